Source: an optimization exercise on an open RTL-to-GDS flow (aim: small area). Production flows keep margins and buffers that such runs may drop. At most, simulation tests tie the RTL to the original design; equivalence was not proved. Runs are listed by start time; runs that overlapped did not see each other's results, and the first one shown may already differ from the original design. Some runs may be left out. An edit can pass the tests and still lose a function that they never use. For runs 5, 6, 19 and 21, only the layout was checked, not whether the RTL still works. Power and IR drop assume default switching activity.

File: design/flow/config.mk
export PLATFORM = sky130hd
export DESIGN_NAME = IPF
export DESIGN_NICKNAME = IPF
export VERILOG_FILES = /design/flow/design.v
export SDC_FILE = /design/flow/constraint.sdc
export NUM_CORES = 4
export LEC_CHECK = 0
export CAP_MARGIN = 60
export CELL_PAD_IN_SITES_DETAIL_PLACEMENT = 2
export CELL_PAD_IN_SITES_GLOBAL_PLACEMENT = 4
export CORE_MARGIN = 2
export CORE_UTILIZATION = 22
export PLACE_DENSITY = 0.32
export SLEW_MARGIN = 40
File: design/flow/constraint.sdc
create_clock -name core_clock -period 10.0 [get_ports {clk}]
set_input_delay 2.0000 -clock core_clock [delete_from_list [all_inputs] [get_ports {clk}]]
set_output_delay 2.0000 -clock core_clock [all_outputs]
set_load 0.01 [all_outputs]
File: design/flow/design.v
module IPF ( clk, reset, in_en, din, ipf_type, ipf_band_pos, ipf_wo_class, ipf_offset, lcu_x, lcu_y, lcu_size, busy, out_en, dout, dout_addr, finish);
    input   clk;
    input   reset;
    input   in_en;
    input   [7:0]  din;
    input   [1:0]  ipf_type;
    input   [4:0]  ipf_band_pos;
    input          ipf_wo_class;
    input   [15:0] ipf_offset;
    input   [2:0]  lcu_x;
    input   [2:0]  lcu_y;
    input   [1:0]  lcu_size;
    output busy;
    output finish;
    output out_en;
    output [7:0] dout;
    output [13:0] dout_addr;
    wire s16 = (lcu_size == 2'd0);
    wire s32 = (lcu_size == 2'd1);
    reg [5:0] col, orow;
    reg [2:0] px, py;      
    reg started, fin;
    wire col_end  = s16 ? (&col[3:0])  : s32 ? (&col[4:0])  : (&col);
    wire col_zero = s16 ? ~(|col[3:0]) : s32 ? ~(|col[4:0]) : ~(|col);
    wire col_one  = s16 ? (col[3:0] == 4'd1) : s32 ? (col[4:0] == 5'd1) : (col == 6'd1);
    wire row_end  = s16 ? (&orow[3:0])  : s32 ? (&orow[4:0])  : (&orow);
    wire row_zero = s16 ? ~(|orow[3:0]) : s32 ? ~(|orow[4:0]) : ~(|orow);
    wire [2:0] xsel = row_end ? px : lcu_x;
    wire [2:0] ysel = row_end ? py : lcu_y;
    always @(posedge clk or posedge reset) begin
        if (reset) begin
            col <= 6'd0;
            orow <= 6'h3f;
            px <= 3'd0;
            py <= 3'd0;
            started <= 1'b0;
            fin <= 1'b0;
        end
        else begin
            px <= xsel;
            py <= ysel;
            started <= started | in_en;
            if (in_en | started) begin
                col <= col + 6'd1;
                if (col_end) orow <= orow + 6'd1;
            end
            if (~in_en & started & row_end & col_end) fin <= 1'b1;
        end
    end
    assign finish = fin;
    assign busy = fin;
    assign out_en = 1'b1;
    wire [6:0] ax = s16 ? {xsel, col[3:0]} : s32 ? {xsel[1:0], col[4:0]} : {xsel[0], col};
    wire [6:0] ay = s16 ? {ysel, orow[3:0]} : s32 ? {ysel[1:0], orow[4:0]} : {ysel[0], orow};
    assign dout_addr = {ay, ax};
    wire [4:0] band = din[7:3];
    wire [4:0] bd = band - ipf_band_pos;
    wire prot = (bd == 5'd0) | (bd == 5'd31) | ((bd == 5'd1) & ~(&ipf_band_pos));
    reg [3:0] boff;
    always @(*) begin
        case (band[1:0])
            2'd0: boff = ipf_offset[15:12];
            2'd1: boff = ipf_offset[11:8];
            2'd2: boff = ipf_offset[7:4];
            default: boff = ipf_offset[3:0];
        endcase
    end
    wire [9:0] bsum = {2'b00, din} + {{6{boff[3]}}, boff};
    wire [7:0] bsat = bsum[9] ? 8'd0 : bsum[8] ? 8'd255 : bsum[7:0];
    wire [7:0] bout = ((ipf_type == 2'd1) & ~prot) ? bsat : din;
    reg [7:0] r0, r1;                  
    reg [7:0] la [1:63];               
    reg [7:0] lb [1:64];               
    wire [7:0] c = s16 ? la[15] : s32 ? la[31] : la[63];    
    wire [7:0] a = s16 ? lb[16] : s32 ? lb[32] : lb[64];    
    wire [7:0] ea = ipf_wo_class ? a : r1;
    wire [7:0] ec = ipf_wo_class ? c : r0;
    wire [7:0] eb = din;
    wire [8:0] esum = ea + eb;
    wire [7:0] em = esum[8:1];
    reg [3:0] eoff;
    always @(*) begin
        if (ec < ea & ec < eb)      eoff = ipf_offset[15:12];
        else if (ec > ea & ec > eb) eoff = ipf_offset[3:0];
        else if (ec < em)           eoff = ipf_offset[11:8];
        else if (ec > em)           eoff = ipf_offset[7:4];
        else                        eoff = 4'd0;
    end
    wire [7:0] eout = ec + {{4{eoff[3]}}, eoff};
    wire eo = (ipf_type == 2'd2);
    wire h_act = eo & ~ipf_wo_class & ~col_zero & ~col_one;
    wire v_act = eo & ipf_wo_class & ~row_end & ~row_zero;
    assign dout = v_act ? eout : c;
    integer i;
    always @(posedge clk) begin
        r0 <= bout;
        r1 <= r0;
        la[1] <= h_act ? eout : r0;
        for (i = 2; i <= 63; i = i + 1) la[i] <= la[i-1];
        lb[1] <= c;
        for (i = 2; i <= 64; i = i + 1) lb[i] <= lb[i-1];
    end
endmodule
File: design/flow/run.sh
#!/bin/bash
# synth_recipe.tcl (not shown) runs the flow's synth.tcl, then flattens the netlist and writes it again
# the make line also repeats each setting of config.mk as NAME=value (left out here)
make -C /OpenROAD-flow-scripts/flow DESIGN_CONFIG=/design/flow/config.mk WORK_HOME=/design/flow/orfs CLKGATE_MAP_FILE= SYNTH_SCRIPT=/design/flow/synth_recipe.tcl finish
==> flow_summary.yaml, run 1 <==
global_route:
  antenna_found_initial: 0
  grt_pass1_wl_um: 76670
  grt.overflow.total: 0
  grt_pass1_vias: 12721
  grt_usage: 0.08774
  grt_max_degree: 21
synth:
  synth_cell_type_count: 55
  synth_top_cells_by_count: "dfxtp_1 (1,032), nand2_1 (62), ha_1 (61)"
  async_flop_share: 0.01901
  synth_top_area_frac: 0.8359
  synth_flop_cell: "dfxtp_1"
  ys_seq_area_frac: 0.8564
  avgSynthCellArea_um2: 16.07
  synth-edff-count: 0
  syn_nets: 1646
  yosys.area.top_type: "dfxtp_1"
  synth_most_common_cell: "dfxtp_1"
  synth_cells: 1538
  synth_area_leaders: "dfxtp_1 (84%), ha_1 (3.1%), dfrtp_1 (1.4%), mux2i_1 (1.3%), mux2_2 (1.2%)"
  synth_seq_cells: 1052
  syn-cell-area_um2: 24720
  ys_warn_count: 3
min_path:
  holdPathStages: 0
  min_path_type: "flip-flop to flip-flop"
  hold_start: "lb[17][5]$_DFF_P_"
  hold_path_end: "lb[18][5]$_DFF_P_"
drt:
  antenna_left: 0
  drt_drc_violations_left: 0
  drtIter0Drc: 369
  drt_pass1_iterations: 4
  wire_per_inst_um: 14.61
  avgViaCountPerCell: 3.390
  num_vias: 11403
  routed_wl_um: 49160
layout:
  layout-drive-gt1-share: 0.1733
  area_growth_pct: 28.26
  fin_nets: 1892
clock_network:
  cts_max_path_buffers: 3
  cts-buffers-inserted: 114
  cts_tree: "built"
  cts-root-buf: "clkbuf_16"
  htree_levels: 3
  clk_pin_slew_ns: 0.05
  cts_sinks: 1052
  clock_latency_ns: 0.69
run_status:
  status: "no timing/DRC/antenna violations"
sta:
  layout_setup_ws_ns: 0.4483
  fin_crit_ns: 9.552
  maxSlewHeadroom: 0.5857
  min_period_over_period: 0.9552
  finalHoldViolCount: 0
  clock-skew-final_ns: 0.03741
  setup_viol: 0
  max_freq_ghz: 0.1047
  tightest_slew_ns: 0.6150
  finalMaxSlewViolations: 0
  rsz0062_at_grt: "no"
power_and_ir_drop:
  ir_worst_vdd_mv: 0.1497
  p_sw_mw: 2.252
  p_seq_frac: 0.503
  sw_frac_of_total: 0.2265
  p_leak_nw: 13.08
  powerDensity_nw_per_um2: 313.7
  pwr-share-clk: 0.417
  total_power_mw: 9.943
  power_frac_comb: 0.080
  intPower_mw: 7.691
critical_path:
  cp.arrival_ns: 7.55
  max_stage_delay_ns: 0.50
  regToRegEndpoint: "la[1][6]$_DFF_P_"
  cp-end-kind: "primary output"
  crit_required_ns: 8.00
  worst-r2r-cell-count: 28
  cp_max_fo: 11
  crit_type: "input port to primary output"
  slowest_stage: "clkdlybuf4s50_1"
  crit_top_cell: "ha_1"
  rrSetupSlack_ns: 4.51
  r2r_start: "lb[64][4]$_DFF_P_"
  critPathLaunchType: "input port"
placement:
  io_buffers: 66
  hpwl_um: 32580
  gp_congestion: 0.6920
  preCtsSetupSlack_ns: -0.1783
flow_run:
  cap_violations: 0
die:
  start_util: 0.2224
  dieArea_um2: 115000
  die_x_um: 339.2
  fp.coreArea_um2: 111100
  rows: 122
  die_height_um: 339.2
  num_io_pins: 68
stage by stage:
step	util	hold WS (ns)	std cells	instance area, um^2	setup TNS [ns]
6_report	0.2853	0.2939	3364	31700	0
5_1_grt	0.2853	0.2996	3363	31700	0
4_1_cts	0.2844	0.2931	3360	31610	-0.005289
3_5_place_dp	0.2498	0.3132	3152	27760	-0.3431
3_3_place_gp	0.2493	0.3097	3146	27710	-0.2889
2_1_floorplan	-	0.3096	1538	24720	0
timing repair:
item | 4_1_cts | 5_1_grt
buffers inserted | 1 | 3
pin swaps | 4 | 8
hold buffers | 0 | 0
hold endpoints to repair | 0 | 0
resized for setup | 9 | 23
setup endpoints to repair | 3 | 5
metal layers:
layer	GRT usage	routed length, um	up-vias
met5	0	0	-
met4	0.04019	1874	0
met3	0.02352	2147	127
met2	0.1333	21500	177
met1	0.1162	23640	5597
li1	-	-	5502
how the worst max path moves through the flow:
| stage | start | end | slack [ns] | cells after the start |
|---|---|---|---|---|
| finish | ipf_wo_class | dout[6] | 0.45 | 29 |
| floorplan | lcu_size[0] | dout[7] | 0.87 | 29 |
| CTS | ipf_wo_class | dout[7] | -0.005 | 29 |
| global route | ipf_wo_class | dout[6] | 0.03 | 31 |
| detailed placement | ipf_wo_class | dout[7] | -0.18 | 29 |
| global placement | ipf_wo_class | dout[7] | -0.18 | 29 |
registers in the layout (all words and copies together), names as in the netlist:
name,cells
orow,6
col,6
lb,512
r0,8
fin,1
px,3
r1,8
py,3
started,1
la,504
power groups by stage:
stage	Clock, mW	Sequential [mW]	Combinational, mW
4_1_cts	4.37	5.02	0.813
2_1_floorplan	0	5.01	0.402
6_report	4.15	5.00	0.797
3_3_place_gp	0	5.09	0.791
3_5_place_dp	0	5.10	0.801
5_1_grt	4.55	5.07	0.898
worst max-delay path, delay by kind of cell:
family          cells  cell delay [ns]
compound gates     12             1.79
xor+xnor            2             0.31
buf+inv             5             1.20
fa+ha+maj           4             1.21
mux                 2             0.43
simple gates        4             0.59
layout by cell type (no fill, tap or decap), types with 4 or more instances in the layout:
master           Yosys  final
dfrtp_1             14     14
clkbuf_16            0    116
a21oi_1             31     27
and3_1               5      5
xnor2_1             19     19
mux2_2              27     25
a21o_1              12     12
nand2_1             62     61
mux2i_1             31     30
clkbuf_8             0     25
buf_4               10     85
dfxtp_1           1032   1032
clkbuf_1            12     35
dfstp_2              6      6
ha_1                61     60
buf_2                2      6
clkdlybuf4s50_1      0     61
xor2_1              10     10
nand4_1              9      9
bufinv_16            0      6
nor2_1              18     17
nor2b_1              5      5
o211ai_1             8      8
nand3_1             14     14
inv_1               46     45
o21ai_1              0      7
a21oi_2              0      4
clkinv_2             0     12
o21ai_0             48     39
cell families after synthesis:
family / after synthesis / share of synthesized area
AO/OA/AOI/OAI: 118 / 0.02997
multiplexers: 62 / 0.02896
adder cells (fa/ha/maj): 65 / 0.03412
other: 1 / 0.0001517
AND/OR/NAND/NOR: 137 / 0.02663
XOR/XNOR: 29 / 0.01028
flip-flops: 1052 / 0.8564
buffers and inverters: 74 / 0.01347
final cells by class:
class,count,area (um^2)
multi-input cells,412,3317
diodes,1,2.502
clock buffers,176,3378
inverters,46,172.7
flip-flops and latches,1052,21170
well taps,1488,1862
fillers,11608,79420
repair buffers,158,1364
clock inverters,31,437.9
==> run 2, diff against run 1 <==
==> design/flow/config.mk (replaced) <==
export PLATFORM = sky130hd
export DESIGN_NAME = IPF
export DESIGN_NICKNAME = IPF
export VERILOG_FILES = /design/flow/design.v
export SDC_FILE = /design/flow/constraint.sdc
export NUM_CORES = 4
export LEC_CHECK = 0
export ABC_AREA = 1
export CAP_MARGIN = 20
export CORE_MARGIN = 2
export CORE_UTILIZATION = 60
export PLACE_DENSITY = 0.7
export SLEW_MARGIN = 20
==> run 2 against run 1 <==
Effect of this change: sequential power down 2%; setup slack better by 0.027 ns; non-clock buffer count down 84; global-route usage up 9.7 points; largest power group unchanged; highest routed layer unchanged.
==> flow_summary.yaml, run 2 <==
drt:
  drt_pass1_iterations: 5
  wire_per_inst_um: 16.05
  num_vias: 11025
  drt_drc_violations_left: 0
  routed_wl_um: 38610
  drtIter0Drc: 555
  avgViaCountPerCell: 4.584
  antenna_left: 0
global_route:
  grt_usage: 0.1851
  grt_pass1_vias: 11332
  grt_max_degree: 21
  grt_pass1_wl_um: 61470
  grt.overflow.total: 0
  antenna_found_initial: 2
die:
  die_x_um: 207.4
  rows: 74
  fp.coreArea_um2: 40830
  dieArea_um2: 42990
  start_util: 0.6076
  num_io_pins: 68
  die_height_um: 207.4
critical_path:
  r2r_start: "lb[16][0]$_DFF_P_"
  cp.arrival_ns: 7.52
  max_stage_delay_ns: 0.53
  critPathLaunch: "lcu_size[0]"
  critPathLaunchType: "input port"
  crit_type: "input port to primary output"
  crit_top_cell: "nand2_1"
  slowest_stage: "clkdlybuf4s50_1"
  cp-end-kind: "primary output"
  cp_max_fo: 9
  crit_required_ns: 8.00
clock_network:
  clk_pin_slew_ns: 0.06
  clock_latency_ns: 0.61
  cts_max_path_buffers: 3
  cts-root-buf: "clkbuf_16"
  cts_sinks: 1052
  htree_levels: 3
  cts_tree: "built"
  cts-buffers-inserted: 89
layout:
  nFillCells: 2555
  area_growth_pct: 17.94
  fin_area_um2: 29260
  n_antenna_cell: 0
  layout-drive-gt1-share: 0.1169
  area.sequential_um2: 21170
  fin_nets: 1913
  mostFrequentLayoutCells: "dfxtp_1 (1,032), nand2_1 (169), inv_1 (94)"
  multiInputGateArea_um2: 3144
  reg_top3: "lb (512), la (504)"
  layout_commonest_cell: "dfxtp_1"
  largest_reg_flops: 512
  top_register: "lb"
sta:
  max_freq_ghz: 0.1050
  hold_ws_ns: 0.3103
  rsz0062_at_grt: "no"
  finalMaxSlewViolations: 0
  clock-skew-final_ns: 0.02368
  finalHoldViolCount: 0
  fin_crit_ns: 9.524
  tns_ns: 0
  maxSlewHeadroom: 0.2245
  min_period_over_period: 0.9524
  setup_viol: 0
  tightest_slew_ns: 1.151
synth:
  synth_cells: 1663
  ys_seq_area_frac: 0.8532
  synth-edff-count: 0
  synth_top_cells_by_count: "dfxtp_1 (1,032), nand2_1 (170), inv_1 (94)"
  synth_most_common_cell: "dfxtp_1"
  synth_top_area_frac: 0.8327
  async_flop_share: 0.01901
  synth_cell_type_count: 50
  synth_flop_cell: "dfxtp_1"
  synth_area_leaders: "dfxtp_1 (83%), ha_1 (3.1%), nand2_1 (2.6%), inv_1 (1.4%), dfrtp_1 (1.4%)"
  ys_warn_count: 3
  synth_seq_cells: 1052
  yosys.area.top_type: "dfxtp_1"
  syn_nets: 1771
  avgSynthCellArea_um2: 14.92
  syn-cell-area_um2: 24810
placement:
  io_buffers: 66
  gp_congestion: 0.8726
  hpwl_um: 23140
  place_area_um2: 26040
min_path:
  min_path_type: "flip-flop to flip-flop"
  hold_start: "la[10][4]$_DFF_P_"
power_and_ir_drop:
  p_leak_nw: 12.66
  powerDensity_nw_per_um2: 309.7
  ir_worst_vdd_mv: 0.1900
run_status:
  status: "no timing/DRC/antenna violations"
flow_run:
  cap_violations: 0
## run 2: cell count changes after synthesis, moves of 11 or more
cell     delta
inv_1      +48
mux2_2     -25
mux2i_1    -31
nand2_1   +108
nand3_1    +21
nor2_1     +15
o21ai_0    -22
o21ai_2    +12
xnor2_1    -11
## run 2: worst max-delay path, delay by kind of cell
kind / cells / cell delay [ns]
simple gates: 13 / 1.56
compound gates: 9 / 1.38
buf+inv: 4 / 1.20
fa+ha+maj: 4 / 1.18
xor+xnor: 1 / 0.20
## run 2: routing by layer
layer | global-route usage | wire, um
met5 | 0 | 0
met4 | 0.06921 | 939
met2 | 0.2836 | 17140
met1 | 0.2603 | 18640
met3 | 0.04085 | 1890
## run 2: worst paths after layout
| path | end | slack (ns) | cells past startpoint |
|---|---|---|---|
| setup reg to reg | la[1][7]$_DFF_P_ | 5.35 | 32 |
| setup / recovery | dout[6] | 0.48 | 31 |
| hold / removal | la[11][4]$_DFF_P_ | 0.31 | 0 |
| hold reg to reg | la[11][4]$_DFF_P_ | 0.31 | 0 |
| min in group asynchronous | col[2]$_DFFE_PP0N_ | 1.90 | 2 |
| max in group asynchronous | py[2]$_DFF_PP0_ | 7.59 | 2 |
## run 2: per-stage QoR
| step | setup WS, ns | cells | utilization | total power [mW] |
|---|---|---|---|---|
| global placement | 0.5893 | 2246 | 0.6378 | 5.495 |
| global route | 0.001115 | 2405 | 0.7166 | 9.422 |
| detailed placement | 0.4138 | 2246 | 0.6378 | 5.521 |
| floorplan | 1.748 | 1663 | - | 5.279 |
| finish | 0.4758 | 2405 | 0.7166 | 9.064 |
| CTS | 0.3988 | 2405 | 0.7156 | 9.151 |
## run 2: power by group
part	internal [mW]	switching (mW)	total (mW)	leakage, nW
Clock	2.16	1.45	3.60	1.57
Sequential	4.72	0.169	4.89	8.75
Combinational	0.227	0.344	0.571	2.34
## run 2: logic make-up (layout without fill, tap and decap cells)
group | count (synthesis) | in the layout | share of synthesized area
AOI/OAI and AO/OA | 111 | 111 | 0.02859
xor gates and xnor gates | 30 | 30 | 0.01150
adders and majority gates | 65 | 65 | 0.03399
buffers and inverters | 126 | 336 | 0.02178
DFF | 1052 | 1052 | 0.8532
muxes | 4 | 4 | 0.001815
other | 1 | 1 | 0.0001511
and+or+nand+nor | 274 | 274 | 0.04902
## run 2: cell type report
cell class | instances | share of cell area
Tap cell | 532 | 0.02275
Sequential cell | 1052 | 0.7234
Inverter | 103 | 0.01321
Multi-Input combinational cell | 485 | 0.1075
Clock inverter | 33 | 0.01732
Timing Repair Buffer | 74 | 0.02463
Clock buffer | 126 | 0.09125
## run 2: timing repair
item,CTS,global route
setup buffers,0,0
hold buffers,0,0
gates resized for setup,0,7
endpoints found under the hold margin,0,0
endpoints found under the setup margin,0,2
==> run 3, diff against run 2 <==
--- a/design/flow/config.mk
+++ b/design/flow/config.mk
@@ -10,4 +10,7 @@
 export CORE_MARGIN = 2
-export CORE_UTILIZATION = 60
-export PLACE_DENSITY = 0.7
+export CORE_UTILIZATION = 70
+export CTS_BUF_LIST = sky130_fd_sc_hd__clkbuf_4 sky130_fd_sc_hd__clkbuf_8
+export CTS_CLUSTER_DIAMETER = 50
+export CTS_CLUSTER_SIZE = 20
+export PLACE_DENSITY = 0.8
 export SLEW_MARGIN = 20
==> run 3 against run 2 <==
Effect of this change: still clean; area after synthesis unchanged; utilization up 6.0 points; clock-buffer cell count is 59 lower; hold slack improved by 0.0078 ns; non-clock buffer count decreased by 1; combinational power is 1% higher; final cell count is 6.7% lower; final area decreased by 7.8%; setup slack got worse by 0.0075 ns; synthesized cell count is the same; highest routed layer unchanged.
==> flow_summary.yaml, run 3 <==
synth:
  yosys.area.top_type: "dfxtp_1"
  synth_most_common_cell: "dfxtp_1"
  ys_seq_area_frac: 0.8532
  synth_top_cells_by_count: "dfxtp_1 (1,032), nand2_1 (170), inv_1 (94)"
  synth_cell_type_count: 50
  synth_top_area_frac: 0.8327
  avgSynthCellArea_um2: 14.92
  synth_area_leaders: "dfxtp_1 (83%), ha_1 (3.1%), nand2_1 (2.6%), inv_1 (1.4%), dfrtp_1 (1.4%)"
  syn-cell-area_um2: 24810
  synth_cells: 1663
  syn_nets: 1771
  synth_flop_cell: "dfxtp_1"
  synth_seq_cells: 1052
  synth-edff-count: 0
  async_flop_share: 0.01901
  ys_warn_count: 3
clock_network:
  cts_hold_buf: 0
  cts-root-buf: "clkbuf_8"
  clock_latency_ns: 0.71
  htree_levels: 2
  cts-buffers-inserted: 60
  cts_max_path_buffers: 3
  cts_tree: "built"
  cts_sinks: 1052
  clk_pin_slew_ns: 0.11
sta:
  min_period_over_period: 0.9532
  layout_setup_ws_ns: 0.4682
  max_freq_ghz: 0.1049
  tightest_slew_ns: 0.9135
  maxSlewHeadroom: 0.3846
  clock-skew-final_ns: 0.03657
  fin_crit_ns: 9.532
  rsz0062_at_grt: "yes"
  setup_viol: 0
  finalHoldViolCount: 0
  finalMaxSlewViolations: 0
power_and_ir_drop:
  powerDensity_nw_per_um2: 268.7
  total_power_mw: 7.245
  ir_worst_vdd_mv: 0.2000
  p_leak_nw: 11.61
global_route:
  grt.overflow.total: 0
  grt_max_degree: 22
  grt_pass1_vias: 11111
  grt_pass1_wl_um: 59490
  antenna_found_initial: 2
  grt_usage: 0.2161
critical_path:
  endpoint: "dout[6]"
  rrSetupSlack_ns: 5.24
  critPathLaunch: "lcu_size[0]"
  r2r_start: "lb[16][3]$_DFF_P_"
  slowest_stage: "clkdlybuf4s50_1"
  cp.arrival_ns: 7.53
  max_stage_delay_ns: 0.53
  crit_top_cell: "nand2_1"
  crit_type: "input port to primary output"
  cp_max_fo: 9
  critPathLaunchType: "input port"
  crit_required_ns: 8.00
  cp-end-kind: "primary output"
  worst-r2r-cell-count: 28
  regToRegEndpoint: "la[1][6]$_DFF_P_"
layout:
  fin_nets: 1883
  largest_reg_flops: 512
  reg_top3: "lb (512), la (504)"
  layout_commonest_cell: "dfxtp_1"
  area.sequential_um2: 21170
  area_growth_pct: 8.684
  multiInputGateArea_um2: 3122
  nFillCells: 1962
  mostFrequentLayoutCells: "dfxtp_1 (1,032), nand2_1 (169), inv_1 (94)"
  top_register: "lb"
  layout-drive-gt1-share: 0.07998
  fin_area_um2: 26970
run_status:
  status: "no timing/DRC/antenna violations"
die:
  start_util: 0.7147
  rows: 68
  die_x_um: 192.3
  die_height_um: 192.3
  dieArea_um2: 36970
  num_io_pins: 68
  fp.coreArea_um2: 34710
drt:
  wire_per_inst_um: 17.23
  num_vias: 10922
  routed_wl_um: 38660
  drtIter0Drc: 668
  avgViaCountPerCell: 4.867
  antenna_left: 0
  drt_drc_violations_left: 0
  drt_pass1_iterations: 5
placement:
  preCtsSetupSlack_ns: 0.2633
  hpwl_um: 25270
  place_area_um2: 25930
  io_buffers: 66
  gp_congestion: 0.8711
flow_run:
  cap_violations: 0
min_path:
  min_path_type: "flip-flop to flip-flop"
==> run 3: cell counts after synthesis <==
Identical to the previous run, type by type.
==> run 3: worst min-delay path by stage <==
stage                                    to  slack [ns]  cells past startpoint         startpoint
final                     lb[14][6]$_DFF_P_        0.32                      0  lb[13][6]$_DFF_P_
after global routing      lb[14][6]$_DFF_P_        0.32                      0  lb[13][6]$_DFF_P_
after CTS                 lb[14][6]$_DFF_P_        0.32                      0  lb[13][6]$_DFF_P_
after detailed placement  la[31][7]$_DFF_P_        0.31                      0  la[30][7]$_DFF_P_
after global placement    lb[21][6]$_DFF_P_        0.31                      0  lb[20][6]$_DFF_P_
after floorplan           la[10][0]$_DFF_P_        0.31                      0   la[9][0]$_DFF_P_
==> run 3: power breakdown <==
part	switching [mW]	internal, mW	leakage (nW)
sequential	0.176	4.72	8.75
combinational	0.352	0.227	2.34
clock	1.16	0.617	0.515
==> run 3: critical path: cells and delay by family <==
kind                       cells  cell delay [ns]
and+or+nand+nor               15             1.84
adders and majority gates      3             0.95
AOI/OAI and AO/OA              8             1.31
xor gates and xnor gates       1             0.18
buffers and inverters          5             1.23
==> run 3: kinds of logic after synthesis <==
logic type | synth area share
other | 0.0001511
AO/OA/AOI/OAI | 0.02859
flip-flops | 0.8532
AND/OR/NAND/NOR | 0.04902
buffers and inverters | 0.02178
adder cells (fa/ha/maj) | 0.03399
multiplexers | 0.001815
XOR/XNOR | 0.01150
==> run 3: cell type report <==
cell class	instances	share of cell area
multi-input combinational	485	0.1158
sequential	1052	0.7850
timing repair buffer	73	0.02654
tap	455	0.02111
clock buffer	67	0.03280
antenna	1	0.00009280
inverter	103	0.01452
clock inverter	8	0.004176
==> run 3: per-layer routing <==
layer	wire, um	global-route usage
met1	17530	0.2913
met2	17590	0.3445
met3	2135	0.04055
met4	1405	0.09659
met5	0	0
==> run 3: metrics by stage <==
stage               cells  utilization  hold WS (ns)  setup TNS, ns
finish               2244       0.7768        0.3181              0
global route         2243       0.7767        0.3212      -0.005705
CTS                  2242       0.7758        0.3171              0
detailed placement   2167       0.7470        0.3121              0
global placement     2167       0.7470        0.3096              0
floorplan            1663            -        0.3096              0
==> run 3: timing repair <==
item,CTS,global route
buffers inserted,0,1
setup endpoints to repair,0,4
gates resized for setup,0,7
==> run 4, diff against run 3 <==
--- a/design/flow/design.v
+++ b/design/flow/design.v
@@ -19,18 +19,20 @@
     wire s32 = (lcu_size == 2'd1);
-    reg [5:0] col, orow;
-    reg [2:0] px, py;      
+    reg [6:0] ox, oy;
     reg started, fin;
-    wire col_end  = s16 ? (&col[3:0])  : s32 ? (&col[4:0])  : (&col);
-    wire col_zero = s16 ? ~(|col[3:0]) : s32 ? ~(|col[4:0]) : ~(|col);
-    wire col_one  = s16 ? (col[3:0] == 4'd1) : s32 ? (col[4:0] == 5'd1) : (col == 6'd1);
-    wire row_end  = s16 ? (&orow[3:0])  : s32 ? (&orow[4:0])  : (&orow);
-    wire row_zero = s16 ? ~(|orow[3:0]) : s32 ? ~(|orow[4:0]) : ~(|orow);
-    wire [2:0] xsel = row_end ? px : lcu_x;
-    wire [2:0] ysel = row_end ? py : lcu_y;
+    wire [6:0] mask = s16 ? 7'h0f : s32 ? 7'h1f : 7'h3f;
+    wire col_end  = &(ox | ~mask);
+    wire col_zero = ~(|(ox & mask));
+    wire col_one  = ((ox & mask) == 7'd1);
+    wire row_end  = &(oy | ~mask);
+    wire row_zero = ~(|(oy & mask));
+    wire adv = in_en | started;
+    wire new_lcu = adv & row_end & col_end;
+    wire [6:0] lx = s16 ? {lcu_x, 4'd0} : s32 ? {lcu_x[1:0], 5'd0} : {lcu_x[0], 6'd0};
+    wire [6:0] ly = s16 ? {lcu_y, 4'd0} : s32 ? {lcu_y[1:0], 5'd0} : {lcu_y[0], 6'd0};
+    wire [6:0] ox_inc = ox + 7'd1;
+    wire [6:0] oy_inc = oy + 7'd1;
     always @(posedge clk or posedge reset) begin
         if (reset) begin
-            col <= 6'd0;
-            orow <= 6'h3f;
-            px <= 3'd0;
-            py <= 3'd0;
+            ox <= 7'd0;
+            oy <= 7'h7f;
             started <= 1'b0;
@@ -39,9 +41,5 @@
         else begin
-            px <= xsel;
-            py <= ysel;
             started <= started | in_en;
-            if (in_en | started) begin
-                col <= col + 6'd1;
-                if (col_end) orow <= orow + 6'd1;
-            end
+            if (adv) ox <= (ox_inc & mask) | ((new_lcu ? lx : ox) & ~mask);
+            if (adv & col_end) oy <= (oy_inc & mask) | ((new_lcu ? ly : oy) & ~mask);
             if (~in_en & started & row_end & col_end) fin <= 1'b1;
@@ -52,5 +50,3 @@
     assign out_en = 1'b1;
-    wire [6:0] ax = s16 ? {xsel, col[3:0]} : s32 ? {xsel[1:0], col[4:0]} : {xsel[0], col};
-    wire [6:0] ay = s16 ? {ysel, orow[3:0]} : s32 ? {ysel[1:0], orow[4:0]} : {ysel[0], orow};
-    assign dout_addr = {ay, ax};
+    assign dout_addr = {oy, ox};
     wire [4:0] band = din[7:3];
@@ -67,4 +63,4 @@
     end
-    wire [9:0] bsum = {2'b00, din} + {{6{boff[3]}}, boff};
-    wire [7:0] bsat = bsum[9] ? 8'd0 : bsum[8] ? 8'd255 : bsum[7:0];
+    wire [8:0] bsum = {1'b0, din} + {1'b0, {4{boff[3]}}, boff};
+    wire [7:0] bsat = (bsum[8] ^ boff[3]) ? {8{~boff[3]}} : bsum[7:0];
     wire [7:0] bout = ((ipf_type == 2'd1) & ~prot) ? bsat : din;
==> design/flow/flow/run.sh (new file) <==
#!/bin/bash
# The standard layout, except that the port buffers use the smallest
# buffer cell (buf_1) instead of the resizer's default choice.
set -euo pipefail
export BUFFER_PORTS_ARGS="-buffer_cell sky130_fd_sc_hd__buf_1"
bash standard.sh > standard.log 2>&1
==> design/flow/standard.sh (new file) <==
#!/bin/bash
# synth_recipe.tcl (not shown) runs the flow's synth.tcl, then flattens the netlist and writes it again
# the make line also repeats each setting of config.mk as NAME=value (left out here)
make -C /OpenROAD-flow-scripts/flow DESIGN_CONFIG=/design/flow/config.mk WORK_HOME=/design/flow/orfs CLKGATE_MAP_FILE= SYNTH_SCRIPT=/design/flow/synth_recipe.tcl "${@:-finish}"
removed: design/flow/run.sh
==> run 4 against run 3 <==
Effect of this change: utilization fell by 1.7 points; hold slack gained 0.0021 ns; global-route usage is 1.1 points higher; clock skew increased by 0.0051 ns; sequential power barely moved; sequential share of layout area grew 1.8 points; non-clock buffer count is 4 lower; critical endpoint is now dout[7]; sequential cell count decreased by 4; wire length increased by 3.7%.
==> flow_summary.yaml, run 4 <==
clock_network:
  cts_max_path_buffers: 3
  cts_tree: "built"
  cts_hold_buf: 0
  clk_pin_slew_ns: 0.12
  htree_levels: 2
  cts-root-buf: "clkbuf_8"
  cts-buffers-inserted: 59
  cts.repair.resized: 0
  cts_setup_buffers: 0
  cts_sinks: 1048
  clock_latency_ns: 0.69
synth:
  synth_cell_type_count: 48
  synth_cells: 1647
  avgSynthCellArea_um2: 14.87
  synth_seq_cells: 1048
  synth_most_common_cell: "dfxtp_1"
  syn-cell-area_um2: 24500
  ys_warn_count: 3
  ys_seq_area_frac: 0.8601
  yosys.area.top_type: "dfxtp_1"
  syn_nets: 1752
  synth_top_area_frac: 0.8434
  synth_top_cells_by_count: "dfxtp_1 (1,032), nand2_1 (151), inv_1 (95)"
  async_flop_share: 0.01527
  synth_area_leaders: "dfxtp_1 (84%), ha_1 (3.0%), nand2_1 (2.3%), inv_1 (1.5%), dfrtp_1 (0.92%)"
  synth_flop_cell: "dfxtp_1"
  synth-edff-count: 0
layout:
  reg_top3: "lb (512), la (504)"
  top_register: "lb"
  fin_nets: 1870
  mostFrequentLayoutCells: "dfxtp_1 (1,032), nand2_1 (151), inv_1 (95)"
  layout_commonest_cell: "dfxtp_1"
  n_antenna_cell: 0
  layout-drive-gt1-share: 0.06303
  largest_reg_flops: 512
  area_growth_pct: 7.146
  fin_area_um2: 26250
sta:
  finalMaxSlewViolations: 0
  rsz0062_at_grt: "no"
  max_freq_ghz: 0.1065
  min_period_over_period: 0.9390
  finalHoldViolCount: 0
  fin_crit_ns: 9.390
  clock-skew-final_ns: 0.04172
  setup_viol: 0
  maxSlewHeadroom: 0.3096
  tns_ns: 0
  tightest_slew_ns: 1.025
flow_run:
  cap_violations: 0
die:
  fp.coreArea_um2: 34540
  die_height_um: 191.1
  num_io_pins: 68
  dieArea_um2: 36510
  rows: 68
  die_x_um: 191.1
  start_util: 0.7092
global_route:
  use_met2: 0.3704
  grt_pass1_wl_um: 61580
  gr-usage-met1: 0.3036
  grt.overflow.total: 0
  grt_max_degree: 22
  antenna_found_initial: 0
  grt_usage: 0.2269
  grt_pass1_vias: 11228
  use_met3: 0.05012
  gr-max-usage-layer: "met2"
critical_path:
  crit_top_cell: "nand2_1"
  crit_type: "input port to primary output"
  cp.buffers_inverters: 6
  slowest_stage: "ha_1"
  cp_max_fo: 13
  cp-end-kind: "primary output"
  cp_top_family: "compound AO/OA/AOI/OAI gates"
  critPathLaunchType: "input port"
  cp.arrival_ns: 7.39
  crit_required_ns: 8.00
  rrSetupSlack_ns: 4.91
  max_stage_delay_ns: 0.36
drt:
  drt_pass1_iterations: 5
  drtIter0Drc: 562
  num_vias: 10889
  wire_per_inst_um: 17.96
  routed_wl_um: 40090
  drt_drc_violations_left: 0
  avgViaCountPerCell: 4.879
  antenna_left: 0
run_status:
  status: "no timing/DRC/antenna violations"
power_and_ir_drop:
  p_leak_nw: 11.25
  powerDensity_nw_per_um2: 273.1
  ir_worst_vdd_mv: 0.1905
placement:
  place_area_um2: 25270
  io_buffers: 66
  hpwl_um: 27690
  gp_congestion: 0.8622
min_path:
  min_path_type: "flip-flop to flip-flop"
## run 4: cell count changes after synthesis, moves of 4 or more
| cell | before | now |
|---|---|---|
| a21oi_1 | 29 | 40 |
| buf_4 | 10 | 2 |
| dfrtp_1 | 14 | 9 |
| nand2_1 | 170 | 151 |
| nand3_1 | 35 | 43 |
| nor3_1 | 3 | 7 |
| o21ai_1 | 10 | 17 |
| o21ai_2 | 12 | 4 |
## run 4: routing by layer
metal  routed length [um]  share of wire
met1                18040           0.45
met2                18700           0.47
met3                 2356          0.059
met4                  989          0.025
met5                    0              0
## run 4: final timing paths
check,start,to,depth (start not counted)
setup / recovery,lcu_size[1],dout[7],37
hold / removal,lb[19][4]$_DFF_P_,lb[20][4]$_DFF_P_,0
setup reg to reg,lb[16][0]$_DFF_P_,la[1][7]$_DFF_P_,33
max in group asynchronous,reset,fin$_DFFE_PP0P_,2
min in group asynchronous,reset,ox[1]$_DFFE_PP0N_,2
hold reg to reg,lb[19][4]$_DFF_P_,lb[20][4]$_DFF_P_,0
## run 4: cell families after synthesis
kind of cell / synth area share
AO/OA/AOI/OAI: 0.02988
XOR/XNOR: 0.009296
adder cells (fa/ha/maj): 0.03289
buffers and inverters: 0.01849
flip-flops: 0.8601
other: 0.0001531
AND/OR/NAND/NOR: 0.04924
## run 4: where the power goes
| part | switching, mW | internal, mW |
|---|---|---|
| logic | 0.353 | 0.171 |
| clock network | 1.14 | 0.617 |
| registers | 0.181 | 4.71 |
| total | 1.67 | 5.50 |
## run 4: layout make-up
class	count	area, um^2
Clock inverter	5	82.58
Inverter	103	389.1
Clock buffer	68	892.1
Multi-Input combinational cell	484	2975
Timing Repair Buffer	69	270.3
Sequential cell	1048	21070
Tap cell	455	569.3
Fill cell	2001	8295
## run 4: through the flow
step | setup WS (ns) | cells | total power, mW | util | hold WS [ns]
CTS | 0.7131 | 2232 | 7.213 | 0.7599 | 0.3083
floorplan | 1.766 | 1647 | 5.233 | - | 0.3096
global placement | 0.9787 | 2159 | 5.421 | 0.7316 | 0.3096
finish | 0.6102 | 2232 | 7.169 | 0.7599 | 0.3202
detailed placement | 0.7424 | 2159 | 5.497 | 0.7316 | 0.3121
global route | 0.08719 | 2232 | 7.453 | 0.7599 | 0.3186
==> run 5, diff against run 4 <==
--- a/design/flow/design.v
+++ b/design/flow/design.v
@@ -74,11 +74,25 @@
     wire [7:0] eb = din;
+    function carry8;
+        input [7:0] x, y;
+        input cin;
+        integer k;
+        begin
+            carry8 = cin;
+            for (k = 0; k < 8; k = k + 1)
+                carry8 = (x[k] & y[k]) | (carry8 & (x[k] | y[k]));
+        end
+    endfunction
     wire [8:0] esum = ea + eb;
     wire [7:0] em = esum[8:1];
+    wire c_lt_m = carry8(em, ~ec, 1'b0);      
+    wire c_gt_m = carry8(ec, ~em, 1'b0);      
+    wire ua = carry8(ea, ~ec, c_gt_m);
+    wire ub = carry8(eb, ~ec, c_gt_m);
     reg [3:0] eoff;
     always @(*) begin
-        if (ec < ea & ec < eb)      eoff = ipf_offset[15:12];
-        else if (ec > ea & ec > eb) eoff = ipf_offset[3:0];
-        else if (ec < em)           eoff = ipf_offset[11:8];
-        else if (ec > em)           eoff = ipf_offset[7:4];
-        else                        eoff = 4'd0;
+        if (c_lt_m & ua & ub)        eoff = ipf_offset[15:12];
+        else if (c_gt_m & ~ua & ~ub) eoff = ipf_offset[3:0];
+        else if (c_lt_m)             eoff = ipf_offset[11:8];
+        else if (c_gt_m)             eoff = ipf_offset[7:4];
+        else                         eoff = 4'd0;
     end
==> design/flow/flow/run.sh (replaced) <==
#!/bin/bash
# Layout flow: the standard flow (standard.sh) with two changes:
#  - after the standard synthesis, its combinational logic is re-mapped by
#    ABC's default script (flow/remap.tcl); the flip-flops are left as they
#    are and checked to be identical, else the standard netlist is kept;
#  - the port buffers use the smallest buffer cell (buf_1).
# Each tool's output goes to a log file in this folder; ORFS also keeps its
# per-step logs under orfs/logs.
set -euo pipefail
export BUFFER_PORTS_ARGS="-buffer_cell sky130_fd_sc_hd__buf_1"

bash standard.sh synth > synth.log 2>&1

res=orfs/results/$FLOW_PLATFORM/IPF/base
cp $res/1_2_yosys.v standard_synth.v
IN_V=standard_synth.v OUT_V=remapped.v yosys -c flow/remap.tcl > remap.log 2>&1 || true

flops() { grep -oE '^ *sky130_fd_sc_hd__(df|ed|sd)[a-z0-9_]+ [^ ]+' "$1" | sort; }
if [ -s remapped.v ] && [ "$(flops standard_synth.v | wc -l)" -gt 0 ] && \
   cmp -s <(flops standard_synth.v) <(flops remapped.v); then
  echo "re-mapped netlist used; flip-flops identical: $(flops remapped.v | wc -l)" > remap_check.log
  cp remapped.v $res/1_2_yosys.v
  touch $res/1_2_yosys.v
else
  echo "re-mapping failed or changed flip-flops; standard netlist kept" > remap_check.log
fi

bash standard.sh > flow.log 2>&1
==> design/flow/flow/remap.tcl (new file) <==
# Re-map the combinational logic of the standard synthesis netlist
# (IN_V) with ABC's default script and a 4 ns delay target, keeping every flip-flop instance (name,
# cell and connections) and the tie cells exactly as they are. Writes OUT_V.
set lib $::env(FLOW_HOME)/platforms/sky130hd/lib/sky130_fd_sc_hd__tt_025C_1v80.lib
yosys read_liberty -ignore_miss_func $lib
yosys read_verilog $::env(IN_V)
yosys hierarchy -top $::env(FLOW_TOP)
yosys setattr -mod -set keep_hierarchy 1 {sky130_fd_sc_hd__df*} {sky130_fd_sc_hd__conb_1}
yosys flatten
yosys opt_clean -purge
yosys abc -D 4000 -liberty $lib -dont_use sky130_fd_sc_hd__lpflow_bleeder_1 -dont_use sky130_fd_sc_hd__lpflow_clkbufkapwr_1 -dont_use sky130_fd_sc_hd__lpflow_clkbufkapwr_16 -dont_use sky130_fd_sc_hd__lpflow_clkbufkapwr_2 -dont_use sky130_fd_sc_hd__lpflow_clkbufkapwr_4 -dont_use sky130_fd_sc_hd__lpflow_clkbufkapwr_8 -dont_use sky130_fd_sc_hd__lpflow_clkinvkapwr_1 -dont_use sky130_fd_sc_hd__lpflow_clkinvkapwr_16 -dont_use sky130_fd_sc_hd__lpflow_clkinvkapwr_2 -dont_use sky130_fd_sc_hd__lpflow_clkinvkapwr_4 -dont_use sky130_fd_sc_hd__lpflow_clkinvkapwr_8 -dont_use sky130_fd_sc_hd__lpflow_decapkapwr_12 -dont_use sky130_fd_sc_hd__lpflow_decapkapwr_3 -dont_use sky130_fd_sc_hd__lpflow_decapkapwr_4 -dont_use sky130_fd_sc_hd__lpflow_decapkapwr_6 -dont_use sky130_fd_sc_hd__lpflow_decapkapwr_8 -dont_use sky130_fd_sc_hd__lpflow_inputiso0n_1 -dont_use sky130_fd_sc_hd__lpflow_inputiso0p_1 -dont_use sky130_fd_sc_hd__lpflow_inputiso1n_1 -dont_use sky130_fd_sc_hd__lpflow_inputiso1p_1 -dont_use sky130_fd_sc_hd__lpflow_inputisolatch_1 -dont_use sky130_fd_sc_hd__lpflow_isobufsrc_1 -dont_use sky130_fd_sc_hd__lpflow_isobufsrc_16 -dont_use sky130_fd_sc_hd__lpflow_isobufsrc_2 -dont_use sky130_fd_sc_hd__lpflow_isobufsrc_4 -dont_use sky130_fd_sc_hd__lpflow_isobufsrc_8 -dont_use sky130_fd_sc_hd__lpflow_isobufsrckapwr_16 -dont_use sky130_fd_sc_hd__lpflow_lsbuf_lh_hl_isowell_tap_1 -dont_use sky130_fd_sc_hd__lpflow_lsbuf_lh_hl_isowell_tap_2 -dont_use sky130_fd_sc_hd__lpflow_lsbuf_lh_hl_isowell_tap_4 -dont_use sky130_fd_sc_hd__lpflow_lsbuf_lh_isowell_4 -dont_use sky130_fd_sc_hd__lpflow_lsbuf_lh_isowell_tap_1 -dont_use sky130_fd_sc_hd__lpflow_lsbuf_lh_isowell_tap_2 -dont_use sky130_fd_sc_hd__lpflow_lsbuf_lh_isowell_tap_4 -dont_use sky130_fd_sc_hd__probe_p_8 -dont_use sky130_fd_sc_hd__probec_p_8 
yosys opt_clean -purge
yosys setattr -mod -set blackbox 1 {sky130_fd_sc_hd__*}
yosys stat -liberty $lib
yosys write_verilog -noattr -nohex -nodec $::env(OUT_V)
--- a/design/flow/config.mk
+++ b/design/flow/config.mk
@@ -12,4 +12,4 @@
 export CTS_BUF_LIST = sky130_fd_sc_hd__clkbuf_4 sky130_fd_sc_hd__clkbuf_8
-export CTS_CLUSTER_DIAMETER = 50
-export CTS_CLUSTER_SIZE = 20
+export CTS_CLUSTER_DIAMETER = 45
+export CTS_CLUSTER_SIZE = 16
 export PLACE_DENSITY = 0.8
==> run 5 against run 4 <==
Effect of this change: still clean on timing, DRC and antenna; critical path depth decreased by 8; utilization increased by 3.9 points; clock-buffer cell count is 20 higher; non-clock buffer count is 91 higher; register-to-register slack got worse by 0.88 ns; area after synthesis down 3.7%; clock skew is 0.020 ns lower; global-route usage rose by 0.30 points; wire length shrank 1.8%; synthesized cell count down 12%; clock power rose by 13%; critical endpoint unchanged; largest power group unchanged.
==> flow_summary.yaml, run 5 <==
power_and_ir_drop:
  ir_worst_vdd_mv: 0.1985
  p_sw_mw: 1.695
  intPower_mw: 5.722
  pwr-share-clk: 0.268
  power_frac_comb: 0.073
  powerDensity_nw_per_um2: 278.3
  sw_frac_of_total: 0.2285
  p_seq_frac: 0.659
  p_leak_nw: 10.86
global_route:
  grt_max_degree: 18
  antenna_found_initial: 0
  grt_usage: 0.2298
  grt.overflow.total: 0
  grt_pass1_vias: 11197
  grt_pass1_wl_um: 61370
critical_path:
  cp.arrival_ns: 7.81
  critPathLaunchType: "input port"
  crit_required_ns: 8.00
  slowest_stage: "o211ai_1"
  crit_type: "input port to primary output"
  max_stage_delay_ns: 0.33
  cp_max_fo: 6
  cp-end-kind: "primary output"
  crit_top_cell: "buf_4"
synth:
  syn_nets: 1500
  syn-cell-area_um2: 23590
  ys_warn_count: 3
  avgSynthCellArea_um2: 16.19
  synth_cells: 1457
sta:
  finalHoldViolCount: 0
  finalMaxSlewViolations: 0
  setup_viol: 0
  fin_crit_ns: 9.813
  tns_ns: 0
  max_freq_ghz: 0.1019
  clock-skew-final_ns: 0.02130
  maxSlewHeadroom: 0.3622
  tightest_slew_ns: 0.9480
  min_period_over_period: 0.9813
  hold_ws_ns: 0.3169
placement:
  io_buffers: 66
  gp_congestion: 0.8412
  hpwl_um: 24600
layout:
  utilization: 0.7989
  reg_top3: "lb (512), la (504)"
  fin_nets: 1739
  layout-drive-gt1-share: 0.1377
  mostFrequentLayoutCells: "dfxtp_1 (1,032), buf_4 (93), clkbuf_8 (82)"
  nFillCells: 1782
  area_growth_pct: 12.99
  top_register: "lb"
  n_antenna_cell: 0
  layout_commonest_cell: "dfxtp_1"
  largest_reg_flops: 512
drt:
  wire_per_inst_um: 18.21
  antenna_left: 0
  num_vias: 10848
  drtIter0Drc: 741
  drt_pass1_iterations: 5
  avgViaCountPerCell: 5.018
  routed_wl_um: 39370
  drt_drc_violations_left: 0
run_status:
  status: "no timing/DRC/antenna violations"
clock_network:
  cts_max_path_buffers: 3
  clk_pin_slew_ns: 0.10
  htree_levels: 3
  clock_latency_ns: 0.65
  cts_tree: "built"
  cts-buffers-inserted: 77
  cts-root-buf: "clkbuf_8"
  cts_sinks: 1048
die:
  rows: 67
  fp.coreArea_um2: 33360
  start_util: 0.7070
  dieArea_um2: 35180
  num_io_pins: 68
  die_x_um: 187.6
  die_height_um: 187.6
flow_run:
  cap_violations: 0
min_path:
  min_path_type: "flip-flop to flip-flop"
==> run 5: changes by cell type in the layout (fill, tap and decap cells not counted), moves of 13 or more <==
cell and delta:
buf_4 +90, nor2b_1 +13, o21ai_1 -16, clkbuf_8 +21, ha_1 -58, nand2_1 -108
nand3_1 -30, inv_1 -95, xnor2_1 +28, clkinv_1 +26
==> run 5: worst max-delay path: cells and delay by family <==
kind | cells | cell delay [ns]
AOI/OAI and AO/OA | 15 | 3.01
buffers and inverters | 6 | 0.95
adders and majority gates | 3 | 0.95
muxes | 2 | 0.43
and+or+nand+nor | 2 | 0.32
xor gates and xnor gates | 1 | 0.14
==> run 5: power by group through the flow <==
stage                     sequential, mW  clock (mW)  combinational, mW
after floorplan                     4.89           0              0.272
after global placement              4.93           0              0.469
after detailed placement            4.97           0              0.481
after CTS                           4.89        2.04              0.511
after global routing                4.93        2.18              0.585
final                               4.89        1.99              0.545
==> run 5: area by class of cell <==
class	count	area, um^2	share of cell area
Sequential cell	1048	21070	0.7904
Multi-Input combinational cell	381	2660	0.09979
Clock buffer	88	1174	0.04403
Timing Repair Buffer	160	985.9	0.03699
Tap cell	448	560.5	0.02103
Inverter	28	105.1	0.003943
Clock inverter	9	101.3	0.003802
==> run 5: final timing paths <==
check                                         end  slack, ns  depth (start not counted)              start
worst max-delay path                      dout[7]       0.19                         29        lcu_size[0]
worst min-delay path            lb[34][7]$_DFF_P_       0.32                          0  lb[33][7]$_DFF_P_
worst max register to register   la[1][7]$_DFF_P_       4.03                         27  lb[32][1]$_DFF_P_
worst min register to register  lb[34][7]$_DFF_P_       0.32                          0  lb[33][7]$_DFF_P_
max in group asynchronous       oy[3]$_DFFE_PP1P_       8.35                          2              reset
min in group asynchronous       ox[0]$_DFFE_PP0N_       1.31                          2              reset
==> run 5: stage by stage <==
| stage | cells | power (mW) | setup slack (ns) | cell area, um^2 |
|---|---|---|---|---|
| finish | 2162 | 7.417 | 0.1869 | 26660 |
| global route | 2162 | 7.702 | -0.06841 | 26660 |
| CTS | 2153 | 7.444 | 0.02954 | 26440 |
| detailed placement | 2054 | 5.454 | -0.6173 | 25030 |
| global placement | 2054 | 5.404 | -0.3531 | 25030 |
| floorplan | 1457 | 5.162 | 0.09590 | 23600 |
==> run 5: timing repair <==
action | in CTS | in global routing
pin swaps | 16 | 24
endpoints found under the hold margin | 0 | 0
resized for setup | 26 | 28
endpoints found under the setup margin | 3 | 2
buffers inserted | 2 | 9
hold buffers | 0 | 0
==> run 5: metal layers <==
layer	vias up	routed length [um]	GRT usage
met3	91	2534	0.05390
met2	359	18200	0.3621
met1	5179	17500	0.3115
met4	2	1053	0.09085
met5	-	69	0.01511
li1	5217	-	-
==> run 6, diff against run 5 <==
--- a/design/flow/design.v
+++ b/design/flow/design.v
@@ -17,4 +17,6 @@
     output [13:0] dout_addr;
-    wire s16 = (lcu_size == 2'd0);
-    wire s32 = (lcu_size == 2'd1);
+    reg [1:0] size;
+    always @(posedge clk) size <= lcu_size;
+    wire s16 = (size == 2'd0);
+    wire s32 = (size == 2'd1);
     reg [6:0] ox, oy;
@@ -88,8 +90,10 @@
     wire c_gt_m = carry8(ec, ~em, 1'b0);      
-    wire ua = carry8(ea, ~ec, c_gt_m);
-    wire ub = carry8(eb, ~ec, c_gt_m);
+    wire c_lt_a = carry8(ea, ~ec, 1'b0);
+    wire c_gt_a = carry8(ec, ~ea, 1'b0);
+    wire c_lt_b = carry8(eb, ~ec, 1'b0);
+    wire c_gt_b = carry8(ec, ~eb, 1'b0);
     reg [3:0] eoff;
     always @(*) begin
-        if (c_lt_m & ua & ub)        eoff = ipf_offset[15:12];
-        else if (c_gt_m & ~ua & ~ub) eoff = ipf_offset[3:0];
+        if (c_lt_a & c_lt_b)         eoff = ipf_offset[15:12];
+        else if (c_gt_a & c_gt_b)    eoff = ipf_offset[3:0];
         else if (c_lt_m)             eoff = ipf_offset[11:8];
==> design/flow/flow/remap.tcl (replaced) <==
# Re-map the combinational logic of the standard synthesis netlist
# (IN_V) with ABC's default script, keeping every flip-flop instance (name,
# cell and connections) and the tie cells exactly as they are. Writes OUT_V.
set lib $::env(FLOW_HOME)/platforms/sky130hd/lib/sky130_fd_sc_hd__tt_025C_1v80.lib
yosys read_liberty -ignore_miss_func $lib
yosys read_verilog $::env(IN_V)
yosys hierarchy -top $::env(FLOW_TOP)
yosys setattr -mod -set keep_hierarchy 1 {sky130_fd_sc_hd__df*} {sky130_fd_sc_hd__conb_1}
yosys flatten
yosys opt_clean -purge
yosys abc -liberty $lib -dont_use sky130_fd_sc_hd__lpflow_bleeder_1 -dont_use sky130_fd_sc_hd__lpflow_clkbufkapwr_1 -dont_use sky130_fd_sc_hd__lpflow_clkbufkapwr_16 -dont_use sky130_fd_sc_hd__lpflow_clkbufkapwr_2 -dont_use sky130_fd_sc_hd__lpflow_clkbufkapwr_4 -dont_use sky130_fd_sc_hd__lpflow_clkbufkapwr_8 -dont_use sky130_fd_sc_hd__lpflow_clkinvkapwr_1 -dont_use sky130_fd_sc_hd__lpflow_clkinvkapwr_16 -dont_use sky130_fd_sc_hd__lpflow_clkinvkapwr_2 -dont_use sky130_fd_sc_hd__lpflow_clkinvkapwr_4 -dont_use sky130_fd_sc_hd__lpflow_clkinvkapwr_8 -dont_use sky130_fd_sc_hd__lpflow_decapkapwr_12 -dont_use sky130_fd_sc_hd__lpflow_decapkapwr_3 -dont_use sky130_fd_sc_hd__lpflow_decapkapwr_4 -dont_use sky130_fd_sc_hd__lpflow_decapkapwr_6 -dont_use sky130_fd_sc_hd__lpflow_decapkapwr_8 -dont_use sky130_fd_sc_hd__lpflow_inputiso0n_1 -dont_use sky130_fd_sc_hd__lpflow_inputiso0p_1 -dont_use sky130_fd_sc_hd__lpflow_inputiso1n_1 -dont_use sky130_fd_sc_hd__lpflow_inputiso1p_1 -dont_use sky130_fd_sc_hd__lpflow_inputisolatch_1 -dont_use sky130_fd_sc_hd__lpflow_isobufsrc_1 -dont_use sky130_fd_sc_hd__lpflow_isobufsrc_16 -dont_use sky130_fd_sc_hd__lpflow_isobufsrc_2 -dont_use sky130_fd_sc_hd__lpflow_isobufsrc_4 -dont_use sky130_fd_sc_hd__lpflow_isobufsrc_8 -dont_use sky130_fd_sc_hd__lpflow_isobufsrckapwr_16 -dont_use sky130_fd_sc_hd__lpflow_lsbuf_lh_hl_isowell_tap_1 -dont_use sky130_fd_sc_hd__lpflow_lsbuf_lh_hl_isowell_tap_2 -dont_use sky130_fd_sc_hd__lpflow_lsbuf_lh_hl_isowell_tap_4 -dont_use sky130_fd_sc_hd__lpflow_lsbuf_lh_isowell_4 -dont_use sky130_fd_sc_hd__lpflow_lsbuf_lh_isowell_tap_1 -dont_use sky130_fd_sc_hd__lpflow_lsbuf_lh_isowell_tap_2 -dont_use sky130_fd_sc_hd__lpflow_lsbuf_lh_isowell_tap_4 -dont_use sky130_fd_sc_hd__probe_p_8 -dont_use sky130_fd_sc_hd__probec_p_8 
yosys opt_clean -purge
yosys setattr -mod -set blackbox 1 {sky130_fd_sc_hd__*}
yosys stat -liberty $lib
yosys write_verilog -noattr -nohex -nodec $::env(OUT_V)
==> run 6 against run 5 <==
Effect of this change: area after synthesis is 0.53% higher; final area is 2.7% lower; via count is 3.0% lower; sequential share of layout area is 2.3 points higher; utilization is 2.3 points lower; critical endpoint unchanged; largest cell class unchanged; highest routed layer is now met4.
==> flow_summary.yaml, run 6 <==
drt:
  drt_pass1_iterations: 5
  num_vias: 10519
  drt_drc_violations_left: 0
  routed_wl_um: 37290
  avgViaCountPerCell: 4.995
  antenna_left: 0
  drtIter0Drc: 685
  wire_per_inst_um: 17.71
placement:
  gp_congestion: 0.8823
  preCtsSetupSlack_ns: 0.2096
  hpwl_um: 23470
  io_buffers: 66
clock_network:
  cts-buffers-inserted: 77
  cts_max_path_buffers: 3
  htree_levels: 3
  cts_tree: "built"
  cts_setup_buffers: 0
  cts-root-buf: "clkbuf_8"
  cts_sinks: 1050
  cts_hold_buf: 0
  clock_latency_ns: 0.66
  clk_pin_slew_ns: 0.09
sta:
  rsz0062_at_grt: "no"
  maxSlewHeadroom: 0.3305
  setup_viol: 0
  tightest_slew_ns: 1.004
  layout_setup_ws_ns: 0.3466
  finalMaxSlewViolations: 0
  min_period_over_period: 0.9653
  fin_crit_ns: 9.653
  tns_ns: 0
  clock-skew-final_ns: 0.04536
  finalHoldViolCount: 0
  max_freq_ghz: 0.1036
critical_path:
  cp_max_fo: 9
  critPathLaunchType: "input port"
  cp.arrival_ns: 7.65
  crit_type: "input port to primary output"
  cp-end-kind: "primary output"
  crit_required_ns: 8.00
layout:
  mostFrequentLayoutCells: "dfxtp_1 (1,034), clkbuf_8 (79), buf_1 (66)"
  n_antenna_cell: 0
  top_register: "lb"
  fin_nets: 1686
  nFillCells: 1841
  layout-drive-gt1-share: 0.08022
  largest_reg_flops: 512
  reg_top3: "lb (512), la (504)"
  area_growth_pct: 9.417
  layout_commonest_cell: "dfxtp_1"
run_status:
  status: "no timing/DRC/antenna violations"
global_route:
  grt_usage: 0.2157
  grt_pass1_wl_um: 57870
  antenna_found_initial: 0
  grt.overflow.total: 0
  grt_pass1_vias: 10705
  grt_max_degree: 30
synth:
  synth_cells: 1476
  avgSynthCellArea_um2: 16.07
  syn_nets: 1519
  syn-cell-area_um2: 23720
  ys_warn_count: 3
die:
  dieArea_um2: 35370
  die_x_um: 188.1
  fp.coreArea_um2: 33450
  rows: 67
  die_height_um: 188.1
  start_util: 0.7090
  num_io_pins: 68
power_and_ir_drop:
  ir_worst_vdd_mv: 0.1940
  p_leak_nw: 10.43
  powerDensity_nw_per_um2: 279.4
min_path:
  min_path_type: "flip-flop to flip-flop"
flow_run:
  cap_violations: 0
==> run 6: worst paths after layout <==
path / startpoint / endpoint / slack (ns) / cells past startpoint
setup reg to reg: size[1]$_DFF_P_ / la[1][7]$_DFF_P_ / 3.78 / 20
max in group asynchronous: reset / asynchronous set/reset pin / 8.36 / 2
min in group asynchronous: reset / ox[1]$_DFFE_PP0N_ / 1.31 / 2
setup / recovery: ipf_wo_class / dout[7] / 0.35 / 23
hold reg to reg: lb[7][1]$_DFF_P_ / lb[8][1]$_DFF_P_ / 0.30 / 0
hold / removal: lb[7][1]$_DFF_P_ / lb[8][1]$_DFF_P_ / 0.30 / 0
==> run 6: report_power, final <==
part,switching (mW),internal [mW],total [mW]
sequential,0.180,4.70,4.88
combinational,0.264,0.164,0.428
clock,1.20,0.749,1.94
==> run 6: timing repair <==
action                     4_1_cts  5_1_grt
setup endpoints to repair        0        1
hold endpoints to repair         0        0
resized for setup                0        6
==> run 6: through the flow <==
stage | instance area (um^2) | hold WS, ns | power [mW] | utilization | cells
floorplan | 23720 | 0.3096 | 5.155 | - | 1476
global placement | 24710 | 0.3096 | 5.340 | 0.7386 | 2012
detailed placement | 24710 | 0.3121 | 5.389 | 0.7386 | 2012
CTS | 25910 | 0.3068 | 7.303 | 0.7747 | 2106
global route | 25950 | 0.3055 | 7.524 | 0.7758 | 2106
finish | 25950 | 0.3013 | 7.251 | 0.7758 | 2106
==> run 6: cell type report <==
type,instances,area (um^2),area share
clock buffers,84,1125,0.04335
clock inverters,10,82.58,0.003182
inverters,27,105.1,0.004050
multi-input cells,399,2550,0.09827
flip-flops and latches,1050,21110,0.8135
well taps,448,560.5,0.02160
repair buffers,88,416.7,0.01606
==> run 6: critical path, stage by stage <==
cell and delay, ns:
buf_1 0.18, clkinvlp_4 0.27, o41ai_1 0.41, buf_4 0.19, xnor2_1 0.10, o311ai_0 0.38, buf_4 0.19, a21o_1 0.16
a311oi_2 0.15, or3_1 0.36, a32o_1 0.28, a31oi_2 0.23, o21ai_0 0.13, a311oi_1 0.33, o21ai_0 0.24, o211ai_1 0.28
a31o_1 0.22, a21oi_1 0.11, maj3_1 0.41, maj3_1 0.39, xnor2_1 0.24, mux2i_1 0.16, buf_1 0.20
==> run 6: layer usage <==
| metal | part of all wire | global-route usage | routed length [um] | vias to the layer above |
|---|---|---|---|---|
| li1 | - | - | - | 5129 |
| met1 | 0.47 | 0.3046 | 17600 | 5006 |
| met2 | 0.44 | 0.3213 | 16310 | 299 |
| met3 | 0.064 | 0.05933 | 2389 | 85 |
| met4 | 0.027 | 0.08359 | 991 | 0 |
| met5 | 0 | 0 | 0 | - |
==> run 7, diff against run 6 <==
--- a/design/flow/design.v
+++ b/design/flow/design.v
@@ -26,7 +26,10 @@
     wire col_zero = ~(|(ox & mask));
-    wire col_one  = ((ox & mask) == 7'd1);
     wire row_end  = &(oy | ~mask);
+    wire row_pen  = &(oy | ~mask | 7'd1) & ~oy[0];
     wire row_zero = ~(|(oy & mask));
-    wire adv = in_en | started;
-    wire new_lcu = adv & row_end & col_end;
+    wire n_col_zero = col_end;
+    wire n_col_one  = col_zero;
+    wire n_row_end  = col_end ? row_pen : row_end;
+    wire n_row_zero = col_end ? row_end : row_zero;
+    wire new_lcu = started & row_end & col_end;
     wire [6:0] lx = s16 ? {lcu_x, 4'd0} : s32 ? {lcu_x[1:0], 5'd0} : {lcu_x[0], 6'd0};
@@ -44,4 +47,4 @@
             started <= started | in_en;
-            if (adv) ox <= (ox_inc & mask) | ((new_lcu ? lx : ox) & ~mask);
-            if (adv & col_end) oy <= (oy_inc & mask) | ((new_lcu ? ly : oy) & ~mask);
+            if (started) ox <= (ox_inc & mask) | ((new_lcu ? lx : ox) & ~mask);
+            if (started & col_end) oy <= (oy_inc & mask) | ((new_lcu ? ly : oy) & ~mask);
             if (~in_en & started & row_end & col_end) fin <= 1'b1;
@@ -90,10 +93,8 @@
     wire c_gt_m = carry8(ec, ~em, 1'b0);      
-    wire c_lt_a = carry8(ea, ~ec, 1'b0);
-    wire c_gt_a = carry8(ec, ~ea, 1'b0);
-    wire c_lt_b = carry8(eb, ~ec, 1'b0);
-    wire c_gt_b = carry8(ec, ~eb, 1'b0);
+    wire ua = carry8(ea, ~ec, c_gt_m);
+    wire ub = carry8(eb, ~ec, c_gt_m);
     reg [3:0] eoff;
     always @(*) begin
-        if (c_lt_a & c_lt_b)         eoff = ipf_offset[15:12];
-        else if (c_gt_a & c_gt_b)    eoff = ipf_offset[3:0];
+        if (c_lt_m & ua & ub)        eoff = ipf_offset[15:12];
+        else if (c_gt_m & ~ua & ~ub) eoff = ipf_offset[3:0];
         else if (c_lt_m)             eoff = ipf_offset[11:8];
@@ -104,7 +105,9 @@
     wire eo = (ipf_type == 2'd2);
-    wire h_act = eo & ~ipf_wo_class & ~col_zero & ~col_one;
-    wire v_act = eo & ipf_wo_class & ~row_end & ~row_zero;
-    assign dout = v_act ? eout : c;
+    wire h_act = eo & ~ipf_wo_class & ~n_col_zero & ~n_col_one;
+    wire v_act = eo & ipf_wo_class & ~n_row_end & ~n_row_zero;
+    reg [7:0] dout_r;
+    assign dout = dout_r;
     integer i;
     always @(posedge clk) begin
+        dout_r <= v_act ? eout : c;
         r0 <= bout;
==> run 7 against run 6 <==
Effect of this change: non-clock buffer count down 17; hold slack better by 0.019 ns; global-route usage down 1.1 points; final area about the same; clock-buffer cell count up 1; combinational power down 5.6%; final cell count down 0.90%; wire length down 5.9%; critical endpoint is now la[1][7]$_DFF_P_; largest cell class unchanged; highest routed layer is now met5.
==> flow_summary.yaml, run 7 <==
global_route:
  antenna_found_initial: 4
  grt_pass1_vias: 10435
  grt_max_degree: 39
  grt.overflow.total: 0
  grt_usage: 0.2044
  grt_pass1_wl_um: 55260
sta:
  maxSlewHeadroom: 0.2608
  max_freq_ghz: 0.1245
  fin_crit_ns: 8.031
  clock-skew-final_ns: 0.02068
  finalMaxSlewViolations: 0
  min_period_over_period: 0.8031
  tns_ns: 0
  tightest_slew_ns: 1.099
  setup_viol: 0
  finalHoldViolCount: 0
  rsz0062_at_grt: "no"
clock_network:
  cts_hold_buf: 0
  cts-root-buf: "clkbuf_8"
  cts_sinks: 1058
  cts.repair.resized: 0
  cts_setup_buffers: 0
  clk_pin_slew_ns: 0.09
  htree_levels: 3
  cts_tree: "built"
  clock_latency_ns: 0.64
  cts_max_path_buffers: 3
  cts-buffers-inserted: 77
power_and_ir_drop:
  power_frac_comb: 0.055
  p_seq_frac: 0.676
  p_leak_nw: 10.40
  pwr-share-clk: 0.269
  ir_worst_vdd_mv: 0.1956
  intPower_mw: 5.692
  p_sw_mw: 1.601
  sw_frac_of_total: 0.2195
  powerDensity_nw_per_um2: 281.1
layout:
  area_growth_pct: 8.795
  largest_reg_flops: 512
  stdcell_count: 2087
  nFillCells: 1932
  layout-drive-gt1-share: 0.06597
  reg_top3: "lb (512), la (504)"
  mostFrequentLayoutCells: "dfxtp_1 (1,042), clkbuf_8 (81), buf_1 (65)"
  area.sequential_um2: 21270
  fin_nets: 1666
  top_register: "lb"
  layout_commonest_cell: "dfxtp_1"
  multiInputGateArea_um2: 2497
placement:
  placed_cells_incl_taps: 1992
  io_buffers: 66
  gp_congestion: 0.8435
  hpwl_um: 22270
die:
  start_util: 0.7110
  dieArea_um2: 35550
  fp.coreArea_um2: 33530
  die_height_um: 188.6
  rows: 67
  die_x_um: 188.6
  num_io_pins: 68
drt:
  drt_pass1_iterations: 5
  antenna_left: 0
  wire_per_inst_um: 16.82
  routed_wl_um: 35100
  drt_drc_violations_left: 0
  avgViaCountPerCell: 4.979
  drtIter0Drc: 677
  num_vias: 10392
critical_path:
  r2r_start: "size[1]$_DFF_P_"
  cp-end-kind: "flip-flop"
  crit_required_ns: 10.51
  slowest_stage: "o32ai_1"
  rrSetupSlack_ns: 3.08
  crit_chain: "clkbuf_2, o31ai_1, o32ai_1, o211ai_1, a311oi_1, o31ai_1, o21ai_0, maj3_1, xnor2_1, a221oi_1, o221ai_1, a21o_1, a21o_1, a21oi_1, a2bb2oi_1, nor4b_1, o31ai_1, a32oi_1, o311ai_0, a31oi_1, o211a_1, nor3_1, o31ai_1"
  critPathLaunch: "ipf_wo_class"
  crit_type: "input port to flip-flop"
  crit_top_cell: "o31ai_1"
  cp.arrival_ns: 8.54
  max_stage_delay_ns: 0.61
  cp_max_fo: 38
  critPathLaunchType: "input port"
  regToRegEndpoint: "la[1][7]$_DFF_P_"
  endpoint: "la[1][7]$_DFF_P_"
  worst-r2r-cell-count: 23
flow_run:
  cap_violations: 0
synth:
  ys_warn_count: 3
  syn-cell-area_um2: 23840
  avgSynthCellArea_um2: 16.19
  syn_nets: 1516
  synth_cells: 1473
min_path:
  holdPathStages: 0
  min_path_type: "flip-flop to flip-flop"
run_status:
  status: "no timing/DRC/antenna violations"
## run 7: final cells by class
cell class | instances | area share
Sequential cell | 1058 | 0.8200
Multi-Input combinational cell | 393 | 0.09628
Clock buffer | 85 | 0.04414
Tap cell | 448 | 0.02161
Timing Repair Buffer | 71 | 0.01105
Clock inverter | 8 | 0.003570
Inverter | 22 | 0.003184
Antenna cell | 2 | 0.0001929
## run 7: power groups by stage
stage / Clock (mW) / Combinational, mW / Sequential (mW)
4_1_cts: 2.01 / 0.399 / 4.94
2_1_floorplan: 0 / 0.272 / 4.95
3_5_place_dp: 0 / 0.396 / 5.03
6_report: 1.96 / 0.404 / 4.93
5_1_grt: 2.16 / 0.444 / 4.98
3_3_place_gp: 0 / 0.387 / 4.99
## run 7: metal layers
| layer | routed length (um) | global-route usage | up-vias | part of all wire |
|---|---|---|---|---|
| li1 | - | - | 5104 | - |
| met1 | 16930 | 0.2978 | 4952 | 0.48 |
| met2 | 15310 | 0.3019 | 260 | 0.44 |
| met3 | 1918 | 0.04638 | 74 | 0.055 |
| met4 | 930 | 0.07933 | 2 | 0.026 |
| met5 | 13 | 0 | - | 0.00037 |
## run 7: critical path, delay by kind of cell
kind	cells	cell delay (ns)
buf+inv	1	0.52
simple gates	2	0.37
fa+ha+maj	1	0.29
xor+xnor	1	0.11
compound gates	18	5.24
## run 7: worst min path at each step
stage / startpoint / end / slack, ns
finish: lb[17][1]$_DFF_P_ / lb[18][1]$_DFF_P_ / 0.32
global route: la[7][1]$_DFF_P_ / la[8][1]$_DFF_P_ / 0.33
CTS: lb[48][0]$_DFF_P_ / lb[49][0]$_DFF_P_ / 0.32
detailed placement: la[60][0]$_DFF_P_ / la[61][0]$_DFF_P_ / 0.31
global placement: la[14][7]$_DFF_P_ / la[15][7]$_DFF_P_ / 0.31
floorplan: la[9][0]$_DFF_P_ / la[10][0]$_DFF_P_ / 0.31
## run 7: metrics by stage
step | cell area (um^2) | utilization | hold slack, ns | power, mW | worst slack [ns]
global placement | 24690 | 0.7363 | 0.3098 | 5.380 | 1.449
global route | 25940 | 0.7735 | 0.3285 | 7.587 | 1.382
finish | 25940 | 0.7735 | 0.3207 | 7.292 | 1.969
floorplan | 23840 | - | 0.3096 | 5.222 | 2.775
CTS | 25930 | 0.7732 | 0.3213 | 7.349 | 1.910
detailed placement | 24690 | 0.7363 | 0.3121 | 5.424 | 1.230
==> run 8, diff against run 7 <==
--- a/design/flow/flow/run.sh
+++ b/design/flow/flow/run.sh
@@ -5,3 +5,4 @@
 #    are and checked to be identical, else the standard netlist is kept;
-#  - the port buffers use the smallest buffer cell (buf_1).
+#  - the port buffers use the smallest buffer cell (buf_1);
+#  - clock tree synthesis inserts no dummy loads.
 # Each tool's output goes to a log file in this folder; ORFS also keeps its
@@ -10,2 +11,3 @@
 export BUFFER_PORTS_ARGS="-buffer_cell sky130_fd_sc_hd__buf_1"
+export CTS_ARGS="-sink_clustering_enable -repair_clock_nets -sink_clustering_size 16 -sink_clustering_max_diameter 45 -buf_list {sky130_fd_sc_hd__clkbuf_4 sky130_fd_sc_hd__clkbuf_8} -dont_use_dummy_load"
 
==> run 8 against run 7 <==
Effect of this change: highest routed layer unchanged; critical endpoint unchanged; final cell count down 0.77%; non-clock buffer count unchanged; final area down 0.68%.
==> flow_summary.yaml, run 8 <==
clock_network:
  cts-root-buf: "clkbuf_8"
  cts_tree: "built"
  cts_setup_buffers: 0
  cts_sinks: 1058
  cts.repair.resized: 0
  cts_max_path_buffers: 3
  htree_levels: 3
  clock_latency_ns: 0.64
  cts-buffers-inserted: 77
  cts_hold_buf: 0
  clk_pin_slew_ns: 0.10
sta:
  setup_viol: 0
  fin_crit_ns: 8.032
  clock-skew-final_ns: 0.06269
  tightest_slew_ns: 1.110
  hold_ws_ns: 0.3102
  finalMaxSlewViolations: 0
  maxSlewHeadroom: 0.2529
  max_freq_ghz: 0.1245
  min_period_over_period: 0.8032
  rsz0062_at_grt: "no"
  tns_ns: 0
  layout_setup_ws_ns: 1.968
  finalHoldViolCount: 0
flow_run:
  cap_violations: 0
layout:
  layout_commonest_cell: "dfxtp_1"
  stdcell_count: 2071
  top_register: "lb"
  utilization: 0.7682
  largest_reg_flops: 512
  layout-drive-gt1-share: 0.05676
  fin_nets: 1666
  reg_top3: "lb (512), la (504)"
  area_growth_pct: 8.051
  mostFrequentLayoutCells: "dfxtp_1 (1,042), clkbuf_8 (77), buf_1 (65)"
  fin_area_um2: 25760
  nFillCells: 1961
die:
  dieArea_um2: 35550
  num_io_pins: 68
  fp.coreArea_um2: 33530
  start_util: 0.7110
  die_x_um: 188.6
  rows: 67
  die_height_um: 188.6
global_route:
  grt_usage: 0.2041
  antenna_found_initial: 4
  grt_max_degree: 39
  grt.overflow.total: 0
  grt_pass1_wl_um: 55230
  grt_pass1_vias: 10393
placement:
  placed_cells_incl_taps: 1992
  hpwl_um: 22270
  place_area_um2: 24690
  gp_congestion: 0.8435
  io_buffers: 66
  preCtsSetupSlack_ns: 1.230
synth:
  synth_cells: 1473
  syn-cell-area_um2: 23840
  avgSynthCellArea_um2: 16.19
  syn_nets: 1516
  ys_warn_count: 3
drt:
  routed_wl_um: 34950
  antenna_left: 0
  avgViaCountPerCell: 5.009
  drt_drc_violations_left: 0
  drtIter0Drc: 611
  wire_per_inst_um: 16.88
  num_vias: 10374
  drt_pass1_iterations: 5
critical_path:
  crit_type: "input port to flip-flop"
  cp.arrival_ns: 8.53
  crit_required_ns: 10.50
  worst-r2r-cell-count: 22
  cp_max_fo: 38
  cp-end-kind: "flip-flop"
  regToRegEndpoint: "la[1][7]$_DFF_P_"
  critPathLaunchType: "input port"
  rrSetupSlack_ns: 3.09
  r2r_start: "size[0]$_DFF_P_"
  critPathLaunch: "ipf_wo_class"
run_status:
  status: "no timing/DRC/antenna violations"
min_path:
  hold_start: "la[3][0]$_DFF_P_"
  holdPathStages: 0
  min_path_type: "flip-flop to flip-flop"
  hold_path_end: "la[4][0]$_DFF_P_"
power_and_ir_drop:
  p_leak_nw: 10.31
  total_power_mw: 7.161
  ir_worst_vdd_mv: 0.1955
  powerDensity_nw_per_um2: 278.0
[run 8: cell type report]
cell class                      count  area, um^2  area share
Antenna cell                        2       5.005   0.0001943
Inverter                           22       82.58    0.003206
Timing Repair Buffer               71       286.5     0.01112
Clock buffer                       77        1060     0.04114
Multi-Input combinational cell    393        2497     0.09694
Tap cell                          448       560.5     0.02176
Sequential cell                  1058       21270      0.8256
[run 8: how the worst max path moves through the flow]
| stage | endpoint |
|---|---|
| after floorplan | dout_r[6]$_DFF_P_ |
| after global placement | dout_r[6]$_DFF_P_ |
| after detailed placement | la[1][7]$_DFF_P_ |
| after CTS | la[1][7]$_DFF_P_ |
| after global routing | la[1][7]$_DFF_P_ |
| final | la[1][7]$_DFF_P_ |
[run 8: power breakdown]
part / internal [mW] / switching (mW)
Combinational: 0.158 / 0.245
Clock: 0.693 / 1.13
Sequential: 4.75 / 0.177
[run 8: critical path, cell delays in order]
cell	delay, ns
clkbuf_2	0.52
o31ai_1	0.16
o32ai_1	0.61
o211ai_1	0.22
a311oi_1	0.44
o31ai_1	0.15
o21ai_0	0.33
maj3_1	0.29
xnor2_1	0.12
a221oi_1	0.44
o221ai_1	0.19
a21o_1	0.18
a21o_1	0.15
a21oi_1	0.15
a2bb2oi_1	0.55
nor4b_1	0.12
o31ai_1	0.43
a32oi_1	0.18
o311ai_0	0.42
a31oi_1	0.23
o211a_1	0.28
nor3_1	0.25
o31ai_1	0.12
[run 8: metal layers]
layer | global-route usage | vias to the layer above | share of wire
met1 | 0.2989 | 4949 | 0.49
met3 | 0.04600 | 77 | 0.051
met4 | 0.07662 | 2 | 0.027
met5 | 0 | - | 0.00031
li1 | - | 5083 | -
met2 | 0.3015 | 263 | 0.43
==> run 9, diff against run 8 <==
--- a/design/flow/flow/run.sh
+++ b/design/flow/flow/run.sh
@@ -11,3 +11,3 @@
 export BUFFER_PORTS_ARGS="-buffer_cell sky130_fd_sc_hd__buf_1"
-export CTS_ARGS="-sink_clustering_enable -repair_clock_nets -sink_clustering_size 16 -sink_clustering_max_diameter 45 -buf_list {sky130_fd_sc_hd__clkbuf_4 sky130_fd_sc_hd__clkbuf_8} -dont_use_dummy_load"
+export CTS_ARGS="-sink_clustering_enable -repair_clock_nets -sink_clustering_size 22 -sink_clustering_max_diameter 45 -buf_list {sky130_fd_sc_hd__clkbuf_4 sky130_fd_sc_hd__clkbuf_8} -dont_use_dummy_load"
 
==> run 9 against run 8 <==
Effect of this change: still clean; fmax rose by 0.18%; sequential power barely moved; utilization fell by 0.74 points; sequential share of layout area increased by 0.80 points; register-to-register slack about the same; area after synthesis stayed put.
==> flow_summary.yaml, run 9 <==
run_status:
  status: "no timing/DRC/antenna violations"
die:
  fp.coreArea_um2: 33530
  start_util: 0.7110
  die_height_um: 188.6
  num_io_pins: 68
  die_x_um: 188.6
  rows: 67
  dieArea_um2: 35550
drt:
  drtIter0Drc: 629
  antenna_left: 0
  drt_pass1_iterations: 7
  routed_wl_um: 35190
  num_vias: 10254
  wire_per_inst_um: 17.14
  avgViaCountPerCell: 4.995
  drt_drc_violations_left: 0
global_route:
  gr-max-usage-layer: "met1"
  grt_pass1_wl_um: 54980
  gr-usage-met1: 0.3040
  grt.overflow.total: 0
  grt_usage: 0.2014
  grt_max_degree: 39
  use_met3: 0.03166
  grt_pass1_vias: 10176
  antenna_found_initial: 3
  use_met2: 0.3001
layout:
  fin_nets: 1648
  layout_commonest_cell: "dfxtp_1"
  mostFrequentLayoutCells: "dfxtp_1 (1,042), buf_1 (65), clkbuf_8 (59)"
  fin_area_um2: 25510
  reg_top3: "lb (512), la (504)"
  area_growth_pct: 7.011
  largest_reg_flops: 512
  layout-drive-gt1-share: 0.04616
  utilization: 0.7609
  top_register: "lb"
flow_run:
  cap_violations: 0
clock_network:
  clk_pin_slew_ns: 0.12
  cts-root-buf: "clkbuf_8"
  cts_hold_buf: 0
  clock_latency_ns: 0.68
  cts_setup_buffers: 0
  cts_max_path_buffers: 3
  cts_tree: "built"
  htree_levels: 2
  cts-buffers-inserted: 59
  cts.repair.resized: 0
  cts_sinks: 1058
sta:
  maxSlewHeadroom: 0.2686
  fin_crit_ns: 8.018
  clock-skew-final_ns: 0.09238
  max_freq_ghz: 0.1247
  layout_setup_ws_ns: 1.983
  rsz0062_at_grt: "no"
  min_period_over_period: 0.8018
  setup_viol: 0
  finalHoldViolCount: 0
  tightest_slew_ns: 1.087
  tns_ns: 0
  finalMaxSlewViolations: 0
synth:
  synth_cells: 1473
  syn-cell-area_um2: 23840
  ys_warn_count: 3
  avgSynthCellArea_um2: 16.19
  syn_nets: 1516
critical_path:
  cp_max_fo: 38
  crit_required_ns: 10.51
  cp.arrival_ns: 8.53
  cp-end-kind: "flip-flop"
  crit_type: "input port to flip-flop"
  critPathLaunchType: "input port"
placement:
  preCtsSetupSlack_ns: 1.230
  place_area_um2: 24690
  io_buffers: 66
  hpwl_um: 22270
  gp_congestion: 0.8435
min_path:
  min_path_type: "flip-flop to flip-flop"
power_and_ir_drop:
  p_leak_nw: 10.19
  powerDensity_nw_per_um2: 273.6
  ir_worst_vdd_mv: 0.1867
  total_power_mw: 6.981
[run 9: stage by stage]
stage / hold WS (ns) / cells
after floorplan: 0.3096 / 1473
after global placement: 0.3098 / 1992
after detailed placement: 0.3121 / 1992
after CTS: 0.2581 / 2051
after global routing: 0.2557 / 2053
final: 0.2737 / 2053
[run 9: final timing paths]
kind                                   start                          to  slack (ns)  depth (start not counted)
max in group asynchronous              reset           oy[6]$_DFFE_PP1P_        8.34                          2
max reg2reg                  size[1]$_DFF_P_            la[1][7]$_DFF_P_        3.10                         23
min in group asynchronous              reset  asynchronous set/reset pin        1.30                          2
min reg2reg                la[25][6]$_DFF_P_           la[26][6]$_DFF_P_        0.27                          0
max                             ipf_wo_class            la[1][7]$_DFF_P_        1.98                         23
min                        la[25][6]$_DFF_P_           la[26][6]$_DFF_P_        0.27                          0
[run 9: cell type report]
| cell class | instances | area [um^2] |
|---|---|---|
| flip-flops and latches | 1058 | 21270 |
| fillers | 1999 | 8019 |
| multi-input cells | 393 | 2497 |
| clock buffers | 59 | 812.0 |
| well taps | 448 | 560.5 |
| repair buffers | 71 | 286.5 |
| inverters | 22 | 82.58 |
| diodes | 2 | 5.005 |
[run 9: worst max-delay path: stages]
cell,delay [ns]
clkbuf_2,0.53
o31ai_1,0.16
o32ai_1,0.61
o211ai_1,0.23
a311oi_1,0.44
o31ai_1,0.15
o21ai_0,0.33
maj3_1,0.29
xnor2_1,0.11
a221oi_1,0.44
o221ai_1,0.19
a21o_1,0.18
a21o_1,0.15
a21oi_1,0.15
a2bb2oi_1,0.53
nor4b_1,0.12
o31ai_1,0.42
a32oi_1,0.18
o311ai_0,0.41
a31oi_1,0.23
o211a_1,0.28
nor3_1,0.25
o31ai_1,0.13
[run 9: metal layers]
metal	wire length, um	vias to the layer above
met5	0	-
met4	978	0
met3	1648	71
met2	15230	236
met1	17330	4902
li1	-	5045
[run 9: power by group]
group | leakage, nW | switching, mW | internal (mW)
registers | 8.79 | 0.180 | 4.75
clock network | 0.424 | 1.11 | 0.532
logic | 0.971 | 0.247 | 0.158
==> run 10, diff against run 9 <==
--- a/design/flow/flow/run.sh
+++ b/design/flow/flow/run.sh
@@ -11,3 +11,3 @@
 export BUFFER_PORTS_ARGS="-buffer_cell sky130_fd_sc_hd__buf_1"
-export CTS_ARGS="-sink_clustering_enable -repair_clock_nets -sink_clustering_size 22 -sink_clustering_max_diameter 45 -buf_list {sky130_fd_sc_hd__clkbuf_4 sky130_fd_sc_hd__clkbuf_8} -dont_use_dummy_load"
+export CTS_ARGS="-sink_clustering_enable -repair_clock_nets -sink_clustering_size 30 -sink_clustering_max_diameter 40 -buf_list {sky130_fd_sc_hd__clkbuf_16} -dont_use_dummy_load"
 
==> run 10 against run 9 <==
Effect of this change: wire length increased by 12%; still clean on timing, DRC and antenna; critical path depth stayed put; sequential cell count unchanged; register-to-register slack worse by 0.15 ns.
==> flow_summary.yaml, run 10 <==
clock_network:
  cts_tree: "built"
  cts-buffers-inserted: 71
  cts-root-buf: "clkbuf_16"
  cts_hold_buf: 0
  cts_max_path_buffers: 3
  cts_setup_buffers: 0
  clock_latency_ns: 0.59
  clk_pin_slew_ns: 0.09
  cts.repair.resized: 0
  htree_levels: 3
  cts_sinks: 1058
placement:
  preCtsSetupSlack_ns: 1.230
  placed_cells_incl_taps: 1992
  gp_congestion: 0.8435
  io_buffers: 66
  hpwl_um: 22270
sta:
  fin_crit_ns: 8.150
  maxSlewHeadroom: 0.2604
  min_period_over_period: 0.8150
  layout_setup_ws_ns: 1.850
  tightest_slew_ns: 1.099
  setup_viol: 0
  rsz0062_at_grt: "no"
  max_freq_ghz: 0.1227
  finalHoldViolCount: 0
  finalMaxSlewViolations: 0
  tns_ns: 0
  clock-skew-final_ns: 0.05165
critical_path:
  rrSetupSlack_ns: 2.95
  crit_type: "input port to flip-flop"
  max_stage_delay_ns: 0.61
  critPathLaunchType: "input port"
  cp.arrival_ns: 8.62
  crit_top_cell: "o31ai_1"
  crit_chain: "clkbuf_2, o31ai_1, o32ai_1, o211ai_1, a311oi_1, o31ai_1, o21ai_0, maj3_1, xnor2_1, a221oi_1, o221ai_1, a21o_1, a21o_1, a21oi_1, a2bb2oi_1, nor4b_1, o31ai_1, a32oi_1, o311ai_0, a31oi_1, o21a_1, xnor2_1, mux2_1"
  regToRegEndpoint: "dout_r[6]$_DFF_P_"
  cp_max_fo: 38
  r2r_start: "size[0]$_DFF_P_"
  worst-r2r-cell-count: 22
  slowest_stage: "o32ai_1"
  crit_required_ns: 10.47
  cp-end-kind: "flip-flop"
die:
  rows: 67
  fp.coreArea_um2: 33530
  dieArea_um2: 35550
  die_x_um: 188.6
  start_util: 0.7110
  die_height_um: 188.6
  num_io_pins: 68
drt:
  routed_wl_um: 39420
  antenna_left: 0
  drtIter0Drc: 877
  drt_pass1_iterations: 5
  num_vias: 10610
  drt_drc_violations_left: 0
  wire_per_inst_um: 19.10
  avgViaCountPerCell: 5.141
power_and_ir_drop:
  ir_worst_vdd_mv: 0.2177
  p_leak_nw: 10.64
  powerDensity_nw_per_um2: 297.6
  total_power_mw: 7.879
global_route:
  grt_max_degree: 39
  grt_pass1_vias: 10975
  grt_usage: 0.2279
  grt_pass1_wl_um: 61100
  antenna_found_initial: 3
  grt.overflow.total: 0
min_path:
  hold_path_end: "lb[40][1]$_DFF_P_"
  holdPathStages: 0
  min_path_type: "flip-flop to flip-flop"
  hold_start: "lb[39][1]$_DFF_P_"
layout:
  area_growth_pct: 11.05
  reg_top3: "lb (512), la (504)"
  stdcell_count: 2064
  largest_reg_flops: 512
  top_register: "lb"
  layout_commonest_cell: "dfxtp_1"
  mostFrequentLayoutCells: "dfxtp_1 (1,042), clkbuf_16 (71), buf_1 (65)"
  utilization: 0.7896
  layout-drive-gt1-share: 0.05325
  fin_nets: 1660
synth:
  synth_cells: 1473
  syn-cell-area_um2: 23840
  ys_warn_count: 3
  avgSynthCellArea_um2: 16.19
  syn_nets: 1516
flow_run:
  cap_violations: 0
run_status:
  status: "no timing/DRC/antenna violations"
run 10: cell types whose count changed in the layout (fill, tap and decap cells not counted):
cell,previous run,this run
clkbuf_16,0,71
clkbuf_8,59,0
diode_2,2,1
run 10: metrics by stage:
step,area (um^2),hold WS [ns]
final,26480,0.2820
after global routing,26480,0.2919
after CTS,26470,0.2859
after detailed placement,24690,0.3121
after global placement,24690,0.3098
after floorplan,23840,0.3096
run 10: how the worst max path moves through the flow:
stage,start,to
after floorplan,ipf_wo_class,dout_r[6]$_DFF_P_
after global placement,ipf_wo_class,dout_r[6]$_DFF_P_
after detailed placement,ipf_wo_class,la[1][7]$_DFF_P_
after CTS,ipf_wo_class,dout_r[6]$_DFF_P_
after global routing,ipf_wo_class,la[1][7]$_DFF_P_
final,ipf_wo_class,dout_r[6]$_DFF_P_
run 10: worst max-delay path, delay by kind of cell:
kind | cells | cell delay [ns]
simple gates | 1 | 0.12
fa+ha+maj | 1 | 0.29
mux | 1 | 0.32
compound gates | 17 | 5.08
xor+xnor | 2 | 0.27
buf+inv | 1 | 0.53
run 10: routing by layer:
layer,part of all wire,global-route usage
met2,0.47,0.3627
met3,0.051,0.04265
met1,0.46,0.3162
met5,0.00033,0
met4,0.025,0.08444
run 10: power breakdown:
group	total [mW]	internal (mW)	switching [mW]
sequential	4.96	4.76	0.198
clock	2.51	1.26	1.25
combinational	0.417	0.158	0.259
run 10: layout make-up:
class                   count  area, um^2
inverters                  22       82.58
flip-flops and latches   1058       21270
diodes                      1       2.502
fillers                  1854        7057
well taps                 448       560.5
repair buffers             71       286.5
clock buffers              71        1777
multi-input cells         393        2497
==> run 11, diff against run 10 <==
--- a/design/flow/flow/run.sh
+++ b/design/flow/flow/run.sh
@@ -11,3 +11,3 @@
 export BUFFER_PORTS_ARGS="-buffer_cell sky130_fd_sc_hd__buf_1"
-export CTS_ARGS="-sink_clustering_enable -repair_clock_nets -sink_clustering_size 30 -sink_clustering_max_diameter 40 -buf_list {sky130_fd_sc_hd__clkbuf_16} -dont_use_dummy_load"
+export CTS_ARGS="-sink_clustering_enable -repair_clock_nets -sink_clustering_size 20 -sink_clustering_max_diameter 35 -buf_list {sky130_fd_sc_hd__clkbuf_4 sky130_fd_sc_hd__clkbuf_8} -dont_use_dummy_load"
 
--- a/design/flow/config.mk
+++ b/design/flow/config.mk
@@ -10,7 +10,7 @@
 export CORE_MARGIN = 2
-export CORE_UTILIZATION = 70
+export CORE_UTILIZATION = 78
 export CTS_BUF_LIST = sky130_fd_sc_hd__clkbuf_4 sky130_fd_sc_hd__clkbuf_8
-export CTS_CLUSTER_DIAMETER = 45
-export CTS_CLUSTER_SIZE = 16
-export PLACE_DENSITY = 0.8
+export CTS_CLUSTER_DIAMETER = 35
+export CTS_CLUSTER_SIZE = 20
+export PLACE_DENSITY = 0.88
 export SLEW_MARGIN = 20
==> run 11 against run 10 <==
Effect of this change: still clean on timing, DRC and antenna; utilization up 6.2 points; clock power down 22%; area after synthesis unchanged; via count up 2.7%; fmax down 2.4%; total power down 6.6%; final cell count down 1.6%; sequential share of layout area up 1.9 points; largest power group unchanged; highest routed layer unchanged.
==> flow_summary.yaml, run 11 <==
run_status:
  status: "no timing/DRC/antenna violations"
critical_path:
  r2r_start: "size[1]$_DFF_P_"
  worst-r2r-cell-count: 23
  cp_max_fo: 38
  crit_chain: "clkbuf_2, o31ai_1, o32ai_1, nand2_1, a311oi_1, o31ai_1, o21ai_0, maj3_1, xnor2_1, a221oi_1, o221ai_1, a21o_1, a21o_1, a21oi_1, a2bb2oi_1, nor4b_1, o31ai_1, a32oi_1, o311ai_0, a31oi_1, o211a_1, nor3_1, o31ai_1"
  critPathLaunch: "ipf_wo_class"
  slowest_stage: "o32ai_1"
  crit_top_cell: "o31ai_1"
  crit_required_ns: 10.53
  max_stage_delay_ns: 0.70
  cp.arrival_ns: 8.88
  critPathLaunchType: "input port"
  cp-end-kind: "flip-flop"
  crit_type: "input port to flip-flop"
sta:
  tns_ns: 0
  maxSlewHeadroom: 0.2499
  tightest_slew_ns: 1.125
  setup_viol: 0
  rsz0062_at_grt: "no"
  fin_crit_ns: 8.348
  finalHoldViolCount: 0
  finalMaxSlewViolations: 0
  max_freq_ghz: 0.1198
  min_period_over_period: 0.8348
  clock-skew-final_ns: 0.07758
clock_network:
  cts_tree: "built"
  cts_max_path_buffers: 3
  cts_hold_buf: 0
  cts_sinks: 1058
  cts-buffers-inserted: 88
  clk_pin_slew_ns: 0.10
  clock_latency_ns: 0.67
  cts.repair.resized: 0
  cts-root-buf: "clkbuf_8"
  htree_levels: 3
  cts_setup_buffers: 0
power_and_ir_drop:
  p_seq_frac: 0.674
  intPower_mw: 5.702
  p_leak_nw: 10.39
  sw_frac_of_total: 0.2253
  power_frac_comb: 0.059
  ir_worst_vdd_mv: 0.2333
  p_sw_mw: 1.658
  pwr-share-clk: 0.267
  powerDensity_nw_per_um2: 284.7
drt:
  avgViaCountPerCell: 5.368
  routed_wl_um: 41000
  wire_per_inst_um: 20.20
  drt_pass1_iterations: 7
  drt_drc_violations_left: 0
  antenna_left: 0
  drtIter0Drc: 1124
  num_vias: 10898
global_route:
  grt_pass1_wl_um: 61870
  grt_usage: 0.2633
  antenna_found_initial: 3
  grt_max_degree: 39
  grt.overflow.total: 0
  grt_pass1_vias: 11304
synth:
  syn-cell-area_um2: 23840
  ys_warn_count: 3
  syn_nets: 1516
  avgSynthCellArea_um2: 16.19
  synth_cells: 1473
layout:
  layout_commonest_cell: "dfxtp_1"
  mostFrequentLayoutCells: "dfxtp_1 (1,042), clkbuf_8 (88), buf_1 (65)"
  layout-drive-gt1-share: 0.06376
  largest_reg_flops: 512
  nFillCells: 1271
  stdcell_count: 2030
  area_growth_pct: 8.428
  fin_nets: 1676
  area.sequential_um2: 21270
  multiInputGateArea_um2: 2506
  reg_top3: "lb (512), la (504)"
  top_register: "lb"
die:
  rows: 64
  num_io_pins: 68
  start_util: 0.7856
  fp.coreArea_um2: 30350
  die_height_um: 178.8
  dieArea_um2: 31980
  die_x_um: 178.8
placement:
  gp_congestion: 0.8723
  placed_cells_incl_taps: 1939
  hpwl_um: 25170
  io_buffers: 66
min_path:
  holdPathStages: 0
  min_path_type: "flip-flop to flip-flop"
  hold_start: "la[28][5]$_DFF_P_"
flow_run:
  cap_violations: 0
-- run 11: path summary, 6_finish.rpt --
| path | end | slack (ns) |
|---|---|---|
| max in group asynchronous | oy[6]$_DFFE_PP1P_ | 8.35 |
| setup reg to reg | la[1][7]$_DFF_P_ | 2.82 |
| min in group asynchronous | asynchronous set/reset pin | 1.31 |
| hold reg to reg | la[29][5]$_DFF_P_ | 0.26 |
| setup / recovery | la[1][7]$_DFF_P_ | 1.65 |
| hold / removal | la[29][5]$_DFF_P_ | 0.26 |
-- run 11: metal layers --
| metal | up-vias | GRT usage | wire, um | part of all wire |
|---|---|---|---|---|
| met5 | - | 0 | 18 | 0.00044 |
| met3 | 147 | 0.05322 | 2957 | 0.072 |
| li1 | 5107 | - | - | - |
| met4 | 2 | 0.1223 | 1734 | 0.042 |
| met2 | 499 | 0.4373 | 19620 | 0.48 |
| met1 | 5143 | 0.3350 | 16670 | 0.41 |
-- run 11: worst max-delay path, delay by kind of cell --
kind                     cells  cell delay (ns)
AND/OR/NAND/NOR              3             0.64
AO/OA/AOI/OAI               17             5.22
buffers and inverters        1             0.58
adder cells (fa/ha/maj)      1             0.31
XOR/XNOR                     1             0.12
-- run 11: per-stage QoR --
stage               utilization  worst slack [ns]  cell area, um^2  power (mW)  hold WS, ns
global placement         0.8113             1.465            24620       5.375       0.3096
detailed placement       0.8113             1.061            24620       5.449       0.3121
floorplan                     -             2.775            23840       5.222       0.3096
finish                   0.8518             1.652            25850       7.360       0.2639
global route             0.8517             1.045            25850       7.606       0.2723
CTS                      0.8512             1.573            25830       7.382       0.2772
-- run 11: area by class of cell --
| class | instances | area share |
|---|---|---|
| Sequential cell | 1058 | 0.8228 |
| Multi-Input combinational cell | 393 | 0.09695 |
| Clock buffer | 88 | 0.04685 |
| Tap cell | 396 | 0.01917 |
| Timing Repair Buffer | 70 | 0.01079 |
| Inverter | 22 | 0.003194 |
| Antenna cell | 3 | 0.0002904 |
-- run 11: power groups by stage --
stage	Sequential, mW	Clock [mW]	Combinational (mW)
after floorplan	4.95	0	0.272
after global placement	4.99	0	0.383
after detailed placement	5.04	0	0.406
after CTS	4.97	2.00	0.419
after global routing	5.00	2.14	0.465
final	4.96	1.96	0.433
==> run 12, diff against run 11 <==
--- a/design/flow/flow/run.sh
+++ b/design/flow/flow/run.sh
@@ -11,3 +11,3 @@
 export BUFFER_PORTS_ARGS="-buffer_cell sky130_fd_sc_hd__buf_1"
-export CTS_ARGS="-sink_clustering_enable -repair_clock_nets -sink_clustering_size 20 -sink_clustering_max_diameter 35 -buf_list {sky130_fd_sc_hd__clkbuf_4 sky130_fd_sc_hd__clkbuf_8} -dont_use_dummy_load"
+export CTS_ARGS="-sink_clustering_enable -repair_clock_nets -sink_clustering_size 13 -sink_clustering_max_diameter 32 -buf_list {sky130_fd_sc_hd__clkbuf_4} -dont_use_dummy_load"
 
--- a/design/flow/config.mk
+++ b/design/flow/config.mk
@@ -10,7 +10,7 @@
 export CORE_MARGIN = 2
-export CORE_UTILIZATION = 78
+export CORE_UTILIZATION = 70
 export CTS_BUF_LIST = sky130_fd_sc_hd__clkbuf_4 sky130_fd_sc_hd__clkbuf_8
-export CTS_CLUSTER_DIAMETER = 35
-export CTS_CLUSTER_SIZE = 20
-export PLACE_DENSITY = 0.88
+export CTS_CLUSTER_DIAMETER = 45
+export CTS_CLUSTER_SIZE = 16
+export PLACE_DENSITY = 0.8
 export SLEW_MARGIN = 20
==> run 12 against run 11 <==
Effect of this change: highest routed layer unchanged; wire length fell by 15%; critical endpoint unchanged; non-clock buffer count rose by 1; sequential share of layout area rose by 0.91 points; clock power fell by 16%; via count fell by 3.2%; fmax rose by 5.7%; critical path depth did not move.
==> flow_summary.yaml, run 12 <==
drt:
  drtIter0Drc: 617
  num_vias: 10553
  routed_wl_um: 34770
  drt_drc_violations_left: 0
  avgViaCountPerCell: 4.999
  wire_per_inst_um: 16.47
  antenna_left: 0
  drt_pass1_iterations: 5
run_status:
  status: "no timing/DRC/antenna violations"
layout:
  multiInputGateArea_um2: 2497
  mostFrequentLayoutCells: "dfxtp_1 (1,042), clkbuf_4 (115), buf_1 (65)"
  stdcell_count: 2111
  fin_nets: 1704
  area_growth_pct: 7.247
  largest_reg_flops: 512
  reg_top3: "lb (512), la (504)"
  layout-drive-gt1-share: 0.07836
  top_register: "lb"
  nFillCells: 2037
  area.sequential_um2: 21270
  layout_commonest_cell: "dfxtp_1"
sta:
  finalMaxSlewViolations: 0
  min_period_over_period: 0.7899
  tns_ns: 0
  maxSlewHeadroom: 0.2727
  max_freq_ghz: 0.1266
  rsz0062_at_grt: "no"
  clock-skew-final_ns: 0.1234
  hold_ws_ns: 0.2341
  tightest_slew_ns: 1.081
  finalHoldViolCount: 0
  setup_viol: 0
  fin_crit_ns: 7.899
clock_network:
  cts_hold_buf: 0
  cts_setup_buffers: 0
  htree_levels: 3
  cts-buffers-inserted: 115
  cts.repair.resized: 0
  cts_max_path_buffers: 3
  clk_pin_slew_ns: 0.11
  cts-root-buf: "clkbuf_4"
  cts_sinks: 1058
  cts_tree: "built"
  clock_latency_ns: 0.83
synth:
  ys_warn_count: 3
  synth_cells: 1473
  syn-cell-area_um2: 23840
  avgSynthCellArea_um2: 16.19
  syn_nets: 1516
critical_path:
  cp-end-kind: "flip-flop"
  rrSetupSlack_ns: 3.08
  regToRegEndpoint: "la[1][7]$_DFF_P_"
  worst-r2r-cell-count: 23
  cp_max_fo: 38
  crit_type: "input port to flip-flop"
  cp.arrival_ns: 8.56
  r2r_start: "size[1]$_DFF_P_"
  critPathLaunchType: "input port"
  crit_required_ns: 10.66
placement:
  hpwl_um: 22270
  placed_cells_incl_taps: 1992
  io_buffers: 66
  gp_congestion: 0.8435
min_path:
  hold_start: "la[1][4]$_DFF_P_"
  min_path_type: "flip-flop to flip-flop"
  hold_path_end: "la[2][4]$_DFF_P_"
  holdPathStages: 0
die:
  die_x_um: 188.6
  fp.coreArea_um2: 33530
  dieArea_um2: 35550
  num_io_pins: 68
  start_util: 0.7110
  die_height_um: 188.6
  rows: 67
power_and_ir_drop:
  p_sw_mw: 1.543
  ir_worst_vdd_mv: 0.1962
  p_leak_nw: 10.29
  sw_frac_of_total: 0.2210
  power_frac_comb: 0.058
  p_seq_frac: 0.706
  powerDensity_nw_per_um2: 273.1
  intPower_mw: 5.439
  pwr-share-clk: 0.236
  total_power_mw: 6.983
global_route:
  antenna_found_initial: 6
  grt_usage: 0.2029
  grt.overflow.total: 0
  grt_pass1_wl_um: 55110
  grt_pass1_vias: 10640
  grt_max_degree: 39
flow_run:
  cap_violations: 0
-- run 12: area by class of cell --
class	instances	area share
clock buffer	115	0.03376
timing repair buffer	71	0.01121
antenna	4	0.0003915
tap	448	0.02192
sequential	1058	0.8318
inverter	22	0.003230
multi-input combinational	393	0.09767
-- run 12: critical path, stage by stage --
cell	delay, ns
clkbuf_2	0.52
o31ai_1	0.16
o32ai_1	0.61
o211ai_1	0.23
a311oi_1	0.44
o31ai_1	0.15
o21ai_0	0.33
maj3_1	0.29
xnor2_1	0.12
a221oi_1	0.45
o221ai_1	0.19
a21o_1	0.18
a21o_1	0.15
a21oi_1	0.15
a2bb2oi_1	0.54
nor4b_1	0.12
o31ai_1	0.44
a32oi_1	0.19
o311ai_0	0.42
a31oi_1	0.22
o211a_1	0.28
nor3_1	0.25
o31ai_1	0.13
-- run 12: worst max-delay path by stage --
| stage | start | depth (start not counted) | end |
|---|---|---|---|
| final | ipf_wo_class | 23 | la[1][7]$_DFF_P_ |
| after global routing | ipf_wo_class | 23 | la[1][7]$_DFF_P_ |
| after CTS | ipf_wo_class | 23 | la[1][7]$_DFF_P_ |
| after detailed placement | ipf_wo_class | 23 | la[1][7]$_DFF_P_ |
| after global placement | ipf_wo_class | 23 | dout_r[6]$_DFF_P_ |
| after floorplan | ipf_wo_class | 22 | dout_r[6]$_DFF_P_ |
-- run 12: stage by stage --
step	cell area, um^2	setup slack (ns)	utilization
floorplan	23840	2.775	-
finish	25570	2.101	0.7625
global route	25570	1.584	0.7625
CTS	25550	2.100	0.7621
detailed placement	24690	1.230	0.7363
global placement	24690	1.449	0.7363
-- run 12: power by group through the flow --
stage	combinational [mW]	clock [mW]	sequential (mW)
2_1_floorplan	0.272	0	4.95
3_3_place_gp	0.387	0	4.99
3_5_place_dp	0.396	0	5.03
4_1_cts	0.399	1.71	4.94
5_1_grt	0.444	1.88	4.98
6_report	0.404	1.65	4.93
-- run 12: metal layers --
| metal | vias up | wire (um) | GRT usage |
|---|---|---|---|
| met5 | - | 13 | 0 |
| met1 | 4994 | 16630 | 0.2929 |
| li1 | 5207 | - | - |
| met2 | 286 | 15300 | 0.2968 |
| met4 | 2 | 852 | 0.08173 |
| met3 | 64 | 1973 | 0.05196 |
==> run 13, diff against run 12 <==
--- a/design/flow/flow/run.sh
+++ b/design/flow/flow/run.sh
@@ -11,3 +11,3 @@
 export BUFFER_PORTS_ARGS="-buffer_cell sky130_fd_sc_hd__buf_1"
-export CTS_ARGS="-sink_clustering_enable -repair_clock_nets -sink_clustering_size 13 -sink_clustering_max_diameter 32 -buf_list {sky130_fd_sc_hd__clkbuf_4} -dont_use_dummy_load"
+export CTS_ARGS="-sink_clustering_enable -repair_clock_nets -sink_clustering_size 10 -sink_clustering_max_diameter 30 -buf_list {sky130_fd_sc_hd__clkbuf_4} -dont_use_dummy_load"
 
==> run 13 against run 12 <==
Effect of this change: register-to-register slack worse by 0.04 ns; still clean on timing, DRC and antenna; largest cell class unchanged; area after synthesis unchanged; critical path depth unchanged.
==> flow_summary.yaml, run 13 <==
drt:
  drt_pass1_iterations: 5
  avgViaCountPerCell: 5.019
  drtIter0Drc: 605
  antenna_left: 0
  wire_per_inst_um: 16.38
  num_vias: 10696
  routed_wl_um: 34920
  drt_drc_violations_left: 0
critical_path:
  max_stage_delay_ns: 0.61
  cp_max_fo: 38
  crit_required_ns: 10.66
  cp-end-kind: "flip-flop"
  critPathLaunchType: "input port"
  cp.arrival_ns: 8.57
  crit_top_cell: "o31ai_1"
  crit_type: "input port to flip-flop"
  crit_chain: "clkbuf_2, o31ai_1, o32ai_1, o211ai_1, a311oi_1, o31ai_1, o21ai_0, maj3_1, xnor2_1, a221oi_1, o221ai_1, a21o_1, a21o_1, a21oi_1, a2bb2oi_1, nor4b_1, o31ai_1, a32oi_1, o311ai_0, a31oi_1, o21a_1, xnor2_1, mux2_1"
  slowest_stage: "o32ai_1"
global_route:
  antenna_found_initial: 5
  grt_pass1_vias: 10765
  grt.overflow.total: 0
  grt_usage: 0.2052
  grt_max_degree: 39
  grt_pass1_wl_um: 55560
sta:
  tns_ns: 0
  rsz0062_at_grt: "no"
  tightest_slew_ns: 1.102
  finalMaxSlewViolations: 0
  fin_crit_ns: 7.912
  hold_ws_ns: 0.2719
  max_freq_ghz: 0.1264
  maxSlewHeadroom: 0.2586
  setup_viol: 0
  finalHoldViolCount: 0
  layout_setup_ws_ns: 2.088
  min_period_over_period: 0.7912
  clock-skew-final_ns: 0.06839
die:
  rows: 67
  die_x_um: 188.6
  fp.coreArea_um2: 33530
  die_height_um: 188.6
  dieArea_um2: 35550
  start_util: 0.7110
  num_io_pins: 68
layout:
  reg_top3: "lb (512), la (504)"
  fin_nets: 1725
  largest_reg_flops: 512
  top_register: "lb"
  area_growth_pct: 7.898
  mostFrequentLayoutCells: "dfxtp_1 (1,042), clkbuf_4 (136), buf_1 (65)"
  layout-drive-gt1-share: 0.08988
  layout_commonest_cell: "dfxtp_1"
clock_network:
  cts_hold_buf: 0
  clock_latency_ns: 0.80
  cts_max_path_buffers: 3
  cts.repair.resized: 0
  htree_levels: 4
  cts_tree: "built"
  cts_sinks: 1058
  clk_pin_slew_ns: 0.09
  cts_setup_buffers: 0
  cts-root-buf: "clkbuf_4"
  cts-buffers-inserted: 136
synth:
  synth_cells: 1473
  ys_warn_count: 3
  avgSynthCellArea_um2: 16.19
  syn_nets: 1516
  syn-cell-area_um2: 23840
power_and_ir_drop:
  powerDensity_nw_per_um2: 276.3
  total_power_mw: 7.107
  p_leak_nw: 10.39
  ir_worst_vdd_mv: 0.1524
placement:
  hpwl_um: 22270
  preCtsSetupSlack_ns: 1.230
  gp_congestion: 0.8435
  io_buffers: 66
flow_run:
  cap_violations: 0
run_status:
  status: "no timing/DRC/antenna violations"
min_path:
  min_path_type: "flip-flop to flip-flop"
==> run 13: cell type report <==
type,instances,area [um^2]
clock buffer,136,1021
multi-input combinational,393,2497
antenna,3,7.507
fill,2002,7807
tap,448,560.5
timing repair buffer,71,286.5
sequential,1058,21270
inverter,22,82.58
==> run 13: power by group <==
group,switching [mW],internal (mW)
clock network,1.15,0.628
logic,0.246,0.158
registers,0.176,4.75
total,1.57,5.54
==> run 13: per-layer routing <==
metal | routed length (um) | vias up | GRT usage
met5 | 11 | - | 0
met1 | 16610 | 5123 | 0.2903
li1 | - | 5238 | -
met3 | 2015 | 53 | 0.05979
met4 | 684 | 2 | 0.08413
met2 | 15590 | 280 | 0.3005
==> run 13: metrics by stage <==
stage | util | instance area (um^2) | std cells
2_1_floorplan | - | 23840 | 1473
3_3_place_gp | 0.7363 | 24690 | 1992
6_report | 0.7672 | 25720 | 2131
3_5_place_dp | 0.7363 | 24690 | 1992
4_1_cts | 0.7668 | 25710 | 2128
5_1_grt | 0.7672 | 25720 | 2131
==> run 13: critical path, delay by kind of cell <==
kind / cells / cell delay, ns
simple gates: 1 / 0.12
xor+xnor: 2 / 0.26
compound gates: 17 / 5.09
mux: 1 / 0.30
fa+ha+maj: 1 / 0.30
buf+inv: 1 / 0.51
==> run 13: final timing paths <==
check / from / endpoint / slack (ns) / depth (start not counted)
min in group asynchronous: reset / asynchronous set/reset pin / 1.18 / 2
worst max register to register: size[1]$_DFF_P_ / dout_r[6]$_DFF_P_ / 3.04 / 23
worst min-delay path: lb[29][4]$_DFF_P_ / lb[30][4]$_DFF_P_ / 0.27 / 0
worst max-delay path: ipf_wo_class / dout_r[6]$_DFF_P_ / 2.09 / 23
worst min register to register: lb[29][4]$_DFF_P_ / lb[30][4]$_DFF_P_ / 0.27 / 0
max in group asynchronous: reset / oy[3]$_DFFE_PP1P_ / 8.48 / 2
==> run 14, diff against run 13 <==
==> design/flow/flow/run.sh (replaced) <==
#!/bin/bash
# Layout flow: the standard flow (standard.sh) with these changes:
#  - after the standard synthesis, its combinational logic is re-mapped by
#    ABC (flow/remap.tcl) with a few random seeds of &deepsyn, and the
#    smallest result is used; the flip-flops are left as they are and
#    checked to be identical, else the standard netlist is kept;
#  - the port buffers use the smallest buffer cell (buf_1);
#  - clock tree synthesis inserts no dummy loads.
# Each tool's output goes to a log file in this folder; ORFS also keeps its
# per-step logs under orfs/logs.
set -euo pipefail
export BUFFER_PORTS_ARGS="-buffer_cell sky130_fd_sc_hd__buf_1"
export CTS_ARGS="-sink_clustering_enable -repair_clock_nets -sink_clustering_size 10 -sink_clustering_max_diameter 30 -buf_list {sky130_fd_sc_hd__clkbuf_4} -dont_use_dummy_load"

bash standard.sh synth > synth.log 2>&1

res=orfs/results/$FLOW_PLATFORM/IPF/base
cp $res/1_2_yosys.v standard_synth.v

flops() { grep -oE '^ *sky130_fd_sc_hd__(df|ed|sd)[a-z0-9_]+ [^ ]+' "$1" | sort; }
nflops=$(flops standard_synth.v | wc -l)

# re-map with seeds 0..7, four at a time
for batch in "0 1 2 3" "4 5 6 7"; do
  for s in $batch; do
    ABC_SEED=$s IN_V=standard_synth.v OUT_V=remap_$s.v timeout 1200 yosys -c flow/remap.tcl > remap_$s.log 2>&1 &
  done
  wait || true
done

best=""; best_area=""
for s in 0 1 2 3 4 5 6 7; do
  [ -s remap_$s.v ] && [ -s remap_$s.v.stat ] || continue
  [ "$nflops" -gt 0 ] && cmp -s <(flops standard_synth.v) <(flops remap_$s.v) || continue
  area=$(grep "Chip area" remap_$s.v.stat | awk '{print $NF}')
  if [ -z "$best" ] || awk "BEGIN{exit !($area < $best_area)}"; then best=$s; best_area=$area; fi
done

if [ -n "$best" ]; then
  echo "re-mapped netlist of seed $best used (cell area $best_area); flip-flops identical: $nflops" > remap_check.log
  cp remap_$best.v $res/1_2_yosys.v
  touch $res/1_2_yosys.v
else
  echo "re-mapping failed or changed flip-flops; standard netlist kept" > remap_check.log
fi

bash standard.sh > flow.log 2>&1
==> design/flow/flow/remap.tcl (replaced) <==
# Re-map the combinational logic of the standard synthesis netlist
# (IN_V) with ABC, keeping every flip-flop instance (name, cell and
# connections) and the tie cells exactly as they are. ABC_SEED picks the
# random seed of ABC's &deepsyn. Writes OUT_V.
set lib $::env(FLOW_HOME)/platforms/sky130hd/lib/sky130_fd_sc_hd__tt_025C_1v80.lib
set seed $::env(ABC_SEED)
set script "+strash;&get,-n;&deepsyn,-J,50,-S,$seed;&put;ifraig;scorr;dc2;strash;&get,-n;&dch,-f;&nf,-a,-R,1000;&put"
yosys read_liberty -ignore_miss_func $lib
yosys read_verilog $::env(IN_V)
yosys hierarchy -top $::env(FLOW_TOP)
yosys setattr -mod -set keep_hierarchy 1 {sky130_fd_sc_hd__df*} {sky130_fd_sc_hd__conb_1}
yosys flatten
yosys opt_clean -purge
yosys abc -script $script -liberty $lib -dont_use sky130_fd_sc_hd__lpflow_bleeder_1 -dont_use sky130_fd_sc_hd__lpflow_clkbufkapwr_1 -dont_use sky130_fd_sc_hd__lpflow_clkbufkapwr_16 -dont_use sky130_fd_sc_hd__lpflow_clkbufkapwr_2 -dont_use sky130_fd_sc_hd__lpflow_clkbufkapwr_4 -dont_use sky130_fd_sc_hd__lpflow_clkbufkapwr_8 -dont_use sky130_fd_sc_hd__lpflow_clkinvkapwr_1 -dont_use sky130_fd_sc_hd__lpflow_clkinvkapwr_16 -dont_use sky130_fd_sc_hd__lpflow_clkinvkapwr_2 -dont_use sky130_fd_sc_hd__lpflow_clkinvkapwr_4 -dont_use sky130_fd_sc_hd__lpflow_clkinvkapwr_8 -dont_use sky130_fd_sc_hd__lpflow_decapkapwr_12 -dont_use sky130_fd_sc_hd__lpflow_decapkapwr_3 -dont_use sky130_fd_sc_hd__lpflow_decapkapwr_4 -dont_use sky130_fd_sc_hd__lpflow_decapkapwr_6 -dont_use sky130_fd_sc_hd__lpflow_decapkapwr_8 -dont_use sky130_fd_sc_hd__lpflow_inputiso0n_1 -dont_use sky130_fd_sc_hd__lpflow_inputiso0p_1 -dont_use sky130_fd_sc_hd__lpflow_inputiso1n_1 -dont_use sky130_fd_sc_hd__lpflow_inputiso1p_1 -dont_use sky130_fd_sc_hd__lpflow_inputisolatch_1 -dont_use sky130_fd_sc_hd__lpflow_isobufsrc_1 -dont_use sky130_fd_sc_hd__lpflow_isobufsrc_16 -dont_use sky130_fd_sc_hd__lpflow_isobufsrc_2 -dont_use sky130_fd_sc_hd__lpflow_isobufsrc_4 -dont_use sky130_fd_sc_hd__lpflow_isobufsrc_8 -dont_use sky130_fd_sc_hd__lpflow_isobufsrckapwr_16 -dont_use sky130_fd_sc_hd__lpflow_lsbuf_lh_hl_isowell_tap_1 -dont_use sky130_fd_sc_hd__lpflow_lsbuf_lh_hl_isowell_tap_2 -dont_use sky130_fd_sc_hd__lpflow_lsbuf_lh_hl_isowell_tap_4 -dont_use sky130_fd_sc_hd__lpflow_lsbuf_lh_isowell_4 -dont_use sky130_fd_sc_hd__lpflow_lsbuf_lh_isowell_tap_1 -dont_use sky130_fd_sc_hd__lpflow_lsbuf_lh_isowell_tap_2 -dont_use sky130_fd_sc_hd__lpflow_lsbuf_lh_isowell_tap_4 -dont_use sky130_fd_sc_hd__probe_p_8 -dont_use sky130_fd_sc_hd__probec_p_8 
yosys opt_clean -purge
yosys setattr -mod -set blackbox 1 {sky130_fd_sc_hd__*}
yosys write_verilog -noattr -nohex -nodec $::env(OUT_V)
# read the result back on its own and check that it is fully mapped
yosys design -reset
yosys read_liberty -lib $lib
yosys read_verilog $::env(OUT_V)
yosys hierarchy -check -top $::env(FLOW_TOP)
yosys check -assert -mapped
yosys tee -o $::env(OUT_V).stat stat -liberty $lib
--- a/design/flow/config.mk
+++ b/design/flow/config.mk
@@ -11,5 +11,5 @@
 export CORE_UTILIZATION = 70
-export CTS_BUF_LIST = sky130_fd_sc_hd__clkbuf_4 sky130_fd_sc_hd__clkbuf_8
-export CTS_CLUSTER_DIAMETER = 45
-export CTS_CLUSTER_SIZE = 16
+export CTS_BUF_LIST = sky130_fd_sc_hd__clkbuf_4
+export CTS_CLUSTER_DIAMETER = 30
+export CTS_CLUSTER_SIZE = 10
 export PLACE_DENSITY = 0.8
==> run 14 against run 13 <==
Effect of this change: sequential cell count unchanged; critical path type unchanged; still clean on timing, DRC and antenna; wire length decreased by 3.8%; final cell count down 3.1%; synthesized cell count shrank 4.6%; highest routed layer is now met4; clock skew up 0.015 ns.
==> flow_summary.yaml, run 14 <==
power_and_ir_drop:
  p_seq_frac: 0.700
  ir_worst_vdd_mv: 0.1454
  sw_frac_of_total: 0.2135
  p_sw_mw: 1.458
  total_power_mw: 6.831
  intPower_mw: 5.372
  power_frac_comb: 0.044
  powerDensity_nw_per_um2: 269.6
  pwr-share-clk: 0.256
  p_leak_nw: 10.33
sta:
  min_period_over_period: 0.9449
  layout_setup_ws_ns: 0.5513
  finalHoldViolCount: 0
  hold_ws_ns: 0.2426
  tightest_slew_ns: 1.068
  clock-skew-final_ns: 0.08345
  finalMaxSlewViolations: 0
  max_freq_ghz: 0.1058
  fin_crit_ns: 9.449
  maxSlewHeadroom: 0.2882
  rsz0062_at_grt: "no"
  setup_viol: 0
critical_path:
  crit_type: "input port to flip-flop"
  regToRegEndpoint: "la[1][7]$_DFF_P_"
  critPathLaunchType: "input port"
  crit_top_cell: "maj3_1"
  worst-r2r-cell-count: 36
  slowest_stage: "maj3_1"
  crit_required_ns: 10.63
  cp-end-kind: "flip-flop"
  r2r_start: "size[0]$_DFF_P_"
  cp_max_fo: 14
  cp.arrival_ns: 10.08
  rrSetupSlack_ns: 1.16
  max_stage_delay_ns: 0.43
layout:
  largest_reg_flops: 512
  layout_commonest_cell: "dfxtp_1"
  fin_nets: 1667
  area_growth_pct: 8.365
  stdcell_count: 2065
  mostFrequentLayoutCells: "dfxtp_1 (1,042), clkbuf_4 (133), buf_1 (66)"
  layout-drive-gt1-share: 0.09864
  top_register: "lb"
  reg_top3: "lb (512), la (504)"
global_route:
  grt_usage: 0.2023
  grt.overflow.total: 0
  antenna_found_initial: 1
  grt_max_degree: 17
  grt_pass1_wl_um: 54110
  grt_pass1_vias: 10467
clock_network:
  clk_pin_slew_ns: 0.10
  cts-root-buf: "clkbuf_4"
  cts-buffers-inserted: 133
  htree_levels: 4
  clock_latency_ns: 0.76
  cts.repair.resized: 0
  cts_max_path_buffers: 3
  cts_setup_buffers: 0
  cts_sinks: 1058
  cts_tree: "built"
  cts_hold_buf: 0
die:
  dieArea_um2: 34880
  start_util: 0.7149
  rows: 66
  die_height_um: 186.8
  fp.coreArea_um2: 32700
  num_io_pins: 68
  die_x_um: 186.8
placement:
  io_buffers: 66
  placed_cells_incl_taps: 1931
  preCtsSetupSlack_ns: -0.08644
  gp_congestion: 0.8967
  hpwl_um: 21870
drt:
  antenna_left: 0
  wire_per_inst_um: 16.27
  drtIter0Drc: 602
  drt_drc_violations_left: 0
  drt_pass1_iterations: 6
  num_vias: 10215
  avgViaCountPerCell: 4.947
  routed_wl_um: 33600
min_path:
  min_path_type: "flip-flop to flip-flop"
  hold_path_end: "la[6][0]$_DFF_P_"
  hold_start: "la[5][0]$_DFF_P_"
  holdPathStages: 0
synth:
  synth_cells: 1405
  avgSynthCellArea_um2: 16.64
  syn_nets: 1448
  ys_warn_count: 3
  syn-cell-area_um2: 23380
flow_run:
  cap_violations: 0
run_status:
  status: "no timing/DRC/antenna violations"
## run 14: changes by cell type in the layout (fill, tap and decap cells not counted), sizes merged, moves of 7 or more
cell,change
a222oi,+9
a22oi,-12
o22ai,+8
o31ai,-10
xnor2,-8
nand3,-7
o21ai,-17
buf,+14
## run 14: area by class of cell
| class | instances | area, um^2 |
|---|---|---|
| timing repair buffer | 84 | 380.4 |
| tap | 442 | 553.0 |
| multi-input combinational | 330 | 2067 |
| sequential | 1058 | 21270 |
| antenna | 1 | 2.502 |
| fill | 1878 | 7367 |
| inverter | 17 | 63.81 |
| clock buffer | 133 | 998.5 |
## run 14: power groups by stage
stage	registers [mW]	logic (mW)	clock network (mW)
2_1_floorplan	4.82	0.182	0
3_3_place_gp	4.85	0.294	0
3_5_place_dp	4.88	0.299	0
4_1_cts	4.79	0.301	1.83
5_1_grt	4.82	0.330	2.00
6_report	4.78	0.302	1.75
## run 14: per-stage QoR
step	utilization	TNS [ns]	area, um^2
finish	0.7747	0	25330
global route	0.7747	0	25330
floorplan	-	0	23380
detailed placement	0.7441	-0.1035	24330
CTS	0.7746	0	25330
global placement	0.7437	0	24320
## run 14: worst max path at each step
stage | startpoint | to | slack [ns]
floorplan | ipf_wo_class | la[1][7]$_DFF_P_ | 0.64
global placement | ipf_wo_class | la[1][7]$_DFF_P_ | 0.14
detailed placement | ipf_wo_class | la[1][7]$_DFF_P_ | -0.09
CTS | ipf_wo_class | la[1][7]$_DFF_P_ | 0.71
global route | ipf_wo_class | la[1][7]$_DFF_P_ | 0.05
finish | ipf_wo_class | la[1][7]$_DFF_P_ | 0.55
## run 14: routing by layer
layer	GRT usage	vias up	routed length, um
met1	0.2821	4843	15610
met2	0.2944	328	14800
li1	-	4989	-
met4	0.08700	0	731
met5	0	-	0
met3	0.06507	55	2461
## run 14: critical path: cells and delay by family
| kind | cells | cell delay, ns |
|---|---|---|
| xor gates and xnor gates | 1 | 0.12 |
| buffers and inverters | 4 | 0.65 |
| AOI/OAI and AO/OA | 14 | 2.27 |
| and+or+nand+nor | 12 | 2.14 |
| adders and majority gates | 8 | 2.72 |
| muxes | 1 | 0.15 |
==> run 15, diff against run 14 <==
--- a/design/flow/design.v
+++ b/design/flow/design.v
@@ -19,4 +19,4 @@
     always @(posedge clk) size <= lcu_size;
-    wire s16 = (size == 2'd0);
-    wire s32 = (size == 2'd1);
+    wire s16 = ~(size[1] | size[0]);     
+    wire s32 = size[0];
     reg [6:0] ox, oy;
@@ -59,14 +59,2 @@
     wire prot = (bd == 5'd0) | (bd == 5'd31) | ((bd == 5'd1) & ~(&ipf_band_pos));
-    reg [3:0] boff;
-    always @(*) begin
-        case (band[1:0])
-            2'd0: boff = ipf_offset[15:12];
-            2'd1: boff = ipf_offset[11:8];
-            2'd2: boff = ipf_offset[7:4];
-            default: boff = ipf_offset[3:0];
-        endcase
-    end
-    wire [8:0] bsum = {1'b0, din} + {1'b0, {4{boff[3]}}, boff};
-    wire [7:0] bsat = (bsum[8] ^ boff[3]) ? {8{~boff[3]}} : bsum[7:0];
-    wire [7:0] bout = ((ipf_type == 2'd1) & ~prot) ? bsat : din;
     reg [7:0] r0, r1;                  
@@ -77,3 +65,3 @@
     wire [7:0] ea = ipf_wo_class ? a : r1;
-    wire [7:0] ec = ipf_wo_class ? c : r0;
+    wire [7:0] ec = ipf_type[0] ? din : ipf_wo_class ? c : r0;
     wire [7:0] eb = din;
@@ -97,3 +85,10 @@
     always @(*) begin
-        if (c_lt_m & ua & ub)        eoff = ipf_offset[15:12];
+        if (ipf_type[0])
+            case (band[1:0])
+                2'd0: eoff = ipf_offset[15:12];
+                2'd1: eoff = ipf_offset[11:8];
+                2'd2: eoff = ipf_offset[7:4];
+                default: eoff = ipf_offset[3:0];
+            endcase
+        else if (c_lt_m & ua & ub)   eoff = ipf_offset[15:12];
         else if (c_gt_m & ~ua & ~ub) eoff = ipf_offset[3:0];
@@ -103,4 +98,7 @@
     end
-    wire [7:0] eout = ec + {{4{eoff[3]}}, eoff};
-    wire eo = (ipf_type == 2'd2);
+    wire [8:0] esum9 = {1'b0, ec} + {1'b0, {4{eoff[3]}}, eoff};
+    wire [7:0] eout = esum9[7:0];
+    wire [7:0] bsat = (esum9[8] ^ eoff[3]) ? {8{~eoff[3]}} : eout;
+    wire [7:0] bout = (ipf_type[0] & ~prot) ? bsat : din;
+    wire eo = ipf_type[1];               
     wire h_act = eo & ~ipf_wo_class & ~n_col_zero & ~n_col_one;
==> run 15 against run 14 <==
Effect of this change: critical path depth increased by 1; synthesized cell count decreased by 0.78%; wire length decreased by 2.6%; final area decreased by 0.40%; first-iteration DRC count increased by 17%; setup slack improved by 0.24 ns; critical endpoint is now r0[6]$_DFF_P_; largest cell class unchanged.
==> flow_summary.yaml, run 15 <==
synth:
  syn_nets: 1437
  ys_warn_count: 3
  avgSynthCellArea_um2: 16.70
  syn-cell-area_um2: 23280
  synth_cells: 1394
drt:
  wire_per_inst_um: 15.93
  antenna_left: 0
  routed_wl_um: 32730
  num_vias: 10045
  drt_pass1_iterations: 7
  drt_drc_violations_left: 0
  drtIter0Drc: 705
  avgViaCountPerCell: 4.888
layout:
  utilization: 0.7736
  top_register: "lb"
  layout-drive-gt1-share: 0.09988
  layout_commonest_cell: "dfxtp_1"
  nFillCells: 1835
  fin_nets: 1657
  mostFrequentLayoutCells: "dfxtp_1 (1,042), clkbuf_4 (134), buf_1 (66)"
  area_growth_pct: 8.378
  stdcell_count: 2055
  reg_top3: "lb (512), la (504)"
  largest_reg_flops: 512
sta:
  clock-skew-final_ns: 0.09460
  max_freq_ghz: 0.1086
  fin_crit_ns: 9.207
  tns_ns: 0
  rsz0062_at_grt: "no"
  setup_viol: 0
  finalHoldViolCount: 0
  finalMaxSlewViolations: 0
  tightest_slew_ns: 1.148
  min_period_over_period: 0.9207
  maxSlewHeadroom: 0.2350
critical_path:
  endpoint: "r0[6]$_DFF_P_"
  cp.arrival_ns: 9.84
  crit_top_cell: "nor2_1"
  max_stage_delay_ns: 0.42
  regToRegEndpoint: "r0[6]$_DFF_P_"
  r2r_start: "size[0]$_DFF_P_"
  slowest_stage: "maj3_1"
  cp-end-kind: "flip-flop"
  worst-r2r-cell-count: 41
  crit_required_ns: 10.63
  cp_max_fo: 7
  critPathLaunchType: "input port"
  crit_type: "input port to flip-flop"
  rrSetupSlack_ns: 1.22
  critPathLaunch: "ipf_wo_class"
global_route:
  grt.overflow.total: 0
  grt_max_degree: 21
  antenna_found_initial: 1
  grt_usage: 0.1983
  grt_pass1_vias: 10377
  grt_pass1_wl_um: 53030
min_path:
  min_path_type: "flip-flop to flip-flop"
clock_network:
  cts_max_path_buffers: 3
  cts-buffers-inserted: 134
  clk_pin_slew_ns: 0.08
  cts.repair.resized: 0
  cts_tree: "built"
  htree_levels: 4
  cts_setup_buffers: 0
  cts-root-buf: "clkbuf_4"
  cts_hold_buf: 0
  clock_latency_ns: 0.81
  cts_sinks: 1058
die:
  die_x_um: 186.4
  num_io_pins: 68
  rows: 66
  die_height_um: 186.4
  dieArea_um2: 34740
  start_util: 0.7138
  fp.coreArea_um2: 32620
placement:
  placed_cells_incl_taps: 1920
  io_buffers: 66
  gp_congestion: 0.8606
  hpwl_um: 21090
power_and_ir_drop:
  powerDensity_nw_per_um2: 294.0
  p_leak_nw: 10.32
  ir_worst_vdd_mv: 0.1698
run_status:
  status: "no timing/DRC/antenna violations"
flow_run:
  cap_violations: 0
[run 15: metrics by stage]
stage               total power [mW]  cell area, um^2  worst slack [ns]  hold WS (ns)
global placement               5.703            24220            0.1958        0.3095
detailed placement             5.760            24220          -0.03467        0.3121
global route                   7.791            25230           0.05679        0.2683
floorplan                      5.504            23280            0.5202        0.3096
CTS                            7.511            25230            0.7708        0.2729
finish                         7.419            25230            0.7928        0.2753
[run 15: worst min path at each step]
stage / startpoint / endpoint / slack (ns) / depth (start not counted)
CTS: la[14][4]$_DFF_P_ / la[15][4]$_DFF_P_ / 0.27 / 0
detailed placement: la[57][6]$_DFF_P_ / la[58][6]$_DFF_P_ / 0.31 / 0
global route: lb[41][1]$_DFF_P_ / lb[42][1]$_DFF_P_ / 0.27 / 0
floorplan: la[9][0]$_DFF_P_ / la[10][0]$_DFF_P_ / 0.31 / 0
finish: la[14][4]$_DFF_P_ / la[15][4]$_DFF_P_ / 0.28 / 0
global placement: lb[13][4]$_DFF_P_ / lb[14][4]$_DFF_P_ / 0.31 / 0
[run 15: worst max-delay path: cells and delay by family]
family | cells | cell delay, ns
xor gates and xnor gates | 2 | 0.32
and+or+nand+nor | 11 | 1.46
AOI/OAI and AO/OA | 19 | 3.36
muxes | 1 | 0.36
buffers and inverters | 3 | 0.50
adders and majority gates | 5 | 1.84
[run 15: final cells by class]
class,count,area (um^2),share of cell area
clock buffers,134,1006,0.03986
diodes,1,2.502,0.00009917
flip-flops and latches,1058,21270,0.8429
multi-input cells,322,1971,0.07809
inverters,14,52.55,0.002083
well taps,442,553.0,0.02192
repair buffers,84,380.4,0.01507
[run 15: metal layers]
layer / vias up / wire (um) / global-route usage
met5: - / 0 / 0
met1: 4736 / 15970 / 0.2857
met3: 73 / 1819 / 0.05623
met4: 0 / 790 / 0.09415
li1: 4957 / - / -
met2: 279 / 14150 / 0.2804
[run 15: report_power, final]
group	internal [mW]	switching [mW]	total [mW]
clock network	0.620	1.13	1.75
registers	5.03	0.245	5.27
logic	0.154	0.240	0.393
total	5.80	1.62	7.42
==> run 16, diff against run 15 <==
--- a/design/flow/flow/run.sh
+++ b/design/flow/flow/run.sh
@@ -12,3 +12,3 @@
 export BUFFER_PORTS_ARGS="-buffer_cell sky130_fd_sc_hd__buf_1"
-export CTS_ARGS="-sink_clustering_enable -repair_clock_nets -sink_clustering_size 10 -sink_clustering_max_diameter 30 -buf_list {sky130_fd_sc_hd__clkbuf_4} -dont_use_dummy_load"
+export CTS_ARGS="-sink_clustering_enable -repair_clock_nets -sink_clustering_size 12 -sink_clustering_max_diameter 26 -buf_list {sky130_fd_sc_hd__clkbuf_4} -dont_use_dummy_load"
 
==> run 16 against run 15 <==
Effect of this change: critical path type unchanged; clock-buffer cell count up 4; total power grew 0.29%; sequential cell count unchanged; largest power group unchanged; first-iteration DRC count up 12%; sequential share of layout area is 0.11 points lower.
==> flow_summary.yaml, run 16 <==
sta:
  finalHoldViolCount: 0
  setup_viol: 0
  rsz0062_at_grt: "no"
  max_freq_ghz: 0.1080
  min_period_over_period: 0.9260
  finalMaxSlewViolations: 0
  layout_setup_ws_ns: 0.7402
  clock-skew-final_ns: 0.09045
  maxSlewHeadroom: 0.2029
  fin_crit_ns: 9.260
  tightest_slew_ns: 1.196
power_and_ir_drop:
  total_power_mw: 7.441
  powerDensity_nw_per_um2: 294.5
  ir_worst_vdd_mv: 0.1727
  p_leak_nw: 10.34
layout:
  layout-drive-gt1-share: 0.1021
  layout_commonest_cell: "dfxtp_1"
  nFillCells: 1844
  reg_top3: "lb (512), la (504)"
  utilization: 0.7746
  fin_nets: 1661
  largest_reg_flops: 512
  area_growth_pct: 8.517
  top_register: "lb"
  mostFrequentLayoutCells: "dfxtp_1 (1,042), clkbuf_4 (138), buf_1 (66)"
  fin_area_um2: 25270
global_route:
  grt_pass1_wl_um: 52680
  antenna_found_initial: 2
  grt.overflow.total: 0
  grt_max_degree: 21
  grt_pass1_vias: 10281
  grt_usage: 0.1972
drt:
  wire_per_inst_um: 15.88
  antenna_left: 0
  routed_wl_um: 32710
  drt_drc_violations_left: 0
  drt_pass1_iterations: 6
  num_vias: 10129
  avgViaCountPerCell: 4.917
  drtIter0Drc: 789
flow_run:
  cap_violations: 0
placement:
  io_buffers: 66
  preCtsSetupSlack_ns: -0.03467
  hpwl_um: 21090
  gp_congestion: 0.8606
  place_area_um2: 24220
die:
  die_height_um: 186.4
  dieArea_um2: 34740
  die_x_um: 186.4
  rows: 66
  fp.coreArea_um2: 32620
  start_util: 0.7138
  num_io_pins: 68
critical_path:
  cp.buffers_inverters: 3
  cp.arrival_ns: 9.86
  cp.depth: 41
  worst-r2r-cell-count: 41
  crit_required_ns: 10.60
  slowest_stage: "maj3_1"
  crit_top_cell: "nor2_1"
  max_stage_delay_ns: 0.42
  crit_type: "input port to flip-flop"
  cp-end-kind: "flip-flop"
  cp_max_fo: 7
  critPathLaunchType: "input port"
  cp_top_family: "compound AO/OA/AOI/OAI gates"
synth:
  syn-cell-area_um2: 23280
  avgSynthCellArea_um2: 16.70
  ys_warn_count: 3
  synth_cells: 1394
  syn_nets: 1437
clock_network:
  cts-root-buf: "clkbuf_4"
  cts_tree: "built"
  htree_levels: 4
  cts_max_path_buffers: 3
  cts-buffers-inserted: 138
  cts_sinks: 1058
  clock_latency_ns: 0.80
  cts_hold_buf: 0
  clk_pin_slew_ns: 0.09
min_path:
  min_path_type: "flip-flop to flip-flop"
  holdPathStages: 0
run_status:
  status: "no timing/DRC/antenna violations"
-- run 16: final cells by class --
class / instances / area, um^2 / area share
sequential: 1058 / 21270 / 0.8418
multi-input combinational: 322 / 1971 / 0.07799
clock buffer: 138 / 1036 / 0.04100
tap: 442 / 553.0 / 0.02189
timing repair buffer: 84 / 380.4 / 0.01505
inverter: 14 / 52.55 / 0.002080
antenna: 2 / 5.005 / 0.0001981
-- run 16: per-stage QoR --
| step | setup TNS (ns) | instances | hold WS, ns |
|---|---|---|---|
| finish | 0 | 2060 | 0.2792 |
| global route | 0 | 2059 | 0.2594 |
| CTS | 0 | 2058 | 0.2577 |
| detailed placement | -0.1273 | 1920 | 0.3121 |
| global placement | 0 | 1919 | 0.3095 |
| floorplan | 0 | 1394 | 0.3096 |
-- run 16: where the power goes --
group / switching, mW / internal, mW / leakage (nW)
clock network: 1.14 / 0.638 / 0.635
logic: 0.241 / 0.154 / 0.905
registers: 0.244 / 5.03 / 8.80
-- run 16: metal layers --
metal  up-vias  part of all wire  track usage
li1       4962                 -            -
met1      4768              0.48       0.2847
met2       311              0.43       0.2783
met3        88             0.061      0.05906
met4         0             0.028      0.08892
met5         -                 0            0
-- run 16: worst register-to-register path: cells and delay by family, from the launching register on --
kind,cells,cell delay [ns]
flip-flops,1,0.49
XOR/XNOR,1,0.16
multiplexers,1,0.36
AO/OA/AOI/OAI,19,3.54
buffers and inverters,2,0.41
adder cells (fa/ha/maj),5,1.84
AND/OR/NAND/NOR,13,1.93
-- run 16: path summary, 6_finish.rpt --
check                                       start                 to  slack (ns)
max in group asynchronous                   reset  oy[1]$_DFFE_PP1P_        8.45
worst min register to register  la[12][2]$_DFF_P_  la[13][2]$_DFF_P_        0.28
worst max-delay path                 ipf_wo_class      r0[3]$_DFF_P_        0.74
worst min-delay path            la[12][2]$_DFF_P_  la[13][2]$_DFF_P_        0.28
min in group asynchronous                   reset    fin$_DFFE_PP0P_        1.17
worst max register to register    size[0]$_DFF_P_      r0[3]$_DFF_P_        1.11
-- run 16: repair_timing --
action | in CTS | in global routing
gates resized for setup | 0 | 3
endpoints found under the hold margin | 0 | 0
buffers inserted | 0 | 0
setup endpoints to repair | 0 | 5
==> run 17, diff against run 16 <==
--- a/design/flow/flow/run.sh
+++ b/design/flow/flow/run.sh
@@ -12,3 +12,3 @@
 export BUFFER_PORTS_ARGS="-buffer_cell sky130_fd_sc_hd__buf_1"
-export CTS_ARGS="-sink_clustering_enable -repair_clock_nets -sink_clustering_size 12 -sink_clustering_max_diameter 26 -buf_list {sky130_fd_sc_hd__clkbuf_4} -dont_use_dummy_load"
+export CTS_ARGS="-sink_clustering_enable -repair_clock_nets -sink_clustering_size 10 -sink_clustering_max_diameter 30 -buf_list {sky130_fd_sc_hd__clkbuf_4} -dont_use_dummy_load"
 
--- a/design/flow/config.mk
+++ b/design/flow/config.mk
@@ -10,3 +10,3 @@
 export CORE_MARGIN = 2
-export CORE_UTILIZATION = 70
+export CORE_UTILIZATION = 60
 export CTS_BUF_LIST = sky130_fd_sc_hd__clkbuf_4
@@ -14,3 +14,3 @@
 export CTS_CLUSTER_SIZE = 10
-export PLACE_DENSITY = 0.8
+export PLACE_DENSITY = 0.65
 export SLEW_MARGIN = 20
==> run 17 against run 16 <==
Effect of this change: synthesized cell count is the same; hold slack got worse by 0.011 ns; largest power group unchanged; global-route usage shrank 3.6 points; largest cell class unchanged; die area up 16%; utilization is 11 points lower.
==> flow_summary.yaml, run 17 <==
run_status:
  status: "no timing/DRC/antenna violations"
global_route:
  grt_max_degree: 23
  grt_pass1_vias: 10064
  grt_usage: 0.1617
  grt.overflow.total: 0
  antenna_found_initial: 1
  grt_pass1_wl_um: 50800
synth:
  ys_warn_count: 3
  syn-cell-area_um2: 23280
  avgSynthCellArea_um2: 16.70
  synth_cells: 1394
  syn_nets: 1437
clock_network:
  cts-root-buf: "clkbuf_4"
  cts-buffers-inserted: 140
  cts_hold_buf: 0
  cts_sinks: 1058
  clk_pin_slew_ns: 0.09
  cts_max_path_buffers: 3
  clock_latency_ns: 0.80
  cts_tree: "built"
  htree_levels: 4
placement:
  io_buffers: 66
  hpwl_um: 19120
  gp_congestion: 0.8673
layout:
  mostFrequentLayoutCells: "dfxtp_1 (1,042), clkbuf_4 (140), buf_1 (66)"
  fin_nets: 1663
  layout_commonest_cell: "dfxtp_1"
  area_growth_pct: 9.006
  top_register: "lb"
  utilization: 0.6598
  reg_top3: "lb (512), la (504)"
  largest_reg_flops: 512
  nFillCells: 2833
  area.sequential_um2: 21270
  layout-drive-gt1-share: 0.1038
  multiInputGateArea_um2: 1977
power_and_ir_drop:
  p_seq_frac: 0.707
  ir_worst_vdd_mv: 0.1354
  p_sw_mw: 1.606
  p_leak_nw: 10.35
  total_power_mw: 7.433
  sw_frac_of_total: 0.2161
  pwr-share-clk: 0.240
  power_frac_comb: 0.053
  intPower_mw: 5.826
  powerDensity_nw_per_um2: 292.8
drt:
  num_vias: 10001
  drt_drc_violations_left: 0
  drt_pass1_iterations: 6
  avgViaCountPerCell: 4.680
  drtIter0Drc: 545
  antenna_left: 0
  wire_per_inst_um: 14.45
  routed_wl_um: 30880
sta:
  setup_viol: 0
  fin_crit_ns: 9.171
  tightest_slew_ns: 1.215
  maxSlewHeadroom: 0.1901
  hold_ws_ns: 0.2683
  clock-skew-final_ns: 0.06849
  finalMaxSlewViolations: 0
  tns_ns: 0
  finalHoldViolCount: 0
  rsz0062_at_grt: "no"
  min_period_over_period: 0.9171
  max_freq_ghz: 0.1090
die:
  die_height_um: 201.0
  fp.coreArea_um2: 38470
  dieArea_um2: 40400
  die_x_um: 201.0
  rows: 72
  start_util: 0.6053
  num_io_pins: 68
critical_path:
  max_stage_delay_ns: 0.42
  crit_required_ns: 10.61
  slowest_stage: "maj3_1"
  cp.arrival_ns: 9.78
  crit_type: "input port to flip-flop"
  crit_top_cell: "a21oi_1"
  cp-end-kind: "flip-flop"
  rrSetupSlack_ns: 1.16
  cp.depth: 40
  cp_top_family: "compound AO/OA/AOI/OAI gates"
  cp.buffers_inverters: 4
  worst-r2r-cell-count: 41
  cp_max_fo: 6
  critPathLaunchType: "input port"
flow_run:
  cap_violations: 0
min_path:
  min_path_type: "flip-flop to flip-flop"
  holdPathStages: 0
[run 17: path summary, 6_finish.rpt]
kind	start	to
worst max-delay path	ipf_wo_class	r0[5]$_DFF_P_
worst min-delay path	la[55][4]$_DFF_P_	la[56][4]$_DFF_P_
worst max register to register	size[0]$_DFF_P_	r0[5]$_DFF_P_
worst min register to register	la[55][4]$_DFF_P_	la[56][4]$_DFF_P_
max in group asynchronous	reset	asynchronous set/reset pin
min in group asynchronous	reset	started$_DFF_PP0_
[run 17: worst reg2reg max path: cells and delay by family (launching register included)]
| family | cells | cell delay, ns |
|---|---|---|
| mux | 1 | 0.36 |
| xor+xnor | 1 | 0.17 |
| flops | 1 | 0.43 |
| fa+ha+maj | 4 | 1.63 |
| buf+inv | 3 | 0.61 |
| compound gates | 20 | 3.64 |
| simple gates | 12 | 1.86 |
[run 17: metrics by stage]
stage                     worst slack, ns  cells  instance area, um^2
final                              0.8291   2137                25380
after global routing              0.06626   2137                25380
after CTS                          0.6842   2136                25370
after detailed placement          -0.1259   1996                24320
after global placement             0.1508   1995                24310
after floorplan                    0.5202   1394                23280
[run 17: area by class of cell]
class | count | share of cell area
clock buffer | 140 | 0.04141
inverter | 14 | 0.002070
sequential | 1058 | 0.8380
antenna | 1 | 0.00009859
timing repair buffer | 84 | 0.01499
multi-input combinational | 322 | 0.07789
tap | 518 | 0.02554
[run 17: power groups by stage]
stage                     Sequential (mW)  Clock (mW)  Combinational, mW
after global placement               5.33           0              0.386
after floorplan                      5.26           0              0.241
after CTS                            5.27        1.89              0.394
final                                5.25        1.78              0.396
after global routing                 5.34        2.07              0.437
after detailed placement             5.36           0              0.392
[run 17: what timing repair did]
action	in CTS	in global routing
gates resized for setup	0	4
buffers inserted	0	0
setup endpoints to repair	0	5
[run 17: routing by layer]
| layer | part of all wire | global-route usage | vias to the layer above |
|---|---|---|---|
| met5 | 0 | 0 | - |
| met1 | 0.52 | 0.2376 | 4684 |
| li1 | - | - | 4975 |
| met4 | 0.024 | 0.07646 | 0 |
| met3 | 0.063 | 0.04903 | 76 |
| met2 | 0.40 | 0.2194 | 266 |
==> run 18, diff against run 17 <==
--- a/design/flow/flow/run.sh
+++ b/design/flow/flow/run.sh
@@ -3,3 +3,3 @@
 #  - after the standard synthesis, its combinational logic is re-mapped by
-#    ABC (flow/remap.tcl) with a few random seeds of &deepsyn, and the
+#    ABC (flow/remap.tcl) with sixteen random seeds of &deepsyn, and the
 #    smallest result is used; the flip-flops are left as they are and
@@ -22,4 +22,4 @@
 
-# re-map with seeds 0..7, four at a time
-for batch in "0 1 2 3" "4 5 6 7"; do
+# re-map with seeds 0..15, four at a time
+for batch in "0 1 2 3" "4 5 6 7" "8 9 10 11" "12 13 14 15"; do
   for s in $batch; do
@@ -31,3 +31,3 @@
 best=""; best_area=""
-for s in 0 1 2 3 4 5 6 7; do
+for s in $(seq 0 15); do
   [ -s remap_$s.v ] && [ -s remap_$s.v.stat ] || continue
--- a/design/flow/config.mk
+++ b/design/flow/config.mk
@@ -10,3 +10,3 @@
 export CORE_MARGIN = 2
-export CORE_UTILIZATION = 60
+export CORE_UTILIZATION = 70
 export CTS_BUF_LIST = sky130_fd_sc_hd__clkbuf_4
@@ -14,3 +14,3 @@
 export CTS_CLUSTER_SIZE = 10
-export PLACE_DENSITY = 0.65
+export PLACE_DENSITY = 0.8
 export SLEW_MARGIN = 20
==> run 18 against run 17 <==
Effect of this change: hold slack better by 0.0070 ns; highest routed layer unchanged; critical endpoint is now r0[6]$_DFF_P_; non-clock buffer count unchanged; setup slack worse by 0.036 ns; sequential share of layout area up 0.49 points; utilization up 11 points; die area down 14%; critical path depth up 1; clock-buffer cell count down 6; first-iteration DRC count up 29%; clock power about the same.
==> flow_summary.yaml, run 18 <==
run_status:
  status: "no timing/DRC/antenna violations"
critical_path:
  worst-r2r-cell-count: 41
  r2r_start: "size[0]$_DFF_P_"
  rrSetupSlack_ns: 1.22
  critPathLaunchType: "input port"
  regToRegEndpoint: "r0[6]$_DFF_P_"
  cp_top_family: "compound AO/OA/AOI/OAI gates"
  cp.buffers_inverters: 3
  cp-end-kind: "flip-flop"
  max_stage_delay_ns: 0.42
  cp.arrival_ns: 9.84
  crit_top_cell: "nor2_1"
  crit_required_ns: 10.63
  crit_type: "input port to flip-flop"
  slowest_stage: "maj3_1"
  cp_max_fo: 7
layout:
  mostFrequentLayoutCells: "dfxtp_1 (1,042), clkbuf_4 (134), buf_1 (66)"
  layout_commonest_cell: "dfxtp_1"
  area.sequential_um2: 21270
  largest_reg_flops: 512
  nFillCells: 1835
  layout-drive-gt1-share: 0.09988
  multiInputGateArea_um2: 1971
  reg_top3: "lb (512), la (504)"
  area_growth_pct: 8.378
  fin_nets: 1657
  top_register: "lb"
flow_run:
  cap_violations: 0
min_path:
  hold_start: "la[14][4]$_DFF_P_"
  min_path_type: "flip-flop to flip-flop"
  hold_path_end: "la[15][4]$_DFF_P_"
  holdPathStages: 0
clock_network:
  cts_sinks: 1058
  htree_levels: 4
  cts-root-buf: "clkbuf_4"
  clk_pin_slew_ns: 0.08
  cts_tree: "built"
  cts-buffers-inserted: 134
  clock_latency_ns: 0.81
  cts_max_path_buffers: 3
sta:
  tightest_slew_ns: 1.148
  finalHoldViolCount: 0
  hold_ws_ns: 0.2753
  rsz0062_at_grt: "no"
  maxSlewHeadroom: 0.2350
  min_period_over_period: 0.9207
  max_freq_ghz: 0.1086
  setup_viol: 0
  fin_crit_ns: 9.207
  clock-skew-final_ns: 0.09460
  finalMaxSlewViolations: 0
  layout_setup_ws_ns: 0.7928
placement:
  preCtsSetupSlack_ns: -0.03467
  io_buffers: 66
  hpwl_um: 21090
  gp_congestion: 0.8606
die:
  die_x_um: 186.4
  die_height_um: 186.4
  num_io_pins: 68
  dieArea_um2: 34740
  fp.coreArea_um2: 32620
  start_util: 0.7138
  rows: 66
synth:
  syn_nets: 1437
  avgSynthCellArea_um2: 16.70
  syn-cell-area_um2: 23280
  ys_warn_count: 3
  synth_cells: 1394
drt:
  avgViaCountPerCell: 4.888
  antenna_left: 0
  drt_pass1_iterations: 7
  drtIter0Drc: 705
  wire_per_inst_um: 15.93
  drt_drc_violations_left: 0
  routed_wl_um: 32730
  num_vias: 10045
power_and_ir_drop:
  p_leak_nw: 10.32
  ir_worst_vdd_mv: 0.1698
  powerDensity_nw_per_um2: 294.0
global_route:
  grt_pass1_vias: 10377
  antenna_found_initial: 1
  grt_usage: 0.1983
  grt_max_degree: 21
  grt.overflow.total: 0
  grt_pass1_wl_um: 53030
## run 18: timing repair
action                     4_1_cts  5_1_grt
gates resized for setup          0        3
setup buffers                    0        0
setup endpoints to repair        0        5
hold buffers                     0        0
## run 18: worst register-to-register path: cells and delay by family, from the launching register on
kind | cells | cell delay, ns
AOI/OAI and AO/OA | 19 | 3.53
and+or+nand+nor | 13 | 1.89
adders and majority gates | 5 | 1.84
DFF | 1 | 0.49
buffers and inverters | 2 | 0.40
muxes | 1 | 0.36
xor gates and xnor gates | 1 | 0.16
## run 18: how the worst max path moves through the flow
stage	startpoint	endpoint	cells past startpoint
2_1_floorplan	ipf_wo_class	r0[3]$_DFF_P_	38
3_3_place_gp	ipf_wo_class	r0[5]$_DFF_P_	42
3_5_place_dp	ipf_wo_class	r0[3]$_DFF_P_	42
4_1_cts	ipf_wo_class	r0[6]$_DFF_P_	42
5_1_grt	ipf_wo_class	r0[5]$_DFF_P_	41
6_report	ipf_wo_class	r0[6]$_DFF_P_	41
## run 18: through the flow
stage / utilization / area (um^2) / setup TNS, ns / instances / power (mW)
floorplan: - / 23280 / 0 / 1394 / 5.504
global placement: 0.7424 / 24220 / 0 / 1919 / 5.703
detailed placement: 0.7426 / 24220 / -0.1273 / 1920 / 5.760
CTS: 0.7734 / 25230 / 0 / 2054 / 7.511
global route: 0.7736 / 25230 / 0 / 2055 / 7.791
finish: 0.7736 / 25230 / 0 / 2055 / 7.419
## run 18: power by group
part / total (mW) / internal (mW) / switching, mW
combinational: 0.393 / 0.154 / 0.240
sequential: 5.27 / 5.03 / 0.245
clock: 1.75 / 0.620 / 1.13
## run 18: layout make-up
type                       instances  share of cell area
antenna                            1          0.00009917
sequential                      1058              0.8429
tap                              442             0.02192
inverter                          14            0.002083
timing repair buffer              84             0.01507
clock buffer                     134             0.03986
multi-input combinational        322             0.07809
## run 18: per-layer routing
metal / GRT usage / up-vias / wire, um
met5: 0 / - / 0
met4: 0.09415 / 0 / 790
met3: 0.05623 / 73 / 1819
met2: 0.2804 / 279 / 14150
met1: 0.2857 / 4736 / 15970
li1: - / 4957 / -
==> run 19, diff against run 18 <==
--- a/design/flow/design.v
+++ b/design/flow/design.v
@@ -17,6 +17,4 @@
     output [13:0] dout_addr;
-    reg [1:0] size;
-    always @(posedge clk) size <= lcu_size;
-    wire s16 = ~(size[1] | size[0]);     
-    wire s32 = size[0];
+    wire s16 = ~(lcu_size[1] | lcu_size[0]);     
+    wire s32 = lcu_size[0];
     reg [6:0] ox, oy;
@@ -38,6 +36,14 @@
     wire [6:0] oy_inc = oy + 7'd1;
+    always @(posedge clk) begin
+        if (~started) begin
+            ox <= 7'd0;
+            oy <= 7'h7f;
+        end
+        else begin
+            ox <= (ox_inc & mask) | ((new_lcu ? lx : ox) & ~mask);
+            if (col_end) oy <= (oy_inc & mask) | ((new_lcu ? ly : oy) & ~mask);
+        end
+    end
     always @(posedge clk or posedge reset) begin
         if (reset) begin
-            ox <= 7'd0;
-            oy <= 7'h7f;
             started <= 1'b0;
@@ -47,4 +53,2 @@
             started <= started | in_en;
-            if (started) ox <= (ox_inc & mask) | ((new_lcu ? lx : ox) & ~mask);
-            if (started & col_end) oy <= (oy_inc & mask) | ((new_lcu ? ly : oy) & ~mask);
             if (~in_en & started & row_end & col_end) fin <= 1'b1;
--- a/design/flow/flow/run.sh
+++ b/design/flow/flow/run.sh
@@ -3,3 +3,3 @@
 #  - after the standard synthesis, its combinational logic is re-mapped by
-#    ABC (flow/remap.tcl) with sixteen random seeds of &deepsyn, and the
+#    ABC (flow/remap.tcl) with a few random seeds of &deepsyn, and the
 #    smallest result is used; the flip-flops are left as they are and
@@ -22,4 +22,4 @@
 
-# re-map with seeds 0..15, four at a time
-for batch in "0 1 2 3" "4 5 6 7" "8 9 10 11" "12 13 14 15"; do
+# re-map with seeds 0..7, four at a time
+for batch in "0 1 2 3" "4 5 6 7"; do
   for s in $batch; do
@@ -31,3 +31,3 @@
 best=""; best_area=""
-for s in $(seq 0 15); do
+for s in 0 1 2 3 4 5 6 7; do
   [ -s remap_$s.v ] && [ -s remap_$s.v.stat ] || continue
==> run 19 against run 18 <==
Effect of this change: utilization rose by 0.46 points; synthesized cell count rose by 1.4%; clock power barely moved.
==> flow_summary.yaml, run 19 <==
placement:
  io_buffers: 66
  gp_congestion: 0.8873
  place_area_um2: 24350
  placed_cells_incl_taps: 1967
  hpwl_um: 22060
run_status:
  status: "no timing/DRC/antenna violations"
clock_network:
  cts_hold_buf: 0
  cts_tree: "built"
  clock_latency_ns: 0.84
  cts_sinks: 1056
  cts-buffers-inserted: 132
  htree_levels: 4
  clk_pin_slew_ns: 0.09
  cts_max_path_buffers: 3
  cts_setup_buffers: 0
  cts-root-buf: "clkbuf_4"
global_route:
  gr-usage-met1: 0.2652
  gr-max-usage-layer: "met2"
  grt_usage: 0.2082
  use_met2: 0.3356
  grt_pass1_vias: 10428
  grt_max_degree: 23
  grt.overflow.total: 0
  grt_pass1_wl_um: 53190
  antenna_found_initial: 2
  use_met3: 0.05498
critical_path:
  cp_top_family: "compound AO/OA/AOI/OAI gates"
  cp-end-kind: "flip-flop"
  slowest_stage: "maj3_1"
  crit_required_ns: 10.62
  crit_type: "input port to flip-flop"
  crit_top_cell: "maj3_1"
  max_stage_delay_ns: 0.43
  cp.buffers_inverters: 3
  cp_max_fo: 3
  critPathLaunchType: "input port"
  cp.arrival_ns: 10.13
drt:
  num_vias: 10139
  antenna_left: 0
  wire_per_inst_um: 16.37
  drt_drc_violations_left: 0
  avgViaCountPerCell: 4.826
  routed_wl_um: 34390
  drtIter0Drc: 521
  drt_pass1_iterations: 5
sta:
  fin_crit_ns: 9.511
  finalHoldViolCount: 0
  min_period_over_period: 0.9511
  finalMaxSlewViolations: 0
  max_freq_ghz: 0.1051
  hold_ws_ns: 0.2351
  setup_viol: 0
  maxSlewHeadroom: 0.4574
  tightest_slew_ns: 0.8139
  clock-skew-final_ns: 0.1111
synth:
  ys_warn_count: 3
  syn_nets: 1457
  synth_cells: 1414
  avgSynthCellArea_um2: 16.41
  syn-cell-area_um2: 23200
layout:
  nFillCells: 1807
  fin_nets: 1702
  multiInputGateArea_um2: 2008
  area.sequential_um2: 21150
  reg_top3: "lb (512), la (504)"
  mostFrequentLayoutCells: "dfxtp_1 (1,054), clkbuf_4 (132), buf_1 (63)"
  layout_commonest_cell: "dfxtp_1"
  top_register: "lb"
  fin_area_um2: 25380
  largest_reg_flops: 512
  layout-drive-gt1-share: 0.1141
  area_growth_pct: 9.387
  stdcell_count: 2101
flow_run:
  cap_violations: 0
die:
  dieArea_um2: 34620
  num_io_pins: 68
  rows: 66
  die_x_um: 186.1
  die_height_um: 186.1
  start_util: 0.7114
  fp.coreArea_um2: 32620
power_and_ir_drop:
  powerDensity_nw_per_um2: 297.5
  p_leak_nw: 10.42
  ir_worst_vdd_mv: 0.1921
min_path:
  min_path_type: "flip-flop to flip-flop"
## run 19: what timing repair did
| item | in CTS | in global routing |
|---|---|---|
| resized for setup | 0 | 9 |
| endpoints found under the setup margin | 0 | 12 |
| endpoints found under the hold margin | 0 | 0 |
## run 19: path summary, 6_finish.rpt
kind,start,endpoint,slack (ns),cells past startpoint
worst max-delay path,lcu_size[1],r0[3]$_DFF_P_,0.49,41
worst min-delay path,la[1][2]$_DFF_P_,la[2][2]$_DFF_P_,0.24,0
worst max register to register,lb[32][1]$_DFF_P_,r0[3]$_DFF_P_,1.83,37
worst min register to register,la[1][2]$_DFF_P_,la[2][2]$_DFF_P_,0.24,0
max in group asynchronous,reset,started$_DFF_PP0_,8.87,2
min in group asynchronous,reset,fin$_DFFE_PP0P_,1.03,2
## run 19: where the power goes
| group | leakage [nW] | switching (mW) | internal, mW |
|---|---|---|---|
| combinational | 1.06 | 0.292 | 0.199 |
| sequential | 8.75 | 0.277 | 5.03 |
| clock | 0.607 | 1.14 | 0.611 |
| total | 10.4 | 1.71 | 5.84 |
## run 19: final cells by class
class                      count  area share
sequential                  1056      0.8332
clock buffer                 132     0.03904
timing repair buffer         111     0.02322
antenna                        2   0.0001972
tap                          442     0.02179
multi-input combinational    335     0.07911
inverter                      23    0.003401
## run 19: stage by stage
stage / setup WS [ns] / util / power (mW) / TNS [ns]
finish: 0.4888 / 0.7782 / 7.551 / 0
floorplan: 0.01179 / - / 5.536 / 0
detailed placement: -0.4807 / 0.7466 / 5.878 / -4.838
global placement: -0.2848 / 0.7466 / 5.807 / -2.489
CTS: 0.2905 / 0.7770 / 7.628 / 0
global route: -0.003292 / 0.7781 / 7.900 / -0.003292
## run 19: layer usage
metal / up-vias / routed length (um)
met5: - / 0
met4: 0 / 920
met1: 4765 / 15580
li1: 5060 / -
met2: 244 / 16410
met3: 70 / 1482
==> run 20, diff against run 19 <==
--- a/design/flow/design.v
+++ b/design/flow/design.v
@@ -17,4 +17,6 @@
     output [13:0] dout_addr;
-    wire s16 = ~(lcu_size[1] | lcu_size[0]);     
-    wire s32 = lcu_size[0];
+    reg [1:0] size;
+    always @(posedge clk) size <= lcu_size;
+    wire s16 = ~(size[1] | size[0]);     
+    wire s32 = size[0];
     reg [6:0] ox, oy;
@@ -36,14 +38,6 @@
     wire [6:0] oy_inc = oy + 7'd1;
-    always @(posedge clk) begin
-        if (~started) begin
+    always @(posedge clk or posedge reset) begin
+        if (reset) begin
             ox <= 7'd0;
             oy <= 7'h7f;
-        end
-        else begin
-            ox <= (ox_inc & mask) | ((new_lcu ? lx : ox) & ~mask);
-            if (col_end) oy <= (oy_inc & mask) | ((new_lcu ? ly : oy) & ~mask);
-        end
-    end
-    always @(posedge clk or posedge reset) begin
-        if (reset) begin
             started <= 1'b0;
@@ -53,2 +47,4 @@
             started <= started | in_en;
+            if (started) ox <= (ox_inc & mask) | ((new_lcu ? lx : ox) & ~mask);
+            if (started & col_end) oy <= (oy_inc & mask) | ((new_lcu ? ly : oy) & ~mask);
             if (~in_en & started & row_end & col_end) fin <= 1'b1;
--- a/design/flow/flow/run.sh
+++ b/design/flow/flow/run.sh
@@ -12,3 +12,3 @@
 export BUFFER_PORTS_ARGS="-buffer_cell sky130_fd_sc_hd__buf_1"
-export CTS_ARGS="-sink_clustering_enable -repair_clock_nets -sink_clustering_size 10 -sink_clustering_max_diameter 30 -buf_list {sky130_fd_sc_hd__clkbuf_4} -dont_use_dummy_load"
+export CTS_ARGS="-sink_clustering_enable -repair_clock_nets -sink_clustering_size 7 -sink_clustering_max_diameter 25 -buf_list {sky130_fd_sc_hd__clkbuf_2 sky130_fd_sc_hd__clkbuf_4} -dont_use_dummy_load"
 
==> run 20 against run 19 <==
Effect of this change: synthesized cell count down 1.4%; sequential cell count up 2; critical path depth unchanged; clock skew down 0.022 ns; register-to-register slack worse by 0.69 ns; combinational power down about 20%; fmax up 3.2%; first-iteration DRC count up 41%; setup slack better by 0.30 ns.
==> flow_summary.yaml, run 20 <==
run_status:
  status: "no timing/DRC/antenna violations"
sta:
  clock-skew-final_ns: 0.08937
  min_period_over_period: 0.9214
  fin_crit_ns: 9.214
  tightest_slew_ns: 1.195
  rsz0062_at_grt: "no"
  setup_viol: 0
  finalHoldViolCount: 0
  finalMaxSlewViolations: 0
  max_freq_ghz: 0.1085
  hold_ws_ns: 0.2722
  maxSlewHeadroom: 0.2034
global_route:
  grt_usage: 0.2012
  grt_pass1_vias: 10754
  grt_max_degree: 21
  antenna_found_initial: 2
  grt.overflow.total: 0
  grt_pass1_wl_um: 53950
placement:
  placed_cells_incl_taps: 1920
  io_buffers: 66
  gp_congestion: 0.8606
  hpwl_um: 21090
layout:
  reg_top3: "lb (512), la (504)"
  top_register: "lb"
  area_growth_pct: 9.839
  layout_commonest_cell: "dfxtp_1"
  largest_reg_flops: 512
  fin_nets: 1702
  layout-drive-gt1-share: 0.1243
  stdcell_count: 2100
  mostFrequentLayoutCells: "dfxtp_1 (1,042), clkbuf_4 (179), buf_1 (66)"
min_path:
  holdPathStages: 0
  hold_start: "lb[3][0]$_DFF_P_"
  min_path_type: "flip-flop to flip-flop"
  hold_path_end: "lb[4][0]$_DFF_P_"
clock_network:
  clk_pin_slew_ns: 0.08
  clock_latency_ns: 0.80
  cts-root-buf: "clkbuf_4"
  cts_max_path_buffers: 3
  cts-buffers-inserted: 179
  cts_sinks: 1058
  cts_hold_buf: 0
  cts.repair.resized: 0
  htree_levels: 4
  cts_setup_buffers: 0
  cts_tree: "built"
synth:
  ys_warn_count: 3
  avgSynthCellArea_um2: 16.70
  syn_nets: 1437
  syn-cell-area_um2: 23280
  synth_cells: 1394
critical_path:
  rrSetupSlack_ns: 1.14
  critPathLaunchType: "input port"
  crit_required_ns: 10.62
  cp.arrival_ns: 9.84
  r2r_start: "size[0]$_DFF_P_"
  crit_top_cell: "nor2_1"
  max_stage_delay_ns: 0.42
  crit_type: "input port to flip-flop"
  regToRegEndpoint: "r0[3]$_DFF_P_"
  cp-end-kind: "flip-flop"
  cp_max_fo: 7
  slowest_stage: "maj3_1"
  worst-r2r-cell-count: 40
drt:
  routed_wl_um: 33390
  wire_per_inst_um: 15.90
  drtIter0Drc: 734
  drt_pass1_iterations: 6
  antenna_left: 0
  num_vias: 10281
  avgViaCountPerCell: 4.896
  drt_drc_violations_left: 0
power_and_ir_drop:
  p_leak_nw: 10.53
  total_power_mw: 7.680
  ir_worst_vdd_mv: 0.1978
  powerDensity_nw_per_um2: 300.3
die:
  dieArea_um2: 34740
  start_util: 0.7138
  fp.coreArea_um2: 32620
  rows: 66
  die_height_um: 186.4
  die_x_um: 186.4
  num_io_pins: 68
flow_run:
  cap_violations: 0
-- run 20: cell types whose count changed in the layout (fill, tap and decap cells not counted), moves of 10 or more --
cell and delta:
nand3_1 -13, clkbuf_4 +47, dfxtp_1 -12, o21ai_0 -14
buf_4 -28, o22ai_1 -10
-- run 20: through the flow --
step / utilization / setup TNS [ns] / instance area, um^2 / worst slack [ns]
2_1_floorplan: - / 0 / 23280 / 0.5202
3_5_place_dp: 0.7426 / -0.1273 / 24220 / -0.03467
5_1_grt: 0.7840 / 0 / 25570 / 0.02026
4_1_cts: 0.7838 / 0 / 25570 / 0.7621
3_3_place_gp: 0.7424 / 0 / 24220 / 0.1958
6_report: 0.7840 / 0 / 25570 / 0.7861
-- run 20: worst max path at each step --
stage / cells past startpoint / endpoint / start / slack, ns
after floorplan: 38 / r0[3]$_DFF_P_ / ipf_wo_class / 0.52
after global placement: 42 / r0[5]$_DFF_P_ / ipf_wo_class / 0.20
after detailed placement: 42 / r0[3]$_DFF_P_ / ipf_wo_class / -0.03
after CTS: 42 / r0[3]$_DFF_P_ / ipf_wo_class / 0.76
after global routing: 41 / r0[3]$_DFF_P_ / ipf_wo_class / 0.02
final: 41 / r0[3]$_DFF_P_ / ipf_wo_class / 0.79
-- run 20: layout make-up --
type | instances | area [um^2]
fillers | 1816 | 7044
repair buffers | 84 | 380.4
diodes | 1 | 2.502
well taps | 442 | 553.0
inverters | 14 | 52.55
multi-input cells | 322 | 1973
clock buffers | 179 | 1344
flip-flops and latches | 1058 | 21270
-- run 20: power by group --
group	total, mW	switching [mW]	internal, mW
registers	5.28	0.248	5.03
clock network	2.01	1.19	0.820
logic	0.392	0.239	0.154
total	7.68	1.68	6.00
-- run 20: critical path, delay by kind of cell --
| family | cells | cell delay, ns |
|---|---|---|
| AO/OA/AOI/OAI | 19 | 3.57 |
| buffers and inverters | 3 | 0.38 |
| AND/OR/NAND/NOR | 11 | 1.37 |
| XOR/XNOR | 2 | 0.31 |
| multiplexers | 1 | 0.36 |
| adder cells (fa/ha/maj) | 5 | 1.84 |
-- run 20: layer usage --
| layer | track usage | part of all wire | vias up |
|---|---|---|---|
| met4 | 0.08615 | 0.020 | 0 |
| met2 | 0.2909 | 0.44 | 326 |
| met1 | 0.2834 | 0.48 | 4847 |
| met5 | 0 | 0 | - |
| met3 | 0.06395 | 0.061 | 53 |
| li1 | - | - | 5055 |
==> run 21, diff against run 20 <==
--- a/design/flow/design.v
+++ b/design/flow/design.v
@@ -17,6 +17,4 @@
     output [13:0] dout_addr;
-    reg [1:0] size;
-    always @(posedge clk) size <= lcu_size;
-    wire s16 = ~(size[1] | size[0]);     
-    wire s32 = size[0];
+    wire s16 = ~(lcu_size[1] | lcu_size[0]);     
+    wire s32 = lcu_size[0];
     reg [6:0] ox, oy;
@@ -38,6 +36,14 @@
     wire [6:0] oy_inc = oy + 7'd1;
+    always @(posedge clk) begin
+        if (~started) begin
+            ox <= 7'd0;
+            oy <= 7'h7f;
+        end
+        else begin
+            ox <= (ox_inc & mask) | ((new_lcu ? lx : ox) & ~mask);
+            if (col_end) oy <= (oy_inc & mask) | ((new_lcu ? ly : oy) & ~mask);
+        end
+    end
     always @(posedge clk or posedge reset) begin
         if (reset) begin
-            ox <= 7'd0;
-            oy <= 7'h7f;
             started <= 1'b0;
@@ -47,4 +53,2 @@
             started <= started | in_en;
-            if (started) ox <= (ox_inc & mask) | ((new_lcu ? lx : ox) & ~mask);
-            if (started & col_end) oy <= (oy_inc & mask) | ((new_lcu ? ly : oy) & ~mask);
             if (~in_en & started & row_end & col_end) fin <= 1'b1;
--- a/design/flow/flow/run.sh
+++ b/design/flow/flow/run.sh
@@ -12,3 +12,3 @@
 export BUFFER_PORTS_ARGS="-buffer_cell sky130_fd_sc_hd__buf_1"
-export CTS_ARGS="-sink_clustering_enable -repair_clock_nets -sink_clustering_size 7 -sink_clustering_max_diameter 25 -buf_list {sky130_fd_sc_hd__clkbuf_2 sky130_fd_sc_hd__clkbuf_4} -dont_use_dummy_load"
+export CTS_ARGS="-sink_clustering_enable -repair_clock_nets -sink_clustering_size 10 -sink_clustering_max_diameter 30 -buf_list {sky130_fd_sc_hd__clkbuf_4} -dont_use_dummy_load"
 
--- a/design/flow/config.mk
+++ b/design/flow/config.mk
@@ -14,2 +14,3 @@
 export CTS_CLUSTER_SIZE = 10
+export GPL_TIMING_DRIVEN = 0
 export PLACE_DENSITY = 0.8
==> run 21 against run 20 <==
Effect of this change: fmax is 5.5% lower; clock-buffer cell count decreased by 47; final area down 1.4%; highest routed layer is now met5.
==> flow_summary.yaml, run 21 <==
run_status:
  status: "no timing/DRC/antenna violations"
critical_path:
  critPathLaunch: "lcu_size[0]"
  max_stage_delay_ns: 0.40
  cp-end-kind: "flip-flop"
  cp_max_fo: 18
  crit_type: "input port to flip-flop"
  r2r_start: "r1[0]$_DFF_P_"
  slowest_stage: "maj3_1"
  cp.arrival_ns: 10.43
  critPathLaunchType: "input port"
  worst-r2r-cell-count: 37
  rrSetupSlack_ns: 1.59
  crit_required_ns: 10.68
  regToRegEndpoint: "r0[3]$_DFF_P_"
  crit_top_cell: "maj3_1"
synth:
  synth_cells: 1414
  syn-cell-area_um2: 23200
  syn_nets: 1457
  ys_warn_count: 3
  avgSynthCellArea_um2: 16.41
layout:
  top_register: "lb"
  mostFrequentLayoutCells: "dfxtp_1 (1,054), clkbuf_4 (132), buf_1 (63)"
  fin_area_um2: 25230
  layout-drive-gt1-share: 0.1048
  layout_commonest_cell: "dfxtp_1"
  largest_reg_flops: 512
  area_growth_pct: 8.708
  fin_nets: 1667
  reg_top3: "lb (512), la (504)"
  utilization: 0.7733
clock_network:
  cts-root-buf: "clkbuf_4"
  cts-buffers-inserted: 132
  cts_tree: "built"
  cts_sinks: 1056
  cts_max_path_buffers: 3
  clock_latency_ns: 0.80
  clk_pin_slew_ns: 0.09
  htree_levels: 4
die:
  start_util: 0.7114
  fp.coreArea_um2: 32620
  die_height_um: 186.1
  dieArea_um2: 34620
  num_io_pins: 68
  die_x_um: 186.1
  rows: 66
placement:
  place_area_um2: 24020
  gp_congestion: 0.8689
  hpwl_um: 20310
  io_buffers: 66
  preCtsSetupSlack_ns: -2.001
drt:
  num_vias: 10057
  drt_pass1_iterations: 5
  avgViaCountPerCell: 4.866
  routed_wl_um: 32830
  drt_drc_violations_left: 0
  wire_per_inst_um: 15.88
  antenna_left: 0
  drtIter0Drc: 437
min_path:
  hold_path_end: "lb[51][1]$_DFF_P_"
  min_path_type: "flip-flop to flip-flop"
  hold_start: "lb[50][1]$_DFF_P_"
  holdPathStages: 0
sta:
  finalMaxSlewViolations: 0
  layout_setup_ws_ns: 0.2491
  finalHoldViolCount: 0
  max_freq_ghz: 0.1026
  clock-skew-final_ns: 0.09072
  maxSlewHeadroom: 0.2964
  tightest_slew_ns: 1.055
  hold_ws_ns: 0.2761
  setup_viol: 0
  min_period_over_period: 0.9751
  fin_crit_ns: 9.751
global_route:
  antenna_found_initial: 4
  grt_max_degree: 39
  grt_pass1_wl_um: 50870
  grt.overflow.total: 0
  grt_pass1_vias: 10209
  grt_usage: 0.1963
power_and_ir_drop:
  ir_worst_vdd_mv: 0.1930
  powerDensity_nw_per_um2: 297.6
  p_leak_nw: 10.28
flow_run:
  cap_violations: 0
run 21: area by class of cell:
type / count / area (um^2)
Antenna cell: 3 / 7.507
Clock buffer: 132 / 991.0
Fill cell: 1889 / 7393
Inverter: 23 / 86.33
Multi-Input combinational cell: 335 / 2098
Sequential cell: 1056 / 21150
Tap cell: 442 / 553.0
Timing Repair Buffer: 76 / 339.1
run 21: worst max-delay path, delay by kind of cell:
family / cells / cell delay (ns)
muxes: 1 / 0.33
buffers and inverters: 2 / 0.36
xor gates and xnor gates: 2 / 0.32
and+or+nand+nor: 10 / 1.61
AOI/OAI and AO/OA: 18 / 3.12
adders and majority gates: 7 / 2.67
run 21: timing repair:
| action | in CTS | in global routing |
|---|---|---|
| endpoints found under the setup margin | 18 | 16 |
| pin swaps | 1 | 6 |
| resized for setup | 11 | 23 |
| setup buffers | 3 | 7 |
| hold buffers | 0 | 0 |
run 21: metal layers:
metal  vias up  share of wire  GRT usage
li1       4995              -          -
met1      4773           0.47     0.2542
met2       218           0.46     0.3025
met3        69          0.044    0.06085
met4         2          0.028    0.09606
met5         -        0.00037          0
run 21: worst max-delay path by stage:
| stage | slack, ns | end | cells past startpoint |
|---|---|---|---|
| global placement | -2.30 | r0[3]$_DFF_P_ | 40 |
| finish | 0.25 | r0[3]$_DFF_P_ | 40 |
| floorplan | 0.01 | r0[3]$_DFF_P_ | 39 |
| global route | -0.06 | r0[3]$_DFF_P_ | 40 |
| CTS | 0.01 | r0[3]$_DFF_P_ | 40 |
| detailed placement | -2.00 | dout_r[7]$_DFF_P_ | 39 |
run 21: where the power goes:
part	internal [mW]	total, mW	switching [mW]
logic	0.183	0.475	0.293
clock network	0.611	1.75	1.14
registers	5.03	5.28	0.258
total	5.82	7.51	1.69
run 21: through the flow:
| step | std cells | TNS [ns] | power, mW |
|---|---|---|---|
| finish | 2067 | 0 | 7.508 |
| global route | 2066 | -0.05596 | 7.864 |
| CTS | 2057 | 0 | 7.555 |
| detailed placement | 1922 | -32.28 | 5.810 |
| global placement | 1922 | -40.45 | 5.739 |
| floorplan | 1414 | 0 | 5.536 |
==> run 22, diff against run 21 <==
--- a/design/flow/design.v
+++ b/design/flow/design.v
@@ -17,4 +17,6 @@
     output [13:0] dout_addr;
-    wire s16 = ~(lcu_size[1] | lcu_size[0]);     
-    wire s32 = lcu_size[0];
+    reg [1:0] size;
+    always @(posedge clk) size <= lcu_size;
+    wire s16 = ~(size[1] | size[0]);     
+    wire s32 = size[0];
     reg [6:0] ox, oy;
@@ -36,14 +38,6 @@
     wire [6:0] oy_inc = oy + 7'd1;
-    always @(posedge clk) begin
-        if (~started) begin
+    always @(posedge clk or posedge reset) begin
+        if (reset) begin
             ox <= 7'd0;
             oy <= 7'h7f;
-        end
-        else begin
-            ox <= (ox_inc & mask) | ((new_lcu ? lx : ox) & ~mask);
-            if (col_end) oy <= (oy_inc & mask) | ((new_lcu ? ly : oy) & ~mask);
-        end
-    end
-    always @(posedge clk or posedge reset) begin
-        if (reset) begin
             started <= 1'b0;
@@ -53,2 +47,4 @@
             started <= started | in_en;
+            if (started) ox <= (ox_inc & mask) | ((new_lcu ? lx : ox) & ~mask);
+            if (started & col_end) oy <= (oy_inc & mask) | ((new_lcu ? ly : oy) & ~mask);
             if (~in_en & started & row_end & col_end) fin <= 1'b1;
==> run 22 against run 21 <==
Effect of this change: final area shrank 0.17%; total power is 1.3% lower; synthesized cell count down 1.4%; clock power about the same; clock-buffer cell count is 1 lower; critical endpoint unchanged; critical path type unchanged; clock skew up 0.014 ns; utilization is 0.13 points lower.
==> flow_summary.yaml, run 22 <==
layout:
  top_register: "lb"
  fin_nets: 1639
  mostFrequentLayoutCells: "dfxtp_1 (1,042), clkbuf_4 (131), buf_1 (65)"
  stdcell_count: 2037
  utilization: 0.7720
  area_growth_pct: 8.157
  layout-drive-gt1-share: 0.09849
  nFillCells: 1845
  area.sequential_um2: 21270
  multiInputGateArea_um2: 2039
  fin_area_um2: 25180
  reg_top3: "lb (512), la (504)"
  largest_reg_flops: 512
  layout_commonest_cell: "dfxtp_1"
drt:
  drt_pass1_iterations: 5
  avgViaCountPerCell: 4.910
  dr_wl_met3_um: 1836
  drtIter0Drc: 630
  wl_met1_um: 15680
  wl_met2_um: 15190
  wire_per_inst_um: 16.31
  antenna_left: 0
  num_vias: 10002
  routed_wl_um: 33230
  top_layer: "met4"
  drt_drc_violations_left: 0
min_path:
  min_path_type: "flip-flop to flip-flop"
  holdPathStages: 0
clock_network:
  clock_latency_ns: 0.78
  cts-buffers-inserted: 131
  cts_sinks: 1058
  cts-root-buf: "clkbuf_4"
  cts_tree: "built"
  cts_max_path_buffers: 3
  htree_levels: 4
  clk_pin_slew_ns: 0.10
  cts_hold_buf: 0
flow_run:
  cap_violations: 0
critical_path:
  crit_type: "input port to flip-flop"
  max_stage_delay_ns: 0.42
  worst-r2r-cell-count: 39
  crit_required_ns: 10.61
  cp.arrival_ns: 10.09
  cp-end-kind: "flip-flop"
  slowest_stage: "maj3_1"
  crit_top_cell: "nor2_1"
  critPathLaunchType: "input port"
  cp_max_fo: 14
placement:
  io_buffers: 66
  hpwl_um: 20890
  placed_cells_incl_taps: 1903
  place_area_um2: 24100
  gp_congestion: 0.8219
die:
  fp.coreArea_um2: 32620
  num_io_pins: 68
  dieArea_um2: 34740
  start_util: 0.7138
  die_x_um: 186.4
  die_height_um: 186.4
  rows: 66
synth:
  ys_warn_count: 3
  syn-cell-area_um2: 23280
  syn_nets: 1437
  synth_cells: 1394
  avgSynthCellArea_um2: 16.70
sta:
  finalMaxSlewViolations: 0
  max_freq_ghz: 0.1055
  min_period_over_period: 0.9481
  fin_crit_ns: 9.481
  tns_ns: 0
  finalHoldViolCount: 0
  maxSlewHeadroom: 0.2651
  tightest_slew_ns: 1.102
  clock-skew-final_ns: 0.1052
  setup_viol: 0
global_route:
  grt_pass1_wl_um: 52630
  grt_pass1_vias: 10356
  antenna_found_initial: 2
  grt.overflow.total: 0
  grt_usage: 0.1964
  grt_max_degree: 28
power_and_ir_drop:
  powerDensity_nw_per_um2: 294.2
  p_leak_nw: 10.27
  ir_worst_vdd_mv: 0.1785
run_status:
  status: "no timing/DRC/antenna violations"
==> run 22: metal layers <==
metal,global-route usage,vias up
met3,0.05642,50
met2,0.2984,265
met1,0.2729,4765
li1,-,4922
met5,0,-
met4,0.07200,0
==> run 22: per-stage QoR <==
stage / power [mW] / worst slack (ns) / hold WS [ns]
after floorplan: 5.504 / 0.5202 / 0.3096
after global placement: 5.682 / -1.731 / 0.3098
after detailed placement: 5.750 / -1.969 / 0.3121
after CTS: 7.478 / 0.02142 / 0.2839
after global routing: 7.762 / -0.07944 / 0.2908
final: 7.409 / 0.5185 / 0.2756
==> run 22: layout make-up <==
class | instances | share of cell area
tap | 442 | 0.02196
multi-input combinational | 322 | 0.08099
inverter | 14 | 0.002633
timing repair inverter | 1 | 0.0001987
sequential | 1058 | 0.8446
clock buffer | 131 | 0.03905
antenna | 1 | 0.00009937
timing repair buffer | 68 | 0.01048
==> run 22: final timing paths <==
kind	from	to	slack [ns]
min	la[1][0]$_DFF_P_	la[2][0]$_DFF_P_	0.28
min in group asynchronous	reset	started$_DFF_PP0_	1.19
max	ipf_wo_class	r0[3]$_DFF_P_	0.52
min reg2reg	la[1][0]$_DFF_P_	la[2][0]$_DFF_P_	0.28
max reg2reg	size[0]$_DFF_P_	r0[3]$_DFF_P_	0.91
max in group asynchronous	reset	oy[3]$_DFFE_PP1P_	8.46
==> run 22: critical path: cells and delay by family <==
family / cells / cell delay [ns]
buffers and inverters: 2 / 0.53
AND/OR/NAND/NOR: 12 / 1.46
XOR/XNOR: 3 / 0.44
adder cells (fa/ha/maj): 4 / 1.62
AO/OA/AOI/OAI: 18 / 3.63
multiplexers: 1 / 0.36
==> run 22: repair_timing <==
item / in CTS / in global routing
pin swaps: 0 / 2
resized for setup: 9 / 12
endpoints found under the setup margin: 20 / 16
endpoints found under the hold margin: 0 / 0
cloned: 0 / 1
setup buffers: 0 / 1
==> run 22: power breakdown <==
part / switching, mW / total [mW] / internal, mW
logic: 0.249 / 0.400 / 0.150
clock network: 1.13 / 1.74 / 0.607
registers: 0.246 / 5.27 / 5.03
==> run 23, diff against run 22 <==
--- a/design/flow/flow/run.sh
+++ b/design/flow/flow/run.sh
@@ -12,3 +12,3 @@
 export BUFFER_PORTS_ARGS="-buffer_cell sky130_fd_sc_hd__buf_1"
-export CTS_ARGS="-sink_clustering_enable -repair_clock_nets -sink_clustering_size 10 -sink_clustering_max_diameter 30 -buf_list {sky130_fd_sc_hd__clkbuf_4} -dont_use_dummy_load"
+export CTS_ARGS="-sink_clustering_enable -repair_clock_nets -sink_clustering_size 12 -sink_clustering_max_diameter 30 -buf_list {sky130_fd_sc_hd__clkbuf_4} -dont_use_dummy_load"
 
==> run 23 against run 22 <==
Effect of this change: final cell count fell by 0.64%; clock power fell by 5%; hold slack got worse by 0.018 ns; area after synthesis did not move; utilization fell by 0.26 points; clock-buffer cell count fell by 13; die area did not move; non-clock buffer count did not move; still clean.
==> flow_summary.yaml, run 23 <==
run_status:
  status: "no timing/DRC/antenna violations"
power_and_ir_drop:
  ir_worst_vdd_mv: 0.1759
  p_leak_nw: 10.21
  powerDensity_nw_per_um2: 291.7
placement:
  io_buffers: 66
  place_area_um2: 24100
  gp_congestion: 0.8219
  preCtsSetupSlack_ns: -1.969
  hpwl_um: 20890
  placed_cells_incl_taps: 1903
synth:
  syn_nets: 1437
  avgSynthCellArea_um2: 16.70
  synth_cells: 1394
  syn-cell-area_um2: 23280
  ys_warn_count: 3
layout:
  layout-drive-gt1-share: 0.09298
  mostFrequentLayoutCells: "dfxtp_1 (1,042), clkbuf_4 (118), buf_1 (65)"
  reg_top3: "lb (512), la (504)"
  fin_nets: 1626
  top_register: "lb"
  largest_reg_flops: 512
  fin_area_um2: 25100
  area_growth_pct: 7.797
  layout_commonest_cell: "dfxtp_1"
  stdcell_count: 2024
drt:
  avgViaCountPerCell: 4.893
  num_vias: 9904
  wire_per_inst_um: 16.16
  drt_pass1_iterations: 8
  routed_wl_um: 32720
  drt_drc_violations_left: 0
  drtIter0Drc: 592
  antenna_left: 0
die:
  rows: 66
  fp.coreArea_um2: 32620
  die_x_um: 186.4
  die_height_um: 186.4
  dieArea_um2: 34740
  num_io_pins: 68
  start_util: 0.7138
min_path:
  holdPathStages: 0
  min_path_type: "flip-flop to flip-flop"
clock_network:
  cts-root-buf: "clkbuf_4"
  clock_latency_ns: 0.75
  clk_pin_slew_ns: 0.11
  cts_max_path_buffers: 3
  cts_tree: "built"
  cts_hold_buf: 0
  cts-buffers-inserted: 118
  htree_levels: 3
  cts_sinks: 1058
sta:
  layout_setup_ws_ns: 0.4973
  fin_crit_ns: 9.503
  setup_viol: 0
  min_period_over_period: 0.9503
  tightest_slew_ns: 1.196
  tns_ns: 0
  maxSlewHeadroom: 0.2028
  finalMaxSlewViolations: 0
  finalHoldViolCount: 0
  clock-skew-final_ns: 0.1051
  hold_ws_ns: 0.2580
  max_freq_ghz: 0.1052
critical_path:
  slowest_stage: "maj3_1"
  critPathLaunchType: "input port"
  cp.arrival_ns: 10.08
  cp-end-kind: "flip-flop"
  crit_type: "input port to flip-flop"
  worst-r2r-cell-count: 39
  crit_top_cell: "maj3_1"
  max_stage_delay_ns: 0.42
  cp_max_fo: 14
  crit_required_ns: 10.58
global_route:
  grt.overflow.total: 0
  grt_usage: 0.1924
  antenna_found_initial: 2
  grt_pass1_wl_um: 52050
  grt_max_degree: 28
  grt_pass1_vias: 10245
flow_run:
  cap_violations: 0
[run 23: routing by layer]
layer,share of wire,track usage
met5,0,0
met4,0.019,0.07969
met3,0.050,0.04533
met2,0.45,0.2918
met1,0.48,0.2706
[run 23: path summary, 6_finish.rpt]
| check | start | endpoint | slack, ns |
|---|---|---|---|
| hold / removal | la[1][6]$_DFF_P_ | la[2][6]$_DFF_P_ | 0.26 |
| setup reg to reg | size[0]$_DFF_P_ | r0[5]$_DFF_P_ | 0.81 |
| hold reg to reg | la[1][6]$_DFF_P_ | la[2][6]$_DFF_P_ | 0.26 |
| min in group asynchronous | reset | asynchronous set/reset pin | 1.20 |
| max in group asynchronous | reset | oy[2]$_DFFE_PP1P_ | 8.45 |
| setup / recovery | ipf_wo_class | r0[5]$_DFF_P_ | 0.50 |
[run 23: area by class of cell]
| type | count | area, um^2 |
|---|---|---|
| antenna | 1 | 2.502 |
| clock buffer | 118 | 885.9 |
| fill | 1844 | 7520 |
| inverter | 14 | 66.31 |
| multi-input combinational | 322 | 2053 |
| sequential | 1058 | 21270 |
| tap | 442 | 553.0 |
| timing repair buffer | 68 | 264.0 |
| timing repair inverter | 1 | 5.005 |
[run 23: what timing repair did]
action,4_1_cts,5_1_grt
buffers inserted,0,1
endpoints found under the hold margin,0,0
cloned,0,1
endpoints found under the setup margin,20,16
pin swaps,0,2
gates resized for setup,10,14
[run 23: per-stage QoR]
stage	power (mW)	util
floorplan	5.504	-
global placement	5.682	0.7384
CTS	7.385	0.7669
detailed placement	5.750	0.7389
finish	7.321	0.7695
global route	7.664	0.7695
[run 23: report_power, final]
group / total (mW) / switching (mW) / internal (mW)
registers: 5.27 / 0.242 / 5.03
clock network: 1.65 / 1.11 / 0.542
logic: 0.402 / 0.251 / 0.151
[run 23: worst max-delay path: cells and delay by family]
| kind | cells | cell delay (ns) |
|---|---|---|
| multiplexers | 1 | 0.36 |
| AO/OA/AOI/OAI | 19 | 3.61 |
| XOR/XNOR | 2 | 0.29 |
| adder cells (fa/ha/maj) | 5 | 1.85 |
| AND/OR/NAND/NOR | 11 | 1.48 |
| buffers and inverters | 2 | 0.48 |
==> run 24, diff against run 23 <==
--- a/design/flow/flow/run.sh
+++ b/design/flow/flow/run.sh
@@ -12,3 +12,3 @@
 export BUFFER_PORTS_ARGS="-buffer_cell sky130_fd_sc_hd__buf_1"
-export CTS_ARGS="-sink_clustering_enable -repair_clock_nets -sink_clustering_size 12 -sink_clustering_max_diameter 30 -buf_list {sky130_fd_sc_hd__clkbuf_4} -dont_use_dummy_load"
+export CTS_ARGS="-sink_clustering_enable -repair_clock_nets -sink_clustering_size 11 -sink_clustering_max_diameter 30 -buf_list {sky130_fd_sc_hd__clkbuf_4} -dont_use_dummy_load"
 
==> run 24 against run 23 <==
Effect of this change: via count stayed put; largest cell class unchanged; combinational power is 1% lower; clock skew hardly changed; global-route usage hardly changed.
==> flow_summary.yaml, run 24 <==
critical_path:
  critPathLaunchType: "input port"
  slowest_stage: "maj3_1"
  critPathLaunch: "ipf_wo_class"
  max_stage_delay_ns: 0.42
  cp_max_fo: 14
  crit_top_cell: "nor2_1"
  cp.arrival_ns: 10.08
  crit_type: "input port to flip-flop"
  crit_required_ns: 10.59
  r2r_start: "size[0]$_DFF_P_"
  cp-end-kind: "flip-flop"
layout:
  layout-drive-gt1-share: 0.09343
  reg_top3: "lb (512), la (504)"
  largest_reg_flops: 512
  top_register: "lb"
  fin_nets: 1629
  fin_area_um2: 25120
  mostFrequentLayoutCells: "dfxtp_1 (1,042), clkbuf_4 (121), buf_1 (65)"
  layout_commonest_cell: "dfxtp_1"
  area_growth_pct: 7.873
  utilization: 0.7700
global_route:
  grt_max_degree: 28
  grt_usage: 0.1922
  grt_pass1_wl_um: 52010
  grt_pass1_vias: 10222
  grt.overflow.total: 0
  antenna_found_initial: 3
sta:
  fin_crit_ns: 9.497
  rsz0062_at_grt: "yes"
  setup_viol: 0
  finalHoldViolCount: 0
  max_freq_ghz: 0.1053
  clock-skew-final_ns: 0.1054
  tightest_slew_ns: 1.114
  min_period_over_period: 0.9497
  maxSlewHeadroom: 0.2571
  tns_ns: 0
  layout_setup_ws_ns: 0.5030
  finalMaxSlewViolations: 0
drt:
  num_vias: 9904
  avgViaCountPerCell: 4.884
  routed_wl_um: 32780
  wire_per_inst_um: 16.16
  drt_drc_violations_left: 0
  antenna_left: 0
  drt_pass1_iterations: 5
  drtIter0Drc: 582
die:
  num_io_pins: 68
  start_util: 0.7138
  fp.coreArea_um2: 32620
  die_x_um: 186.4
  dieArea_um2: 34740
  die_height_um: 186.4
  rows: 66
synth:
  syn_nets: 1437
  synth_cells: 1394
  ys_warn_count: 3
  avgSynthCellArea_um2: 16.70
  syn-cell-area_um2: 23280
run_status:
  status: "no timing/DRC/antenna violations"
clock_network:
  cts_max_path_buffers: 3
  cts_sinks: 1058
  cts-root-buf: "clkbuf_4"
  clk_pin_slew_ns: 0.10
  cts_hold_buf: 0
  cts_tree: "built"
  clock_latency_ns: 0.76
  cts-buffers-inserted: 121
  htree_levels: 3
placement:
  io_buffers: 66
  place_area_um2: 24100
  preCtsSetupSlack_ns: -1.969
  gp_congestion: 0.8219
  hpwl_um: 20890
flow_run:
  cap_violations: 0
power_and_ir_drop:
  powerDensity_nw_per_um2: 292.2
  ir_worst_vdd_mv: 0.1732
  p_leak_nw: 10.22
  total_power_mw: 7.338
min_path:
  min_path_type: "flip-flop to flip-flop"
  hold_start: "la[1][6]$_DFF_P_"
[run 24: changes by cell type in the layout (fill, tap and decap cells not counted), sizes merged]
cell	change
clkbuf	+3
diode	+1
[run 24: power by group]
group | total (mW) | switching (mW) | internal [mW]
Clock | 1.67 | 1.12 | 0.555
Combinational | 0.398 | 0.248 | 0.151
Sequential | 5.27 | 0.242 | 5.03
[run 24: timing repair]
item | CTS | global route
pin swaps | 0 | 2
gates resized for setup | 9 | 13
buffers inserted | 0 | 1
gates cloned | 0 | 1
endpoints found under the setup margin | 20 | 16
[run 24: layout make-up]
cell class	instances	area (um^2)
flip-flops and latches	1058	21270
fillers	1851	7502
diodes	2	5.005
repair buffers	68	264.0
repair inverters	1	5.005
well taps	442	553.0
multi-input cells	322	2046
clock buffers	121	908.4
inverters	14	66.31
[run 24: routing by layer]
metal,up-vias,wire (um),global-route usage
met5,-,0,0
met4,0,593,0.07723
met3,54,1557,0.04721
met2,224,14850,0.2915
met1,4728,15770,0.2702
li1,4898,-,-
[run 24: worst max-delay path, delay by kind of cell]
family	cells	cell delay, ns
AND/OR/NAND/NOR	12	1.50
XOR/XNOR	3	0.44
AO/OA/AOI/OAI	18	3.60
multiplexers	1	0.36
buffers and inverters	2	0.54
adder cells (fa/ha/maj)	4	1.62
[run 24: final timing paths]
check                                              to  slack, ns  cells after the start
hold reg to reg                      la[2][6]$_DFF_P_       0.27                      0
hold / removal                       la[2][6]$_DFF_P_       0.27                      0
min in group asynchronous  asynchronous set/reset pin       1.22                      2
setup / recovery                        r0[5]$_DFF_P_       0.50                     40
max in group asynchronous           oy[3]$_DFFE_PP1P_       8.39                      2
setup reg to reg                        r0[5]$_DFF_P_       0.88                     39
[run 24: per-stage QoR]
stage | hold slack, ns | instances
floorplan | 0.3096 | 1394
global placement | 0.3098 | 1902
detailed placement | 0.3121 | 1903
CTS | 0.2694 | 2024
global route | 0.2712 | 2028
finish | 0.2728 | 2028

-- what the ideal ports hide --
The results above use ideal ports. As a check the final layouts listed here were re-extracted and re-timed, cells and wires unchanged.
Step 1 sets driving cells, clkbuf_16 on the clock port and buf_2 on the other inputs (assumed; they add their load-dependent delay and slew).
Step 2 moves the port delays by t, midway between the first and last clock arrival at a register: inputs arrive t later, outputs are due t later. That takes back most of the time a late clock gives input paths.
Slacks: no drivers / after step 1 / after step 2; pairs: no drivers / after step 1.
run	shift t [ns]	slack for setup (ns)	worst hold slack (ns)	worst setup path at the end	slew at the worst register clock pin (ns)
run 1	0.742	0.448 / 0.422 / 0.422	0.294 / 0.294 / 0.294	input to output	0.07 / 0.07
run 2	0.653	0.476 / 0.402 / 0.402	0.310 / 0.310 / 0.310	input to output	0.07 / 0.07
run 3	0.737	0.468 / 0.390 / 0.390	0.318 / 0.318 / 0.318	input to output	0.12 / 0.12
run 4	0.721	0.610 / 0.552 / 0.552	0.320 / 0.320 / 0.320	input to output	0.12 / 0.12
run 5	0.690	0.187 / 0.097 / 0.097	0.317 / 0.317 / 0.317	input to output	0.11 / 0.11
run 6	0.682	0.347 / 0.281 / 0.281	0.301 / 0.301 / 0.301	input to output	0.11 / 0.11
run 7	0.681	1.969 / 1.957 / 1.276	0.321 / 0.321 / 0.321	input to register	0.10 / 0.10
run 8	0.657	1.968 / 1.958 / 1.300	0.310 / 0.310 / 0.310	input to register	0.10 / 0.10
run 9	0.683	1.983 / 1.973 / 1.290	0.274 / 0.274 / 0.274	input to register	0.13 / 0.13
run 10	0.612	1.850 / 1.841 / 1.229	0.282 / 0.282 / 0.282	input to register	0.09 / 0.09
run 11	0.674	1.652 / 1.637 / 0.962	0.264 / 0.264 / 0.264	input to register	0.11 / 0.11
run 12	0.814	2.101 / 2.091 / 1.277	0.234 / 0.234 / 0.234	input to register	0.13 / 0.13
run 13	0.808	2.088 / 2.074 / 1.266	0.272 / 0.272 / 0.272	input to register	0.10 / 0.10
run 14	0.777	0.551 / 0.569 / -0.208	0.243 / 0.243 / 0.243	input to register	0.10 / 0.10
run 15	0.806	0.793 / 0.779 / -0.027	0.275 / 0.275 / 0.275	input to register	0.10 / 0.10
run 16	0.811	0.740 / 0.722 / -0.089	0.279 / 0.279 / 0.279	input to register	0.11 / 0.11
run 17	0.808	0.829 / 0.761 / -0.047	0.268 / 0.268 / 0.268	input to register	0.10 / 0.10
run 18	0.806	0.793 / 0.779 / -0.027	0.275 / 0.275 / 0.275	input to register	0.10 / 0.10
run 19	0.817	0.489 / 0.516 / -0.301	0.235 / 0.235 / 0.235	input to register	0.11 / 0.11
run 20	0.811	0.786 / 0.781 / -0.030	0.272 / 0.272 / 0.272	input to register	0.08 / 0.08
run 21	0.804	0.249 / 0.278 / -0.527	0.276 / 0.276 / 0.276	input to register	0.10 / 0.10
run 22	0.770	0.519 / 0.510 / -0.260	0.276 / 0.276 / 0.276	input to register	0.10 / 0.10
run 23	0.744	0.497 / 0.488 / -0.257	0.258 / 0.258 / 0.258	input to register	0.12 / 0.12
run 24	0.748	0.503 / 0.490 / -0.258	0.273 / 0.273 / 0.273	input to register	0.11 / 0.11
With both steps, setup timing fails in 11 of these runs, where it was met with ideal ports. The setup slack of run 17, which loses most, moves by -0.068 ns with the drivers and by -0.876 ns with both steps.
